This is an optimization exercise on Yosys and OpenROAD, whose aim is small area, not a production implementation.
At most, simulation tests tie the RTL to the original design; equivalence was not proved.
The runs stand in the order in which they began. Some may have run side by side, so a run need not build on the results above it, and the first need not be the original design.
Some runs may be left out. An edit can pass the tests and still lose a function that they never use.
No functional check of the RTL was part of runs 6, 7 and 12.
In runs 7 to 15 the design's own scripts or RTL, not TritonCTS, make the clock network.
The flow treats the clock pin as an ideal source. Dropping or thinning the clock tree relies on that and would not hold on a real chip.
Power and IR drop assume default switching activity.

File: design/flow/run.sh
#!/bin/bash
# synth_recipe.tcl (not shown) runs the flow's synth.tcl, then flattens the netlist and writes it again
# the make line also repeats each setting of config.mk as NAME=value (left out here)
make -C /OpenROAD-flow-scripts/flow DESIGN_CONFIG=/design/flow/config.mk WORK_HOME=/design/flow/orfs CLKGATE_MAP_FILE= SYNTH_SCRIPT=/design/flow/synth_recipe.tcl finish
File: design/flow/constraint.sdc
create_clock -name core_clock -period 10.0 [get_ports {clk}]
set_input_delay 2.0000 -clock core_clock [delete_from_list [all_inputs] [get_ports {clk}]]
set_output_delay 2.0000 -clock core_clock [all_outputs]
set_load 0.01 [all_outputs]
File: design/flow/config.mk
export PLATFORM = sky130hd
export DESIGN_NAME = pong_top
export DESIGN_NICKNAME = pong_top
export VERILOG_FILES = /design/flow/design.v
export SDC_FILE = /design/flow/constraint.sdc
export NUM_CORES = 4
export LEC_CHECK = 0
export CAP_MARGIN = 20
export CORE_MARGIN = 2
export CORE_UTILIZATION = 40
export SLEW_MARGIN = 20
File: design/flow/design.v
`timescale 1ns / 1ps
module AISO(reset, clk, reset_S);
    input           reset, clk;
    output  wire    reset_S;
    reg             Qmeta, Qok;
    always @ (posedge reset, posedge clk)
        begin 
        if (reset) {Qmeta,Qok}  <= 2'b0;
        else       {Qmeta,Qok} <= {1'b1,Qmeta};
        end
    assign reset_S = ~Qok;
endmodule
`timescale 1ns / 1ps
module pulsegeneration(reset, clk, tick);
    input               clk, reset;
    output              tick;
    reg       [19:0]    count, n_count;
    always @(posedge clk, posedge reset)
        if (reset) 
            count <= 0;
        else 
            count <= n_count;
    always @ (*)
        if(tick)
            n_count = 20'b0;
        else
            n_count = count + 1'b1;
    assign tick = (count == 20'd999_999);
endmodule
`timescale 1ns / 1ps
module DBstatemachine(reset, clk, sw, m_tick, out);
    input           clk, reset;
    input           sw, m_tick;
    output          out;
    reg     [2:0]   state, next_state;
    reg             out, next_out;
    parameter       ZERO = 3'b000, Wait1_1 = 3'b001, 
                    Wait1_2 = 3'b010, Wait1_3 = 3'b011,
                    ONE = 3'b100, Wait0_1 = 3'b101,
                    Wait0_2 = 3'b110, Wait0_3 = 3'b111;  
always @ (*)
    begin 
        case (state)
           ZERO:    {next_state, next_out} = (sw) ? {Wait1_1,1'b0} 
                                                  : {ZERO,1'b0};
           Wait1_1: {next_state, next_out} = (sw) ? (m_tick? {Wait1_2,1'b0} 
                                                  : {Wait1_1,1'b0}) 
                                                  : {ZERO,1'b0};
           Wait1_2: {next_state, next_out} = (sw) ? (m_tick? {Wait1_3,1'b0} 
                                                  : {Wait1_2,1'b0}) 
                                                  : {ZERO,1'b0};
           Wait1_3: {next_state, next_out} = (sw) ? (m_tick? {ONE,1'b1}     
                                                  : {Wait1_3,1'b0}) 
                                                  : {ZERO,1'b0}; 
           ONE    : {next_state, next_out} = (sw) ? {ONE, 1'b1} 
                                                  : {Wait0_1, 1'b1};
           Wait0_1: {next_state, next_out} = (sw) ? {ONE, 1'b1} 
                                                  : (m_tick? {Wait0_2,1'b1} 
                                                  : {Wait0_1,1'b1});
           Wait0_2: {next_state, next_out} = (sw) ? {ONE, 1'b1}
                                                  : (m_tick? {Wait0_3,1'b1} 
                                                  : {Wait0_2,1'b1});
           Wait0_3: {next_state, next_out} = (sw) ? {ONE, 1'b1} 
                                                  : (m_tick? {ZERO,1'b0}    
                                                  : {Wait0_3,1'b1});
           default: {next_state, next_out} = {ZERO, 1'b0};
        endcase
    end 
always @ (posedge reset, posedge clk) 
    if (reset) begin
        state <= 3'b000;
        out <= 1'b0;
        end
    else begin
        state <= next_state;
        out <= next_out;
        end
endmodule
`timescale 1ns / 1ps
module debounce (reset, clk, button_in, db_signal);
    input               reset, clk, button_in;
    output              db_signal;
    wire                tick;
    pulsegeneration 
        pulse           (.reset(reset), .clk(clk), .tick(tick));
    DBstatemachine
        statemachine    (.reset(reset), .clk(clk), .sw(button_in), 
                         .m_tick(tick), .out(db_signal));
endmodule
`timescale 1ns / 1ps
module pong_graph_animate(clk, rst, btn, video_on, pixel_x, pixel_y, graph_rgb);
    input                clk, rst;
    input        [1:0]   btn;
    input                video_on;
    input        [9:0]   pixel_x, pixel_y;
    output reg  [11:0]   graph_rgb;
    localparam  MAX_X = 640;
    localparam  MAX_Y = 480;
    wire         wall_on, paddle_on, sq_ball_on, rd_ball_on;
    wire  [11:0] wall_rgb, paddle_rgb, ball_rgb;
    wire   [9:0] paddle_y_t, paddle_y_b;
    reg    [9:0] paddle_y_reg, paddle_y_next;
    reg    [9:0] ball_x_reg, ball_y_reg;
    wire   [9:0] ball_x_next, ball_y_next;
    reg    [9:0] x_delta_reg, x_delta_next;
    reg    [9:0] y_delta_reg, y_delta_next;
    wire         refr_tick;
    always @(posedge clk, posedge rst)
        if (rst)
            begin
                paddle_y_reg <= 10'd204;
                ball_x_reg <= 0;
                ball_y_reg <= 0;
                x_delta_reg <= 10'h2;
                y_delta_reg <= 10'h2;
            end
         else 
            begin
                paddle_y_reg <= paddle_y_next;
                ball_x_reg <= ball_x_next;
                ball_y_reg <= ball_y_next;
                x_delta_reg <= x_delta_next;
                y_delta_reg <= y_delta_next;
            end
    assign refr_tick = (pixel_y == 481) && (pixel_x == 0);
    localparam WALL_X_L = 32;
    localparam WALL_X_R = 35;
    assign wall_on = (WALL_X_L <= pixel_x) && (pixel_x <= WALL_X_R);
    assign wall_rgb = 12'h00f;  
    localparam PADDLE_X_L = 600;
    localparam PADDLE_X_R = 603;
    localparam PADDLE_Y_SIZE = 72;
    localparam PADDLE_Y_T = MAX_Y/2 - PADDLE_Y_SIZE/2;  
    localparam PADDLE_Y_B = PADDLE_Y_T + PADDLE_Y_SIZE - 1;  
    localparam  PADDLE_V = 2;  
    assign paddle_y_t = paddle_y_reg;
    assign paddle_y_b = paddle_y_t + PADDLE_Y_SIZE - 1;
    assign paddle_on = (PADDLE_X_L <= pixel_x) && (pixel_x <= PADDLE_X_R) &&
                       (paddle_y_t <= pixel_y) && (pixel_y <= paddle_y_b);
    always @*
    begin 
        paddle_y_next = paddle_y_reg;
        if (refr_tick)
            if (btn[1] & (paddle_y_b < (MAX_Y -1 - PADDLE_V)))
                paddle_y_next = paddle_y_reg + PADDLE_V;  
            else if (btn[0] & (paddle_y_t > PADDLE_V))
                paddle_y_next = paddle_y_reg - PADDLE_V;  
    end
    assign paddle_rgb = 12'h0f0;    
    localparam BALL_SIZE = 8;
    wire [9:0]  ball_x_l, ball_x_r;  
    wire [9:0]  ball_y_t, ball_y_b;
    localparam BALL_V_P = 1;   
    localparam BALL_V_N = -1;  
    wire [2:0]  rom_addr, rom_col;
    wire        rom_bit;
    reg  [7:0]  rom_data;
    always @*
        case(rom_addr) 
            3'h0: rom_data = 8'b00111100;
            3'h1: rom_data = 8'b01111110;
            3'h2: rom_data = 8'b11111111;
            3'h3: rom_data = 8'b11111111;
            3'h4: rom_data = 8'b11111111;
            3'h5: rom_data = 8'b11111111;
            3'h6: rom_data = 8'b01111110;
            3'h7: rom_data = 8'b00111100;
        endcase
    assign ball_x_l = ball_x_reg;
    assign ball_y_t = ball_y_reg;
    assign ball_x_r = ball_x_l + BALL_SIZE - 1;
    assign ball_y_b = ball_y_t + BALL_SIZE - 1;
    assign rom_addr = pixel_y[2:0] - ball_y_t[2:0];
    assign rom_col = pixel_x[2:0] - ball_x_l[2:0];
    assign rom_bit = rom_data[rom_col];
    assign rd_ball_on = sq_ball_on & rom_bit;
    assign sq_ball_on = (ball_x_l <= pixel_x) && (pixel_x <= ball_x_r) &&
                        (ball_y_t <= pixel_y) && (pixel_y <= ball_y_b);
    assign ball_rgb = 12'hf00;   
    assign ball_x_next = (refr_tick) ? ball_x_reg + x_delta_reg : ball_x_reg;
    assign ball_y_next = (refr_tick) ? ball_y_reg + y_delta_reg : ball_y_reg;
    always @*
    begin
        x_delta_next = x_delta_reg;
        y_delta_next = y_delta_reg;
        if (ball_y_t < 1)  
            y_delta_next = BALL_V_P;
        else if (ball_y_b > (MAX_Y - 1))  
            y_delta_next = BALL_V_N;
        else if (ball_x_l <= WALL_X_R)   
            x_delta_next = BALL_V_P;     
        else if ((PADDLE_X_L <= ball_x_r) && (ball_x_r <= PADDLE_X_R) &&
                 (paddle_y_t <= ball_y_b) && (ball_y_t <= paddle_y_b))
            x_delta_next = BALL_V_N;
    end
    always @*
        if (~video_on)
            graph_rgb = 12'h0;
        else 
            if (wall_on)
                graph_rgb = wall_rgb;
            else if (paddle_on)
                graph_rgb = paddle_rgb;
            else if (rd_ball_on)
                graph_rgb = ball_rgb;
            else 
                graph_rgb = 12'haaa;
endmodule
`timescale 1ns / 1ps
module pong_top(clk, rst, btn, video_on, pixel_x, pixel_y, rgb);
    input           clk, rst;
    input    [1:0]  btn;
    input           video_on;
    input    [9:0]  pixel_x, pixel_y;
    output  [11:0]  rgb;
    wire            reset_S;
    wire     [1:0]  button;
    AISO
        AISO(.reset(rst), .clk(clk), .reset_S(reset_S));
    debounce
          d0(.reset(reset_S), .clk(clk), .button_in(btn[0]), .db_signal(button[0]));
    debounce
          d1(.reset(reset_S), .clk(clk), .button_in(btn[1]), .db_signal(button[1]));
    pong_graph_animate
         GRAPH(.clk(clk),
               .rst(reset_S),
               .btn(button),
               .video_on(video_on),
               .pixel_x(pixel_x),
               .pixel_y(pixel_y),
               .graph_rgb(rgb)
               );
endmodule
==> results of run 1 <==
## stage by stage
| stage | std cells | instance area [sq um] | total power [mW] |
|---|---|---|---|
| after global placement | 1074 | 7780 | 0.411 |
| after floorplan | 832 | 7250 | 0.384 |
| after CTS | 1090 | 8090 | 0.749 |
| after global routing | 1090 | 8090 | 0.774 |
| after detailed placement | 1074 | 7780 | 0.411 |
| final | 1090 | 8090 | 0.737 |
## worst max-delay path, cell delays in order
cell and delay [ns]:
clkdlybuf4s50_1 0.50, inv_1 0.07, ha_1 0.21, fa_1 0.51, xor2_1 0.18, o211ai_1 0.17, o31a_1 0.15, o22a_1 0.13
o311ai_0 0.12, a211oi_1 0.38, and2_1 0.21, clkdlybuf4s50_1 0.54
## per-layer routing
layer,vias up,wire length (um)
li1,3020,-
met1,2832,8350
met2,113,7480
met3,16,623
met4,0,184
met5,-,0
## path summary, 6_finish.rpt
kind	end	slack [ns]	cells after the start
setup / recovery	rgb[8]	2.82	12
hold / removal	AISO.Qok	0.35	0
setup reg to reg	GRAPH.x_delta_reg[8]	6.24	13
hold reg to reg	AISO.Qok	0.35	0
max in group asynchronous	AISO.Qok	8.06	2
min in group asynchronous	GRAPH.ball_x_reg[5]	0.44	1
## final cells by class
| type | count | area, sq um |
|---|---|---|
| Sequential cell | 83 | 2090 |
| Clock inverter | 5 | 61.3 |
| Inverter | 60 | 225 |
| Clock buffer | 11 | 243 |
| Fill cell | 1728 | 9750 |
| Timing Repair Buffer | 41 | 402 |
| Multi-Input combinational cell | 661 | 4790 |
| Tap cell | 229 | 287 |
## cell families (layout without fill, tap and decap cells)
kind of cell / Yosys count / in the layout / share of synthesized area, %
multiplexers: 4 / 4 / 0.587
buffers and inverters: 88 / 117 / 5.18
flip-flops: 83 / 83 / 28.8
XOR/XNOR: 89 / 89 / 11.1
other: 1 / 1 / 0.0518
AND/OR/NAND/NOR: 304 / 304 / 21.2
AO/OA/AOI/OAI: 159 / 159 / 14.6
adder cells (fa/ha/maj): 104 / 104 / 18.5
## Yosys cell counts, drive strengths merged, types with 3 or more instances
| master | n |
|---|---|
| a21oi | 37 |
| nand3 | 35 |
| or4 | 3 |
| o211ai | 7 |
| nand2b | 11 |
| nor4 | 10 |
| fa | 5 |
| o31a | 4 |
| o21bai | 4 |
| nand4 | 31 |
| clkbuf | 16 |
| ha | 99 |
| xor2 | 37 |
| o311ai | 3 |
| a21o | 9 |
| a211oi | 10 |
| buf | 12 |
| nand2 | 72 |
| o21a | 11 |
| o31ai | 4 |
| dfrtp | 77 |
| inv | 60 |
| nor3 | 25 |
| nor2 | 63 |
| or3 | 10 |
| and3 | 12 |
| and4 | 5 |
| a211o | 5 |
| xnor2 | 50 |
| dfstp | 6 |
| nor2b | 13 |
| o21ai | 40 |
| or2 | 3 |
| a31oi | 6 |
## power by group through the flow
stage / logic (mW) / registers, mW / clock network (mW)
finish: 0.0652 / 0.339 / 0.333
global route: 0.0738 / 0.339 / 0.361
CTS: 0.0659 / 0.339 / 0.344
detailed placement: 0.0653 / 0.345 / 0
global placement: 0.0653 / 0.345 / 0
floorplan: 0.0349 / 0.349 / 0
==> results.tsv, run 1 <==
stage	metric	value	unit
clocking	CTS buffer count	9	
drt	vias	5981	
worst_hold_path	HP Start	AISO.Qmeta	
pwr	Psw	169	uW
sta	Tcrit/Tclk final	71.8	%
floorplan	die area	19200	sq um
yosys	Mapped Cells	832	
drt	DR vias/cell	5.49	
global_route	global-route wire length before repair	28.4	mm
setup_path	RR Startpoint	GRAPH.paddle_y_reg[2]	
global_route	initial antenna violation count	0	
floorplan	io pins	37	
clocking	setup repair bufs after CTS	0	
clocking	Hold-fix buffers, CTS	0	
placement	dpl ws	2.83	ns
floorplan	Initial Util	40.6	%
yosys	register bit total from synthesis	83	
sta	# setup viols final	0	
floorplan	Die X	139	um
clocking	root buf cell	clkbuf_16	
clocking	Resized cells post-CTS	0	
finish	Antenna Cells	0	
sta	post-route setup slack	2.82	ns
sta	RSZ-0062 raised after global routing	no	
sta	Hold Vio Cnt, Final	0	
global_route	GRT Overall Usage	17.9	%
yosys	Syn Nets	961	
global_route	met2 usage	28.4	%
sta	Slew @ Worst Pin	0.989	ns
pwr	Clk pwr share	45.1	%
yosys	Area contributors post-synth	dfrtp_1, ha_1, xnor2_1, xor2_1, nand2_1	
pwr	Peak VDD IR	82.0	uV
finish	commonest non-fill, non-tap cell in the layout	ha_1	
setup_path	critical path peak fanout	3	
yosys	ys flop type	dfrtp_1	
global_route	busiest grt layer	met2	
sta	Slew Limit Fails	0	
finish	Top Registers	d0.pulse.count x20, d1.pulse.count x20	
drt	Iteration-0 DRC Markers	307	
setup_path	Critical Path AT	5.18	ns
pwr	sequential power share	46.0	%
yosys	Post-synth EDFFs	0	
clocking	clock slew at reported path FFs	0.06	ns
yosys	Post-Syn Area per Cell	8.71	sq um
setup_path	Crit. End Element	primary output	
drt	total routed wirelength	16.6	mm
pwr	P_int	569	uW
yosys	post-synth cell types	68	
clocking	Clock Tree Buf Depth	2	
yosys	ys async rst share	100	%
finish	final core utilization	45.4	%
placement	PortBufs	36	
yosys	sequential share of the synthesized area	28.8	%
floorplan	die height	139	um
finish	final-stage net count	985	
setup_path	WP data required	8.00	ns
pwr	Leak	3.67	nW
finish	synth-to-layout area growth	11.7	%
setup_path	Critical path origin	pixel_x[0]	
drt	ANT nets after route	0	
global_route	met3 Use GR	1.93	%
pwr	pwr dens	91.1	nW/um^2
finish	most frequent cells in the layout	ha_1, dfrtp_1, nand2_1, nor2_1, inv_1	
setup_path	crit path kind	input pin to primary output	
worst_hold_path	HP Class	flop to flop	
run_status	status	no timing/DRC/antenna violations	
pwr	combinational share of power	8.8	%
sta	fin crit period	7.18	ns
placement	routability cong.	0.891	
sta	Slew Limit Headroom	34.1	%
clocking	clock latency (worst-skew pair)	0.33	ns
clocking	clk sinks	83	
yosys	Synthesis Warnings	4	
yosys	share of the synthesized area in the top cell type	26.6	%
global_route	M1 GR Usage	26.1	%
floorplan	cell row count	49	
sta	skew final	0.00922	ns
run	Max-Cap Viols	0	
setup_path	CP Launch Type	input pin	
yosys	cell taking the most area after synthesis	dfrtp_1	
floorplan	Core Area	17800	sq um
pwr	switch share	22.9	%
finish	share of layout cells above drive strength 1	4.88	%
drt	DR DRC count	0	
global_route	vias in the first global route	5705	
sta	setup_tns	0	ns
yosys	Syn Std Cell Area	7250	sq um
sta	worst hold margin	0.351	ns
placement	DP HPWL	12.7	mm
drt	Pre-antenna DRT Iters	5	
global_route	total grt overflow	0	
sta	FMAX	0.139	GHz
global_route	largest net degree at the start of global routing	82	
drt	Avg WL per Cell	15.3	um
clocking	CTS tree	yes	
clocking	H-tree Lvls	3	
==> run 2, diff against run 1 <==
==> design/flow/design.v (replaced) <==
`timescale 1ns / 1ps
module AISO(reset, clk, reset_S);
    input           reset, clk;
    output  wire    reset_S;
    reg             Qmeta, Qok;
    always @ (posedge reset, posedge clk)
        if (reset) {Qmeta,Qok} <= 2'b0;
        else       {Qmeta,Qok} <= {1'b1,Qmeta};
    assign reset_S = ~Qok;
endmodule
`timescale 1ns / 1ps
module pulsegeneration(reset, clk, tick);
    input               clk, reset;
    output              tick;
    localparam [19:0] END  = 20'h41653;
    localparam [19:0] MASK = 20'hBFFFF;
    reg  [19:0] q;
    wire        clr = reset | tick;
    assign tick = ((q & MASK) == (END & MASK));
    always @(posedge clk)
        q <= {~(q[18:0] | {19{clr}}), ~(clr | (q[19] ^ q[16]))};
endmodule
`timescale 1ns / 1ps
module DBstatemachine(reset, clk, sw, m_tick, out);
    input           clk, reset;
    input           sw, m_tick;
    output reg      out;
    reg     [1:0]   cnt;
    wire            diff = sw ^ out;
    always @(posedge clk)
        if (reset) begin
            out <= 1'b0;
            cnt <= 2'd0;
        end else if (!diff)
            cnt <= 2'd0;
        else if (cnt == 2'd0)
            cnt <= 2'd1;
        else if (m_tick) begin
            cnt <= cnt + 2'd1;
            if (cnt == 2'd3) out <= ~out;
        end
endmodule
`timescale 1ns / 1ps
module debounce (reset, clk, tick, button_in, db_signal);
    input               reset, clk, tick, button_in;
    output              db_signal;
    DBstatemachine
        statemachine    (.reset(reset), .clk(clk), .sw(button_in),
                         .m_tick(tick), .out(db_signal));
endmodule
`timescale 1ns / 1ps
module pong_graph_animate(clk, rst, btn, video_on, pixel_x, pixel_y, graph_rgb);
    input                clk, rst;
    input        [1:0]   btn;
    input                video_on;
    input        [9:0]   pixel_x, pixel_y;
    output       [11:0]  graph_rgb;
    reg     [8:0]   pad;
    reg     [9:0]   bx, by;
    reg             vi, vx, vy;
    wire    [8:0]   pad_n;
    wire    [9:0]   bx_n, by_n;
    wire            vi_n, vx_n, vy_n;
    graph_core core(.btn(btn), .video_on(video_on), .pixel_x(pixel_x), .pixel_y(pixel_y),
                    .pad(pad), .bx(bx), .by(by), .vi(vi), .vx(vx), .vy(vy),
                    .graph_rgb(graph_rgb), .pad_n(pad_n), .bx_n(bx_n), .by_n(by_n),
                    .vi_n(vi_n), .vx_n(vx_n), .vy_n(vy_n));
    always @(posedge clk, posedge rst)
        if (rst) begin
            pad <= 9'd102;
            bx  <= 10'd0;
            by  <= 10'd0;
        end else begin
            pad <= pad_n;
            bx  <= bx_n;
            by  <= by_n;
        end
    always @(posedge clk)
        if (rst) begin
            vi <= 1'b1; vx <= 1'b1; vy <= 1'b0;
        end else begin
            vi <= vi_n; vx <= vx_n; vy <= vy_n;
        end
endmodule
module graph_core(btn, video_on, pixel_x, pixel_y, pad, bx, by, vi, vx, vy,
                  graph_rgb, pad_n, bx_n, by_n, vi_n, vx_n, vy_n);
    input        [1:0]   btn;
    input                video_on;
    input        [9:0]   pixel_x, pixel_y;
    input        [8:0]   pad;
    input        [9:0]   bx, by;
    input                vi, vx, vy;
    output       [11:0]  graph_rgb;
    output reg   [8:0]   pad_n;
    output       [9:0]   bx_n, by_n;
    output reg           vi_n, vx_n, vy_n;
    function ge10;
        input [9:0] x;
        input [9:0] k;
        integer i;
        reg g;
        begin
            g = 1'b1;
            for (i = 0; i < 10; i = i + 1)
                g = k[i] ? (x[i] & g) : (x[i] | g);
            ge10 = g;
        end
    endfunction
    function nob10;
        input [9:0] a;
        input [9:0] b;
        integer i;
        reg g;
        begin
            g = 1'b1;
            for (i = 0; i < 10; i = i + 1)
                g = (a[i] & ~b[i]) | (~(a[i] ^ b[i]) & g);
            nob10 = g;
        end
    endfunction
    function [9:0] step10;
        input [9:0] x;
        input       en, up2, down;
        integer i;
        reg c;
        begin
            step10[0] = x[0] ^ (en & ~up2);
            c = en & (up2 | (x[0] ^ down));
            for (i = 1; i < 10; i = i + 1) begin
                step10[i] = x[i] ^ c;
                c = c & (x[i] ^ (down & ~up2));
            end
        end
    endfunction
    wire refr = (pixel_y == 10'd481) && (pixel_x == 10'd0);
    wire pad_dn = btn[1] & ~ge10({1'b0, pad}, 10'd203);
    wire pad_up = ~pad_dn & btn[0] & ge10({1'b0, pad}, 10'd2);
    wire pen = refr & (pad_dn | pad_up);
    reg pc;
    integer j;
    always @* begin
        pc = pen;
        for (j = 0; j < 9; j = j + 1) begin
            pad_n[j] = pad[j] ^ pc;
            pc = pc & (pad[j] ^ pad_up);
        end
    end
    assign bx_n = step10(bx, refr, vi, vx);
    assign by_n = step10(by, refr, vi & vx, vy);
    wire top  = (by == 10'd0);
    wire bot  = ge10(by, 10'd473) & ~ge10(by, 10'd1017);
    wire wall = ~ge10(bx, 10'd36);
    wire hitx = (bx[9:2] == 8'd148) & (bx[1:0] != 2'd0) | (bx == 10'd596);
    wire [9:0] byb = by + 10'd7;
    wire hity = nob10(byb, {pad, 1'b0}) & ~ge10(by, 10'd1017) &
                nob10({pad, 1'b0} + 10'd71, by);
    always @* begin
        vi_n = vi; vx_n = vx; vy_n = vy;
        if (top) begin
            vy_n = 1'b0;
            if (vi) vx_n = 1'b0;
        end else if (bot) begin
            vy_n = 1'b1;
            if (vi) vx_n = 1'b0;
        end else if (wall) begin
            vi_n = 1'b0; vx_n = 1'b0;
        end else if (hitx && hity) begin
            vi_n = 1'b0; vx_n = 1'b1;
        end
    end
    wire wall_on = (pixel_x[9:2] == 8'd8);                   
    wire paddle_on = (pixel_x[9:2] == 8'd150) &&
                     nob10(pixel_y, {pad, 1'b0}) &&
                     nob10({pad, 1'b0} + 10'd71, pixel_y);
    wire xin = nob10(pixel_x, bx) & ~ge10(bx, 10'd1017) & nob10(bx + 10'd7, pixel_x);
    wire yin = nob10(pixel_y, by) & ~ge10(by, 10'd1017) & nob10(by + 10'd7, pixel_y);
    wire [2:0] c = pixel_x[2:0] - bx[2:0];
    wire [2:0] r = pixel_y[2:0] - by[2:0];
    reg rom_bit;
    always @*
        case (r)
            3'd0, 3'd7: rom_bit = (c >= 3'd2) && (c <= 3'd5);
            3'd1, 3'd6: rom_bit = (c >= 3'd1) && (c <= 3'd6);
            default:    rom_bit = 1'b1;
        endcase
    wire ball_on = xin & yin & rom_bit;
    assign graph_rgb = !video_on ? 12'h000 :
                       wall_on   ? 12'h00f :
                       paddle_on ? 12'h0f0 :
                       ball_on   ? 12'hf00 : 12'haaa;
endmodule
`timescale 1ns / 1ps
module pong_top(clk, rst, btn, video_on, pixel_x, pixel_y, rgb);
    input           clk, rst;
    input    [1:0]  btn;
    input           video_on;
    input    [9:0]  pixel_x, pixel_y;
    output  [11:0]  rgb;
    wire            reset_S;
    wire            tick;
    wire     [1:0]  button;
    AISO
        AISO(.reset(rst), .clk(clk), .reset_S(reset_S));
    pulsegeneration
        pulse(.reset(reset_S), .clk(clk), .tick(tick));
    debounce
          d0(.reset(reset_S), .clk(clk), .tick(tick), .button_in(btn[0]), .db_signal(button[0]));
    debounce
          d1(.reset(reset_S), .clk(clk), .tick(tick), .button_in(btn[1]), .db_signal(button[1]));
    pong_graph_animate
         GRAPH(.clk(clk),
               .rst(reset_S),
               .btn(button),
               .video_on(video_on),
               .pixel_x(pixel_x),
               .pixel_y(pixel_y),
               .graph_rgb(rgb)
               );
endmodule
==> run 2 against run 1 <==
Worst setup slack improved by 0.055 ns. Die area fell by 27%. Still clean on timing, DRC and antenna. Sequential cell count fell by 23. Hold slack got worse by 0.076 ns.
==> results.tsv, run 2 <==
stage	metric	value	unit	change
finish	final-stage net count	746		-24%
pwr	Peak VDD IR	84.4	uV	+2.9%
drt	total routed wirelength	12.4	mm	-25%
sta	skew final	0.00584	ns	-0.00338 ns
setup_path	Worst path slowest cell	clkdlybuf4s50_1		
finish	final non-filler cell total	816		-25%
yosys	ys async rst share	51.7	%	-48 points
yosys	Post-Syn Area per Cell	8.44	sq um	-3.1%
finish	most frequent cells in the layout	ha_1, inv_1, nor2_1, xnor2_1, nand2_1		
yosys	sequential share of the synthesized area	26.1	%	-2.7 points
floorplan	die height	118	um	-15%
clocking	Hold-fix buffers, CTS	0		unchanged
yosys	Post-synth top cells	ha_1, inv_1, nor2_1, xnor2_1, nand2_1		
setup_path	WP data required	8.00	ns	about the same
placement	cell count after placement	800		-26%
yosys	post-synth cell types	63		-7.4%
drt	DR vias/cell	5.26		-4.1%
clocking	Resized cells post-CTS	0		unchanged
drt	Iteration-0 DRC Markers	205		-33%
sta	worst hold margin	0.275	ns	-0.0761 ns
floorplan	Die X	118	um	-15%
sta	fin crit period	7.13	ns	-0.0547 ns
run_status	status	no timing/DRC/antenna violations		
sta	Hold Vio Cnt, Final	0		unchanged
finish	Top Registers	pulse.q x20, GRAPH.bx x10, GRAPH.by x10		
setup_path	Cell Chain, Critical Path	clkdlybuf4s50_1 > inv_1 > ha_1 > inv_1 > fa_1 > xor2_1 > o211a_1 > o21ai_0 > nand3_1 > nor4_1 > and2_1 > clkdlybuf4s50_1		
yosys	register bit total from synthesis	60		-28%
sta	Slew @ Worst Pin	0.614	ns	-0.375 ns
placement	DP HPWL	10.2	mm	-20%
setup_path	critical path peak fanout	3		unchanged
global_route	initial antenna violation count	0		unchanged
finish	post-route cell area	6010	sq um	-26%
finish	max reg flops	20		
placement	placed standard-cell area	5640	sq um	-27%
drt	vias	4292		-28%
setup_path	Critical Path AT	5.13	ns	-0.05 ns
placement	routability cong.	0.928		+4.1%
clocking	Clock Tree Buf Depth	2		unchanged
finish	final core utilization	47.4	%	+2.1 points
drt	Avg WL per Cell	15.2	um	-0.20%
setup_path	CP Launch Type	input pin		
placement	PortBufs	36		unchanged
pwr	total power after layout	682	uW	-7.5%
finish	largest reg by FF count	pulse.q		
yosys	cell taking the most area after synthesis	ha_1		
clocking	clock latency (worst-skew pair)	0.33	ns	about the same
finish	share of layout cells above drive strength 1	5.75	%	+0.87 points
yosys	Syn Std Cell Area	5220	sq um	-28%
finish	commonest non-fill, non-tap cell in the layout	ha_1		
setup_path	Crit. End Element	primary output		
clocking	H-tree Lvls	3		unchanged
sta	Slew Limit Headroom	59.1	%	+25 points
sta	# setup viols final	0		unchanged
clocking	CTS tree	yes		
floorplan	Initial Util	41.2	%	+0.54 points
yosys	Mapped Cells	618		-26%
setup_path	CP peak stage delay	0.54	ns	about the same
global_route	total grt overflow	0		unchanged
floorplan	io pins	37		unchanged
clocking	CTS buffer count	9		unchanged
sta	post-route setup slack	2.87	ns	+0.0547 ns
yosys	ys flop type	dfxtp_1		
sta	Tcrit/Tclk final	71.3	%	-0.55 points
sta	Slew Limit Fails	0		unchanged
sta	FMAX	0.140	GHz	+0.77%
yosys	Area contributors post-synth	ha_1, dfrtp_1, dfxtp_1, xnor2_1, inv_1		
drt	DR DRC count	0		unchanged
worst_hold_path	HP Class	flop to async pin		
pwr	pwr dens	113	nW/um^2	+24%
global_route	largest net degree at the start of global routing	35		-57%
clocking	clock slew at reported path FFs	0.05	ns	about the same
finish	Antenna Cells	0		unchanged
drt	ANT nets after route	0		unchanged
setup_path	crit path kind	input pin to primary output		
placement	dpl ws	2.87	ns	+0.0416 ns
global_route	vias in the first global route	4258		-25%
clocking	clk sinks	60		-28%
clocking	setup repair bufs after CTS	0		unchanged
global_route	global-route wire length before repair	20.7	mm	-27%
yosys	Synthesis Warnings	5		+1
yosys	Post-synth EDFFs	0		unchanged
global_route	GRT Overall Usage	18.6	%	+0.75 points
finish	synth-to-layout area growth	15.2	%	
yosys	share of the synthesized area in the top cell type	19.2	%	-7.4 points
floorplan	cell row count	41		-16%
pwr	Leak	2.57	nW	-30%
sta	RSZ-0062 raised after global routing	no		
floorplan	Core Area	12700	sq um	-29%
drt	Pre-antenna DRT Iters	6		+1
clocking	root buf cell	clkbuf_16		
yosys	Syn Nets	725		-25%
finish	fillcell total	1253		-27%
yosys	most common cell in the netlist	ha_1		
run	Max-Cap Viols	0		unchanged
floorplan	die area	14000	sq um	-27%
sta	setup_tns	0	ns	unchanged
## run 2: final timing paths
kind,to,depth (start not counted),slack (ns),start
max,rgb[10],12,2.87,pixel_y[0]
min,GRAPH.pad[7],1,0.27,AISO.Qok
min reg2reg,GRAPH.pad[7],1,0.27,AISO.Qok
max reg2reg,GRAPH.vx,10,6.89,GRAPH.pad[1]
min in group core_clock,AISO.Qok,0,0.35,AISO.Qmeta
max in group asynchronous,AISO.Qmeta,2,8.08,rst
## run 2: logic make-up (layout without fill, tap and decap cells)
group,Yosys count,count (layout),share of synthesized area [%]
and+or+nand+nor,199,199,19.3
AOI/OAI and AO/OA,105,105,13.7
buffers and inverters,95,121,7.85
adders and majority gates,82,82,20.0
xor gates and xnor gates,68,68,11.4
DFF,60,60,26.1
muxes,8,8,1.56
other,1,1,0.0719
## run 2: power by group
group          switching (mW)  internal (mW)
combinational          0.0335         0.0300
sequential            0.00429          0.249
clock                   0.105          0.260
## run 2: cell type report
type                       count  area [sq um]  share of cell area [%]
timing repair buffer          37           368                    6.12
clock buffer                  14           305                    5.08
clock inverter                 2          60.1                   0.999
sequential                    60          1360                    22.7
inverter                      68           255                    4.25
multi-input combinational    463          3440                    57.3
tap                          172           215                    3.58
## run 2: worst max-delay path, delay by kind of cell
kind | cells | cell delay, ns
AND/OR/NAND/NOR | 3 | 0.70
adder cells (fa/ha/maj) | 2 | 0.66
XOR/XNOR | 1 | 0.19
AO/OA/AOI/OAI | 2 | 0.42
buffers and inverters | 4 | 1.15
## run 2: layer usage
layer  global-route usage [%]  vias to the layer above  share of wire, %
met5                        0                        -                 0
met1                     23.7                     2043                47
met2                     31.3                       72                48
met3                     3.47                       17               3.3
met4                     7.08                        0               1.7
li1                         -                     2160                 -
==> run 3, diff against run 2 <==
==> design/flow/flow/run.sh (new file) <==
#!/bin/bash
# Own layout flow: the standard flow (standard.sh) with
#  - synthesis by the standard flow's synthesis script, but Yosys's abc pass given an
#    area-oriented ABC script (abc.script) and no full/half-adder extraction;
#  - port buffers of the smallest buffer cell;
#  - clock tree synthesis without dummy loads.
# Every tool's output goes to a log file in the work folder (and ORFS's own
# logs under orfs/logs).
set -euo pipefail
W=$PWD
export FLOW_ABC_SCRIPT=$W/flow/abc.script
EXTRA="SYNTH_SCRIPT=$W/flow/synth.tcl ADDER_MAP_FILE="
EXTRA="$EXTRA BUFFER_PORTS_ARGS='-buffer_cell sky130_fd_sc_hd__buf_1'"
EXTRA="$EXTRA CTS_ARGS='-sink_clustering_enable -repair_clock_nets -dont_use_dummy_load'"
sed -e "s|SYNTH_SCRIPT=[^ ]*|$EXTRA|" standard.sh > own_standard.sh
bash own_standard.sh synth > synth.log 2>&1
bash own_standard.sh finish > layout.log 2>&1
==> design/flow/flow/abc.script (new file) <==
strash
dc2
balance
rewrite
refactor
balance
rewrite
rewrite -z
balance
refactor -z
rewrite -z
balance
dch -f
map -a
mfs2
strash
dch -f
map -a
==> design/flow/flow/synth.tcl (new file) <==
# The standard flow's synthesis script (synth_recipe.tcl), with Yosys's abc pass run on
# an area-oriented ABC script instead of ORFS's speed script.
proc synth {args} { yosys synth -nofsm -noshare {*}$args }
proc abc {args} {
  set i [lsearch -exact $args -script]
  if {$i >= 0} { lset args [expr {$i + 1}] $::env(FLOW_ABC_SCRIPT) }
  yosys abc {*}$args
}
source $::env(SCRIPTS_DIR)/synth.tcl
# left out here: clear keep_hierarchy, flatten, clean up, hide names made inside functions, write 1_2_yosys.v
==> design/flow/standard.sh (new file) <==
#!/bin/bash
# synth_recipe.tcl (not shown) runs the flow's synth.tcl, then flattens the netlist and writes it again
# the make line also repeats each setting of config.mk as NAME=value (left out here)
make -C /OpenROAD-flow-scripts/flow DESIGN_CONFIG=/design/flow/config.mk WORK_HOME=/design/flow/orfs CLKGATE_MAP_FILE= SYNTH_SCRIPT=/design/flow/synth_recipe.tcl "${@:-finish}"
removed: design/flow/run.sh
==> run 3 against run 2 <==
Power is 33% lower. Cell count shrank 7.1%. Combinational power down 35%.
==> results.tsv, run 3 <==
stage	metric	value	unit	change
run_status	status	no timing/DRC/antenna violations		
clocking	Hold-fix buffers, CTS	0		unchanged
setup_path	CP peak stage delay	0.30	ns	-0.24 ns
clocking	root buf cell	clkbuf_8		
yosys	cell taking the most area after synthesis	dfrtp_1		
yosys	share of the synthesized area in the top cell type	17.2	%	-2.0 points
yosys	Synthesis Warnings	5		unchanged
sta	worst hold margin	0.275	ns	+0.0000950 ns
setup_path	crit path kind	input pin to primary output		
yosys	Syn Nets	610		-16%
yosys	Post-synth top cells	nor2_1, clkinv_1, nand2_1, xor2_1, a21oi_1		
global_route	total grt overflow	0		unchanged
floorplan	die height	103	um	-13%
yosys	Post-Syn Area per Cell	6.72	sq um	-20%
global_route	GRT Overall Usage	20.2	%	+1.6 points
setup_path	critical path's most frequent cell	nand2_1		
sta	Slew Limit Fails	0		unchanged
finish	post-route cell area	4320	sq um	-28%
clocking	CTS buffer count	9		unchanged
setup_path	Worst path depth	17		+5
drt	met1 WL	5.14	mm	-12%
finish	final non-filler cell total	758		-7.1%
clocking	clk sinks	60		unchanged
finish	final-stage net count	652		-13%
drt	DR DRC count	0		unchanged
setup_path	critical path peak fanout	6		+3
sta	setup_tns	0	ns	unchanged
sta	Tcrit/Tclk final	65.6	%	-5.7 points
floorplan	io pins	37		unchanged
setup_path	CP endpoint	rgb[8]		
drt	metal3 WL	405	um	-2.6%
placement	routability cong.	0.886		-4.5%
worst_hold_path	HP Class	flop to async pin		
clocking	H-tree Lvls	3		unchanged
pwr	total power after layout	457	uW	-33%
setup_path	reg2reg path depth	19		+9
floorplan	cell row count	36		-12%
pwr	Leak	1.72	nW	-33%
drt	DR vias/cell	5.21		-0.95%
drt	Iteration-0 DRC Markers	245		+20%
setup_path	Critical Path AT	4.56	ns	-0.57 ns
floorplan	Core Area	9640	sq um	-24%
drt	Avg WL per Cell	13.5	um	-11%
setup_path	Cell Chain, Critical Path	buf_1 > clkinv_1 > nand2_1 > nand2_1 > or2_2 > nand2_1 > clkinv_1 > nand2_1 > clkinv_1 > o21ai_0 > nand2_1 > nor4_1 > nand2_1 > a31oi_1 > nand3_1 > nor3_1 > buf_1		
global_route	initial antenna violation count	0		unchanged
run	Max-Cap Viols	0		unchanged
setup_path	crit-path leading delay family	simple AND/OR/NAND/NOR gates		
yosys	Post-synth EDFFs	0		unchanged
drt	total routed wirelength	10.2	mm	-18%
yosys	register bit total from synthesis	60		unchanged
setup_path	CP Launch Type	input pin		
placement	cell count after placement	749		-6.4%
drt	top layer in use	met4		
finish	synth-to-layout area growth	9.96	%	
finish	Antenna Cells	0		unchanged
yosys	Mapped Cells	585		-5.3%
sta	FMAX	0.153	GHz	+8.7%
drt	routed wl met2	4.61	mm	-23%
global_route	vias in the first global route	3564		-16%
yosys	Syn Std Cell Area	3930	sq um	-25%
finish	Top Registers	pulse.q x20, GRAPH.bx x10, GRAPH.by x10		
floorplan	die area	10600	sq um	-24%
yosys	ys async rst share	51.7	%	unchanged
yosys	sequential share of the synthesized area	34.6	%	+8.5 points
clocking	Clock Tree Buf Depth	2		unchanged
placement	placed standard-cell area	4200	sq um	-26%
drt	ANT nets after route	0		unchanged
setup_path	Critical path origin	pixel_x[2]		
global_route	largest net degree at the start of global routing	36		+2.9%
setup_path	RR Startpoint	GRAPH.by[1]		
clocking	setup repair bufs after CTS	0		unchanged
sta	fin crit period	6.56	ns	-0.570 ns
finish	commonest non-fill, non-tap cell in the layout	nor2_1		
clocking	clock latency (worst-skew pair)	0.34	ns	about the same
sta	skew final	0.0282	ns	+0.0223 ns
pwr	Peak VDD IR	66.0	uV	-22%
sta	Slew @ Worst Pin	0.717	ns	+0.103 ns
setup_path	reg2reg setup slack	6.84	ns	-0.05 ns
drt	Pre-antenna DRT Iters	4		-2
yosys	ys flop type	dfxtp_1		
finish	max reg flops	20		unchanged
yosys	Area contributors post-synth	dfrtp_1, dfxtp_1, nor2_1, clkinv_1, xor2_1		
setup_path	worst path buffer plus inverter count	5		+1
clocking	clock slew at reported path FFs	0.08	ns	+0.03 ns
sta	Slew Limit Headroom	52.2	%	-6.9 points
placement	PortBufs	36		unchanged
setup_path	WP data required	8.00	ns	about the same
placement	DP HPWL	8.09	mm	-21%
setup_path	Crit. End Element	primary output		
floorplan	Initial Util	40.8	%	-0.39 points
sta	# setup viols final	0		unchanged
setup_path	Worst path slowest cell	or2_2		
sta	RSZ-0062 raised after global routing	no		
finish	largest reg by FF count	pulse.q		
drt	vias	3949		-8.0%
clocking	CTS tree	yes		
finish	share of layout cells above drive strength 1	3.04	%	-2.7 points
floorplan	Die X	103	um	-13%
pwr	pwr dens	106	nW/um^2	-6.8%
setup_path	RR Endpoint	GRAPH.vi		
finish	most frequent cells in the layout	nor2_1, clkinv_1, nand2_1, buf_1, xor2_1		
global_route	global-route wire length before repair	16.8	mm	-19%
yosys	most common cell in the netlist	nor2_1		
clocking	Resized cells post-CTS	0		unchanged
sta	Hold Vio Cnt, Final	0		unchanged
yosys	post-synth cell types	33		-48%
-- run 3: worst min path at each step --
stage	to	from	depth (start not counted)	slack [ns]
3_3_place_gp	GRAPH.bx[7]	AISO.Qok	1	0.30
4_1_cts	GRAPH.by[8]	AISO.Qok	1	0.29
2_1_floorplan	AISO.Qok	AISO.Qmeta	0	0.33
6_report	GRAPH.by[6]	AISO.Qok	1	0.27
3_5_place_dp	GRAPH.bx[8]	AISO.Qok	1	0.31
5_1_grt	GRAPH.by[8]	AISO.Qok	1	0.32
-- run 3: worst register-to-register path, delay by kind of cell, from the launching register on --
family                 cells  cell delay (ns)
AO/OA/AOI/OAI              5             0.74
buffers and inverters      5             0.61
AND/OR/NAND/NOR            9             1.21
flip-flops                 1             0.47
-- run 3: per-layer routing --
metal | global-route usage, % | vias to the layer above
met5 | 0 | -
met4 | 4.76 | 0
met3 | 4.00 | 8
met1 | 28.3 | 1840
met2 | 32.3 | 72
li1 | - | 2029
-- run 3: final cells by class --
type | instances | area [sq um]
Fill cell | 1048 | 5320
Multi-Input combinational cell | 411 | 2120
Sequential cell | 60 | 1360
Inverter | 108 | 405
Tap cell | 133 | 166
Timing Repair Buffer | 37 | 143
Clock buffer | 9 | 124
-- run 3: cells by family (layout without fill, tap and decap cells) --
logic type / Yosys count / in the layout / synth area share, %
simple gates: 254 / 254 / 26.7
compound gates: 121 / 121 / 19.3
buf+inv: 114 / 154 / 11.5
flops: 60 / 60 / 34.6
xor+xnor: 35 / 35 / 7.80
other cells: 1 / 1 / 0.0954
-- run 3: stage by stage --
| stage | setup WS, ns | utilization [%] |
|---|---|---|
| finish | 3.44 | 44.8 |
| global route | 3.11 | 44.8 |
| detailed placement | 3.50 | 43.5 |
| floorplan | 3.84 | - |
| CTS | 3.48 | 44.8 |
| global placement | 3.62 | 43.5 |
-- run 3: power by group --
| group | internal (mW) | switching, mW | leakage (nW) | total (mW) |
|---|---|---|---|---|
| clock | 0.0800 | 0.0844 | 0.0647 | 0.164 |
| combinational | 0.0138 | 0.0275 | 1.05 | 0.0413 |
| sequential | 0.248 | 0.00326 | 0.603 | 0.251 |
==> run 4, diff against run 3 <==
--- a/design/flow/design.v
+++ b/design/flow/design.v
@@ -55,10 +55,10 @@
     input                video_on;
     input        [9:0]   pixel_x, pixel_y;
     output       [11:0]  graph_rgb;
-    reg     [8:0]   pad;
+    reg     [7:0]   pad;
     reg     [9:0]   bx, by;
     reg             vi, vx, vy;
-    wire    [8:0]   pad_n;
+    wire    [7:0]   pad_n;
     wire    [9:0]   bx_n, by_n;
     wire            vi_n, vx_n, vy_n;
     graph_core core(.btn(btn), .video_on(video_on), .pixel_x(pixel_x), .pixel_y(pixel_y),
@@ -67,7 +67,7 @@
                     .vi_n(vi_n), .vx_n(vx_n), .vy_n(vy_n));
     always @(posedge clk, posedge rst)
         if (rst) begin
-            pad <= 9'd102;
+            pad <= 8'd102;
             bx  <= 10'd0;
             by  <= 10'd0;
         end else begin
@@ -87,13 +87,27 @@
     input        [1:0]   btn;
     input                video_on;
     input        [9:0]   pixel_x, pixel_y;
-    input        [8:0]   pad;
+    input        [7:0]   pad;
     input        [9:0]   bx, by;
     input                vi, vx, vy;
     output       [11:0]  graph_rgb;
-    output reg   [8:0]   pad_n;
+    output       [7:0]   pad_n;
     output       [9:0]   bx_n, by_n;
     output reg           vi_n, vx_n, vy_n;
+    function [10:0] sub10;
+        input [9:0] a;
+        input [9:0] b;
+        integer i;
+        reg w;
+        begin
+            w = 1'b0;
+            for (i = 0; i < 10; i = i + 1) begin
+                sub10[i] = a[i] ^ b[i] ^ w;
+                w = (~a[i] & b[i]) | (~(a[i] ^ b[i]) & w);
+            end
+            sub10[10] = w;
+        end
+    endfunction
     function ge10;
         input [9:0] x;
         input [9:0] k;
@@ -104,18 +118,6 @@
             for (i = 0; i < 10; i = i + 1)
                 g = k[i] ? (x[i] & g) : (x[i] | g);
             ge10 = g;
-        end
-    endfunction
-    function nob10;
-        input [9:0] a;
-        input [9:0] b;
-        integer i;
-        reg g;
-        begin
-            g = 1'b1;
-            for (i = 0; i < 10; i = i + 1)
-                g = (a[i] & ~b[i]) | (~(a[i] ^ b[i]) & g);
-            nob10 = g;
         end
     endfunction
     function [9:0] step10;
@@ -133,27 +135,22 @@
         end
     endfunction
     wire refr = (pixel_y == 10'd481) && (pixel_x == 10'd0);
-    wire pad_dn = btn[1] & ~ge10({1'b0, pad}, 10'd203);
-    wire pad_up = ~pad_dn & btn[0] & ge10({1'b0, pad}, 10'd2);
+    wire pad_dn = btn[1] & ~ge10({2'b0, pad}, 10'd203);
+    wire pad_up = ~pad_dn & btn[0] & ge10({2'b0, pad}, 10'd2);
     wire pen = refr & (pad_dn | pad_up);
-    reg pc;
-    integer j;
-    always @* begin
-        pc = pen;
-        for (j = 0; j < 9; j = j + 1) begin
-            pad_n[j] = pad[j] ^ pc;
-            pc = pc & (pad[j] ^ pad_up);
-        end
-    end
+    wire [9:0] pad_s = step10({2'b0, pad}, pen, 1'b0, pad_up);
+    assign pad_n = pad_s[7:0];
     assign bx_n = step10(bx, refr, vi, vx);
     assign by_n = step10(by, refr, vi & vx, vy);
     wire top  = (by == 10'd0);
     wire bot  = ge10(by, 10'd473) & ~ge10(by, 10'd1017);
     wire wall = ~ge10(bx, 10'd36);
     wire hitx = (bx[9:2] == 8'd148) & (bx[1:0] != 2'd0) | (bx == 10'd596);
-    wire [9:0] byb = by + 10'd7;
-    wire hity = nob10(byb, {pad, 1'b0}) & ~ge10(by, 10'd1017) &
-                nob10({pad, 1'b0} + 10'd71, by);
+    wire [10:0] qd = sub10({1'b0, by[9:1]}, {2'b0, pad});
+    wire [9:0] q = qd[9:0];
+    wire q_lo = (q[9:6] == 4'd0) & (~q[5] | (q[4:2] == 3'd0));
+    wire q_neg = (q[9:2] == 8'hff) & ((q[1:0] != 2'd0) | by[0]);
+    wire hity = q_lo | q_neg;
     always @* begin
         vi_n = vi; vx_n = vx; vy_n = vy;
         if (top) begin
@@ -169,13 +166,15 @@
         end
     end
     wire wall_on = (pixel_x[9:2] == 8'd8);                   
-    wire paddle_on = (pixel_x[9:2] == 8'd150) &&
-                     nob10(pixel_y, {pad, 1'b0}) &&
-                     nob10({pad, 1'b0} + 10'd71, pixel_y);
-    wire xin = nob10(pixel_x, bx) & ~ge10(bx, 10'd1017) & nob10(bx + 10'd7, pixel_x);
-    wire yin = nob10(pixel_y, by) & ~ge10(by, 10'd1017) & nob10(by + 10'd7, pixel_y);
-    wire [2:0] c = pixel_x[2:0] - bx[2:0];
-    wire [2:0] r = pixel_y[2:0] - by[2:0];
+    wire [10:0] pd = sub10({1'b0, pixel_y[9:1]}, {2'b0, pad});
+    wire paddle_on = (pixel_x[9:2] == 8'd150) & ~pd[10] & (pd[9:6] == 4'd0) &
+                     (~pd[5] | (pd[4:2] == 3'd0));
+    wire [10:0] dx = sub10(pixel_x, bx);
+    wire [10:0] dy = sub10(pixel_y, by);
+    wire xin = ~dx[10] & (dx[9:3] == 7'd0) & ~((bx[9:3] == 7'h7f) & (bx[2:0] != 3'd0));
+    wire yin = ~dy[10] & (dy[9:3] == 7'd0) & ~((by[9:3] == 7'h7f) & (by[2:0] != 3'd0));
+    wire [2:0] c = dx[2:0];
+    wire [2:0] r = dy[2:0];
     reg rom_bit;
     always @*
         case (r)
==> design/flow/flow/abc.script (replaced) <==
strash
dc2
balance
rewrite
refactor
balance
rewrite
rewrite -z
balance
refactor -z
rewrite -z
balance
dch -f
amap
==> run 4 against run 3 <==
Sequential power down 2%. Power shrank 1.8%. Highest routed layer unchanged. Worst setup slack worse by 0.37 ns. Register-to-register slack worse by 0.49 ns. Cell count down 15%. Hold slack improved by 0.0030 ns. First-iteration DRC count is 11% lower. Fmax shrank 5.4%. Cell area is 10% lower.
==> results.tsv, run 4 <==
stage	metric	value	unit	change
pwr	pwr dens	115	nW/um^2	+9.0%
finish	largest reg by FF count	pulse.q		
setup_path	Critical Path AT	4.93	ns	+0.37 ns
yosys	Post-synth EDFFs	0		unchanged
global_route	global-route wire length before repair	14.6	mm	-13%
yosys	ys async rst share	50.8	%	-0.82 points
setup_path	WP data required	8.00	ns	about the same
yosys	Mapped Cells	500		-15%
clocking	clk sinks	59		-1.7%
drt	Pre-antenna DRT Iters	5		+1
pwr	switch share	24.7	%	-0.50 points
finish	share of layout cells above drive strength 1	2.59	%	-0.45 points
pwr	Clk pwr share	36.2	%	+0.2 points
floorplan	io pins	37		unchanged
yosys	Synthesis Warnings	5		unchanged
setup_path	Crit. End Element	primary output		
global_route	vias in the first global route	3215		-9.8%
run	Max-Cap Viols	0		unchanged
pwr	Peak VDD IR	75.8	uV	+15%
pwr	combinational share of power	8.7	%	-0.3 points
sta	FMAX	0.144	GHz	-5.4%
sta	# setup viols final	0		unchanged
yosys	share of the synthesized area in the top cell type	18.4	%	+1.2 points
floorplan	die area	9600	sq um	-9.7%
sta	Tcrit/Tclk final	69.3	%	+3.7 points
sta	skew final	0.0183	ns	-0.00990 ns
yosys	sequential share of the synthesized area	37.8	%	+3.2 points
yosys	Area contributors post-synth	dfrtp_1, dfxtp_1, nor2_1, clkinv_1, o21ai_0		
floorplan	Core Area	8640	sq um	-10%
drt	vias	3534		-11%
worst_hold_path	HP Class	flop to async pin		
drt	total routed wirelength	8.88	mm	-13%
pwr	Leak	1.35	nW	-22%
pwr	P_int	338	uW	-1.2%
sta	Slew @ Worst Pin	0.879	ns	+0.162 ns
drt	DR vias/cell	5.45		+4.7%
run_status	status	no timing/DRC/antenna violations		
pwr	sequential power share	55.1	%	about the same
setup_path	CP Launch Type	input pin		
pwr	Psw	111	uW	-3.8%
drt	ANT nets after route	0		unchanged
sta	Slew Limit Headroom	41.2	%	-11 points
sta	Hold Vio Cnt, Final	0		unchanged
finish	final-stage net count	567		-13%
drt	Avg WL per Cell	13.7	um	+1.5%
finish	commonest non-fill, non-tap cell in the layout	nor2_1		
clocking	root buf cell	clkbuf_8		
global_route	initial antenna violation count	0		unchanged
floorplan	die height	98.0	um	-5.0%
drt	Iteration-0 DRC Markers	217		-11%
yosys	cell taking the most area after synthesis	dfrtp_1		
sta	RSZ-0062 raised after global routing	no		
floorplan	Die X	98.0	um	-5.0%
global_route	GRT Overall Usage	18.9	%	-1.3 points
sta	fin crit period	6.93	ns	+0.373 ns
finish	most frequent cells in the layout	nor2_1, clkinv_1, o21ai_0, buf_1, a21oi_1		
yosys	Syn Nets	525		-14%
placement	routability cong.	0.892		+0.73%
floorplan	cell row count	34		-5.6%
clocking	Hold-fix buffers, CTS	0		unchanged
clocking	H-tree Lvls	3		unchanged
finish	Antenna Cells	0		unchanged
clocking	clock slew at reported path FFs	0.07	ns	about the same
clocking	clock latency (worst-skew pair)	0.33	ns	about the same
finish	synth-to-layout area growth	10.1	%	
yosys	most common cell in the netlist	nor2_1		
yosys	Post-Syn Area per Cell	7.07	sq um	+5.2%
yosys	Post-synth top cells	nor2_1, clkinv_1, o21ai_0, a21oi_1, nand2_1		
floorplan	Initial Util	40.9	%	+0.14 points
clocking	CTS buffer count	9		unchanged
sta	setup_tns	0	ns	unchanged
placement	PortBufs	36		unchanged
sta	worst hold margin	0.278	ns	+0.00298 ns
setup_path	critical path peak fanout	4		-2
global_route	total grt overflow	0		unchanged
clocking	setup repair bufs after CTS	0		unchanged
setup_path	crit path kind	input pin to primary output		
clocking	Resized cells post-CTS	0		unchanged
yosys	register bit total from synthesis	59		-1.7%
yosys	ys flop type	dfxtp_1		
finish	max reg flops	20		unchanged
clocking	CTS tree	yes		
clocking	Clock Tree Buf Depth	2		unchanged
global_route	largest net degree at the start of global routing	35		-2.8%
drt	DR DRC count	0		unchanged
sta	Slew Limit Fails	0		unchanged
yosys	post-synth cell types	35		+6.1%
placement	DP HPWL	6.98	mm	-14%
finish	Top Registers	pulse.q x20, GRAPH.bx x10, GRAPH.by x10		
yosys	Syn Std Cell Area	3530	sq um	-10%
-- run 4: metal layers --
metal | up-vias | GRT usage, % | share of wire, %
li1 | 1845 | - | -
met1 | 1585 | 25.4 | 49
met2 | 88 | 30.0 | 44
met3 | 16 | 3.79 | 4.6
met4 | 0 | 7.59 | 2.2
met5 | - | 0 | 0
-- run 4: layout make-up --
cell class | count | area (sq um)
multi-input cells | 369 | 1910
repair buffers | 37 | 143
fillers | 902 | 4740
flip-flops and latches | 59 | 1340
clock buffers | 9 | 124
well taps | 108 | 135
inverters | 66 | 248
-- run 4: worst paths after layout --
kind                            slack [ns]          from  depth (start not counted)      endpoint
worst max register to register        6.35  GRAPH.pad[3]                         14  GRAPH.pad[7]
worst min-delay path                  0.28      AISO.Qok                          1  GRAPH.pad[7]
worst min register to register        0.28      AISO.Qok                          1  GRAPH.pad[7]
worst max-delay path                  3.07    pixel_y[2]                         16        rgb[3]
max in group asynchronous             8.44           rst                          2      AISO.Qok
min in group core_clock               0.35    AISO.Qmeta                          0      AISO.Qok
-- run 4: cells by family after synthesis --
group,after synthesis,share of synthesized area [%]
AO/OA/AOI/OAI,162,28.8
buffers and inverters,72,8.29
flip-flops,59,37.8
other,1,0.106
AND/OR/NAND/NOR,206,25.0
-- run 4: stage by stage --
stage	setup WS, ns	cells	area (sq um)	power [mW]	utilization (%)
2_1_floorplan	3.50	500	3530	0.277	-
4_1_cts	2.87	648	3890	0.454	45.0
3_3_place_gp	2.98	639	3770	0.290	43.6
3_5_place_dp	2.90	639	3770	0.291	43.6
6_report	3.07	648	3890	0.448	45.1
5_1_grt	2.61	648	3890	0.469	45.1
-- run 4: power by group through the flow --
stage	registers, mW	clock network (mW)	logic, mW
after floorplan	0.253	0	0.0243
after global placement	0.252	0	0.0385
after detailed placement	0.252	0	0.0391
after global routing	0.248	0.177	0.0443
after CTS	0.247	0.167	0.0393
final	0.247	0.162	0.0392
-- run 4: worst max-delay path: stages --
cell and delay [ns]:
buf_1 0.14, clkinv_1 0.12, o21ai_0 0.28, o22ai_1 0.13, and2_0 0.17, nor2_1 0.11, or2_0 0.15, o21ai_0 0.11
nand2_1 0.09, o21a_1 0.12, a31o_1 0.09, o21ai_0 0.08, a2111oi_1 0.71, clkinv_1 0.21, a31o_1 0.28, buf_1 0.13
==> run 5, diff against run 4 <==
--- a/design/flow/flow/run.sh
+++ b/design/flow/flow/run.sh
@@ -11,7 +11,7 @@
 export FLOW_ABC_SCRIPT=$W/flow/abc.script
 EXTRA="SYNTH_SCRIPT=$W/flow/synth.tcl ADDER_MAP_FILE="
 EXTRA="$EXTRA BUFFER_PORTS_ARGS='-buffer_cell sky130_fd_sc_hd__buf_1'"
-EXTRA="$EXTRA CTS_ARGS='-sink_clustering_enable -repair_clock_nets -dont_use_dummy_load'"
+EXTRA="$EXTRA CTS_ARGS='-sink_clustering_enable -sink_clustering_size 30 -sink_clustering_max_diameter 80 -buf_list sky130_fd_sc_hd__clkbuf_4 -repair_clock_nets -dont_use_dummy_load'"
 sed -e "s|SYNTH_SCRIPT=[^ ]*|$EXTRA|" standard.sh > own_standard.sh
 bash own_standard.sh synth > synth.log 2>&1
 bash own_standard.sh finish > layout.log 2>&1
==> run 5 against run 4 <==
Critical path depth is the same. Die area did not move. Area after synthesis unchanged. First-iteration DRC count shrank 11%. Cell area shrank 1.4%. Via count decreased by 0.17%. Clock skew rose by 0.0087 ns. Global-route usage decreased by 0.075 points. Synthesized cell count unchanged.
==> results.tsv, run 5 <==
stage	metric	value	unit	change
yosys	Area contributors post-synth	dfrtp_1, dfxtp_1, nor2_1, clkinv_1, o21ai_0		
sta	Hold Vio Cnt, Final	0		unchanged
run_status	status	no timing/DRC/antenna violations		
placement	DP HPWL	6.98	mm	unchanged
yosys	ys async rst share	50.8	%	unchanged
placement	PortBufs	36		unchanged
global_route	total grt overflow	0		unchanged
yosys	Syn Nets	525		unchanged
setup_path	Cell Chain, Critical Path	buf_1 > clkinv_1 > o21ai_0 > o22ai_1 > and2_0 > nor2_1 > or2_0 > o21ai_0 > nand2_1 > o21a_1 > a31o_1 > o21ai_0 > a2111oi_1 > clkinv_1 > a31o_1 > buf_1		
placement	placed standard-cell area	3770	sq um	unchanged
setup_path	CP endpoint	rgb[3]		
yosys	Post-synth top cells	nor2_1, clkinv_1, o21ai_0, a21oi_1, nand2_1		
sta	Slew Limit Headroom	44.6	%	+3.3 points
yosys	ys flop type	dfxtp_1		
sta	worst hold margin	0.282	ns	+0.00423 ns
sta	# setup viols final	0		unchanged
yosys	Post-synth EDFFs	0		unchanged
global_route	initial antenna violation count	0		unchanged
drt	vias	3528		-0.17%
sta	Tcrit/Tclk final	68.8	%	-0.51 points
finish	fillcell total	905		+0.33%
clocking	CTS buffer count	9		unchanged
finish	share of layout cells above drive strength 1	2.59	%	unchanged
setup_path	RR Startpoint	GRAPH.pad[3]		
run	Max-Cap Viols	0		unchanged
setup_path	CP peak stage delay	0.67	ns	-0.04 ns
sta	FMAX	0.145	GHz	+0.74%
pwr	Peak VDD IR	69.3	uV	-8.5%
setup_path	critical path's most frequent cell	o21ai_0		
floorplan	cell row count	34		unchanged
clocking	clock slew at reported path FFs	0.10	ns	+0.03 ns
yosys	sequential share of the synthesized area	37.8	%	unchanged
setup_path	crit-path leading delay family	compound AO/OA/AOI/OAI gates		
pwr	pwr dens	105	nW/um^2	-8.5%
setup_path	CP Launch Type	input pin		
yosys	Mapped Cells	500		unchanged
sta	setup_tns	0	ns	unchanged
floorplan	die height	98.0	um	unchanged
pwr	total power after layout	405	uW	-9.8%
worst_hold_path	HP Class	flop to async pin		
finish	commonest non-fill, non-tap cell in the layout	nor2_1		
yosys	cell taking the most area after synthesis	dfrtp_1		
setup_path	reg2reg setup slack	6.36	ns	about the same
setup_path	Critical Path AT	4.88	ns	-0.05 ns
floorplan	die area	9600	sq um	unchanged
yosys	share of the synthesized area in the top cell type	18.4	%	unchanged
finish	post-route cell area	3830	sq um	-1.4%
setup_path	worst path buffer plus inverter count	4		unchanged
floorplan	Initial Util	40.9	%	unchanged
finish	most frequent cells in the layout	nor2_1, clkinv_1, o21ai_0, buf_1, a21oi_1		
global_route	vias in the first global route	3183		-1.0%
global_route	global-route wire length before repair	14.6	mm	about the same
yosys	Synthesis Warnings	5		unchanged
sta	skew final	0.0270	ns	+0.00872 ns
clocking	Clock Tree Buf Depth	2		unchanged
drt	Iteration-0 DRC Markers	193		-11%
finish	Top Registers	pulse.q x20, GRAPH.bx x10, GRAPH.by x10		
placement	routability cong.	0.892		unchanged
clocking	clock latency (worst-skew pair)	0.39	ns	+0.06 ns
setup_path	crit path kind	input pin to primary output		
setup_path	reg2reg path depth	14		unchanged
setup_path	Critical path origin	pixel_y[2]		
sta	RSZ-0062 raised after global routing	no		
finish	max reg flops	20		unchanged
sta	Slew @ Worst Pin	0.829	ns	-0.0500 ns
yosys	Post-Syn Area per Cell	7.07	sq um	unchanged
setup_path	RR Endpoint	GRAPH.pad[7]		
floorplan	Core Area	8640	sq um	unchanged
floorplan	io pins	37		unchanged
drt	total routed wirelength	8.84	mm	-0.48%
setup_path	Worst path slowest cell	a2111oi_1		
yosys	Syn Std Cell Area	3530	sq um	unchanged
floorplan	Die X	98.0	um	unchanged
drt	DR DRC count	0		unchanged
clocking	setup repair bufs after CTS	0		unchanged
setup_path	Crit. End Element	primary output		
global_route	largest net degree at the start of global routing	35		unchanged
clocking	CTS tree	yes		
pwr	Leak	1.32	nW	-1.7%
clocking	Hold-fix buffers, CTS	0		unchanged
yosys	register bit total from synthesis	59		unchanged
drt	Avg WL per Cell	13.6	um	-0.48%
drt	ANT nets after route	0		unchanged
global_route	GRT Overall Usage	18.8	%	-0.075 points
setup_path	critical path peak fanout	4		unchanged
setup_path	WP data required	8.00	ns	about the same
clocking	root buf cell	clkbuf_4		
clocking	clk sinks	59		unchanged
finish	final-stage net count	567		unchanged
sta	fin crit period	6.88	ns	-0.0511 ns
yosys	post-synth cell types	35		unchanged
finish	synth-to-layout area growth	8.53	%	
sta	Slew Limit Fails	0		unchanged
clocking	Resized cells post-CTS	0		unchanged
setup_path	Worst path depth	16		unchanged
drt	DR vias/cell	5.44		-0.17%
finish	largest reg by FF count	pulse.q		
drt	Pre-antenna DRT Iters	5		unchanged
yosys	most common cell in the netlist	nor2_1		
clocking	H-tree Lvls	3		unchanged
finish	Antenna Cells	0		unchanged
[run 5: cells by family (layout without fill, tap and decap cells)]
group                  count (synthesis)  count (layout)  share of synthesized area, %
and+or+nand+nor                      206             206                          25.0
buffers and inverters                 72             112                          8.29
AOI/OAI and AO/OA                    162             162                          28.8
other                                  1               1                         0.106
DFF                                   59              59                          37.8
[run 5: worst min-delay path by stage]
stage	start	end	slack, ns	cells past startpoint
6_report	AISO.Qok	GRAPH.by[4]	0.28	1
5_1_grt	AISO.Qok	GRAPH.by[8]	0.33	1
4_1_cts	AISO.Qok	GRAPH.by[8]	0.31	1
3_5_place_dp	AISO.Qok	GRAPH.by[4]	0.29	1
3_3_place_gp	AISO.Qok	GRAPH.by[4]	0.29	1
2_1_floorplan	AISO.Qmeta	AISO.Qok	0.33	0
[run 5: stage by stage]
stage	setup WS, ns	util (%)	std cells
4_1_cts	2.87	44.4	648
6_report	3.12	44.4	648
3_5_place_dp	2.90	43.6	639
3_3_place_gp	2.98	43.6	639
5_1_grt	2.61	44.4	648
2_1_floorplan	3.50	-	500
[run 5: where the power goes]
group	internal (mW)	switching (mW)
combinational	0.0138	0.0253
clock	0.0418	0.0769
sequential	0.243	0.00328
[run 5: cell type report]
type / count / area [sq um] / share of cell area, %
tap: 108 / 135 / 3.52
timing repair buffer: 37 / 143 / 3.72
sequential: 59 / 1340 / 34.8
clock buffer: 9 / 67.6 / 1.76
inverter: 66 / 248 / 6.46
multi-input combinational: 369 / 1910 / 49.7
[run 5: routing by layer]
layer / wire length, um / up-vias / track usage, %
li1: - / 1847 / -
met1: 4200 / 1568 / 25.3
met2: 3930 / 94 / 30.2
met3: 511 / 19 / 4.22
met4: 193 / 0 / 6.30
met5: 0 / - / 0
[run 5: worst register-to-register path: stages (launching register included)]
cell	delay (ns)
dfrtp_1	0.45
clkinv_1	0.21
o21ai_0	0.26
a31oi_1	0.14
or2_0	0.26
a41oi_1	0.60
nor2_1	0.11
nor2_1	0.21
o221ai_1	0.22
nor2_1	0.25
o221ai_1	0.22
nor2_1	0.24
o221ai_1	0.17
nor2_1	0.14
a21oi_1	0.05
==> run 6, diff against run 5 <==
--- a/design/flow/design.v
+++ b/design/flow/design.v
@@ -169,10 +169,28 @@
     wire [10:0] pd = sub10({1'b0, pixel_y[9:1]}, {2'b0, pad});
     wire paddle_on = (pixel_x[9:2] == 8'd150) & ~pd[10] & (pd[9:6] == 4'd0) &
                      (~pd[5] | (pd[4:2] == 3'd0));
-    wire [10:0] dx = sub10(pixel_x, bx);
-    wire [10:0] dy = sub10(pixel_y, by);
-    wire xin = ~dx[10] & (dx[9:3] == 7'd0) & ~((bx[9:3] == 7'h7f) & (bx[2:0] != 3'd0));
-    wire yin = ~dy[10] & (dy[9:3] == 7'd0) & ~((by[9:3] == 7'h7f) & (by[2:0] != 3'd0));
+    function inrange;
+        input [9:0] a;       
+        input [9:0] b;       
+        input       w;       
+        integer i;
+        reg c, ok;
+        begin
+            c = w;
+            ok = 1'b1;
+            for (i = 3; i < 10; i = i + 1) begin
+                ok = ok & ~(a[i] ^ b[i] ^ c);
+                c = b[i] & ~a[i];
+            end
+            inrange = ok & ~c & ~((b[9:3] == 7'h7f) & (b[2:0] != 3'd0));
+        end
+    endfunction
+    wire [10:0] dxl = sub10({7'd0, pixel_x[2:0]}, {7'd0, bx[2:0]});
+    wire [10:0] dyl = sub10({7'd0, pixel_y[2:0]}, {7'd0, by[2:0]});
+    wire xin = inrange(pixel_x, bx, dxl[10]);
+    wire yin = inrange(pixel_y, by, dyl[10]);
+    wire [10:0] dx = dxl;
+    wire [10:0] dy = dyl;
     wire [2:0] c = dx[2:0];
     wire [2:0] r = dy[2:0];
     reg rom_bit;
--- a/design/flow/flow/run.sh
+++ b/design/flow/flow/run.sh
@@ -11,7 +11,7 @@
 export FLOW_ABC_SCRIPT=$W/flow/abc.script
 EXTRA="SYNTH_SCRIPT=$W/flow/synth.tcl ADDER_MAP_FILE="
 EXTRA="$EXTRA BUFFER_PORTS_ARGS='-buffer_cell sky130_fd_sc_hd__buf_1'"
-EXTRA="$EXTRA CTS_ARGS='-sink_clustering_enable -sink_clustering_size 30 -sink_clustering_max_diameter 80 -buf_list sky130_fd_sc_hd__clkbuf_4 -repair_clock_nets -dont_use_dummy_load'"
+EXTRA="$EXTRA CTS_ARGS='-sink_clustering_enable -sink_clustering_size 60 -sink_clustering_max_diameter 300 -buf_list sky130_fd_sc_hd__clkbuf_8 -repair_clock_nets -dont_use_dummy_load'"
 sed -e "s|SYNTH_SCRIPT=[^ ]*|$EXTRA|" standard.sh > own_standard.sh
 bash own_standard.sh synth > synth.log 2>&1
 bash own_standard.sh finish > layout.log 2>&1
==> run 6 against run 5 <==
Hold slack got worse by 0.018 ns. Sequential share of layout area is 0.27 points lower. Non-clock buffer count up 1. Cell count down 1.9%. Core utilization increased by 0.57 points. Area after synthesis decreased by 0.92%. Die area decreased by 0.89%. Worst setup slack improved by 0.44 ns. Fmax rose by 6.8%. Register-to-register slack better by 0.29 ns. First-iteration DRC count fell by 17%.
==> results.tsv, run 6 <==
stage	metric	value	unit	change
yosys	ys async rst share	50.8	%	unchanged
sta	fin crit period	6.44	ns	-0.439 ns
sta	Hold Vio Cnt, Final	0		unchanged
placement	routability cong.	0.884		-0.89%
finish	fillcell total	915		+1.1%
floorplan	cell row count	34		unchanged
yosys	sequential share of the synthesized area	38.2	%	+0.35 points
yosys	most common cell in the netlist	nor2_1		
clocking	clock slew at reported path FFs	0.08	ns	-0.02 ns
finish	share of layout cells above drive strength 1	2.84	%	+0.25 points
finish	Antenna Cells	0		unchanged
setup_path	Crit. End Element	primary output		
drt	Avg WL per Cell	13.7	um	+0.25%
floorplan	io pins	37		unchanged
clocking	CTS tree	yes		
setup_path	WP data required	8.00	ns	about the same
clocking	setup repair bufs after CTS	0		unchanged
finish	final-stage net count	555		-2.1%
finish	Top Registers	pulse.q x20, GRAPH.bx x10, GRAPH.by x10		
yosys	register bit total from synthesis	59		unchanged
yosys	post-synth cell types	41		+17%
run	Max-Cap Viols	0		unchanged
sta	Slew Limit Headroom	61.5	%	+17 points
drt	ANT nets after route	0		unchanged
global_route	GRT Overall Usage	19.4	%	+0.60 points
clocking	clk sinks	59		unchanged
clocking	Hold-fix buffers, CTS	0		unchanged
drt	vias	3509		-0.54%
floorplan	Die X	97.6	um	-0.44%
yosys	Syn Std Cell Area	3500	sq um	-0.92%
sta	skew final	0.0314	ns	+0.00443 ns
sta	RSZ-0062 raised after global routing	no		
placement	PortBufs	36		unchanged
setup_path	reg2reg path depth	22		+8
clocking	CTS buffer count	9		unchanged
setup_path	CP Launch Type	input pin		
yosys	Syn Nets	512		-2.5%
finish	largest reg by FF count	pulse.q		
clocking	root buf cell	clkbuf_8		
sta	# setup viols final	0		unchanged
pwr	Peak VDD IR	73.1	uV	+5.5%
sta	Tcrit/Tclk final	64.4	%	-4.4 points
yosys	Synthesis Warnings	5		unchanged
drt	DR vias/cell	5.52		+1.3%
run_status	status	no timing/DRC/antenna violations		
global_route	global-route wire length before repair	15.2	mm	+4.4%
yosys	Post-synth top cells	nor2_1, clkinv_1, o21ai_0, nand2_1, a21oi_1		
clocking	Clock Tree Buf Depth	2		unchanged
yosys	Mapped Cells	487		-2.6%
clocking	H-tree Lvls	3		unchanged
pwr	Leak	1.34	nW	+1.6%
setup_path	crit path kind	input pin to primary output		
yosys	Post-synth EDFFs	0		unchanged
finish	max reg flops	20		unchanged
drt	total routed wirelength	8.70	mm	-1.6%
global_route	initial antenna violation count	0		unchanged
finish	final non-filler cell total	636		-1.9%
pwr	total power after layout	452	uW	+12%
placement	DP HPWL	6.91	mm	-1.0%
floorplan	die area	9520	sq um	-0.89%
yosys	share of the synthesized area in the top cell type	18.6	%	+0.17 points
setup_path	Critical Path AT	4.44	ns	-0.44 ns
placement	cell count after placement	627		-1.9%
finish	most frequent cells in the layout	nor2_1, clkinv_1, o21ai_0, nand2_1, buf_1		
drt	Pre-antenna DRT Iters	5		unchanged
floorplan	die height	97.6	um	-0.44%
sta	Slew @ Worst Pin	0.574	ns	-0.256 ns
sta	Slew Limit Fails	0		unchanged
finish	commonest non-fill, non-tap cell in the layout	nor2_1		
setup_path	critical path peak fanout	4		unchanged
floorplan	Initial Util	40.7	%	-0.18 points
yosys	ys flop type	dfxtp_1		
pwr	pwr dens	117	nW/um^2	+11%
yosys	Area contributors post-synth	dfrtp_1, dfxtp_1, nor2_1, clkinv_1, o21ai_0		
worst_hold_path	HP Class	flop to async pin		
sta	FMAX	0.155	GHz	+6.8%
setup_path	RR Startpoint	GRAPH.pad[1]		
setup_path	RR Endpoint	GRAPH.vx		
global_route	largest net degree at the start of global routing	35		unchanged
global_route	total grt overflow	0		unchanged
global_route	vias in the first global route	3285		+3.2%
setup_path	reg2reg setup slack	6.65	ns	+0.29 ns
clocking	Resized cells post-CTS	0		unchanged
drt	DR DRC count	0		unchanged
drt	Iteration-0 DRC Markers	161		-17%
yosys	cell taking the most area after synthesis	dfrtp_1		
yosys	Post-Syn Area per Cell	7.19	sq um	+1.7%
clocking	clock latency (worst-skew pair)	0.34	ns	-0.05 ns
finish	synth-to-layout area growth	10.4	%	
floorplan	Core Area	8590	sq um	-0.49%
sta	setup_tns	0	ns	unchanged
[run 6: worst max path at each step]
stage | startpoint | endpoint | slack (ns) | cells past startpoint
detailed placement | pixel_y[2] | rgb[10] | 3.60 | 16
floorplan | pixel_y[2] | rgb[10] | 3.90 | 15
global route | pixel_y[2] | rgb[8] | 3.10 | 16
finish | pixel_y[2] | rgb[10] | 3.56 | 16
CTS | pixel_y[2] | rgb[10] | 3.58 | 16
global placement | pixel_y[2] | rgb[10] | 3.70 | 15
[run 6: kinds of logic after synthesis]
family | after synthesis | synth area share, %
flops | 59 | 38.2
other cells | 1 | 0.107
buf+inv | 75 | 8.68
simple gates | 189 | 23.2
compound gates | 163 | 29.8
[run 6: final cells by class]
| class | count | area, sq um | share of cell area [%] |
|---|---|---|---|
| clock buffer | 9 | 124 | 3.20 |
| inverter | 69 | 259 | 6.70 |
| multi-input combinational | 353 | 1860 | 48.1 |
| sequential | 59 | 1340 | 34.6 |
| tap | 108 | 135 | 3.50 |
| timing repair buffer | 38 | 150 | 3.88 |
[run 6: routing by layer]
metal	GRT usage, %	vias to the layer above	part of all wire [%]
li1	-	1821	-
met1	25.4	1589	48
met2	31.5	86	45
met3	5.04	13	5.7
met4	6.20	0	1.6
met5	0	-	0
[run 6: power by group]
group | switching [mW] | internal, mW | total [mW]
Clock | 0.0823 | 0.0798 | 0.162
Sequential | 0.00365 | 0.244 | 0.248
Combinational | 0.0272 | 0.0146 | 0.0418
[run 6: critical path, cell delays in order]
cell and delay (ns):
buf_1 0.16, clkinv_1 0.13, o21ai_0 0.24, nor2_1 0.09, a21oi_1 0.15, nor2_1 0.08
a21oi_1 0.14, or2_0 0.15, o21ai_0 0.12, nand2_1 0.09, o21ai_0 0.11, o221ai_1 0.33
clkinv_1 0.15, nor2_1 0.17, and2_0 0.17, buf_1 0.16
[run 6: per-stage QoR]
step	hold WS, ns	area [sq um]	utilization [%]	setup slack [ns]
after floorplan	0.331	3500	-	3.90
after global placement	0.295	3740	43.5	3.70
after detailed placement	0.305	3740	43.5	3.60
after CTS	0.292	3860	45.0	3.58
after global routing	0.312	3860	45.0	3.10
final	0.264	3860	45.0	3.56
==> run 7, diff against run 6 <==
==> design/flow/flow/run.sh (replaced) <==
#!/bin/bash
# Own layout flow: the standard flow (standard.sh) with
#  - synthesis by the standard flow's synthesis script, but Yosys's abc pass given an
#    area-oriented ABC script (abc.script) and no full/half-adder extraction;
#  - port buffers of the smallest buffer cell;
#  - the clock tree replaced after clock tree synthesis by one clkbuf_16
#    driving every flip-flop (post_cts.tcl).
# Every tool's output goes to a log file in the work folder (and ORFS's own
# logs under orfs/logs).
set -euo pipefail
W=$PWD
export FLOW_ABC_SCRIPT=$W/flow/abc.script
export POST_CTS_TCL=$W/flow/post_cts.tcl FLOW_CLK_NBUF=4 FLOW_CLK_BUF=sky130_fd_sc_hd__clkbuf_8
EXTRA="SYNTH_SCRIPT=$W/flow/synth.tcl ADDER_MAP_FILE="
EXTRA="$EXTRA BUFFER_PORTS_ARGS='-buffer_cell sky130_fd_sc_hd__buf_1'"
EXTRA="$EXTRA CTS_ARGS='-sink_clustering_enable -repair_clock_nets -dont_use_dummy_load'"
sed -e "s|SYNTH_SCRIPT=[^ ]*|$EXTRA|" standard.sh > own_standard.sh
bash own_standard.sh synth > synth.log 2>&1
bash own_standard.sh finish > layout.log 2>&1
==> design/flow/flow/post_cts.tcl (new file) <==
# Replace the clock tree that clock_tree_synthesis built by a single level of
# clock buffers: the clock port drives FLOW_CLK_NBUF buffers of type
# FLOW_CLK_BUF, each driving the flip-flops of one vertical strip of the
# core (sinks split by x position into equal groups), placed at the group's
# centre; then the placement is legalised again.
set block [ord::get_db_block]
set db [ord::get_db]
set clk_port [$block findBTerm clk]
set clk_net [$clk_port getNet]
set nbuf $::env(FLOW_CLK_NBUF)
set bufm [$db findMaster $::env(FLOW_CLK_BUF)]

# collect the clock tree: buffers reachable from the clock net, and sinks
set sinks {}
set tree_insts {}
set tree_nets {}
set todo [list $clk_net]
while {[llength $todo] > 0} {
  set net [lindex $todo 0]
  set todo [lrange $todo 1 end]
  foreach it [$net getITerms] {
    if {![$it isInputSignal] && [$it getIoType] ne "INPUT"} { continue }
    set inst [$it getInst]
    set m [[$inst getMaster] getName]
    if {[string match "*clkbuf*" $m] || [string match "*clkinv*" $m] || ([string match "*__buf_*" $m] && [string match "clk*" [$inst getName]])} {
      if {[lsearch -exact $tree_insts $inst] < 0} {
        lappend tree_insts $inst
        foreach ot [$inst getITerms] {
          if {[$ot getIoType] eq "OUTPUT" && [$ot getNet] ne "NULL"} {
            lappend tree_nets [$ot getNet]
            lappend todo [$ot getNet]
          }
        }
      }
    } else {
      lappend sinks $it
    }
  }
}
puts "post_cts: [llength $tree_insts] clock tree cells, [llength $sinks] sinks"
foreach inst $tree_insts {
  if {[string match "*clkinv*" [[$inst getMaster] getName]]} { error "post_cts: clock inverter in the tree" }
}
# detach everything
foreach it $sinks { $it disconnect }
foreach inst $tree_insts { odb::dbInst_destroy $inst }
foreach net $tree_nets { odb::dbNet_destroy $net }

# sort sinks by x and split into groups
set keyed {}
foreach it $sinks {
  set inst [$it getInst]
  set bb [$inst getBBox]
  lappend keyed [list [expr {([$bb xMin] + [$bb xMax]) / 2}] [expr {([$bb yMin] + [$bb yMax]) / 2}] $it]
}
set keyed [lsort -integer -index 0 $keyed]
set n [llength $keyed]
for {set g 0} {$g < $nbuf} {incr g} {
  set lo [expr {($g * $n) / $nbuf}]
  set hi [expr {(($g + 1) * $n) / $nbuf - 1}]
  set net [odb::dbNet_create $block "clknet_leaf_$g"]
  $net setSigType CLOCK
  set inst [odb::dbInst_create $block $bufm "clkbuf_leaf_$g"]
  [$inst findITerm A] connect $clk_net
  [$inst findITerm X] connect $net
  set sx 0; set sy 0
  foreach k [lrange $keyed $lo $hi] {
    [lindex $k 2] connect $net
    incr sx [lindex $k 0]; incr sy [lindex $k 1]
  }
  set cnt [expr {$hi - $lo + 1}]
  $inst setLocation [expr {$sx / $cnt}] [expr {$sy / $cnt}]
  $inst setPlacementStatus PLACED
  puts "post_cts: clkbuf_leaf_$g drives $cnt sinks"
}
detailed_placement
check_placement -verbose
estimate_parasitics -placement
report_clock_skew
==> run 7 against run 6 <==
First-iteration DRC count rose by 13%. Cell area shrank 1.8%. Global-route usage down 0.41 points. Die area unchanged. Power fell by 14%. Combinational power is essentially flat. Cell count decreased by 0.79%. Sequential share of layout area increased by 0.63 points. Clock skew is 0.0050 ns lower. Synthesized cell count stayed put. Worst setup slack better by 0.017 ns. Sequential cell count did not move. Critical endpoint unchanged. Highest routed layer unchanged.
==> results.tsv, run 7 <==
stage	metric	value	unit	change
run	Max-Cap Viols	0		unchanged
run_status	status	no timing/DRC/antenna violations		
sta	Slew Limit Fails	0		unchanged
drt	total routed wirelength	8.61	mm	-1.0%
clocking	clock slew at reported path FFs	0.11	ns	+0.03 ns
setup_path	crit path kind	input pin to primary output		
yosys	share of the synthesized area in the top cell type	18.6	%	unchanged
finish	share of layout cells above drive strength 1	1.91	%	-0.93 points
pwr	Psw	94.1	uW	-17%
yosys	Synthesis Warnings	5		unchanged
finish	area of the multi-input gates	1860	sq um	unchanged
finish	FF+latch area	1340	sq um	unchanged
finish	commonest non-fill, non-tap cell in the layout	nor2_1		
placement	DP HPWL	6.91	mm	unchanged
yosys	sequential share of the synthesized area	38.2	%	unchanged
drt	ANT nets after route	0		unchanged
pwr	P_int	296	uW	-13%
setup_path	reg2reg setup slack	6.68	ns	+0.03 ns
global_route	total grt overflow	0		unchanged
setup_path	Critical path origin	pixel_y[2]		
pwr	combinational share of power	10.7	%	+1.4 points
yosys	ys async rst share	50.8	%	unchanged
pwr	pwr dens	103	nW/um^2	-12%
global_route	initial antenna violation count	0		unchanged
yosys	Mapped Cells	487		unchanged
setup_path	Worst path slowest cell	o221ai_1		
clocking	clock latency (worst-skew pair)	0.17	ns	-0.17 ns
floorplan	Die X	97.6	um	unchanged
setup_path	RR Startpoint	GRAPH.pad[1]		
yosys	post-synth cell types	41		unchanged
sta	fin crit period	6.42	ns	-0.0168 ns
finish	most frequent cells in the layout	nor2_1, clkinv_1, o21ai_0, nand2_1, buf_1		
placement	PortBufs	36		unchanged
sta	# setup viols final	0		unchanged
pwr	Leak	1.31	nW	-2.7%
global_route	largest net degree at the start of global routing	35		unchanged
yosys	most common cell in the netlist	nor2_1		
drt	Avg WL per Cell	13.6	um	-0.26%
pwr	switch share	24.1	%	-0.90 points
yosys	Post-synth EDFFs	0		unchanged
floorplan	die area	9520	sq um	unchanged
drt	Iteration-0 DRC Markers	182		+13%
sta	Slew Limit Headroom	61.8	%	+0.35 points
sta	Hold Vio Cnt, Final	0		unchanged
drt	met1 WL	4.10	mm	-2.1%
finish	final-stage net count	550		-0.90%
sta	skew final	0.0264	ns	-0.00504 ns
setup_path	Cell Chain, Critical Path	buf_1 > clkinv_1 > o21ai_0 > nor2_1 > a21oi_1 > nor2_1 > a21oi_1 > or2_0 > o21ai_0 > nand2_1 > o21ai_0 > o221ai_1 > clkinv_1 > nor2_1 > and2_0 > buf_1		
placement	dpl ws	3.60	ns	unchanged
finish	largest reg by FF count	pulse.q		
drt	vias	3460		-1.4%
clocking	clk sinks	59		unchanged
finish	synth-to-layout area growth	8.43	%	
sta	RSZ-0062 raised after global routing	no		
pwr	Peak VDD IR	141	uV	+93%
yosys	Syn Std Cell Area	3500	sq um	unchanged
worst_hold_path	HP Class	flop to async pin		
sta	worst hold margin	0.247	ns	-0.0170 ns
drt	top layer in use	met4		
floorplan	Initial Util	40.7	%	unchanged
floorplan	Core Area	8590	sq um	unchanged
global_route	GRT Overall Usage	19.0	%	-0.41 points
setup_path	CP Launch Type	input pin		
setup_path	WP data required	8.00	ns	about the same
yosys	Area contributors post-synth	dfrtp_1, dfxtp_1, nor2_1, clkinv_1, o21ai_0		
drt	routed wl met2	3.97	mm	+2.4%
setup_path	critical path peak fanout	4		unchanged
setup_path	Critical Path AT	4.42	ns	-0.02 ns
floorplan	die height	97.6	um	unchanged
sta	Slew @ Worst Pin	0.569	ns	-0.00524 ns
finish	Top Registers	pulse.q x20, GRAPH.bx x10, GRAPH.by x10		
finish	fillcell total	921		+0.66%
pwr	Clk pwr share	25.8	%	-10 points
drt	Pre-antenna DRT Iters	4		-1
setup_path	Crit. End Element	primary output		
drt	metal3 WL	433	um	-13%
floorplan	cell row count	34		unchanged
yosys	Post-synth top cells	nor2_1, clkinv_1, o21ai_0, nand2_1, a21oi_1		
pwr	sequential power share	63.5	%	+8.6 points
setup_path	CP peak stage delay	0.33	ns	about the same
drt	DR DRC count	0		unchanged
floorplan	io pins	37		unchanged
setup_path	crit-path leading delay family	compound AO/OA/AOI/OAI gates		
finish	max reg flops	20		unchanged
setup_path	reg2reg path depth	20		-9.1%
sta	post-route setup slack	3.58	ns	+0.0168 ns
yosys	Syn Nets	512		unchanged
yosys	Post-Syn Area per Cell	7.19	sq um	unchanged
setup_path	RR Endpoint	GRAPH.vx		
setup_path	worst path buffer plus inverter count	4		unchanged
yosys	cell taking the most area after synthesis	dfrtp_1		
sta	FMAX	0.156	GHz	+0.26%
yosys	ys flop type	dfxtp_1		
global_route	global-route wire length before repair	15.1	mm	-0.64%
sta	Tcrit/Tclk final	64.2	%	-0.17 points
global_route	vias in the first global route	3240		-1.4%
yosys	register bit total from synthesis	59		unchanged
pwr	total power after layout	390	uW	-14%
sta	setup_tns	0	ns	unchanged
placement	routability cong.	0.884		unchanged
finish	Antenna Cells	0		unchanged
drt	DR vias/cell	5.48		-0.62%
==> run 7: per-stage QoR <==
stage,instance area [sq um],std cells,util (%)
final,3800,631,44.2
after global routing,3800,631,44.2
after detailed placement,3740,627,43.5
after global placement,3740,627,43.5
after floorplan,3500,487,-
==> run 7: logic make-up after synthesis <==
kind of cell,share of synthesized area [%]
compound gates,29.8
simple gates,23.2
flops,38.2
buf+inv,8.68
other cells,0.107
==> run 7: power by group through the flow <==
| stage | combinational, mW | clock [mW] | sequential (mW) |
|---|---|---|---|
| floorplan | 0.0270 | 0 | 0.253 |
| global placement | 0.0411 | 0 | 0.252 |
| detailed placement | 0.0421 | 0 | 0.253 |
| global route | 0.0484 | 0.113 | 0.249 |
| finish | 0.0418 | 0.100 | 0.248 |
==> run 7: layout make-up <==
| class | instances | share of cell area (%) |
|---|---|---|
| Timing Repair Buffer | 38 | 3.96 |
| Sequential cell | 59 | 35.2 |
| Tap cell | 108 | 3.56 |
| Inverter | 69 | 6.82 |
| Buffer | 4 | 1.45 |
| Multi-Input combinational cell | 353 | 49.0 |
==> run 7: how the worst max path moves through the flow <==
stage	to	slack (ns)	cells past startpoint
floorplan	rgb[10]	3.90	15
global placement	rgb[10]	3.70	15
detailed placement	rgb[10]	3.60	16
global route	rgb[8]	3.10	16
finish	rgb[10]	3.58	16
==> run 7: layer usage <==
metal  GRT usage (%)  vias to the layer above
li1                -                     1812
met1            25.0                     1570
met2            32.1                       68
met3            4.17                       10
met4            4.27                        0
met5               0                        -
==> run 8, diff against run 7 <==
--- a/design/flow/design.v
+++ b/design/flow/design.v
@@ -1,11 +1,11 @@
 `timescale 1ns / 1ps
-module AISO(reset, clk, reset_S);
-    input           reset, clk;
+module AISO(reset, clk, meta, reset_S);
+    input           reset, clk, meta;
     output  wire    reset_S;
-    reg             Qmeta, Qok;
+    reg             Qok;
     always @ (posedge reset, posedge clk)
-        if (reset) {Qmeta,Qok} <= 2'b0;
-        else       {Qmeta,Qok} <= {1'b1,Qmeta};
+        if (reset) Qok <= 1'b0;
+        else       Qok <= Qok | meta;
     assign reset_S = ~Qok;
 endmodule
 `timescale 1ns / 1ps
@@ -49,8 +49,9 @@
                          .m_tick(tick), .out(db_signal));
 endmodule
 `timescale 1ns / 1ps
-module pong_graph_animate(clk, rst, btn, video_on, pixel_x, pixel_y, graph_rgb);
-    input                clk, rst;
+module pong_graph_animate(clk, arst, rst, meta, btn, video_on, pixel_x, pixel_y, graph_rgb);
+    input                clk, arst, rst;
+    output               meta;
     input        [1:0]   btn;
     input                video_on;
     input        [9:0]   pixel_x, pixel_y;
@@ -75,12 +76,17 @@
             bx  <= bx_n;
             by  <= by_n;
         end
+    assign meta = vy;
     always @(posedge clk)
         if (rst) begin
-            vi <= 1'b1; vx <= 1'b1; vy <= 1'b0;
+            vi <= 1'b1; vx <= 1'b1;
         end else begin
-            vi <= vi_n; vx <= vx_n; vy <= vy_n;
-        end
+            vi <= vi_n; vx <= vx_n;
+        end
+    always @(posedge clk, posedge arst)
+        if (arst)     vy <= 1'b0;
+        else if (rst) vy <= ~vy;
+        else          vy <= vy_n;
 endmodule
 module graph_core(btn, video_on, pixel_x, pixel_y, pad, bx, by, vi, vx, vy,
                   graph_rgb, pad_n, bx_n, by_n, vi_n, vx_n, vy_n);
@@ -193,13 +199,9 @@
     wire [10:0] dy = dyl;
     wire [2:0] c = dx[2:0];
     wire [2:0] r = dy[2:0];
-    reg rom_bit;
-    always @*
-        case (r)
-            3'd0, 3'd7: rom_bit = (c >= 3'd2) && (c <= 3'd5);
-            3'd1, 3'd6: rom_bit = (c >= 3'd1) && (c <= 3'd6);
-            default:    rom_bit = 1'b1;
-        endcase
+    wire [1:0] er = r[2] ? ~r[1:0] : r[1:0];
+    wire [1:0] ec = c[2] ? ~c[1:0] : c[1:0];
+    wire rom_bit = er[1] | ec[1] | (er[0] & ec[0]);
     wire ball_on = xin & yin & rom_bit;
     assign graph_rgb = !video_on ? 12'h000 :
                        wall_on   ? 12'h00f :
@@ -216,8 +218,9 @@
     wire            reset_S;
     wire            tick;
     wire     [1:0]  button;
+    wire            meta;
     AISO
-        AISO(.reset(rst), .clk(clk), .reset_S(reset_S));
+        AISO(.reset(rst), .clk(clk), .meta(meta), .reset_S(reset_S));
     pulsegeneration
         pulse(.reset(reset_S), .clk(clk), .tick(tick));
     debounce
@@ -226,7 +229,9 @@
           d1(.reset(reset_S), .clk(clk), .tick(tick), .button_in(btn[1]), .db_signal(button[1]));
     pong_graph_animate
          GRAPH(.clk(clk),
+               .arst(rst),
                .rst(reset_S),
+               .meta(meta),
                .btn(button),
                .video_on(video_on),
                .pixel_x(pixel_x),
==> design/flow/flow/run.sh (replaced) <==
#!/bin/bash
# Own layout flow: the standard flow (standard.sh) with
#  - synthesis by the standard flow's synthesis script, except that Yosys's abc pass is
#    run with each area-oriented ABC script abc*.script and the smallest
#    result kept (synth.tcl), and no full/half-adder extraction;
#  - port buffers of the smallest buffer cell (buf_1);
#  - the clock tree that clock tree synthesis builds replaced by one level
#    of clock buffers (post_cts.tcl, run as ORFS's POST_CTS_TCL hook).
# Every tool's output goes to a log file in the work folder (synth.log,
# layout.log) and ORFS's own logs under orfs/logs.
set -euo pipefail
W=$PWD
export FLOW_FLOW_DIR=$W/flow
export POST_CTS_TCL=$W/flow/post_cts.tcl
export FLOW_CLK_NBUF=${FLOW_CLK_NBUF:-4} FLOW_CLK_BUF=sky130_fd_sc_hd__clkbuf_8
EXTRA="SYNTH_SCRIPT=$W/flow/synth.tcl ADDER_MAP_FILE="
EXTRA="$EXTRA BUFFER_PORTS_ARGS='-buffer_cell sky130_fd_sc_hd__buf_1'"
EXTRA="$EXTRA CTS_ARGS='-sink_clustering_enable -repair_clock_nets -dont_use_dummy_load'"
sed -e "s|SYNTH_SCRIPT=[^ ]*|$EXTRA|" standard.sh > own_standard.sh
bash own_standard.sh synth > synth.log 2>&1
bash own_standard.sh finish > layout.log 2>&1
==> design/flow/flow/abc1.script (new file) <==
strash
dc2
balance
rewrite
refactor
balance
rewrite
rewrite -z
balance
refactor -z
rewrite -z
balance
dch -f
amap
==> design/flow/flow/abc2.script (new file) <==
strash
dc2
balance
rewrite
refactor
balance
rewrite
rewrite -z
balance
refactor -z
rewrite -z
balance
dc2
balance
rewrite
refactor
balance
rewrite
rewrite -z
balance
refactor -z
rewrite -z
balance
dch -f
amap
==> design/flow/flow/abc3.script (new file) <==
strash
ifraig
dc2
balance
rewrite
refactor
balance
rewrite
rewrite -z
balance
refactor -z
rewrite -z
balance
fraig
dch -f
amap
==> design/flow/flow/abc4.script (new file) <==
strash
dc2
balance
rewrite
refactor
balance
rewrite
rewrite -z
balance
refactor -z
rewrite -z
balance
dch
amap
==> design/flow/flow/abc5.script (new file) <==
strash
dch -f
amap
mfs2
strash
dch -f
amap
==> design/flow/flow/abc6.script (new file) <==
strash
dc2
balance; rewrite; refactor; balance; rewrite; rewrite -z; balance; refactor -z; rewrite -z; balance
dch -f
map -a
mfs2
strash
dch -f
map -a
--- a/design/flow/flow/post_cts.tcl
+++ b/design/flow/flow/post_cts.tcl
@@ -1,8 +1,8 @@
 # Replace the clock tree that clock_tree_synthesis built by a single level of
 # clock buffers: the clock port drives FLOW_CLK_NBUF buffers of type
-# FLOW_CLK_BUF, each driving the flip-flops of one vertical strip of the
-# core (sinks split by x position into equal groups), placed at the group's
-# centre; then the placement is legalised again.
+# FLOW_CLK_BUF, each driving one group of flip-flops (groups made by
+# recursive bisection of their positions), placed at the group's centre;
+# then the placement is legalised again.
 set block [ord::get_db_block]
 set db [ord::get_db]
 set clk_port [$block findBTerm clk]
@@ -46,32 +46,45 @@
 foreach inst $tree_insts { odb::dbInst_destroy $inst }
 foreach net $tree_nets { odb::dbNet_destroy $net }
 
-# sort sinks by x and split into groups
+# split the sinks into groups by recursive bisection along the longer side
+# of their bounding box, in proportion to the number of buffers on each side
+proc my_split {items nb} {
+  if {$nb <= 1} { return [list $items] }
+  set xs {}; set ys {}
+  foreach k $items { lappend xs [lindex $k 0]; lappend ys [lindex $k 1] }
+  set xs [lsort -integer $xs]; set ys [lsort -integer $ys]
+  set w [expr {[lindex $xs end] - [lindex $xs 0]}]
+  set h [expr {[lindex $ys end] - [lindex $ys 0]}]
+  set idx [expr {$w >= $h ? 0 : 1}]
+  set sorted [lsort -integer -index $idx $items]
+  set nl [expr {$nb / 2}]
+  set cut [expr {([llength $sorted] * $nl) / $nb}]
+  return [concat [my_split [lrange $sorted 0 [expr {$cut - 1}]] $nl] \
+                 [my_split [lrange $sorted $cut end] [expr {$nb - $nl}]]]
+}
 set keyed {}
 foreach it $sinks {
   set inst [$it getInst]
   set bb [$inst getBBox]
   lappend keyed [list [expr {([$bb xMin] + [$bb xMax]) / 2}] [expr {([$bb yMin] + [$bb yMax]) / 2}] $it]
 }
-set keyed [lsort -integer -index 0 $keyed]
-set n [llength $keyed]
-for {set g 0} {$g < $nbuf} {incr g} {
-  set lo [expr {($g * $n) / $nbuf}]
-  set hi [expr {(($g + 1) * $n) / $nbuf - 1}]
+set g 0
+foreach group [my_split $keyed $nbuf] {
   set net [odb::dbNet_create $block "clknet_leaf_$g"]
   $net setSigType CLOCK
   set inst [odb::dbInst_create $block $bufm "clkbuf_leaf_$g"]
   [$inst findITerm A] connect $clk_net
   [$inst findITerm X] connect $net
   set sx 0; set sy 0
-  foreach k [lrange $keyed $lo $hi] {
+  foreach k $group {
     [lindex $k 2] connect $net
     incr sx [lindex $k 0]; incr sy [lindex $k 1]
   }
-  set cnt [expr {$hi - $lo + 1}]
+  set cnt [llength $group]
   $inst setLocation [expr {$sx / $cnt}] [expr {$sy / $cnt}]
   $inst setPlacementStatus PLACED
   puts "post_cts: clkbuf_leaf_$g drives $cnt sinks"
+  incr g
 }
 detailed_placement
 check_placement -verbose
==> design/flow/flow/synth.tcl (replaced) <==
# The standard flow's synthesis script (synth_recipe.tcl), with Yosys's abc pass run on
# each of the area-oriented ABC scripts abc*.script beside this file in turn
# (from the same starting netlist); the smallest result is kept.
proc synth {args} { yosys synth -nofsm -noshare {*}$args }
proc my_area {libargs} {
  set f $::env(RESULTS_DIR)/abc_try_stat.txt
  tee -q -o $f stat {*}$libargs
  set fh [open $f r]
  set txt [read $fh]
  close $fh
  if {![regexp {Chip area for module '[^']*': ([0-9.]+)} $txt -> a]} { error "no area in stat" }
  return $a
}
proc abc {args} {
  set i [lsearch -exact $args -script]
  set libargs {}
  foreach {k} [lsearch -all -exact $args -liberty] { lappend libargs -liberty [lindex $args [expr {$k + 1}]] }
  set scripts [lsort [glob [file join $::env(FLOW_FLOW_DIR) abc*.script]]]
  yosys design -save my_pre_abc
  set best ""
  set best_area 0
  foreach s $scripts {
    yosys design -load my_pre_abc
    set a $args
    lset a [expr {$i + 1}] $s
    yosys abc {*}$a
    yosys opt_clean
    set area [my_area $libargs]
    puts "FLOW_ABC $s area $area"
    if {![info exists first_area]} { set first_area $area }
    # a script whose result lost logic (far smaller than the first) is skipped
    if {$area < 0.8 * $first_area} { continue }
    if {$best eq "" || $area < $best_area} { set best $s; set best_area $area }
  }
  puts "FLOW_ABC best $best area $best_area"
  yosys design -load my_pre_abc
  lset args [expr {$i + 1}] $best
  yosys abc {*}$args
}
source $::env(SCRIPTS_DIR)/synth.tcl
# left out here: clear keep_hierarchy, flatten, clean up, hide names made inside functions, write 1_2_yosys.v
removed: design/flow/flow/abc.script
==> run 8 against run 7 <==
Sequential share of layout area barely moved. Hold slack better by 0.043 ns. Area after synthesis fell by 1.3%. Routed wire length rose by 1.4%. Register-to-register slack got worse by 0.83 ns. Clock power is essentially flat. Core utilization up 0.90 points. Critical path type unchanged. Critical endpoint is now rgb[5]. Highest routed layer unchanged.
==> results.tsv, run 8 <==
stage	metric	value	unit	change
sta	Slew Limit Fails	0		unchanged
yosys	Post-synth top cells	nor2_1, clkinv_1, a21oi_1, nand2_1, o21ai_0		
setup_path	CP peak stage delay	0.45	ns	+0.12 ns
yosys	Compound-Gate Fraction of Synth Area	29.2	%	-0.64 points
drt	DR DRC count	0		unchanged
clocking	clock slew at reported path FFs	0.13	ns	+0.02 ns
yosys	Post-synth EDFFs	0		unchanged
sta	Tcrit/Tclk final	66.4	%	+2.1 points
setup_path	CP Launch Type	input pin		
setup_path	Critical Path AT	4.64	ns	+0.22 ns
drt	Pre-antenna DRT Iters	4		unchanged
finish	area of the multi-input gates	1840	sq um	-1.3%
floorplan	die height	97.0	um	-0.60%
finish	FF+latch area	1320	sq um	-1.5%
floorplan	Initial Util	41.7	%	+0.92 points
drt	routed wl met2	4.13	mm	+3.9%
drt	Avg WL per Cell	13.8	um	+1.3%
drt	metal3 WL	324	um	-25%
placement	routability cong.	0.843		-4.7%
yosys	post-synthesis adder-cell area fraction	0	%	unchanged
finish	fillcell total	862		-6.4%
drt	Iteration-0 DRC Markers	139		-24%
drt	DR vias/cell	5.49		+0.13%
global_route	largest net degree at the start of global routing	21		-40%
pwr	Leak	1.23	nW	-5.7%
floorplan	Core Area	8300	sq um	-3.4%
sta	FMAX	0.151	GHz	-3.2%
sta	Slew @ Worst Pin	0.860	ns	+0.291 ns
worst_hold_path	HP Class	flop to async pin		
finish	final-stage net count	554		+0.73%
floorplan	Die X	97.0	um	-0.60%
finish	largest reg by FF count	pulse.q		
yosys	register bit total from synthesis	58		-1.7%
global_route	vias in the first global route	3098		-4.4%
global_route	GRT Overall Usage	18.9	%	-0.13 points
yosys	share of the synthesized area in the top cell type	18.8	%	+0.24 points
floorplan	cell row count	33		-2.9%
finish	final core utilization	45.1	%	+0.90 points
sta	setup_tns	0	ns	unchanged
sta	RSZ-0062 raised after global routing	no		
setup_path	critical path peak fanout	4		unchanged
yosys	Post-Syn Area per Cell	7.03	sq um	-2.3%
yosys	ys flop type	dfxtp_1		
drt	top layer in use	met4		
run_status	status	no timing/DRC/antenna violations		
sta	# setup viols final	0		unchanged
finish	share of layout cells above drive strength 1	1.71	%	-0.20 points
finish	most frequent cells in the layout	nor2_1, clkinv_1, a21oi_1, nand2_1, o21ai_0		
setup_path	critical path's most frequent cell	o21ai_0		
setup_path	Worst path slowest cell	nor4_1		
finish	synth-to-layout area growth	8.22	%	
setup_path	crit path kind	input pin to primary output		
yosys	xor-xnor portion of the synthesized cell area	0	%	unchanged
yosys	Simple-Gate Fraction of Synth Area	23.9	%	+0.73 points
yosys	cell taking the most area after synthesis	dfrtp_1		
setup_path	WP data required	8.00	ns	about the same
sta	fin crit period	6.64	ns	+0.214 ns
pwr	total power after layout	365	uW	-6.3%
yosys	Synthesis Warnings	5		unchanged
finish	Antenna Cells	0		unchanged
sta	post-route setup slack	3.36	ns	-0.214 ns
yosys	largest family of logic cells by synthesized area	compound AO/OA/AOI/OAI gates		
placement	PortBufs	36		unchanged
drt	met1 WL	4.13	mm	+0.73%
sta	skew final	0.0365	ns	+0.0101 ns
finish	Top Registers	pulse.q x20, GRAPH.bx x10, GRAPH.by x10		
run	Max-Cap Viols	0		unchanged
global_route	total grt overflow	0		unchanged
yosys	Syn Std Cell Area	3460	sq um	-1.3%
clocking	clk sinks	58		-1.7%
yosys	Mapped Cells	492		+1.0%
yosys	Area contributors post-synth	dfrtp_1, dfxtp_1, nor2_1, a21oi_1, clkinv_1		
drt	ANT nets after route	0		unchanged
yosys	post-synth cell types	33		-20%
sta	Hold Vio Cnt, Final	0		unchanged
finish	max reg flops	20		unchanged
yosys	most common cell in the netlist	nor2_1		
setup_path	Cell Chain, Critical Path	buf_1 > clkinv_1 > o21ai_0 > o22ai_1 > nand2_1 > o21ai_0 > nand2_1 > o21ai_0 > nand2_1 > o21ai_0 > nand2_1 > o21ai_0 > nor2_1 > a21oi_1 > nor4_1 > clkinv_1 > a21oi_1 > buf_1		
drt	vias	3470		+0.29%
pwr	Peak VDD IR	84.8	uV	-40%
global_route	initial antenna violation count	0		unchanged
setup_path	Crit. End Element	primary output		
pwr	pwr dens	97.6	nW/um^2	-4.9%
yosys	sequential share of the synthesized area	38.1	%	-0.096 points
yosys	ys async rst share	51.7	%	+0.88 points
clocking	clock latency (worst-skew pair)	0.18	ns	about the same
global_route	global-route wire length before repair	14.7	mm	-3.0%
yosys	mux share of post-synthesis cell area	0	%	unchanged
finish	commonest non-fill, non-tap cell in the layout	nor2_1		
drt	total routed wirelength	8.73	mm	+1.4%
placement	dpl ws	3.49	ns	-0.112 ns
yosys	Syn Nets	517		+0.98%
placement	DP HPWL	6.89	mm	-0.17%
floorplan	io pins	37		unchanged
sta	Slew Limit Headroom	42.2	%	-20 points
floorplan	die area	9400	sq um	-1.2%
## run 8: cell families (layout without fill, tap and decap cells)
| kind of cell | count (synthesis) | after routing |
|---|---|---|
| DFF | 58 | 58 |
| buffers and inverters | 75 | 110 |
| AOI/OAI and AO/OA | 164 | 164 |
| and+or+nand+nor | 195 | 195 |
## run 8: layout make-up
class                           instances  share of cell area [%]
Inverter                               69                    6.92
Sequential cell                        58                    35.2
Buffer                                  4                    1.47
Tap cell                              105                    3.51
Multi-Input combinational cell        359                    49.1
Timing Repair Buffer                   37                    3.81
## run 8: critical path: cells and delay by family
kind	cells	cell delay, ns
compound gates	8	1.03
buf+inv	4	0.65
simple gates	6	0.95
## run 8: path summary, 6_finish.rpt
kind,startpoint,endpoint,slack [ns],cells after the start
worst max-delay path,pixel_y[2],rgb[5],3.36,18
worst max register to register,GRAPH.pad[2],GRAPH.pad[7],5.85,13
worst min register to register,AISO.Qok,GRAPH.by[4],0.29,0
max in group asynchronous,rst,AISO.Qok,8.26,2
worst min-delay path,AISO.Qok,GRAPH.by[4],0.29,0
min in group core_clock,pulse.q[18],pulse.q[19],0.38,1
## run 8: metrics by stage
step                area, sq um  std cells  hold WS (ns)
floorplan                  3460        492         0.368
finish                     3740        632         0.290
global route               3740        632         0.379
global placement           3690        628         0.372
detailed placement         3690        628         0.348
## run 8: per-layer routing
metal | up-vias | GRT usage (%)
met1 | 1567 | 26.1
li1 | 1832 | -
met3 | 12 | 3.40
met4 | 0 | 4.88
met5 | - | 0
met2 | 59 | 30.7
## run 8: power by group
part           internal, mW  switching [mW]
logic                0.0117          0.0207
clock network        0.0371          0.0623
registers             0.233        0.000276
==> run 9, diff against run 8 <==
--- a/design/flow/flow/run.sh
+++ b/design/flow/flow/run.sh
@@ -12,7 +12,7 @@
 W=$PWD
 export FLOW_FLOW_DIR=$W/flow
 export POST_CTS_TCL=$W/flow/post_cts.tcl
-export FLOW_CLK_NBUF=${FLOW_CLK_NBUF:-4} FLOW_CLK_BUF=sky130_fd_sc_hd__clkbuf_8
+export FLOW_CLK_NBUF=${FLOW_CLK_NBUF:-2} FLOW_CLK_BUF=sky130_fd_sc_hd__clkbuf_16
 EXTRA="SYNTH_SCRIPT=$W/flow/synth.tcl ADDER_MAP_FILE="
 EXTRA="$EXTRA BUFFER_PORTS_ARGS='-buffer_cell sky130_fd_sc_hd__buf_1'"
 EXTRA="$EXTRA CTS_ARGS='-sink_clustering_enable -repair_clock_nets -dont_use_dummy_load'"
==> run 9 against run 8 <==
Still clean on timing, DRC and antenna. Synthesized cell count is the same. Combinational power is essentially flat. Cell count shrank 0.32%. Fmax grew 0.56%. Sequential share of layout area is essentially flat. Hold slack gained 0.020 ns. Sequential cell count is the same. Critical path depth is the same. Cell area shrank 0.13%. Global-route usage shrank 0.52 points. Via count grew 0.12%. Critical path type unchanged. Critical endpoint unchanged. Largest cell class unchanged. Largest power group unchanged.
==> results.tsv, run 9 <==
stage	metric	value	unit	change
run_status	status	no timing/DRC/antenna violations		
setup_path	Crit. End Element	primary output		
yosys	Post-Syn Area per Cell	7.03	sq um	unchanged
global_route	GRT Overall Usage	18.4	%	-0.52 points
finish	Top Registers	pulse.q x20, GRAPH.bx x10, GRAPH.by x10		
clocking	clock slew at reported path FFs	0.12	ns	about the same
setup_path	Cell Chain, Critical Path	buf_1 > clkinv_1 > o21ai_0 > o22ai_1 > nand2_1 > o21ai_0 > nand2_1 > o21ai_0 > nand2_1 > o21ai_0 > nand2_1 > o21ai_0 > nor2_1 > a21oi_1 > nor4_1 > clkinv_1 > a21oi_1 > buf_1		
finish	share of layout cells above drive strength 1	1.33	%	-0.37 points
finish	fillcell total	857		-0.58%
setup_path	critical path's most frequent cell	o21ai_0		
finish	largest reg by FF count	pulse.q		
finish	area of the multi-input gates	1840	sq um	unchanged
setup_path	reg2reg path depth	13		unchanged
clocking	clk sinks	58		unchanged
global_route	vias in the first global route	3095		-0.097%
placement	cell count after placement	628		unchanged
drt	Pre-antenna DRT Iters	4		unchanged
sta	fin crit period	6.60	ns	-0.0372 ns
yosys	Area contributors post-synth	dfrtp_1, dfxtp_1, nor2_1, a21oi_1, clkinv_1		
run	Max-Cap Viols	0		unchanged
yosys	Post-synth top cells	nor2_1, clkinv_1, a21oi_1, nand2_1, o21ai_0		
worst_hold_path	HP Class	flop to async pin		
setup_path	critical path peak fanout	4		unchanged
yosys	register bit total from synthesis	58		unchanged
yosys	share of the synthesized area in the top cell type	18.8	%	unchanged
yosys	Post-synth EDFFs	0		unchanged
drt	DR vias/cell	5.51		+0.43%
yosys	Syn Std Cell Area	3460	sq um	unchanged
floorplan	die area	9400	sq um	unchanged
placement	DP HPWL	6.89	mm	unchanged
pwr	Peak VDD IR	87.0	uV	+2.6%
placement	PortBufs	36		unchanged
finish	synth-to-layout area growth	8.07	%	
sta	Slew Limit Fails	0		unchanged
pwr	pwr dens	97.6	nW/um^2	about the same
placement	dpl ws	3.49	ns	unchanged
drt	ANT nets after route	0		unchanged
global_route	total grt overflow	0		unchanged
sta	FMAX	0.152	GHz	+0.56%
floorplan	io pins	37		unchanged
setup_path	RR Endpoint	GRAPH.pad[7]		
setup_path	RR Startpoint	GRAPH.pad[2]		
placement	routability cong.	0.843		unchanged
sta	# setup viols final	0		unchanged
global_route	initial antenna violation count	0		unchanged
setup_path	WP data required	8.00	ns	about the same
setup_path	Critical Path AT	4.60	ns	-0.04 ns
finish	most frequent cells in the layout	nor2_1, clkinv_1, a21oi_1, nand2_1, o21ai_0		
drt	total routed wirelength	8.62	mm	-1.2%
drt	Iteration-0 DRC Markers	131		-5.8%
clocking	clock latency (worst-skew pair)	0.18	ns	about the same
finish	FF+latch area	1320	sq um	unchanged
finish	commonest non-fill, non-tap cell in the layout	nor2_1		
setup_path	Worst path slowest cell	nor4_1		
floorplan	die height	97.0	um	unchanged
yosys	cell taking the most area after synthesis	dfrtp_1		
floorplan	Die X	97.0	um	unchanged
floorplan	cell row count	33		unchanged
yosys	Syn Nets	517		unchanged
setup_path	CP peak stage delay	0.45	ns	about the same
drt	DR DRC count	0		unchanged
yosys	Mapped Cells	492		unchanged
sta	Slew @ Worst Pin	0.870	ns	+0.0102 ns
yosys	Synthesis Warnings	5		unchanged
finish	final non-filler cell total	630		-0.32%
finish	max reg flops	20		unchanged
sta	Hold Vio Cnt, Final	0		unchanged
sta	Tcrit/Tclk final	66.0	%	-0.37 points
setup_path	reg2reg setup slack	5.82	ns	-0.03 ns
global_route	global-route wire length before repair	14.6	mm	-0.66%
floorplan	Core Area	8300	sq um	unchanged
setup_path	crit path kind	input pin to primary output		
sta	setup_tns	0	ns	unchanged
drt	vias	3474		+0.12%
yosys	most common cell in the netlist	nor2_1		
sta	Slew Limit Headroom	41.5	%	-0.68 points
sta	skew final	0.0168	ns	-0.0196 ns
drt	Avg WL per Cell	13.7	um	-0.92%
yosys	ys flop type	dfxtp_1		
finish	final-stage net count	552		-0.36%
sta	RSZ-0062 raised after global routing	no		
yosys	sequential share of the synthesized area	38.1	%	unchanged
floorplan	Initial Util	41.7	%	unchanged
global_route	largest net degree at the start of global routing	30		+43%
sta	post-route setup slack	3.40	ns	+0.0372 ns
setup_path	CP Launch Type	input pin		
finish	Antenna Cells	0		unchanged
pwr	Leak	1.23	nW	-0.33%
yosys	post-synth cell types	33		unchanged
yosys	ys async rst share	51.7	%	unchanged
-- run 9: critical path: cells and delay by family --
family / cells / cell delay [ns]
AO/OA/AOI/OAI: 8 / 1.02
AND/OR/NAND/NOR: 6 / 0.94
buffers and inverters: 4 / 0.64
-- run 9: logic make-up (layout without fill, tap and decap cells) --
group / count (synthesis) / after routing / share of synthesized area, %
AOI/OAI and AO/OA: 164 / 164 / 29.2
buffers and inverters: 75 / 108 / 8.79
DFF: 58 / 58 / 38.1
and+or+nand+nor: 195 / 195 / 23.9
-- run 9: per-stage QoR --
step                hold slack (ns)  total power, mW  area, sq um  util, %
floorplan                     0.368            0.260         3460        -
global placement              0.372            0.270         3690     44.4
detailed placement            0.348            0.270         3690     44.4
global route                  0.393            0.381         3740     45.0
finish                        0.310            0.365         3740     45.0
-- run 9: worst max-delay path by stage --
stage | startpoint | to | slack (ns) | depth (start not counted)
3_3_place_gp | pixel_y[2] | rgb[5] | 3.63 | 18
5_1_grt | pixel_y[2] | rgb[5] | 2.89 | 18
3_5_place_dp | pixel_y[2] | rgb[5] | 3.49 | 18
6_report | pixel_y[2] | rgb[5] | 3.40 | 18
2_1_floorplan | pixel_y[2] | rgb[7] | 3.96 | 17
-- run 9: area by class of cell --
type | instances | share of cell area [%]
Buffer | 2 | 1.34
Inverter | 69 | 6.93
Multi-Input combinational cell | 359 | 49.2
Sequential cell | 58 | 35.2
Tap cell | 105 | 3.52
Timing Repair Buffer | 37 | 3.82
-- run 9: per-layer routing --
layer / up-vias / global-route usage [%] / wire length (um)
met1: 1566 / 25.8 / 4120
met4: 0 / 4.98 / 139
met3: 11 / 1.37 / 256
li1: 1832 / - / -
met2: 65 / 30.6 / 4100
met5: - / 0 / 0
-- run 9: report_power, final --
group,switching (mW),internal [mW]
combinational,0.0207,0.0117
sequential,0.000280,0.233
clock,0.0615,0.0373
total,0.0825,0.282
==> run 10, diff against run 9 <==
--- a/design/flow/config.mk
+++ b/design/flow/config.mk
@@ -7,5 +7,5 @@
 export LEC_CHECK = 0
 export CAP_MARGIN = 20
 export CORE_MARGIN = 2
-export CORE_UTILIZATION = 40
+export CORE_UTILIZATION = 60
 export SLEW_MARGIN = 20
==> run 10 against run 9 <==
Global-route usage rose by 9.3 points. Die area is 32% lower. Power down 0.14%. Cell count fell by 5.2%. Largest cell class unchanged. Largest power group unchanged.
==> results.tsv, run 10 <==
stage	metric	value	unit	change
run_status	status	no timing/DRC/antenna violations		
sta	Tcrit/Tclk final	67.0	%	+0.98 points
setup_path	Critical Path AT	4.70	ns	+0.10 ns
finish	largest reg by FF count	pulse.q		
global_route	GRT Overall Usage	27.7	%	+9.3 points
yosys	Post-synth top cells	nor2_1, clkinv_1, a21oi_1, nand2_1, o21ai_0		
yosys	Syn Nets	517		unchanged
sta	Hold Vio Cnt, Final	0		unchanged
floorplan	cell row count	27		-18%
global_route	vias in the first global route	3308		+6.9%
setup_path	WP data required	8.00	ns	about the same
yosys	ys async rst share	51.7	%	unchanged
sta	# setup viols final	0		unchanged
setup_path	CP Launch Type	input pin		
sta	post-route setup slack	3.30	ns	-0.0980 ns
worst_hold_path	HP Class	flop to async pin		
floorplan	io pins	37		unchanged
finish	most frequent cells in the layout	nor2_1, clkinv_1, a21oi_1, nand2_1, o21ai_0		
yosys	cell taking the most area after synthesis	dfrtp_1		
setup_path	critical path peak fanout	4		unchanged
yosys	sequential share of the synthesized area	38.1	%	unchanged
floorplan	Initial Util	62.4	%	+21 points
finish	Antenna Cells	0		unchanged
yosys	post-synth cell types	33		unchanged
drt	ANT nets after route	0		unchanged
clocking	clk sinks	58		unchanged
yosys	Mapped Cells	492		unchanged
finish	fillcell total	514		-40%
floorplan	Core Area	5540	sq um	-33%
global_route	largest net degree at the start of global routing	30		unchanged
yosys	Area contributors post-synth	dfrtp_1, dfxtp_1, nor2_1, a21oi_1, clkinv_1		
yosys	Synthesis Warnings	5		unchanged
finish	Top Registers	pulse.q x20, GRAPH.bx x10, GRAPH.by x10		
clocking	clock latency (worst-skew pair)	0.18	ns	about the same
drt	Pre-antenna DRT Iters	5		+1
sta	Slew @ Worst Pin	0.894	ns	+0.0239 ns
sta	FMAX	0.149	GHz	-1.5%
yosys	Post-synth EDFFs	0		unchanged
placement	routability cong.	0.889		+5.5%
run	Max-Cap Viols	0		unchanged
sta	fin crit period	6.70	ns	+0.0980 ns
finish	share of layout cells above drive strength 1	1.33	%	unchanged
global_route	global-route wire length before repair	14.3	mm	-2.3%
sta	Slew Limit Headroom	39.8	%	-1.7 points
placement	DP HPWL	6.59	mm	-4.4%
drt	total routed wirelength	8.44	mm	-2.0%
finish	final core utilization	66.7	%	+22 points
setup_path	crit path kind	input pin to primary output		
yosys	most common cell in the netlist	nor2_1		
placement	dpl ws	3.42	ns	-0.0690 ns
sta	RSZ-0062 raised after global routing	no		
global_route	total grt overflow	0		unchanged
yosys	register bit total from synthesis	58		unchanged
finish	commonest non-fill, non-tap cell in the layout	nor2_1		
global_route	initial antenna violation count	0		unchanged
placement	placed standard-cell area	3640	sq um	-1.1%
sta	worst hold margin	0.188	ns	-0.122 ns
yosys	ys flop type	dfxtp_1		
finish	post-route cell area	3690	sq um	-1.1%
sta	Slew Limit Fails	0		unchanged
drt	Iteration-0 DRC Markers	301		+130%
finish	max reg flops	20		unchanged
drt	Avg WL per Cell	14.1	um	+3.4%
sta	skew final	0.0234	ns	+0.00659 ns
placement	PortBufs	36		unchanged
setup_path	Crit. End Element	primary output		
pwr	Leak	1.23	nW	unchanged
drt	vias	3536		+1.8%
yosys	share of the synthesized area in the top cell type	18.8	%	unchanged
sta	setup_tns	0	ns	unchanged
drt	DR vias/cell	5.92		+7.4%
yosys	Post-Syn Area per Cell	7.03	sq um	unchanged
finish	synth-to-layout area growth	6.88	%	
clocking	clock slew at reported path FFs	0.12	ns	about the same
pwr	pwr dens	98.6	nW/um^2	+0.98%
finish	final-stage net count	552		unchanged
floorplan	Die X	79.9	um	-18%
floorplan	die area	6380	sq um	-32%
pwr	Peak VDD IR	105	uV	+20%
yosys	Syn Std Cell Area	3460	sq um	unchanged
drt	DR DRC count	0		unchanged
floorplan	die height	79.9	um	-18%
run 10: cell counts in the layout (fill, tap and decap cells not counted):
No cell type changed its count.
run 10: layout make-up:
type / count / area [sq um] / share of cell area (%)
Buffer: 2 / 50.0 / 1.35
Inverter: 69 / 259 / 7.01
Multi-Input combinational cell: 359 / 1840 / 49.7
Sequential cell: 58 / 1320 / 35.6
Tap cell: 72 / 90.1 / 2.44
Timing Repair Buffer: 37 / 143 / 3.86
run 10: final timing paths:
path	from	to	slack, ns	cells after the start
setup / recovery	pixel_y[2]	rgb[5]	3.30	18
hold / removal	AISO.Qok	GRAPH.pad[3]	0.19	0
setup reg to reg	GRAPH.pad[5]	GRAPH.pad[7]	5.81	13
hold reg to reg	AISO.Qok	GRAPH.pad[3]	0.19	0
max in group asynchronous	rst	AISO.Qok	8.27	2
min in group core_clock	pulse.q[11]	pulse.q[12]	0.40	1
run 10: report_power, final:
group	switching (mW)	total, mW	internal, mW
logic	0.0203	0.0320	0.0117
registers	0.000278	0.234	0.233
clock network	0.0614	0.0987	0.0373
total	0.0820	0.364	0.282
run 10: cell families (layout without fill, tap and decap cells):
| group | after synthesis | count (layout) | share of synthesized area (%) |
|---|---|---|---|
| buffers and inverters | 75 | 108 | 8.79 |
| flip-flops | 58 | 58 | 38.1 |
| AO/OA/AOI/OAI | 164 | 164 | 29.2 |
| AND/OR/NAND/NOR | 195 | 195 | 23.9 |
run 10: layer usage:
metal | track usage, % | vias up | routed length, um
met4 | 8.81 | 0 | 162
met1 | 36.1 | 1601 | 3930
met3 | 2.38 | 19 | 256
li1 | - | 1835 | -
met5 | 0 | - | 0
met2 | 48.4 | 81 | 4100
run 10: metrics by stage:
step	std cells	power, mW
final	597	0.364
after global routing	597	0.377
after detailed placement	595	0.270
after global placement	595	0.269
after floorplan	492	0.260
run 10: critical path, stage by stage:
cell and delay, ns:
buf_1 0.15, clkinv_1 0.14, o21ai_0 0.16, o22ai_1 0.10, nand2_1 0.09, o21ai_0 0.09, nand2_1 0.08, o21ai_0 0.10
nand2_1 0.09, o21ai_0 0.10, nand2_1 0.10, o21ai_0 0.11, nor2_1 0.10, a21oi_1 0.04, nor4_1 0.56, clkinv_1 0.24
a21oi_1 0.24, buf_1 0.19
==> run 11, diff against run 10 <==
--- a/design/flow/flow/run.sh
+++ b/design/flow/flow/run.sh
@@ -12,7 +12,7 @@
 W=$PWD
 export FLOW_FLOW_DIR=$W/flow
 export POST_CTS_TCL=$W/flow/post_cts.tcl
-export FLOW_CLK_NBUF=${FLOW_CLK_NBUF:-2} FLOW_CLK_BUF=sky130_fd_sc_hd__clkbuf_16
+export FLOW_CLK_NBUF=2 FLOW_CLK_BUF=sky130_fd_sc_hd__clkbuf_16
 EXTRA="SYNTH_SCRIPT=$W/flow/synth.tcl ADDER_MAP_FILE="
 EXTRA="$EXTRA BUFFER_PORTS_ARGS='-buffer_cell sky130_fd_sc_hd__buf_1'"
 EXTRA="$EXTRA CTS_ARGS='-sink_clustering_enable -repair_clock_nets -dont_use_dummy_load'"
==> design/flow/flow/abc7.script (new file) <==
strash
dc2
balance
rewrite
refactor
balance
rewrite
rewrite -z
balance
refactor -z
rewrite -z
balance
resub -K 8
resub -K 10 -N 2
dch -f
amap
==> design/flow/flow/abc8.script (new file) <==
strash
dc2
balance
rewrite
refactor
balance
rewrite
rewrite -z
balance
refactor -z
rewrite -z
balance
dc2
balance
rewrite
refactor
balance
rewrite
rewrite -z
balance
refactor -z
rewrite -z
balance
dc2
balance
rewrite
refactor
balance
rewrite
rewrite -z
balance
refactor -z
rewrite -z
balance
dch -f
amap
--- a/design/flow/config.mk
+++ b/design/flow/config.mk
@@ -7,5 +7,5 @@
 export LEC_CHECK = 0
 export CAP_MARGIN = 20
 export CORE_MARGIN = 2
-export CORE_UTILIZATION = 60
+export CORE_UTILIZATION = 40
 export SLEW_MARGIN = 20
==> run 11 against run 10 <==
Still clean. Die area is 47% higher. Routed wire length up 2.1%. Synthesized cell count unchanged. Largest cell class unchanged. Largest power group unchanged.
==> results.tsv, run 11 <==
stage	metric	value	unit	change
finish	fillcell total	857		+67%
yosys	most common cell in the netlist	nor2_1		
drt	Pre-antenna DRT Iters	4		-1
setup_path	WP data required	8.00	ns	about the same
drt	vias	3474		-1.8%
setup_path	critical path's most frequent cell	o21ai_0		
sta	Slew @ Worst Pin	0.870	ns	-0.0239 ns
setup_path	Critical Path AT	4.60	ns	-0.10 ns
run	Max-Cap Viols	0		unchanged
placement	routability cong.	0.843		-5.2%
sta	Hold Vio Cnt, Final	0		unchanged
global_route	GRT Overall Usage	18.4	%	-9.3 points
global_route	total grt overflow	0		unchanged
drt	ANT nets after route	0		unchanged
clocking	clock latency (worst-skew pair)	0.18	ns	about the same
drt	DR DRC count	0		unchanged
global_route	vias in the first global route	3095		-6.4%
sta	skew final	0.0168	ns	-0.00659 ns
yosys	Synthesis Warnings	5		unchanged
sta	RSZ-0062 raised after global routing	no		
finish	share of layout cells above drive strength 1	1.33	%	unchanged
finish	max reg flops	20		unchanged
finish	post-route cell area	3740	sq um	+1.1%
setup_path	CP Launch Type	input pin		
floorplan	io pins	37		unchanged
finish	Top Registers	pulse.q x20, GRAPH.bx x10, GRAPH.by x10		
yosys	Post-synth top cells	nor2_1, clkinv_1, a21oi_1, nand2_1, o21ai_0		
drt	Iteration-0 DRC Markers	131		-56%
clocking	clk sinks	58		unchanged
floorplan	die area	9400	sq um	+47%
yosys	Area contributors post-synth	dfrtp_1, dfxtp_1, nor2_1, a21oi_1, clkinv_1		
setup_path	CP peak stage delay	0.45	ns	-0.11 ns
yosys	Post-Syn Area per Cell	7.03	sq um	unchanged
global_route	global-route wire length before repair	14.6	mm	+2.4%
placement	placed standard-cell area	3690	sq um	+1.1%
finish	Antenna Cells	0		unchanged
pwr	combinational share of power	8.9	%	about the same
yosys	post-synth cell types	33		unchanged
yosys	share of the synthesized area in the top cell type	18.8	%	unchanged
pwr	Clk pwr share	27.1	%	about the same
global_route	met2 usage	30.6	%	-18 points
run_status	status	no timing/DRC/antenna violations		
yosys	Syn Nets	517		unchanged
clocking	clock slew at reported path FFs	0.12	ns	about the same
drt	DR vias/cell	5.51		-6.9%
yosys	cell taking the most area after synthesis	dfrtp_1		
placement	PortBufs	36		unchanged
finish	area of the multi-input gates	1840	sq um	unchanged
yosys	Post-synth EDFFs	0		unchanged
setup_path	crit path kind	input pin to primary output		
yosys	Mapped Cells	492		unchanged
placement	DP HPWL	6.89	mm	+4.6%
yosys	register bit total from synthesis	58		unchanged
yosys	ys flop type	dfxtp_1		
worst_hold_path	HP Class	flop to async pin		
finish	FF+latch area	1320	sq um	unchanged
drt	total routed wirelength	8.62	mm	+2.1%
floorplan	Die X	97.0	um	+21%
finish	synth-to-layout area growth	8.07	%	
pwr	pwr dens	97.6	nW/um^2	-0.97%
sta	# setup viols final	0		unchanged
pwr	switch share	22.6	%	+0.10 points
sta	setup_tns	0	ns	unchanged
global_route	largest net degree at the start of global routing	30		unchanged
sta	Slew Limit Headroom	41.5	%	+1.7 points
finish	final core utilization	45.0	%	-22 points
pwr	Leak	1.23	nW	unchanged
yosys	sequential share of the synthesized area	38.1	%	unchanged
yosys	ys async rst share	51.7	%	unchanged
drt	Avg WL per Cell	13.7	um	-3.3%
setup_path	reg2reg path depth	13		unchanged
sta	fin crit period	6.60	ns	-0.0980 ns
sta	FMAX	0.152	GHz	+1.5%
setup_path	Crit. End Element	primary output		
finish	largest reg by FF count	pulse.q		
setup_path	Cell Chain, Critical Path	buf_1 > clkinv_1 > o21ai_0 > o22ai_1 > nand2_1 > o21ai_0 > nand2_1 > o21ai_0 > nand2_1 > o21ai_0 > nand2_1 > o21ai_0 > nor2_1 > a21oi_1 > nor4_1 > clkinv_1 > a21oi_1 > buf_1		
finish	most frequent cells in the layout	nor2_1, clkinv_1, a21oi_1, nand2_1, o21ai_0		
sta	Slew Limit Fails	0		unchanged
global_route	met3 Use GR	1.37	%	-1.0 points
global_route	initial antenna violation count	0		unchanged
floorplan	Initial Util	41.7	%	-21 points
pwr	Peak VDD IR	87.0	uV	-17%
pwr	sequential power share	64.0	%	about the same
floorplan	Core Area	8300	sq um	+50%
setup_path	critical path peak fanout	4		unchanged
global_route	busiest grt layer	met2		
floorplan	die height	97.0	um	+21%
pwr	P_int	282	uW	about the same
finish	commonest non-fill, non-tap cell in the layout	nor2_1		
yosys	Syn Std Cell Area	3460	sq um	unchanged
global_route	M1 GR Usage	25.8	%	-10 points
sta	Tcrit/Tclk final	66.0	%	-0.98 points
pwr	Psw	82.5	uW	+0.60%
floorplan	cell row count	33		+22%
setup_path	Worst path slowest cell	nor4_1		
finish	final-stage net count	552		unchanged
## run 11: cell counts after synthesis
Identical to the previous run, type by type.
## run 11: layout make-up
class,instances,share of cell area (%)
Inverter,69,6.93
Sequential cell,58,35.2
Timing Repair Buffer,37,3.82
Buffer,2,1.34
Tap cell,105,3.52
Multi-Input combinational cell,359,49.2
## run 11: final timing paths
kind / from / end / slack, ns
worst max-delay path: pixel_y[2] / rgb[5] / 3.40
worst min-delay path: AISO.Qok / GRAPH.by[7] / 0.31
worst max register to register: GRAPH.pad[2] / GRAPH.pad[7] / 5.82
worst min register to register: AISO.Qok / GRAPH.by[7] / 0.31
max in group asynchronous: rst / GRAPH.vy / 8.27
min in group core_clock: pulse.q[18] / pulse.q[19] / 0.39
## run 11: cell families (layout without fill, tap and decap cells)
family | after synthesis | count (layout) | synth area share, %
buffers and inverters | 75 | 108 | 8.79
DFF | 58 | 58 | 38.1
and+or+nand+nor | 195 | 195 | 23.9
AOI/OAI and AO/OA | 164 | 164 | 29.2
## run 11: metrics by stage
step	hold WS (ns)	total power [mW]	worst slack [ns]	cells
final	0.310	0.365	3.40	630
after global routing	0.393	0.381	2.89	630
after detailed placement	0.348	0.270	3.49	628
after global placement	0.372	0.270	3.63	628
after floorplan	0.368	0.260	3.96	492
## run 11: per-layer routing
| metal | up-vias | wire, um |
|---|---|---|
| li1 | 1832 | - |
| met1 | 1566 | 4120 |
| met2 | 65 | 4100 |
| met3 | 11 | 256 |
| met4 | 0 | 139 |
| met5 | - | 0 |
## run 11: worst max-delay path, delay by kind of cell
family | cells | cell delay, ns
AO/OA/AOI/OAI | 8 | 1.02
AND/OR/NAND/NOR | 6 | 0.94
buffers and inverters | 4 | 0.64
## run 11: power groups by stage
stage	combinational (mW)	sequential [mW]	clock [mW]
after floorplan	0.0214	0.238	0
after global placement	0.0314	0.238	0
final	0.0324	0.234	0.0988
after detailed placement	0.0319	0.238	0
after global routing	0.0370	0.234	0.110
==> run 12, diff against run 11 <==
--- a/design/flow/design.v
+++ b/design/flow/design.v
@@ -152,11 +152,11 @@
     wire bot  = ge10(by, 10'd473) & ~ge10(by, 10'd1017);
     wire wall = ~ge10(bx, 10'd36);
     wire hitx = (bx[9:2] == 8'd148) & (bx[1:0] != 2'd0) | (bx == 10'd596);
-    wire [10:0] qd = sub10({1'b0, by[9:1]}, {2'b0, pad});
-    wire [9:0] q = qd[9:0];
-    wire q_lo = (q[9:6] == 4'd0) & (~q[5] | (q[4:2] == 3'd0));
-    wire q_neg = (q[9:2] == 8'hff) & ((q[1:0] != 2'd0) | by[0]);
-    wire hity = q_lo | q_neg;
+    wire [10:0] qd = sub10({2'b0, by[8:1]}, {2'b0, pad});
+    wire [8:0] q = qd[8:0];
+    wire q_lo = ~q[8] & (q[7:6] == 2'd0) & (~q[5] | (q[4:2] == 3'd0));
+    wire q_neg = (q[8:2] == 7'h7f) & ((q[1:0] != 2'd0) | by[0]);
+    wire hity = ~by[9] & (q_lo | q_neg);
     always @* begin
         vi_n = vi; vx_n = vx; vy_n = vy;
         if (top) begin
@@ -172,8 +172,8 @@
         end
     end
     wire wall_on = (pixel_x[9:2] == 8'd8);                   
-    wire [10:0] pd = sub10({1'b0, pixel_y[9:1]}, {2'b0, pad});
-    wire paddle_on = (pixel_x[9:2] == 8'd150) & ~pd[10] & (pd[9:6] == 4'd0) &
+    wire [10:0] pd = sub10({2'b0, pixel_y[8:1]}, {2'b0, pad});
+    wire paddle_on = (pixel_x[9:2] == 8'd150) & ~pixel_y[9] & ~pd[10] & (pd[7:6] == 2'd0) &
                      (~pd[5] | (pd[4:2] == 3'd0));
     function inrange;
         input [9:0] a;       
==> run 12 against run 11 <==
Cell count is 0.32% lower. Clock power shrank 3.8%. Fmax shrank 1.1%. Routed wire length fell by 1.8%. First-iteration DRC count grew 58%. Critical path depth shrank 6. Core utilization up 0.12 points. Combinational power is 8.0% lower. Largest power group unchanged. Still clean on timing, DRC and antenna. Highest routed layer unchanged. Sequential power hardly changed. Worst setup slack worse by 0.072 ns. Power is 1.7% lower.
==> results.tsv, run 12 <==
stage	metric	value	unit	change
sta	# setup viols final	0		unchanged
finish	Top Registers	pulse.q x20, GRAPH.bx x10, GRAPH.by x10		
clocking	clock latency (worst-skew pair)	0.17	ns	about the same
setup_path	Crit. End Element	primary output		
finish	largest reg by FF count	pulse.q		
setup_path	CP endpoint	rgb[8]		
finish	max reg flops	20		unchanged
yosys	Post-synth top cells	nor2_1, clkinv_1, nand2_1, o21ai_0, a21oi_1		
pwr	Leak	1.22	nW	-0.78%
floorplan	die area	9430	sq um	+0.28%
placement	routability cong.	0.829		-1.7%
sta	setup_tns	0	ns	unchanged
setup_path	critical path peak fanout	4		unchanged
finish	final non-filler cell total	628		-0.32%
drt	Iteration-0 DRC Markers	207		+58%
sta	Tcrit/Tclk final	66.7	%	+0.72 points
sta	Slew Limit Headroom	42.6	%	+1.1 points
global_route	GRT Overall Usage	17.7	%	-0.71 points
clocking	clk sinks	58		unchanged
finish	most frequent cells in the layout	nor2_1, clkinv_1, nand2_1, o21ai_0, buf_1		
yosys	Mapped Cells	490		-0.41%
floorplan	Core Area	8300	sq um	unchanged
yosys	most common cell in the netlist	nor2_1		
drt	DR DRC count	0		unchanged
sta	RSZ-0062 raised after global routing	no		
sta	Slew Limit Fails	0		unchanged
drt	Pre-antenna DRT Iters	5		+1
setup_path	RR Endpoint	GRAPH.pad[7]		
finish	final-stage net count	550		-0.36%
drt	vias	3466		-0.23%
global_route	largest net degree at the start of global routing	32		+6.7%
worst_hold_path	HP Class	flop to async pin		
sta	FMAX	0.150	GHz	-1.1%
yosys	Post-Syn Area per Cell	7.08	sq um	+0.70%
finish	post-route cell area	3750	sq um	+0.27%
yosys	register bit total from synthesis	58		unchanged
pwr	total power after layout	358	uW	-1.7%
drt	total routed wirelength	8.47	mm	-1.8%
global_route	total grt overflow	0		unchanged
setup_path	Cell Chain, Critical Path	buf_1 > clkinv_1 > o21ai_0 > nor3_1 > or4_1 > or4_1 > nor4_1 > o221ai_1 > nor4_1 > nand2_1 > nor2_1 > buf_1		
setup_path	WP data required	8.00	ns	about the same
yosys	Syn Std Cell Area	3470	sq um	+0.29%
clocking	clock slew at reported path FFs	0.11	ns	about the same
yosys	ys async rst share	51.7	%	unchanged
yosys	Post-synth EDFFs	0		unchanged
finish	commonest non-fill, non-tap cell in the layout	nor2_1		
yosys	share of the synthesized area in the top cell type	18.8	%	-0.054 points
drt	Avg WL per Cell	13.5	um	-1.4%
floorplan	Die X	97.1	um	+0.14%
finish	fillcell total	874		+2.0%
yosys	Area contributors post-synth	dfrtp_1, dfxtp_1, nor2_1, o21ai_0, clkinv_1		
global_route	vias in the first global route	3046		-1.6%
pwr	Peak VDD IR	82.1	uV	-5.7%
setup_path	reg2reg setup slack	6.47	ns	+0.65 ns
setup_path	Worst path slowest cell	or4_1		
setup_path	Critical path origin	pixel_y[6]		
pwr	pwr dens	95.7	nW/um^2	-2.0%
yosys	post-synth cell types	37		+12%
floorplan	io pins	37		unchanged
yosys	cell taking the most area after synthesis	dfrtp_1		
finish	share of layout cells above drive strength 1	1.34	%	+0.0051 points
drt	DR vias/cell	5.52		about the same
global_route	initial antenna violation count	0		unchanged
run	Max-Cap Viols	0		unchanged
floorplan	cell row count	33		unchanged
sta	fin crit period	6.67	ns	+0.0718 ns
sta	skew final	0.00578	ns	-0.0111 ns
setup_path	reg2reg path depth	14		+1
placement	PortBufs	36		unchanged
placement	placed standard-cell area	3700	sq um	+0.27%
yosys	Synthesis Warnings	5		unchanged
floorplan	die height	97.1	um	+0.14%
finish	synth-to-layout area growth	8.05	%	about the same
yosys	ys flop type	dfxtp_1		
setup_path	CP Launch Type	input pin		
run_status	status	no timing/DRC/antenna violations		
yosys	Syn Nets	515		-0.39%
setup_path	Critical Path AT	4.67	ns	+0.07 ns
floorplan	Initial Util	41.8	%	+0.12 points
setup_path	CP peak stage delay	0.50	ns	+0.05 ns
yosys	sequential share of the synthesized area	38.0	%	-0.11 points
setup_path	crit path kind	input pin to primary output		
finish	Antenna Cells	0		unchanged
global_route	global-route wire length before repair	14.2	mm	-2.9%
sta	Hold Vio Cnt, Final	0		unchanged
sta	Slew @ Worst Pin	0.860	ns	-0.00987 ns
placement	cell count after placement	626		-0.32%
drt	ANT nets after route	0		unchanged
placement	DP HPWL	6.85	mm	-0.61%
setup_path	RR Startpoint	GRAPH.pad[3]		
==> run 12: cell types whose count changed after synthesis, sizes merged, moves of 3 or more <==
cell / before / now
a221oi: 7 / 4
clkinv: 69 / 60
o21a: 9 / 13
o22ai: 20 / 12
o21ai: 39 / 52
a21oi: 52 / 29
nor4: 8 / 3
nand2: 43 / 52
a22oi: 5 / 12
==> run 12: through the flow <==
stage          util [%]  hold WS (ns)  setup WS, ns
6_report           45.1         0.263          3.33
5_1_grt            45.1         0.327          2.98
3_5_place_dp       44.5         0.274          3.36
3_3_place_gp       44.5         0.269          3.40
2_1_floorplan         -         0.368          3.67
==> run 12: power breakdown <==
group          switching [mW]  total, mW  internal (mW)
Sequential           0.000315      0.234          0.233
Clock                  0.0579     0.0950         0.0372
Combinational          0.0186     0.0298         0.0112
Total                  0.0768      0.358          0.282
==> run 12: logic make-up (layout without fill, tap and decap cells) <==
group                  after synthesis  in the layout  share of synthesized area (%)
DFF                                 58             58                           38.0
AOI/OAI and AO/OA                  155            155                           28.0
and+or+nand+nor                    211            211                           26.3
buffers and inverters               66             99                           7.80
==> run 12: how the worst min path moves through the flow <==
| stage | to |
|---|---|
| finish | GRAPH.by[0] |
| global route | GRAPH.by[0] |
| floorplan | pulse.q[19] |
| detailed placement | GRAPH.by[6] |
| global placement | GRAPH.by[6] |
==> run 12: layout make-up <==
| cell class | count | area [sq um] | share of cell area [%] |
|---|---|---|---|
| Inverter | 60 | 225 | 6.01 |
| Multi-Input combinational cell | 366 | 1880 | 50.2 |
| Sequential cell | 58 | 1320 | 35.1 |
| Tap cell | 105 | 131 | 3.51 |
| Timing Repair Buffer | 37 | 143 | 3.81 |
| Buffer | 2 | 50.0 | 1.34 |
==> run 12: layer usage <==
layer	vias up	GRT usage, %	share of wire [%]
li1	1810	-	-
met1	1567	25.6	50
met2	79	28.6	44
met3	10	1.44	4.6
met4	0	4.66	1.8
met5	-	0	0
==> run 12: critical path: cells and delay by family <==
kind | cells | cell delay [ns]
simple gates | 7 | 1.81
compound gates | 2 | 0.41
buf+inv | 3 | 0.45
==> run 13, diff against run 12 <==
--- a/design/flow/design.v
+++ b/design/flow/design.v
@@ -57,10 +57,12 @@
     input        [9:0]   pixel_x, pixel_y;
     output       [11:0]  graph_rgb;
     reg     [7:0]   pad;
-    reg     [9:0]   bx, by;
+    reg     [9:0]   bx;
+    reg     [8:0]   by;
     reg             vi, vx, vy;
     wire    [7:0]   pad_n;
-    wire    [9:0]   bx_n, by_n;
+    wire    [9:0]   bx_n;
+    wire    [8:0]   by_n;
     wire            vi_n, vx_n, vy_n;
     graph_core core(.btn(btn), .video_on(video_on), .pixel_x(pixel_x), .pixel_y(pixel_y),
                     .pad(pad), .bx(bx), .by(by), .vi(vi), .vx(vx), .vy(vy),
@@ -70,7 +72,7 @@
         if (rst) begin
             pad <= 8'd102;
             bx  <= 10'd0;
-            by  <= 10'd0;
+            by  <= 9'd0;
         end else begin
             pad <= pad_n;
             bx  <= bx_n;
@@ -94,11 +96,13 @@
     input                video_on;
     input        [9:0]   pixel_x, pixel_y;
     input        [7:0]   pad;
-    input        [9:0]   bx, by;
+    input        [9:0]   bx;
+    input        [8:0]   by;
     input                vi, vx, vy;
     output       [11:0]  graph_rgb;
     output       [7:0]   pad_n;
-    output       [9:0]   bx_n, by_n;
+    output       [9:0]   bx_n;
+    output       [8:0]   by_n;
     output reg           vi_n, vx_n, vy_n;
     function [10:0] sub10;
         input [9:0] a;
@@ -147,16 +151,18 @@
     wire [9:0] pad_s = step10({2'b0, pad}, pen, 1'b0, pad_up);
     assign pad_n = pad_s[7:0];
     assign bx_n = step10(bx, refr, vi, vx);
-    assign by_n = step10(by, refr, vi & vx, vy);
-    wire top  = (by == 10'd0);
-    wire bot  = ge10(by, 10'd473) & ~ge10(by, 10'd1017);
+    wire [9:0] by_s = step10({1'b0, by}, refr, vi & vx, vy);
+    assign by_n = by_s[8:0];
+    wire by_top = &by;       
+    wire top  = (by == 9'd0);
+    wire bot  = ge10({1'b0, by}, 10'd473) & ~by_top;
     wire wall = ~ge10(bx, 10'd36);
     wire hitx = (bx[9:2] == 8'd148) & (bx[1:0] != 2'd0) | (bx == 10'd596);
     wire [10:0] qd = sub10({2'b0, by[8:1]}, {2'b0, pad});
     wire [8:0] q = qd[8:0];
     wire q_lo = ~q[8] & (q[7:6] == 2'd0) & (~q[5] | (q[4:2] == 3'd0));
     wire q_neg = (q[8:2] == 7'h7f) & ((q[1:0] != 2'd0) | by[0]);
-    wire hity = ~by[9] & (q_lo | q_neg);
+    wire hity = ~by_top & (q_lo | q_neg);
     always @* begin
         vi_n = vi; vx_n = vx; vy_n = vy;
         if (top) begin
@@ -194,7 +200,7 @@
     wire [10:0] dxl = sub10({7'd0, pixel_x[2:0]}, {7'd0, bx[2:0]});
     wire [10:0] dyl = sub10({7'd0, pixel_y[2:0]}, {7'd0, by[2:0]});
     wire xin = inrange(pixel_x, bx, dxl[10]);
-    wire yin = inrange(pixel_y, by, dyl[10]);
+    wire yin = ~pixel_y[9] & ~by_top & inrange({1'b0, pixel_y[8:0]}, {1'b0, by}, dyl[10]);
     wire [10:0] dx = dxl;
     wire [10:0] dy = dyl;
     wire [2:0] c = dx[2:0];
==> run 13 against run 12 <==
Sequential power decreased by 2%. Highest routed layer unchanged. Hold slack gained 0.030 ns. Combinational power increased by 2%. Largest power group unchanged. Critical path type unchanged. Global-route usage rose by 2.0 points.
==> results.tsv, run 13 <==
stage	metric	value	unit	change
setup_path	reg2reg setup slack	6.40	ns	-0.07 ns
sta	Slew Limit Headroom	55.8	%	+13 points
pwr	Peak VDD IR	91.5	uV	+11%
yosys	Area contributors post-synth	dfrtp_1, dfxtp_1, nor2_1, clkinv_1, a21oi_1		
yosys	ys async rst share	50.9	%	-0.85 points
drt	total routed wirelength	8.80	mm	+3.9%
finish	commonest non-fill, non-tap cell in the layout	nor2_1		
sta	RSZ-0062 raised after global routing	no		
drt	Pre-antenna DRT Iters	4		-1
yosys	Simple-Gate Fraction of Synth Area	24.2	%	-2.0 points
drt	DR vias/cell	5.67		+2.8%
sta	Slew @ Worst Pin	0.658	ns	-0.203 ns
sta	Slew Limit Fails	0		unchanged
sta	post-route setup slack	3.45	ns	+0.120 ns
setup_path	Crit. End Element	primary output		
yosys	Syn Std Cell Area	3380	sq um	-2.4%
setup_path	Critical path origin	pixel_y[2]		
setup_path	Critical Path AT	4.55	ns	-0.12 ns
sta	FMAX	0.153	GHz	+1.8%
finish	max reg flops	20		unchanged
yosys	Post-synth EDFFs	0		unchanged
sta	Hold Vio Cnt, Final	0		unchanged
setup_path	CP Launch Type	input pin		
global_route	global-route wire length before repair	14.3	mm	+0.78%
floorplan	io pins	37		unchanged
floorplan	Die X	96.0	um	-1.2%
setup_path	crit-path leading delay family	compound AO/OA/AOI/OAI gates		
sta	skew final	0.0170	ns	+0.0112 ns
floorplan	Core Area	8220	sq um	-1.0%
drt	Avg WL per Cell	14.6	um	+8.0%
yosys	sequential share of the synthesized area	38.2	%	+0.20 points
drt	Iteration-0 DRC Markers	237		+14%
yosys	post-synth cell types	36		-2.7%
yosys	Mapped Cells	466		-4.9%
yosys	ys flop type	dfxtp_1		
floorplan	Initial Util	41.2	%	-0.60 points
yosys	Compound-Gate Fraction of Synth Area	29.5	%	+1.5 points
yosys	xor-xnor portion of the synthesized cell area	0	%	unchanged
setup_path	WP data required	8.00	ns	about the same
placement	DP HPWL	6.99	mm	+2.0%
yosys	Post-synth top cells	nor2_1, clkinv_1, a21oi_1, o21ai_0, dfxtp_1		
yosys	most common cell in the netlist	nor2_1		
yosys	largest family of logic cells by synthesized area	compound AO/OA/AOI/OAI gates		
yosys	Post-Syn Area per Cell	7.26	sq um	+2.6%
sta	setup_tns	0	ns	unchanged
worst_hold_path	HP Class	flop to async pin		
finish	post-route cell area	3660	sq um	-2.2%
floorplan	die height	96.0	um	-1.2%
pwr	pwr dens	97.7	nW/um^2	+2.1%
drt	DR DRC count	0		unchanged
setup_path	critical path peak fanout	4		unchanged
placement	placed standard-cell area	3610	sq um	-2.3%
clocking	clock slew at reported path FFs	0.12	ns	about the same
yosys	post-synthesis adder-cell area fraction	0	%	unchanged
global_route	GRT Overall Usage	19.7	%	+2.0 points
yosys	cell taking the most area after synthesis	dfrtp_1		
drt	ANT nets after route	0		unchanged
setup_path	Cell Chain, Critical Path	buf_1 > clkinv_1 > o21ai_0 > nor2_1 > a21oi_1 > nor2_1 > a21oi_1 > or2_0 > o21ai_0 > nand2_1 > o21ai_0 > nor2_1 > a21oi_1 > a211oi_1 > clkinv_1 > a31o_1 > buf_1		
finish	synth-to-layout area growth	8.25	%	
global_route	largest net degree at the start of global routing	37		+16%
sta	Tcrit/Tclk final	65.5	%	-1.2 points
global_route	initial antenna violation count	0		unchanged
placement	routability cong.	0.899		+8.5%
sta	# setup viols final	0		unchanged
sta	worst hold margin	0.293	ns	+0.0295 ns
setup_path	RR Endpoint	GRAPH.pad[7]		
floorplan	die area	9210	sq um	-2.3%
setup_path	Worst path slowest cell	a211oi_1		
finish	share of layout cells above drive strength 1	1.40	%	+0.064 points
setup_path	RR Startpoint	GRAPH.pad[3]		
setup_path	crit path kind	input pin to primary output		
global_route	vias in the first global route	3132		+2.8%
pwr	Leak	1.23	nW	+0.52%
finish	Top Registers	pulse.q x20, GRAPH.bx x10, GRAPH.by x9		
yosys	Synthesis Warnings	5		unchanged
clocking	clock latency (worst-skew pair)	0.18	ns	about the same
run_status	status	no timing/DRC/antenna violations		
global_route	total grt overflow	0		unchanged
setup_path	CP peak stage delay	0.42	ns	-0.08 ns
drt	vias	3426		-1.2%
clocking	clk sinks	57		-1.7%
yosys	register bit total from synthesis	57		-1.7%
finish	most frequent cells in the layout	nor2_1, clkinv_1, a21oi_1, o21ai_0, buf_1		
finish	final-stage net count	526		-4.4%
yosys	share of the synthesized area in the top cell type	18.5	%	-0.27 points
finish	largest reg by FF count	pulse.q		
setup_path	reg2reg path depth	15		+1
sta	fin crit period	6.55	ns	-0.120 ns
yosys	Syn Nets	491		-4.7%
placement	dpl ws	3.51	ns	+0.144 ns
yosys	mux share of post-synthesis cell area	0	%	unchanged
setup_path	worst path buffer plus inverter count	4		+1
placement	PortBufs	36		unchanged
floorplan	cell row count	33		unchanged
run	Max-Cap Viols	0		unchanged
finish	Antenna Cells	0		unchanged
run 13: cell types whose count changed in the layout (fill, tap and decap cells not counted), sizes merged, moves of 3 or more:
cell,delta
o211ai,+3
nor2,-5
nand2,-25
a21oi,+14
nor2b,+5
a2111oi,+4
o2111ai,+3
o21ai,-14
o32ai,-3
a221oi,+3
run 13: layout make-up:
class                   instances  area [sq um]
multi-input cells             342          1820
repair buffers                 37           143
well taps                     105           131
fillers                       855          4550
flip-flops and latches         57          1290
inverters                      61           229
plain buffers                   2          50.0
run 13: where the power goes:
part	leakage [nW]	internal [mW]	switching [mW]	total, mW
sequential	0.525	0.229	0.000288	0.229
clock	0.0246	0.0373	0.0606	0.0978
combinational	0.676	0.0113	0.0190	0.0304
total	1.23	0.278	0.0799	0.358
run 13: cell families (layout without fill, tap and decap cells):
| kind of cell | count (synthesis) | count (layout) |
|---|---|---|
| flops | 57 | 57 |
| buf+inv | 67 | 100 |
| simple gates | 185 | 185 |
| compound gates | 157 | 157 |
run 13: worst max path at each step:
| stage | endpoint | slack (ns) | cells after the start |
|---|---|---|---|
| 6_report | rgb[1] | 3.45 | 17 |
| 5_1_grt | rgb[3] | 3.07 | 17 |
| 3_5_place_dp | rgb[1] | 3.51 | 17 |
| 3_3_place_gp | rgb[1] | 3.60 | 17 |
| 2_1_floorplan | rgb[3] | 3.89 | 16 |
run 13: worst reg2reg max path, cell delays in order (launching register included):
cell and delay (ns):
dfrtp_1 0.49, clkinv_1 0.25, o21ai_0 0.26, a31oi_1 0.13, nor2_1 0.26, o41ai_1 0.20
clkinv_1 0.16, nor2_1 0.07, nor2_1 0.21, o221ai_1 0.20, a221oi_1 0.43, o221ai_1 0.30
nor2_1 0.22, o221ai_1 0.16, nor2_1 0.12, a21oi_1 0.05
run 13: through the flow:
stage,util (%),instances,total power [mW]
5_1_grt,44.6,604,0.374
6_report,44.6,604,0.358
2_1_floorplan,-,466,0.254
3_3_place_gp,44.0,602,0.264
3_5_place_dp,44.0,602,0.264
run 13: metal layers:
metal	up-vias	track usage, %	part of all wire [%]
met5	-	0	0
met4	0	7.98	2.6
met3	12	1.88	3.9
met2	66	34.0	48
met1	1607	25.1	45
li1	1741	-	-
==> run 14, diff against run 13 <==
--- a/design/flow/design.v
+++ b/design/flow/design.v
@@ -145,8 +145,8 @@
         end
     endfunction
     wire refr = (pixel_y == 10'd481) && (pixel_x == 10'd0);
-    wire pad_dn = btn[1] & ~ge10({2'b0, pad}, 10'd203);
-    wire pad_up = ~pad_dn & btn[0] & ge10({2'b0, pad}, 10'd2);
+    wire pad_dn = btn[1] & (pad != 8'd203);
+    wire pad_up = ~pad_dn & btn[0] & (pad != 8'd1);
     wire pen = refr & (pad_dn | pad_up);
     wire [9:0] pad_s = step10({2'b0, pad}, pen, 1'b0, pad_up);
     assign pad_n = pad_s[7:0];
==> run 14 against run 13 <==
Still clean on timing, DRC and antenna. Highest routed layer unchanged. Cell count increased by 0.83%. Die area decreased by 0.28%. Routed wire length decreased by 7.2%. First-iteration DRC count decreased by 35%. Sequential cell count unchanged.
==> results.tsv, run 14 <==
stage	metric	value	unit	change
global_route	initial antenna violation count	0		unchanged
finish	most frequent cells in the layout	nor2_1, clkinv_1, o21ai_0, nand2_1, buf_1		
sta	Tcrit/Tclk final	66.2	%	+0.71 points
yosys	Syn Nets	496		+1.0%
sta	RSZ-0062 raised after global routing	no		
sta	fin crit period	6.62	ns	+0.0707 ns
yosys	Post-synth top cells	nor2_1, clkinv_1, o21ai_0, nand2_1, a21oi_1		
finish	Antenna Cells	0		unchanged
pwr	total power after layout	356	uW	-0.52%
placement	placed standard-cell area	3600	sq um	-0.28%
finish	commonest non-fill, non-tap cell in the layout	nor2_1		
placement	DP HPWL	6.49	mm	-7.1%
floorplan	io pins	37		unchanged
setup_path	critical path peak fanout	4		unchanged
finish	Top Registers	pulse.q x20, GRAPH.bx x10, GRAPH.by x9		
drt	DR vias/cell	5.48		-3.4%
sta	skew final	0.00651	ns	-0.0105 ns
setup_path	Crit. End Element	primary output		
finish	final core utilization	44.7	%	+0.10 points
sta	# setup viols final	0		unchanged
yosys	Post-synth EDFFs	0		unchanged
global_route	vias in the first global route	2956		-5.6%
sta	Slew @ Worst Pin	0.899	ns	+0.242 ns
yosys	sequential share of the synthesized area	38.3	%	+0.11 points
run	Max-Cap Viols	0		unchanged
drt	ANT nets after route	0		unchanged
pwr	pwr dens	97.4	nW/um^2	-0.24%
finish	final-stage net count	531		+0.95%
drt	top layer in use	met4		
placement	routability cong.	0.924		+2.8%
finish	synth-to-layout area growth	8.27	%	about the same
yosys	Synthesis Warnings	5		unchanged
yosys	ys async rst share	50.9	%	unchanged
sta	Slew Limit Fails	0		unchanged
sta	FMAX	0.151	GHz	-1.1%
drt	metal3 WL	387	um	+13%
yosys	Area contributors post-synth	dfrtp_1, dfxtp_1, nor2_1, o21ai_0, clkinv_1		
finish	share of layout cells above drive strength 1	1.39	%	-0.014 points
setup_path	Critical Path AT	4.62	ns	+0.07 ns
floorplan	die height	95.8	um	-0.14%
worst_hold_path	HP Class	flop to async pin		
finish	final non-filler cell total	609		+0.83%
drt	total routed wirelength	8.16	mm	-7.2%
yosys	register bit total from synthesis	57		unchanged
finish	max reg flops	20		unchanged
pwr	Peak VDD IR	81.7	uV	-11%
global_route	total grt overflow	0		unchanged
global_route	GRT Overall Usage	18.8	%	-0.88 points
floorplan	Die X	95.8	um	-0.14%
yosys	share of the synthesized area in the top cell type	18.5	%	+0.055 points
drt	Iteration-0 DRC Markers	153		-35%
drt	met1 WL	3.95	mm	-0.35%
clocking	clock slew at reported path FFs	0.11	ns	about the same
sta	worst hold margin	0.274	ns	-0.0185 ns
floorplan	Core Area	8180	sq um	-0.50%
yosys	cell taking the most area after synthesis	dfrtp_1		
placement	dpl ws	3.37	ns	-0.131 ns
yosys	most common cell in the netlist	nor2_1		
global_route	largest net degree at the start of global routing	32		-14%
clocking	clk sinks	57		unchanged
placement	cell count after placement	607		+0.83%
sta	Hold Vio Cnt, Final	0		unchanged
global_route	global-route wire length before repair	13.8	mm	-3.6%
setup_path	WP data required	8.00	ns	about the same
sta	setup_tns	0	ns	unchanged
sta	Slew Limit Headroom	40.1	%	-16 points
floorplan	cell row count	33		unchanged
drt	vias	3337		-2.6%
yosys	Syn Std Cell Area	3370	sq um	-0.30%
yosys	Post-Syn Area per Cell	7.16	sq um	-1.4%
finish	largest reg by FF count	pulse.q		
finish	post-route cell area	3650	sq um	-0.27%
yosys	post-synth cell types	40		+11%
placement	PortBufs	36		unchanged
setup_path	CP Launch Type	input pin		
setup_path	crit path kind	input pin to primary output		
drt	routed wl met2	3.68	mm	-14%
yosys	Mapped Cells	471		+1.1%
drt	DR DRC count	0		unchanged
drt	Pre-antenna DRT Iters	5		+1
floorplan	Initial Util	41.3	%	+0.086 points
sta	post-route setup slack	3.38	ns	-0.0707 ns
drt	Avg WL per Cell	13.4	um	-8.0%
floorplan	die area	9180	sq um	-0.28%
clocking	clock latency (worst-skew pair)	0.17	ns	about the same
run_status	status	no timing/DRC/antenna violations		
yosys	ys flop type	dfxtp_1		
pwr	Leak	1.21	nW	-1.5%
-- run 14: cell count changes after synthesis, sizes merged, moves of 3 or more --
cell | before | now
nand2 | 27 | 45
a21oi | 43 | 31
o21ai | 38 | 46
nor2b | 6 | 1
a22oi | 14 | 10
nor3 | 14 | 10
o21a | 11 | 7
a221oi | 7 | 4
a31oi | 2 | 5
clkinv | 61 | 58
o31ai | 0 | 3
-- run 14: kinds of logic after synthesis --
logic type / after synthesis / synth area share (%)
AND/OR/NAND/NOR: 198 / 25.6
AO/OA/AOI/OAI: 152 / 28.4
buffers and inverters: 64 / 7.79
flip-flops: 57 / 38.3
-- run 14: per-layer routing --
layer / GRT usage (%) / vias up
li1: - / 1749
met1: 26.8 / 1508
met2: 30.8 / 71
met3: 1.41 / 9
met4: 4.88 / 0
met5: 0 / -
-- run 14: worst paths after layout --
check,cells after the start,from,to,slack [ns]
setup reg to reg,18,GRAPH.pad[6],GRAPH.pad[7],5.82
hold / removal,1,AISO.Qok,GRAPH.bx[0],0.27
min in group core_clock,1,pulse.q[18],pulse.q[19],0.39
max in group asynchronous,2,rst,AISO.Qok,8.27
hold reg to reg,1,AISO.Qok,GRAPH.bx[0],0.27
setup / recovery,16,pixel_y[2],rgb[5],3.38
-- run 14: where the power goes --
part	leakage (nW)	total [mW]	internal, mW	switching [mW]
clock network	0.0246	0.0963	0.0372	0.0591
logic	0.649	0.0301	0.0109	0.0192
registers	0.534	0.229	0.229	0.000248
total	1.21	0.356	0.277	0.0785
-- run 14: final cells by class --
cell class / count / area (sq um)
fillers: 892 / 4520
multi-input cells: 350 / 1820
flip-flops and latches: 57 / 1290
inverters: 58 / 218
repair buffers: 37 / 143
well taps: 105 / 131
plain buffers: 2 / 50.0
-- run 14: critical path: stages --
cell and delay, ns:
buf_1 0.16, clkinv_1 0.13, o21ai_0 0.27, nor2_1 0.09, a21oi_1 0.15, nor2_1 0.08, a21oi_1 0.18, or2_0 0.16
o21ai_0 0.11, nand2_1 0.10, o21ai_0 0.10, and2_0 0.17, nor4_1 0.53, nor2_1 0.08, nor2_1 0.14, buf_1 0.17
==> run 15, diff against run 14 <==
--- a/design/flow/config.mk
+++ b/design/flow/config.mk
@@ -8,4 +8,5 @@
 export CAP_MARGIN = 20
 export CORE_MARGIN = 2
 export CORE_UTILIZATION = 40
+export GPL_TIMING_DRIVEN = 0
 export SLEW_MARGIN = 20
==> run 15 against run 14 <==
Fmax fell by 4.8%. Combinational power rose by 2%. Largest cell class unchanged. Still clean. Critical path type unchanged. Critical endpoint is now rgb[10]. Clock skew increased by 0.0018 ns. Core utilization increased by 0.47 points. Critical path depth shrank 5.
==> results.tsv, run 15 <==
stage	metric	value	unit	change
run_status	status	no timing/DRC/antenna violations		
drt	vias	3389		+1.6%
setup_path	WP data required	8.00	ns	about the same
yosys	Post-synth top cells	nor2_1, clkinv_1, o21ai_0, nand2_1, a21oi_1		
sta	Slew Limit Fails	0		unchanged
yosys	Area contributors post-synth	dfrtp_1, dfxtp_1, nor2_1, o21ai_0, clkinv_1		
setup_path	RR Endpoint	GRAPH.pad[7]		
finish	area of the multi-input gates	1820	sq um	unchanged
floorplan	io pins	37		unchanged
pwr	sequential power share	63.8	%	-0.7 points
global_route	vias in the first global route	2967		+0.37%
setup_path	critical path peak fanout	5		+1
yosys	ys flop type	dfxtp_1		
pwr	Clk pwr share	27.6	%	+0.5 points
finish	most frequent cells in the layout	nor2_1, clkinv_1, o21ai_0, nand2_1, buf_1		
setup_path	CP Launch Type	input pin		
floorplan	die area	9180	sq um	unchanged
sta	Tcrit/Tclk final	69.5	%	+3.3 points
pwr	Leak	1.23	nW	+2.2%
finish	fillcell total	887		-0.56%
finish	largest reg by FF count	pulse.q		
finish	final-stage net count	536		+0.94%
finish	commonest non-fill, non-tap cell in the layout	nor2_1		
setup_path	RR Startpoint	GRAPH.pad[6]		
drt	DR DRC count	0		unchanged
placement	dpl ws	2.99	ns	-0.387 ns
drt	Pre-antenna DRT Iters	5		unchanged
drt	total routed wirelength	8.03	mm	-1.6%
yosys	most common cell in the netlist	nor2_1		
global_route	largest net degree at the start of global routing	32		unchanged
yosys	share of the synthesized area in the top cell type	18.5	%	unchanged
placement	PortBufs	36		unchanged
yosys	cell taking the most area after synthesis	dfrtp_1		
pwr	P_int	278	uW	+0.32%
finish	Top Registers	pulse.q x20, GRAPH.bx x10, GRAPH.by x9		
floorplan	cell row count	33		unchanged
yosys	Post-synth EDFFs	0		unchanged
floorplan	die height	95.8	um	unchanged
floorplan	Core Area	8180	sq um	unchanged
global_route	global-route wire length before repair	13.1	mm	-4.6%
clocking	clk sinks	57		unchanged
yosys	Mapped Cells	471		unchanged
global_route	initial antenna violation count	0		unchanged
setup_path	Crit. End Element	primary output		
yosys	register bit total from synthesis	57		unchanged
global_route	GRT Overall Usage	17.9	%	-0.89 points
pwr	combinational share of power	8.5	%	about the same
finish	max reg flops	20		unchanged
clocking	clock slew at reported path FFs	0.12	ns	about the same
pwr	switch share	22.6	%	+0.51 points
sta	fin crit period	6.95	ns	+0.331 ns
yosys	Synthesis Warnings	5		unchanged
placement	cell count after placement	612		+0.82%
drt	Iteration-0 DRC Markers	175		+14%
yosys	post-synth cell types	40		unchanged
sta	skew final	0.00835	ns	+0.00184 ns
pwr	total power after layout	359	uW	+0.98%
clocking	clock latency (worst-skew pair)	0.17	ns	about the same
setup_path	Critical Path AT	4.95	ns	+0.33 ns
finish	Antenna Cells	0		unchanged
sta	post-route setup slack	3.05	ns	-0.331 ns
floorplan	Initial Util	41.3	%	unchanged
drt	DR vias/cell	5.52		+0.73%
drt	Avg WL per Cell	13.1	um	-2.4%
finish	synth-to-layout area growth	9.42	%	
finish	share of layout cells above drive strength 1	2.55	%	+1.2 points
drt	ANT nets after route	0		unchanged
placement	DP HPWL	6.35	mm	-2.1%
sta	setup_tns	0	ns	unchanged
setup_path	reg2reg setup slack	5.87	ns	+0.05 ns
sta	Slew @ Worst Pin	0.902	ns	+0.00243 ns
pwr	Peak VDD IR	82.0	uV	+0.26%
sta	Slew Limit Headroom	39.9	%	-0.16 points
finish	final non-filler cell total	614		+0.82%
yosys	Post-Syn Area per Cell	7.16	sq um	unchanged
floorplan	Die X	95.8	um	unchanged
worst_hold_path	HP Class	flop to async pin		
pwr	pwr dens	97.4	nW/um^2	about the same
run	Max-Cap Viols	0		unchanged
placement	routability cong.	0.866		-6.3%
yosys	sequential share of the synthesized area	38.3	%	unchanged
sta	Hold Vio Cnt, Final	0		unchanged
setup_path	reg2reg path depth	18		unchanged
yosys	Syn Std Cell Area	3370	sq um	unchanged
yosys	Syn Nets	496		unchanged
pwr	Psw	81.2	uW	+3.3%
global_route	total grt overflow	0		unchanged
sta	# setup viols final	0		unchanged
sta	RSZ-0062 raised after global routing	no		
finish	FF+latch area	1290	sq um	about the same
yosys	ys async rst share	50.9	%	unchanged
sta	FMAX	0.144	GHz	-4.8%
setup_path	crit path kind	input pin to primary output		
[run 15: cell families after synthesis]
| family | synth area share (%) |
|---|---|
| and+or+nand+nor | 25.6 |
| AOI/OAI and AO/OA | 28.4 |
| buffers and inverters | 7.79 |
| DFF | 38.3 |
[run 15: stage by stage]
step	hold slack, ns	cell area [sq um]	util [%]
final	0.326	3690	45.1
after global routing	0.387	3690	45.1
after detailed placement	0.349	3640	44.5
after global placement	0.370	3640	44.5
after floorplan	0.368	3370	-
[run 15: worst max-delay path: stages]
cell       delay (ns)
buf_1            0.18
nor2_1           0.10
a221o_1          0.36
or4_1            0.49
a2111oi_0        0.38
o211ai_1         0.17
a2111oi_0        0.37
o21ai_0          0.31
nor3_1           0.31
buf_4            0.15
buf_1            0.14
[run 15: worst max path at each step]
stage / slack, ns / end / startpoint / cells after the start
6_report: 3.05 / rgb[10] / pixel_y[7] / 11
5_1_grt: 2.71 / rgb[10] / pixel_y[7] / 11
3_3_place_gp: 3.03 / rgb[10] / pixel_y[7] / 11
2_1_floorplan: 3.62 / rgb[10] / pixel_y[8] / 9
3_5_place_dp: 2.99 / rgb[10] / pixel_y[7] / 11
[run 15: cell type report]
| cell class | instances | area share, % |
|---|---|---|
| inverter | 58 | 5.90 |
| buffer | 8 | 2.58 |
| sequential | 57 | 35.0 |
| multi-input combinational | 350 | 49.3 |
| tap | 105 | 3.56 |
| timing repair buffer | 36 | 3.66 |
[run 15: power groups by stage]
stage	sequential, mW	combinational [mW]	clock [mW]
final	0.229	0.0307	0.0993
after global routing	0.230	0.0353	0.109
after detailed placement	0.234	0.0305	0
after global placement	0.234	0.0299	0
after floorplan	0.234	0.0195	0
[run 15: layer usage]
layer  track usage (%)  share of wire (%)  vias up
met5                 0                  0        -
met4              4.88                1.2        0
met3              1.88                5.2        6
met2              30.5                 46       74
met1              24.1                 48     1537
li1                  -                  -     1772

-- port drivers added, routing unchanged --
No port has a modelled driver above. Below, the same layouts with a new extraction and two added sets of constraints.
Step 1 assumes that a clkbuf_16 drives the clock port and a buf_2 every other input.
Step 2 adds t to the input delays and takes it off the output delays; t is the mean of the earliest and latest rising clock arrival at the registers after step 1. Input paths then give back, and output paths get back, about the clock's delay inside the block.
Three values: no drivers, after step 1, after step 2; two values: the first two.
| run | t (ns) | setup slack, ns | worst data-port slew with drivers (ns) |
|---|---|---|---|
| run 1 | 0.368 | 2.819 / 2.794 / 2.794 | 0.03 |
| run 2 | 0.370 | 2.873 / 2.851 / 2.851 | 0.04 |
| run 3 | 0.358 | 3.443 / 3.417 / 3.417 | 0.05 |
| run 4 | 0.355 | 3.070 / 3.042 / 3.042 | 0.05 |
| run 5 | 0.403 | 3.121 / 3.093 / 3.093 | 0.04 |
| run 6 | 0.358 | 3.561 / 3.534 / 3.534 | 0.05 |
| run 7 | 0.210 | 3.577 / 3.551 / 3.551 | 0.05 |
| run 8 | 0.224 | 3.364 / 3.329 / 3.329 | 0.04 |
| run 9 | 0.219 | 3.401 / 3.365 / 3.365 | 0.04 |
| run 10 | 0.218 | 3.303 / 3.274 / 3.274 | 0.05 |
| run 11 | 0.219 | 3.401 / 3.365 / 3.365 | 0.04 |
| run 12 | 0.213 | 3.329 / 3.303 / 3.303 | 0.04 |
| run 13 | 0.221 | 3.449 / 3.427 / 3.427 | 0.03 |
| run 14 | 0.215 | 3.378 / 3.354 / 3.354 | 0.04 |
| run 15 | 0.222 | 3.047 / 3.020 / 3.020 | 0.04 |
After both steps setup and hold are still met in every run listed.
